What follows belongs to an exercise in optimizing a design on an open flow for small area, a short achievable clock period and few clock cycles; a production flow would make more cautious choices. Where RTL was checked, it was by simulation tests only, not by an equivalence proof against the original. Runs are listed by start time; runs that overlapped did not see each other's results, and the first one shown may already differ from the original design. The series may have gaps, and a smaller design here may also do less where the tests do not look. No functional check of the RTL was part of runs 11, 12, 14 and 17. No activity file was given, so power comes from the tool's default toggle rates.

$ cat flow/run.sh
#!/bin/bash
# synth_recipe.tcl (not shown) runs the flow's synth.tcl, then flattens the netlist and writes it again
# the make line also repeats each setting of config.mk as NAME=value (left out here)
make -C /OpenROAD-flow-scripts/flow DESIGN_CONFIG=/design/flow/config.mk WORK_HOME=/design/flow/orfs CLKGATE_MAP_FILE= SYNTH_SCRIPT=/design/flow/synth_recipe.tcl finish
$ cat flow/config.mk
export PLATFORM = sky130hd
export DESIGN_NAME = control
export DESIGN_NICKNAME = control
export VERILOG_FILES = /design/flow/design.v
export SDC_FILE = /design/flow/constraint.sdc
export NUM_CORES = 8
export LEC_CHECK = 0
export CAP_MARGIN = 20
export CORE_MARGIN = 2
export CORE_UTILIZATION = 40
export SLEW_MARGIN = 20
$ cat flow/constraint.sdc
create_clock -name core_clock -period 32.0 [get_ports {i_clk}]
set_input_delay 6.4000 -clock core_clock [delete_from_list [all_inputs] [get_ports {i_clk}]]
set_output_delay 6.4000 -clock core_clock [all_outputs]
set_load 0.01 [all_outputs]
$ cat flow/design.v
module cla_nbit #(
  parameter n = 4
) (
  input   [n-1:0] a,
  input   [n-1:0] b,
  input           ci,
  output  [n-1:0] s,
  output          co
);
  wire [n-1:0] g;
  wire [n-1:0] p;
  /*verilator lint_off UNOPTFLAT*/
  wire [  n:0] c;
  /*verilator lint_on UNOPTFLAT*/
  assign c[0] = ci;
  assign co   = c[n];
  genvar i;   
  generate
    for (i = 0; i < n; i = i + 1) begin : addbit
      assign s[i] = a[i] ^ b[i] ^ c[i];
      assign g[i] = a[i] & b[i];
      assign p[i] = a[i] | b[i];
      assign c[i + 1] = g[i] | (p[i] & c[i]);
    end
  endgenerate
endmodule
module mul2x2(
  input  [1:0] a,
  input  [1:0] b,
  output [3:0] c
);
  wire [3:0] tmp;
  assign tmp[0] = a[0] & b[0];
  assign tmp[1] = (a[1]&b[0]) ^ (a[0]&b[1]);
  assign tmp[2] = (a[0]&b[1]) & (a[1]&b[0]) ^ (a[1]&b[1]);
  assign tmp[3] = (a[0]&b[1]) & (a[1]&b[0]) & (a[1]&b[1]);
  assign c 	= {tmp[3],tmp[2],tmp[1],tmp[0]};
endmodule
module mul4x4(
  input  [3:0] a,
  input  [3:0] b,
  output [7:0] c
);
  wire [15:0] tmp1;
  wire [ 5:0] result1;
  wire [ 5:0] result2;
  wire 	      co1,co2,co3;
  mul2x2 u1(a[3:2],b[3:2],tmp1[15:12]);
  mul2x2 u2(a[1:0],b[3:2],tmp1[11:8]);
  mul2x2 u3(a[3:2],b[1:0],tmp1[7:4]);
  mul2x2 u4(a[1:0],b[1:0],tmp1[3:0]);
  cla_nbit #(.n(6)) u5({tmp1[15:12],2'b0},{2'b0,tmp1[11:8]},1'b0	,result1	,co1);
  cla_nbit #(.n(6)) u6({2'b0,tmp1[7:4]}  ,{4'b0,tmp1[3:2]} ,co1 	,result2	,co2);
  cla_nbit #(.n(6)) u7(result1           ,result2	   ,co2 	,c[7:2] 	,co3);
  assign c[1:0] = tmp1[1:0];
endmodule
module mul8x8(
  input  [ 7:0] a,
  input  [ 7:0] b,
  output [15:0] c
);
  wire [31:0] tmp1;
  wire [11:0] result1;
  wire [11:0] result2;
  wire        co1,co2,co3;
  mul4x4 u1(a[7:4],b[7:4],tmp1[31:24]);
  mul4x4 u2(a[3:0],b[7:4],tmp1[23:16]);
  mul4x4 u3(a[7:4],b[3:0],tmp1[15:8]);
  mul4x4 u4(a[3:0],b[3:0],tmp1[7:0]);
  cla_nbit #(.n(12)) u5({tmp1[31:24],4'b0} ,{4'b0,tmp1[23:16]} ,1'b0 ,result1 ,co1);
  cla_nbit #(.n(12)) u6({4'b0,tmp1[15:8]}  ,{8'b0,tmp1[7:4]}   ,co1  ,result2 ,co2);
  cla_nbit #(.n(12)) u7(result1		   ,result2	       ,co2  ,c[15:4] ,co3);
  assign c[3:0] = tmp1[3:0];
endmodule
module mul16x16(
  input  [15:0] a,
  input  [15:0] b,
  output [31:0] c);
  wire [63:0] tmp1,tmp2;
  wire [23:0] result1;
  wire [23:0] result2;
  wire co1,co2,co3;
  assign tmp2 = tmp1;
  mul8x8 u1(a[15:8],b[15:8],tmp1[63:48]);
  mul8x8 u2(a[7:0] ,b[15:8],tmp1[47:32]);
  mul8x8 u3(a[15:8],b[ 7:0],tmp1[31:16]);
  mul8x8 u4(a[7:0] ,b[ 7:0],tmp1[15:0]);
  cla_nbit #(.n(24)) u5({tmp2[63:48],8'b0} ,{8'b0,tmp2[47:32]} ,1'b0 ,result1 ,co1);
  cla_nbit #(.n(24)) u6({8'b0,tmp2[31:16]} ,{16'b0,tmp2[15:8]} ,co1  ,result2 ,co2);
  cla_nbit #(.n(24)) u7(result1            ,result2            ,co2  ,c[31:8] ,co3);
  assign c[7:0] = tmp2[7:0];
endmodule
module mul_normalizer (
  input  [ 4:0] exponent,
  input  [21:0] mantissa_prod,
  output [14:0] result
);
  wire [4:0] result_exponent;
  wire [9:0] result_mantissa;
  assign result_exponent = (mantissa_prod[21]) ? (exponent + 1'b1): exponent;
  assign result_mantissa = (mantissa_prod[21]) ? mantissa_prod[20:11]:mantissa_prod[19:10];
  assign result          = {result_exponent,result_mantissa};
endmodule
module int_fp_mul (
  input         mode,
  input  [15:0] a,
  input  [15:0] b,
  output [15:0] c,
  output        error  
);
  wire [15:0] c_tmp;
  wire        c_sign,a_zero,b_zero;
  wire [ 4:0] sum_exponent, biased_sum_exponent;
  wire [15:0] multiplier_input1,multiplier_input2;
  wire [31:0] multiplier_output;
  wire [14:0] normalized_out;
  wire [21:0] mantissa_prod;
  wire c1,c2,underflow,overflow;
  assign overflow = (c1 && c2 && ~biased_sum_exponent[4]) ? 1'b1 :1'b0;
  assign underflow = (~c1 && ~c2 && biased_sum_exponent[4]) ? 1'b1:1'b0;
  assign a_zero = ~(|a);
  assign b_zero = ~(|b);
  assign c_sign = a[15] ^ b[15];
  assign multiplier_input1 = mode ? {5'b0,1'b1,a[9:0]} : ((a[7]==1'b0) ? {9'b0,a[6:0]} : {9'b0,~a[6:0]+1'b1});
  assign multiplier_input2 = mode ? {5'b0,1'b1,b[9:0]} : ((b[7]==1'b0) ? {9'b0,b[6:0]} : {9'b0,~b[6:0]+1'b1});
  assign c = mode ? ((a_zero | b_zero) ? 16'b0 : c_tmp) : ((a[7]^b[7] == 1'b0) ? multiplier_output[15:0] : {1'b1,~multiplier_output[14:0]+1'b1});
  assign c_tmp = (~error) ? {c_sign,normalized_out} : (underflow ? {c_sign,15'b0000_0000_0000_000} : {c_sign,5'b1111_1,10'b0000_0000_00});
  assign error = overflow | underflow; 
  assign mantissa_prod = multiplier_output[21:0];
  mul16x16 u1(multiplier_input1,multiplier_input2,multiplier_output);
  cla_nbit #(.n(5)) u2(a[14:10],b[14:10],1'b0,sum_exponent,c1);  
  cla_nbit #(.n(5)) u3(sum_exponent, 5'b10001,1'b0,biased_sum_exponent,c2);  
  mul_normalizer u4(biased_sum_exponent,mantissa_prod,normalized_out);
endmodule
module alignment (
  input  [14:0] bigger, 
  input  [14:0] smaller,
  output [10:0] aligned_small
);
  wire c1;
  wire [4:0] bigger_exponent, smaller_exponent, shift_bits;
  assign bigger_exponent  = bigger  [14:10];
  assign smaller_exponent = smaller [14:10];
  assign aligned_small    = ({1'b1,smaller[9:0]} >> shift_bits);
  cla_nbit #(.n(5)) u1(bigger_exponent,~smaller_exponent+1'b1,1'b0,shift_bits,c1);
endmodule
module add_normalizer (
  input             sign,
  input      [ 4:0] exponent,
  input      [10:0] mantissa_add,
  output reg [15:0] result,
  input             if_carray,
  input             if_sub
);
  reg [4:0] number_of_zero_lead;
  reg [10:0] norm_mantissa_add;
  reg [9:0] mantissa_tmp;
  wire [4:0] shift_left_exp;
  wire c1;
  always @ (*) begin
    if (mantissa_add[10:4] == 7'b0000_001) begin
      number_of_zero_lead = 5'd6;
      norm_mantissa_add   = (mantissa_add << 4'd6);
    end else if (mantissa_add[10:5] == 6'b0000_01) begin 
      number_of_zero_lead = 5'd5;
      norm_mantissa_add   = (mantissa_add << 4'd5);
    end else if (mantissa_add[10:6] == 5'b0000_1) begin
      number_of_zero_lead = 5'd4;
      norm_mantissa_add   = (mantissa_add << 4'd4);
    end else if (mantissa_add[10:7] == 4'b0001) begin
      number_of_zero_lead = 5'd3;
      norm_mantissa_add   = (mantissa_add << 4'd3);
    end else if (mantissa_add[10:8] == 3'b001) begin
      number_of_zero_lead = 5'd2;
      norm_mantissa_add   = (mantissa_add << 4'd2);
    end else if (mantissa_add[10:9] == 2'b01) begin
      number_of_zero_lead = 5'd1;
      norm_mantissa_add   = (mantissa_add << 4'd1);
    end else begin 
      number_of_zero_lead = 5'd0;
      norm_mantissa_add   = mantissa_add[10:0];
    end 
  end
  always @(*) begin
    result[15]      = sign;
    if (!if_sub) begin 
      result[14:10] = if_carray ? exponent + 1'b1 : exponent;
      result[9:0]   = if_carray ? mantissa_add[10:1] : mantissa_add[9:0];
    end else begin 
      result[14:10] = shift_left_exp;
      result[9:0]   = norm_mantissa_add[9:0];
    end 
  end
  cla_nbit #(.n(5)) u1(exponent,~number_of_zero_lead+1'b1,1'b0,shift_left_exp,c1);
endmodule
module int_fp_add (
  input         mode,
  input  [15:0] a,
  input  [15:0] b,
  output [15:0] c
);
  wire [10:0] adder_input_1,adder_input_2,aligned_small,adder_output;
  wire if_sub,a_sign, b_sign, c_sign,c1, c2;
  wire [15:0] normalized_out;
  wire [4:0] higher_add,higher_a,higher_b;
  wire [15:0] result;
  reg [14:0] bigger, smaller;
  reg a_larger_b;
  assign a_sign        = a[15];
  assign b_sign        = b[15];
  assign if_sub        = (a_sign == b_sign) ? 1'b0 : 1'b1;
  assign c_sign        = a_larger_b ? a_sign : b_sign;
  assign higher_a      = (mode == 1'b0) ? a[15:11] : 5'b0;
  assign higher_b      = (mode == 1'b0) ? b[15:11] : 5'b0;
  assign adder_input_1 = (mode==1'b0) ? a[10:0] :{1'b1,bigger[9:0]};
  assign adder_input_2 = (mode==1'b0) ? b[10:0] : (if_sub ? ~aligned_small + 1'b1 : aligned_small);
  assign c             = (mode == 1'b0) ? {higher_add,adder_output} :
                         (a[14:0] == 15'b0) ? b :
                         (b[14:0] == 15'b0) ? a : result;
  always @(*) begin
    if (a[14:0] > b[14:0]) begin
      bigger = a[14:0];
      smaller = b[14:0];
      a_larger_b = 1'b1;
    end else begin 
      bigger = b[14:0];
      smaller = a[14:0];
      a_larger_b = 1'b0;
    end 
  end
  alignment u1(bigger,smaller,aligned_small);
  cla_nbit #(.n(11)) u2(adder_input_1,adder_input_2,1'b0,adder_output,c1);
  cla_nbit #(.n(5)) u3(higher_a,higher_b,c1,higher_add,c2);
  add_normalizer u4(c_sign,bigger[14:10],adder_output,result,c1,if_sub);
endmodule
module mac_unit
(
  input     [15:0] in_a,  
  input     [15:0] in_b,  
  input     [15:0] in_c,  
  input 	   mode,
  output    [15:0] mac_out,
  output 	   error
);
  wire [15:0] mul_out;
  int_fp_add add(
    .mode  (mode   ),
    .a     (mul_out),
    .b     (in_c   ),
    .c     (mac_out)
  );
  int_fp_mul mul(
    .mode  (mode   ),
    .a     (in_a   ),
    .b     (in_b   ),
    .c     (mul_out),
    .error (error  )
  );
endmodule
`default_nettype none
module delay2 #(
  parameter WIDTH = 16,
  parameter DEPTH = 3
) (
  input  wire                 clk,
  input  wire                 reset,
  input  wire [WIDTH - 1 : 0] data_in,
  output wire [WIDTH - 1 : 0] data_out
);
  wire [WIDTH - 1 : 0] connect_wire [DEPTH : 0];
  assign data_out        = connect_wire[DEPTH];
  assign connect_wire[0] = data_in;
  genvar i;
  generate
    for (i = 1; i <= DEPTH; i = i + 1) begin
      dff #(.WIDTH(WIDTH)) DFF(
        .clk(clk),
        .rst(reset),
        .inp(connect_wire[i-1]),
        .outp(connect_wire[i]));
    end
  endgenerate
endmodule
module dff#(
    parameter WIDTH = 1
  ) (
    input wire clk,
    input wire rst,
    input wire [WIDTH-1:0] inp,
    output reg [WIDTH-1:0] outp
  );
  always @(posedge clk) begin
    outp <= rst ? {WIDTH{1'b0}} : inp;
  end
endmodule
`default_nettype wire
`default_nettype none
module PE #(
  parameter W = 16
) (
  input  wire                 i_clk,
  input  wire                 i_rst,
  input  wire                 i_en,
  input  wire                 i_mode,
  input  wire [    W - 1 : 0] i_A,
  input  wire [    W - 1 : 0] i_B,
  output wire [    W - 1 : 0] o_A,
  output wire [    W - 1 : 0] o_B,
  output reg  [    W - 1 : 0] o_C,
  output wire                 o_error
);
  wire sync_load;
  assign o_A = i_A_buffered;
  assign o_B = i_B_buffered;
  assign sync_load = i_rst | ~i_en;
  wire [W - 1 : 0] i_A_buffered;
  wire [W - 1 : 0] i_B_buffered;
  reg  [15 : 0] accu;
  wire [15 : 0] mac_out;
  delay2 #(.WIDTH(W), .DEPTH(1)) delayA(.clk(i_clk), .reset(i_rst), .data_in(i_A), .data_out(i_A_buffered));
  delay2 #(.WIDTH(W), .DEPTH(1)) delayB(.clk(i_clk), .reset(i_rst), .data_in(i_B), .data_out(i_B_buffered));
  always @(posedge i_clk) begin
    if (sync_load) begin
      accu <= 0;
      o_C  <= 0;
    end
    else begin
      accu <= mac_out;
      o_C  <= mac_out;
    end
  end
  mac_unit u0_mac(
    .in_a    (i_A_buffered),
    .in_b    (i_B_buffered),
    .in_c    (accu),
    .mode    (i_mode),
    .mac_out (mac_out),
    .error   (o_error)
  );
endmodule
`default_nettype wire
`default_nettype none
module systolic #(
  parameter W = 16,
  parameter N = 3
) (
  input  wire                         i_clk,
  input  wire                         i_rst,
  input  wire                         i_en,
  input  wire                         i_mode,
  input  wire [        W * N - 1 : 0] i_A,
  input  wire [        W * N - 1 : 0] i_B,
  output wire [    W * N * N - 1 : 0] o_C
);
  localparam O_VEC_WIDTH = W;
  wire [W - 1 : 0] a00, a01, a02, b00, b01, b02;
  wire [W - 1 : 0] pe_a_00_01, pe_a_01_02, pe_a_10_11, pe_a_11_12, pe_a_20_21, pe_a_21_22;
  wire [W - 1 : 0] pe_b_00_10, pe_b_01_11, pe_b_02_12, pe_b_10_20, pe_b_11_21, pe_b_12_22;
  wire pe00_err, pe01_err, pe02_err, pe10_err, pe11_err, pe12_err, pe20_err, pe21_err, pe22_err;
  wire [O_VEC_WIDTH - 1 : 0] c00, c01, c02, c10, c11, c12, c20, c21, c22;
  assign a00 = i_A[0 * W +: W];
  assign a01 = i_A[1 * W +: W];
  assign a02 = i_A[2 * W +: W];
  assign b00 = i_B[0 * W +: W];
  assign b01 = i_B[1 * W +: W];
  assign b02 = i_B[2 * W +: W];
  PE #(.W(W)) PE00(.i_clk(i_clk),.i_rst(i_rst),.i_en(i_en), .i_mode(i_mode), .i_A(a00),        .i_B(b00),      .o_A(pe_a_00_01),.o_B(pe_b_00_10),.o_C(c00), .o_error(pe00_err));
  PE #(.W(W)) PE01(.i_clk(i_clk),.i_rst(i_rst),.i_en(i_en), .i_mode(i_mode), .i_A(pe_a_00_01), .i_B(b01),      .o_A(pe_a_01_02),.o_B(pe_b_01_11),.o_C(c01), .o_error(pe01_err));
  PE #(.W(W)) PE02(.i_clk(i_clk),.i_rst(i_rst),.i_en(i_en), .i_mode(i_mode), .i_A(pe_a_01_02), .i_B(b02),      .o_A(),          .o_B(pe_b_02_12),.o_C(c02), .o_error(pe02_err));
  PE #(.W(W)) PE10(.i_clk(i_clk),.i_rst(i_rst),.i_en(i_en), .i_mode(i_mode), .i_A(a01),       .i_B(pe_b_00_10),.o_A(pe_a_10_11),.o_B(pe_b_10_20),.o_C(c10), .o_error(pe10_err));
  PE #(.W(W)) PE11(.i_clk(i_clk),.i_rst(i_rst),.i_en(i_en), .i_mode(i_mode), .i_A(pe_a_10_11),.i_B(pe_b_01_11),.o_A(pe_a_11_12),.o_B(pe_b_11_21),.o_C(c11), .o_error(pe11_err));
  PE #(.W(W)) PE12(.i_clk(i_clk),.i_rst(i_rst),.i_en(i_en), .i_mode(i_mode), .i_A(pe_a_11_12),.i_B(pe_b_02_12),.o_A(),          .o_B(pe_b_12_22),.o_C(c12), .o_error(pe12_err));
  PE #(.W(W)) PE20(.i_clk(i_clk),.i_rst(i_rst),.i_en(i_en), .i_mode(i_mode), .i_A(a02),       .i_B(pe_b_10_20),.o_A(pe_a_20_21),.o_B(),          .o_C(c20), .o_error(pe20_err));
  PE #(.W(W)) PE21(.i_clk(i_clk),.i_rst(i_rst),.i_en(i_en), .i_mode(i_mode), .i_A(pe_a_20_21),.i_B(pe_b_11_21),.o_A(pe_a_21_22),.o_B(),          .o_C(c21), .o_error(pe21_err));
  PE #(.W(W)) PE22(.i_clk(i_clk),.i_rst(i_rst),.i_en(i_en), .i_mode(i_mode), .i_A(pe_a_21_22),.i_B(pe_b_12_22),.o_A(),          .o_B(),          .o_C(c22), .o_error(pe22_err));
  assign o_C[0 * O_VEC_WIDTH +: O_VEC_WIDTH] = c00;
  assign o_C[1 * O_VEC_WIDTH +: O_VEC_WIDTH] = c01;
  assign o_C[2 * O_VEC_WIDTH +: O_VEC_WIDTH] = c02;
  assign o_C[3 * O_VEC_WIDTH +: O_VEC_WIDTH] = c10;
  assign o_C[4 * O_VEC_WIDTH +: O_VEC_WIDTH] = c11;
  assign o_C[5 * O_VEC_WIDTH +: O_VEC_WIDTH] = c12;
  assign o_C[6 * O_VEC_WIDTH +: O_VEC_WIDTH] = c20;
  assign o_C[7 * O_VEC_WIDTH +: O_VEC_WIDTH] = c21;
  assign o_C[8 * O_VEC_WIDTH +: O_VEC_WIDTH] = c22;
endmodule
`default_nettype none
module control #(
  parameter W = 16,
  parameter N = 3
) (
  input  wire                         i_clk,
  input  wire                         i_rst,
  input  wire                         i_en,
  input  wire                         i_mode,
  input  wire [    W * N * N - 1 : 0] i_A,
  input  wire [    W * N * N - 1 : 0] i_B,
  output wire [    W * N * N - 1 : 0] o_C,
  output wire                         o_done
);
  reg [3 : 0] states, next_states;
  reg  [W - 1 : 0] a00, a01, a02;
  wire [W - 1 : 0] a01_q, a02_q;
  reg  [W - 1 : 0] b00, b01, b02;
  wire [W - 1 : 0] b01_q, b02_q;
  wire [W * N - 1 : 0] A_in;
  wire [W * N - 1 : 0] B_in;
  assign A_in = {a02_q, a01_q, a00};
  assign B_in = {b02_q, b01_q, b00};  
  always @(posedge i_clk) begin
    if (i_rst | ~i_en) begin
      states <= 4'b0000;
    end
    else if (i_en) begin
      states <= next_states;
    end
  end
  always @(*) begin
    if (states == 4'b1001) begin
      next_states = 4'b1001;
    end else begin
      next_states = states + 4'b0001;
    end
  end
  assign o_done = (states == 4'b1001);	
  always @(*) begin
    case (states)
      4'b0001: begin
        a00 = i_A[    W - 1 : 0 * W];
        a01 = i_A[2 * W - 1 : 1 * W];
        a02 = i_A[3 * W - 1 : 2 * W];
        b00 = i_B[    W - 1 : 0 * W];
        b01 = i_B[2 * W - 1 : 1 * W];
        b02 = i_B[3 * W - 1 : 2 * W];
      end
      4'b0010: begin
        a00 = i_A[4 * W - 1 : 3 * W];
        a01 = i_A[5 * W - 1 : 4 * W];
        a02 = i_A[6 * W - 1 : 5 * W];
        b00 = i_B[4 * W - 1 : 3 * W];
        b01 = i_B[5 * W - 1 : 4 * W];
        b02 = i_B[6 * W - 1 : 5 * W];
      end
      4'b0011: begin
        a00 = i_A[7 * W - 1 : 6 * W];
        a01 = i_A[8 * W - 1 : 7 * W];
        a02 = i_A[9 * W - 1 : 8 * W];
        b00 = i_B[7 * W - 1 : 6 * W];
        b01 = i_B[8 * W - 1 : 7 * W];
        b02 = i_B[9 * W - 1 : 8 * W];
      end
      default: begin
	a00 = 0;
	a01 = 0;
	a02 = 0;
	b00 = 0;
	b01 = 0;
	b02 = 0;
      end
    endcase
  end
  systolic #(.W(W), .N(N)) sys(.i_clk(i_clk), .i_rst(i_rst), .i_en(i_en), .i_mode(i_mode), .i_A(A_in), .i_B(B_in), .o_C(o_C));
  delay2 #(.WIDTH(W), .DEPTH(1)) delayA1(.clk(i_clk), .reset(i_rst), .data_in(a01), .data_out(a01_q));
  delay2 #(.WIDTH(W), .DEPTH(2)) delayA2(.clk(i_clk), .reset(i_rst), .data_in(a02), .data_out(a02_q));
  delay2 #(.WIDTH(W), .DEPTH(1)) delayB1(.clk(i_clk), .reset(i_rst), .data_in(b01), .data_out(b01_q));
  delay2 #(.WIDTH(W), .DEPTH(2)) delayB2(.clk(i_clk), .reset(i_rst), .data_in(b02), .data_out(b02_q));
endmodule
`default_nettype wire
==> results.txt, run 1 <==
----------------------------------------------------
[Synthesis]
  Instance count of the mapped netlist ... between 10000 and 15000
  Count of flip-flops with a built-in enable after synthesis ... 0
  FF+latch count, synth ... ~530
  Count of yosys warnings during synthesis ... 7
  Unique masters post-synth ... 109
  Most used DFF post-synth ... dfxtp_1
  Netlist Area Pre-Place ... slightly above 0.1 mm²
  Sequential share of the synthesized area ... 0.103
  Synthesized Nets ... between 15000 and 20000
  Asr flop ratio synth ... 0
  Average cell area after synthesis ... between 8 and 9 µm²

[Finish]
  Nets ... about 16000
  Area growth from synthesis to layout ... 16.4%
  Top library cells by usage in the layout, fill and taps aside ... inv_1, nor2_1, ha_1, fa_1, nand2_1
  Fill cell count ... between 20000 and 30000
  Largest registers ... delayA2.genblk1.DFF.outp x32, delayB2.genblk1.DFF.outp x32
  Fraction of the core area covered by cells at the end of the flow ... 0.469
  Number of standard cells in the layout, taps in and fillers out ... 16893
  Most common cell after layout, fill and taps aside ... inv_1
  Ratio of cells with drive above 1 in the final layout ... 0.126
  FF/Latch Area ... 0.0107 mm²
  Total area of multi-input combinational cells ... approximately 0.085 mm²

[Min path]
  Worst Hold Launch ... delayB2.genblk1[1].DFF.outp[1]
  Number of stages on the worst hold path ... 1
  Hold Path Sink ... delayB2.genblk1[2].DFF.outp[1]
  Class of the tightest hold or removal check ... reg -> reg

[Worst setup path]
  Max incr delay on CP ... just under 0.5 ns
  Critical Path Source Type ... primary input
  Critical R2R Capture ... sys.PE01.o_C[14]
  Crit path depth ... between 100 and 150
  Crit Path Category ... in -> reg
  Critical-path maximum fanout ... 9
  Cell occurring most often along the worst timing path ... fa_2
  Cell depth of the worst flop-to-flop path ... between 100 and 150
  Crit end category ... flip-flop
  Combined buffer and inverter count along the critical path ... 23
  Source of the worst register-to-register timing path ... sys.PE01.delayB.genblk1[1].DFF.outp[0]
  Data required time at the worst endpoint ... 32.60 ns
  Setup slack, reg-to-reg ... slightly below 5 ns
  Kind of cell adding the most delay to the critical path ... adder cells
  Data arrival time of the critical path ... 31.81 ns
  Library cell contributing the largest single delay on the critical path ... fa_1

[CTS]
  Clock sink count ... 532
  H-tree depth ... 3
  Clock buffer count from CTS ... 74
  Buffer type at the clock tree root ... clkbuf_16
  Clock tree from TritonCTS ... done
  Post-CTS clock slew at the launch and capture registers of the worst setup and hold paths ... 0.06 ns
  Worst-skew pair later-pin latency ... 0.73 ns
  Deepest clock path buffer count ... 3
  CTS Hold Buffers Added ... 0

[Timing]
  Slew HR ... 0.283
  Final worst path period need ... 31.21 ns
  Max Transition Viols Final ... 0
  Count of endpoints failing setup in the final report ... 0
  Max Clk Rate ... around 0.032 GHz
  Least-Margin Pin Slew ... 1.07 ns
  Hold Fails Final Rpt ... 0
  Unrepaired setup endpoints after global routing ... true
  Post-Route Skew ... 0.0403 ns
  Post-route clock period utilization ... 0.975

[Pwr]
  Worst-case vdd ir drop ... between 0.04 and 0.05 mV
  Cell Pwr Density ... between 30 and 40 mW/mm²
  Cell leakage power ... 55.5 nW

[GRT]
  Global-route total usage across every layer ... 0.266
  First-pass GRT wire length ... 550000 µm
  Number of global-route vias before repair ... 91090
  Number of antenna violations at the first check in global routing ... 11
  Pin count of the biggest net entering global routing ... 92
  Final global-route overflow total ... 0

[Placement]
  Buffers on Ports ... 436
  Routability Congestion ... 0.972
  Number of instances in the placed design ... approximately 17000
  Dpl hpwl ... 294000 µm

[Floorplan]
  Height of the die ... approximately 500 µm
  Cell Rows ... 186
  Std-Cell Core Area ... approximately 0.26 mm²
  Number of placed I/O pins ... 437
  Initial core utilization ... 0.403
  Die boundary width ... a little over 500 µm
  Die ar. ... 0.263 mm²

[Route]
  Vias per cell ... roughly 5.6
  Number of nets still failing antenna checks after routing ... 0
  Final WL ... about 360000 µm
  Wire length per cell after detailed routing ... ~21 µm
  Number of violations reported at the end of detailed-routing iteration 0 ... between 8000 and 9000
  Vias ... approximately 94000
  Post-route DRC ... 0
  Length of the first detailed-routing pass in iterations ... 9

[Status]
  Status ... timing/DRC/antenna clean

[Run]
  # Max-Cap Violations ... 0

----------------------------------------------------
## cells in the mapped netlist, types with 78 or more instances
cell type / number / area share
xor2_1: 205 / 0.017
o211ai_1: 84 / 0.0061
nor3_1: 142 / 0.0069
a31oi_1: 123 / 0.0074
o22ai_1: 83 / 0.0050
mux2i_1: 257 / 0.025
dfxtp_1: 532 / 0.10
nand3_1: 221 / 0.011
nor4_1: 111 / 0.0067
nor2b_1: 287 / 0.017
xnor2_1: 326 / 0.028
nand2_1: 777 / 0.028
inv_1: 2083 / 0.076
clkbuf_1: 515 / 0.019
mux2_2: 98 / 0.011
fa_1: 1089 / 0.21
and3_1: 176 / 0.011
a222oi_1: 99 / 0.0096
ha_1: 1413 / 0.17
nand2b_1: 78 / 0.0047
nor2_1: 1645 / 0.060
and2_1: 120 / 0.0073
o21ai_0: 451 / 0.022
a211oi_1: 169 / 0.012
a21oi_1: 576 / 0.028
## metrics by stage
stage | setup WS (ns) | area (µm²) | total power [mW] | TNS [ns] | hold slack [ns]
floorplan | -0.247 | 106000 | 2.63 | -0.513 | 0.414
global placement | -0.0567 | 116000 | 3.41 | -0.0567 | 0.418
detailed placement | -0.243 | 116000 | 3.39 | -1.85 | 0.424
CTS | 0.516 | 119000 | 4.31 | 0 | 0.437
global route | -0.205 | 120000 | 4.75 | -0.517 | 0.456
finish | 0.792 | 120000 | 4.44 | 0 | 0.434
## worst reg2reg max path, delay by kind of cell, from the launching register on
family,cells,cell delay (ns)
XOR/XNOR,4,0.68
buffers and inverters,20,1.72
multiplexers,2,0.48
flip-flops,1,0.54
AO/OA/AOI/OAI,13,2.60
AND/OR/NAND/NOR,12,2.67
adder cells (fa/ha/maj),58,18.24
## cells by family after synthesis
logic type                 share of synthesized area
and+or+nand+nor                                0.175
buffers and inverters                         0.0992
adders and majority gates                      0.385
AOI/OAI and AO/OA                              0.145
xor gates and xnor gates                      0.0457
DFF                                            0.103
muxes                                         0.0462
## layer usage
metal | share of wire | track usage
met2 | 0.44 | 0.413
met1 | 0.46 | 0.385
met5 | 0.00020 | 0
met4 | 0.025 | 0.0636
met3 | 0.081 | 0.0416
## final cells by class
cell class	count	share of cell area
sequential	532	0.0885
multi-input combinational	9607	0.709
timing repair inverter	1	0.0000935
clock buffer	93	0.0170
tap	3384	0.0352
timing repair buffer	1123	0.0799
antenna	4	0.0000831
inverter	2104	0.0658
clock inverter	45	0.00427
## how the worst max path moves through the flow
stage / startpoint / end / slack [ns]
after floorplan: i_mode / sys.PE20.accu[14] / -0.25
after global placement: i_mode / sys.PE02.o_C[14] / -0.06
after detailed placement: i_mode / sys.PE12.accu[14] / -0.24
after CTS: i_mode / sys.PE12.accu[14] / 0.52
after global routing: i_mode / sys.PE11.accu[14] / -0.21
final: i_mode / sys.PE01.o_C[14] / 0.79
## power by group
part           internal (mW)  total (mW)  switching [mW]
clock                  0.505       0.895           0.390
combinational           1.15        2.83            1.68
sequential             0.676       0.711          0.0347
## repair_timing
action | CTS | global route
endpoints found under the setup margin | 0 | 29
gates resized for setup | 0 | 305
buffers inserted | 0 | 69
Testbench counts, summed over its fixed seeds: cycles 32,000.
==> run 2: changes to the inputs <==
==> flow/design.v (replaced) <==
`default_nettype none
module control #(
  parameter W = 16,
  parameter N = 3
) (
  input  wire                         i_clk,
  input  wire                         i_rst,
  input  wire                         i_en,
  input  wire                         i_mode,
  input  wire [    W * N * N - 1 : 0] i_A,
  input  wire [    W * N * N - 1 : 0] i_B,
  output wire [    W * N * N - 1 : 0] o_C,
  output wire                         o_done
);
  localparam [3:0] LAST = 4'd12;
  reg [3:0] cnt;
  always @(posedge i_clk) begin
    if (i_rst | ~i_en) cnt <= 4'd0;
    else if (cnt != LAST) cnt <= cnt + 4'd1;
  end
  assign o_done = (cnt == LAST);
  reg mode;
  always @(posedge i_clk) mode <= i_mode;
  reg [15:0] a_op;
  reg [15:0] b_op0, b_op1, b_op2;
  always @(posedge i_clk) begin
    case (cnt)
      4'd0: a_op <= i_A[0*16 +: 16];
      4'd1: a_op <= i_A[1*16 +: 16];
      4'd2: a_op <= i_A[2*16 +: 16];
      4'd3: a_op <= i_A[3*16 +: 16];
      4'd4: a_op <= i_A[4*16 +: 16];
      4'd5: a_op <= i_A[5*16 +: 16];
      4'd6: a_op <= i_A[6*16 +: 16];
      4'd7: a_op <= i_A[7*16 +: 16];
      default: a_op <= i_A[8*16 +: 16];
    endcase
    if (cnt < 4'd3) begin
      b_op0 <= i_B[0*16 +: 16]; b_op1 <= i_B[1*16 +: 16]; b_op2 <= i_B[2*16 +: 16];
    end else if (cnt < 4'd6) begin
      b_op0 <= i_B[3*16 +: 16]; b_op1 <= i_B[4*16 +: 16]; b_op2 <= i_B[5*16 +: 16];
    end else begin
      b_op0 <= i_B[6*16 +: 16]; b_op1 <= i_B[7*16 +: 16]; b_op2 <= i_B[8*16 +: 16];
    end
  end
  wire first = (cnt >= 4'd2) & (cnt <= 4'd4);
  wire [47:0] c0, c1, c2;
  mac_lane lane0(.clk(i_clk), .mode(mode), .first(first), .a(a_op), .b(b_op0), .r0(c0[32 +: 16]), .r1(c0[16 +: 16]), .r2(c0[0 +: 16]));
  mac_lane lane1(.clk(i_clk), .mode(mode), .first(first), .a(a_op), .b(b_op1), .r0(c1[32 +: 16]), .r1(c1[16 +: 16]), .r2(c1[0 +: 16]));
  mac_lane lane2(.clk(i_clk), .mode(mode), .first(first), .a(a_op), .b(b_op2), .r0(c2[32 +: 16]), .r1(c2[16 +: 16]), .r2(c2[0 +: 16]));
  assign o_C[0*16 +: 16] = c0[0 +: 16];
  assign o_C[1*16 +: 16] = c1[0 +: 16];
  assign o_C[2*16 +: 16] = c2[0 +: 16];
  assign o_C[3*16 +: 16] = c0[16 +: 16];
  assign o_C[4*16 +: 16] = c1[16 +: 16];
  assign o_C[5*16 +: 16] = c2[16 +: 16];
  assign o_C[6*16 +: 16] = c0[32 +: 16];
  assign o_C[7*16 +: 16] = c1[32 +: 16];
  assign o_C[8*16 +: 16] = c2[32 +: 16];
endmodule
module mac_lane (
  input  wire        clk,
  input  wire        mode,
  input  wire        first,
  input  wire [15:0] a,
  input  wire [15:0] b,
  output reg  [15:0] r0,
  output reg  [15:0] r1,
  output reg  [15:0] r2
);
  wire [15:0] p;
  fmul u_mul(.mode(mode), .a(a), .b(b), .c(p));
  reg [15:0] p_q;
  always @(posedge clk) p_q <= p;
  wire [15:0] acc = first ? 16'h0000 : r1;
  wire [27:0] s1;
  fadd_s1 u_s1(.mode(mode), .a(p_q), .b(acc), .s(s1));
  reg [27:0] s1_q;
  always @(posedge clk) s1_q <= s1;
  wire [15:0] sum;
  fadd_s2 u_s2(.mode(mode), .s(s1_q), .c(sum));
  always @(posedge clk) begin
    r0 <= sum;
    r1 <= r0;
    r2 <= r1;
  end
endmodule
module fmul (
  input  wire        mode,
  input  wire [15:0] a,
  input  wire [15:0] b,
  output wire [15:0] c
);
  wire [6:0] ma7 = a[7] ? -a[6:0] : a[6:0];
  wire [6:0] mb7 = b[7] ? -b[6:0] : b[6:0];
  wire [10:0] x = mode ? {1'b1, a[9:0]} : {4'b0, ma7};
  wire [10:0] y = mode ? {1'b1, b[9:0]} : {4'b0, mb7};
  wire [21:0] p = x * y;
  wire [5:0] s = a[14:10] + b[14:10];
  wire ovf = s >= 6'd47;
  wire unf = s < 6'd15;
  wire [4:0] e = s[4:0] - 5'd15;
  wire [4:0] ex = p[21] ? e + 5'd1 : e;
  wire [9:0] mt = p[21] ? p[20:11] : p[19:10];
  wire sg = a[15] ^ b[15];
  wire zero = ~|a | ~|b;
  wire [15:0] fp = zero ? 16'h0000 : unf ? {sg, 15'b0} : ovf ? {sg, 5'b11111, 10'b0} : {sg, ex, mt};
  wire neg = a[7] ^ b[7];
  wire [14:0] np = -p[14:0];
  wire [15:0] it = neg ? {1'b1, np} : {2'b0, p[13:0]};
  assign c = mode ? fp : it;
endmodule
module fadd_s1 (
  input  wire        mode,
  input  wire [15:0] a,
  input  wire [15:0] b,
  output wire [27:0] s
);
  wire agb = a[14:0] > b[14:0];
  wire [14:0] big = agb ? a[14:0] : b[14:0];
  wire [14:0] sml = agb ? b[14:0] : a[14:0];
  wire sg = agb ? a[15] : b[15];
  wire byp = (a[14:0] == 15'b0) | (b[14:0] == 15'b0);
  wire sub = (a[15] ^ b[15]) & ~byp;
  wire [4:0] sh = big[14:10] - sml[14:10];
  wire [10:0] al = byp ? 11'b0 : ({1'b1, sml[9:0]} >> sh);
  wire [15:0] isum = a + b;
  assign s = mode ? {sub, sg, big, al} : {1'b0, isum, 11'b0};
endmodule
module fadd_s2 (
  input  wire        mode,
  input  wire [27:0] s,
  output wire [15:0] c
);
  wire sub = s[27];
  wire sg = s[26];
  wire [14:0] big = s[25:11];
  wire [10:0] al = s[10:0];
  wire [10:0] op2 = sub ? -al : al;
  wire [11:0] sum = {1'b1, big[9:0]} + op2;
  wire [10:0] m = sum[10:0];
  wire cy = sum[11];
  reg [2:0] nz;
  always @(*) begin
    if (m[10:4] == 7'b0000001) nz = 3'd6;
    else if (m[10:5] == 6'b000001) nz = 3'd5;
    else if (m[10:6] == 5'b00001) nz = 3'd4;
    else if (m[10:7] == 4'b0001) nz = 3'd3;
    else if (m[10:8] == 3'b001) nz = 3'd2;
    else if (m[10:9] == 2'b01) nz = 3'd1;
    else nz = 3'd0;
  end
  wire [10:0] mn = m << nz;
  wire [14:0] rfp = sub ? {big[14:10] - {2'b0, nz}, mn[9:0]} :
                    cy  ? {big[14:10] + 5'd1, m[10:1]} : {big[14:10], m[9:0]};
  assign c = mode ? {sg, rfp} : {s[26:11]};
endmodule
`default_nettype wire
==> run 2 against run 1 <==
Net effect: cell count is 65% lower; setup slack better by 23 ns; highest routed layer is now met4; global-route usage decreased by 2.5 points.
==> results.txt, run 2 <==
----------------------------------------------------
[Timing]
  Count of endpoints failing setup in the final report ... 0 (unchanged)
  Hold Fails Final Rpt ... 0 (unchanged)
  Post-Route Skew ... 0.0142 ns (-0.0261 ns)
  Unrepaired setup endpoints after global routing ... false
  Post-route clock period utilization ... 0.270 (-0.705)
  Fin Setup TNS ... 0 ns (unchanged)
  Slew HR ... 0.302 (+0.0194)
  Least-Margin Pin Slew ... 1.04 ns (-0.0326 ns)
  Max Clk Rate ... 0.116 GHz (+260%)
  Final worst path period need ... 8.65 ns (-22.56 ns)
  Max Transition Viols Final ... 0 (unchanged)

[Synthesis]
  Synth top cells by count ... inv_1, nand2_1, nor2_1, ha_1, dfxtp_1
  Unique masters post-synth ... 100 (-8.3%)
  FF+latch count, synth ... 345 (-35%)
  Share of the synthesized area in the top cell type ... 0.190 (-0.0206)
  Most used DFF post-synth ... dfxtp_1
  Count of flip-flops with a built-in enable after synthesis ... 0 (unchanged)
  Sequential share of the synthesized area ... 0.190 (+0.0872)
  Asr flop ratio synth ... 0 (unchanged)
  Count of yosys warnings during synthesis ... 3 (-4)
  Leading area contributor after synthesis ... dfxtp_1
  Instance count of the mapped netlist ... 4399 (-66%)
  Synthesized Nets ... 5314 (-66%)
  Cells taking the most area after synthesis ... dfxtp_1, fa_1, ha_1
  Top-count cell post-synth ... inv_1
  Average cell area after synthesis ... 8.26 µm² (+2.6%)
  Netlist Area Pre-Place ... 0.0363 mm² (-65%)

[CTS]
  Clock buffer count from CTS ... 43 (-42%)
  Number of gates resized after cts ... 0 (unchanged)
  Clock sink count ... 345 (-35%)
  Deepest clock path buffer count ... 3 (unchanged)
  Buffer type at the clock tree root ... clkbuf_16
  Worst-skew pair later-pin latency ... 0.59 ns (-0.14 ns)
  Buffers inserted during post-CTS setup optimization ... 0 (unchanged)
  CTS Hold Buffers Added ... 0 (unchanged)
  Post-CTS clock slew at the launch and capture registers of the worst setup and hold paths ... 0.06 ns (about the same)
  H-tree depth ... 2 (-1)
  Clock tree from TritonCTS ... done

[Route]
  Met2 Wirelength ... 52800 µm (-66%)
  Post-route DRC ... 0 (unchanged)
  Final WL ... 115000 µm (-68%)
  Wire length per cell after detailed routing ... 19.4 µm (-9.0%)
  Vias ... 32656 (-65%)
  DR top layer ... met4
  Number of violations reported at the end of detailed-routing iteration 0 ... 2065 (-76%)
  Length of the first detailed-routing pass in iterations ... 5 (-4)
  Number of nets still failing antenna checks after routing ... 0 (unchanged)
  Wire length on met1 ... 53200 µm (-68%)
  Vias per cell ... 5.49 (-1.0%)
  Routed met3 length ... 6220 µm (-79%)

[GRT]
  Global-route total usage across every layer ... 0.241 (-0.0250)
  First-pass GRT wire length ... 180000 µm (-67%)
  Final global-route overflow total ... 0 (unchanged)
  Number of antenna violations at the first check in global routing ... 1 (-10)
  Pin count of the biggest net entering global routing ... 171 (+86%)
  Number of global-route vias before repair ... 31817 (-65%)

[Placement]
  Buffers on Ports ... 436 (unchanged)
  Routability Congestion ... 0.906 (-6.9%)
  Dpl hpwl ... 91500 µm (-69%)

[Status]
  Status ... timing/DRC/antenna clean

[Worst setup path]
  Crit end category ... output port
  Data arrival time of the critical path ... 2.25 ns (-29.56 ns)
  Critical-path maximum fanout ... 10 (+1)
  Critical Path Source Type ... flip-flop
  Data required time at the worst endpoint ... 25.60 ns (-7.00 ns)
  Crit Path Category ... reg -> out

[Finish]
  Ratio of cells with drive above 1 in the final layout ... 0.0501 (-0.0761)
  Area growth from synthesis to layout ... 19.2%
  Largest registers ... lane0.s1_q x28, lane1.s1_q x28, lane2.s1_q x28
  Most common cell after layout, fill and taps aside ... inv_1
  Nets ... 5649 (-65%)
  Top library cells by usage in the layout, fill and taps aside ... inv_1, clkdlybuf4s50_1, nand2_1, nor2_1, ha_1

[Floorplan]
  Height of the die ... 305 µm (-40%)
  Die ar. ... 0.0932 mm² (-65%)
  Initial core utilization ... 0.404 (+0.000969)
  Number of placed I/O pins ... 437 (unchanged)
  Std-Cell Core Area ... 0.0900 mm² (-65%)
  Cell Rows ... 110 (-41%)
  Die boundary width ... 305 µm (-40%)

[Run]
  # Max-Cap Violations ... 0 (unchanged)

[Min path]
  Class of the tightest hold or removal check ... reg -> reg

----------------------------------------------------
run 2: layout make-up:
class | instances | area, µm²
fillers | 8803 | 46700
well taps | 1176 | 1470
clock inverters | 27 | 319
multi-input cells | 3386 | 27000
clock buffers | 53 | 1160
flip-flops and latches | 345 | 6910
diodes | 1 | 2.50
inverters | 488 | 1830
repair buffers | 470 | 4630
run 2: path summary, 6_finish.rpt:
check,from,end,slack [ns],cells after the start
worst max-delay path,cnt[1],o_done,23.35,5
worst min-delay path,lane2.s1_q[26],lane2.r0[15],0.33,0
worst max register to register,a_op[0],lane0.p_q[12],24.29,27
worst min register to register,lane2.s1_q[26],lane2.r0[15],0.33,0
run 2: worst max-delay path: stages (launching register included):
cell	delay, ns
dfxtp_1	0.54
inv_1	0.14
ha_1	0.25
nand3_1	0.19
inv_1	0.07
clkdlybuf4s50_1	0.48
run 2: cells by family after synthesis:
kind of cell / count (synthesis) / share of synthesized area
simple gates: 1385 / 0.181
compound gates: 950 / 0.176
buf+inv: 668 / 0.0700
fa+ha+maj: 623 / 0.267
flops: 345 / 0.190
xor+xnor: 232 / 0.0559
mux: 196 / 0.0597
run 2: per-stage QoR:
| step | std cells | hold slack, ns | utilization | cell area, µm² | worst slack, ns |
|---|---|---|---|---|---|
| 6_report | 5946 | 0.326 | 0.481 | 43300 | 23.35 |
| 5_1_grt | 5946 | 0.332 | 0.481 | 43300 | 23.23 |
| 4_1_cts | 5945 | 0.326 | 0.481 | 43300 | 23.33 |
| 3_5_place_dp | 5865 | 0.312 | 0.465 | 41800 | 23.96 |
| 3_3_place_gp | 5865 | 0.310 | 0.465 | 41800 | 24.01 |
| 2_1_floorplan | 4399 | 0.310 | - | 36300 | 24.44 |
run 2: layer usage:
| layer | up-vias | global-route usage |
|---|---|---|
| met1 | 15611 | 0.333 |
| li1 | 15942 | - |
| met2 | 965 | 0.398 |
| met4 | 0 | 0.0640 |
| met5 | - | 0 |
| met3 | 138 | 0.0297 |
Testbench counts for the RTL of run 2, summed over its fixed seeds: cycles 41,600.
Power of run 2 is not shown: the default activity estimate is doubtful for this run.
==> run 3: changes to the inputs <==
--- a/flow/design.v
+++ b/flow/design.v
@@ -14,3 +14,3 @@
 );
-  localparam [3:0] LAST = 4'd12;
+  localparam [3:0] LAST = 4'd11;
   reg [3:0] cnt;
@@ -45,7 +45,8 @@
   end
-  wire first = (cnt >= 4'd2) & (cnt <= 4'd4);
+  reg clr;
+  always @(posedge i_clk) clr <= (cnt <= 4'd2);
   wire [47:0] c0, c1, c2;
-  mac_lane lane0(.clk(i_clk), .mode(mode), .first(first), .a(a_op), .b(b_op0), .r0(c0[32 +: 16]), .r1(c0[16 +: 16]), .r2(c0[0 +: 16]));
-  mac_lane lane1(.clk(i_clk), .mode(mode), .first(first), .a(a_op), .b(b_op1), .r0(c1[32 +: 16]), .r1(c1[16 +: 16]), .r2(c1[0 +: 16]));
-  mac_lane lane2(.clk(i_clk), .mode(mode), .first(first), .a(a_op), .b(b_op2), .r0(c2[32 +: 16]), .r1(c2[16 +: 16]), .r2(c2[0 +: 16]));
+  mac_lane lane0(.clk(i_clk), .mode(mode), .clr(clr), .a(a_op), .b(b_op0), .r0(c0[32 +: 16]), .r1(c0[16 +: 16]), .r2(c0[0 +: 16]));
+  mac_lane lane1(.clk(i_clk), .mode(mode), .clr(clr), .a(a_op), .b(b_op1), .r0(c1[32 +: 16]), .r1(c1[16 +: 16]), .r2(c1[0 +: 16]));
+  mac_lane lane2(.clk(i_clk), .mode(mode), .clr(clr), .a(a_op), .b(b_op2), .r0(c2[32 +: 16]), .r1(c2[16 +: 16]), .r2(c2[0 +: 16]));
   assign o_C[0*16 +: 16] = c0[0 +: 16];
@@ -63,3 +64,3 @@
   input  wire        mode,
-  input  wire        first,
+  input  wire        clr,
   input  wire [15:0] a,
@@ -74,9 +75,4 @@
   always @(posedge clk) p_q <= p;
-  wire [15:0] acc = first ? 16'h0000 : r1;
-  wire [27:0] s1;
-  fadd_s1 u_s1(.mode(mode), .a(p_q), .b(acc), .s(s1));
-  reg [27:0] s1_q;
-  always @(posedge clk) s1_q <= s1;
   wire [15:0] sum;
-  fadd_s2 u_s2(.mode(mode), .s(s1_q), .c(sum));
+  fadd u_add(.mode(mode), .x(p_q), .y(r2), .c(sum));
   always @(posedge clk) begin
@@ -84,3 +80,3 @@
     r1 <= r0;
-    r2 <= r1;
+    r2 <= clr ? 16'h0000 : r1;
   end
@@ -108,36 +104,35 @@
   wire neg = a[7] ^ b[7];
-  wire [14:0] np = -p[14:0];
-  wire [15:0] it = neg ? {1'b1, np} : {2'b0, p[13:0]};
-  assign c = mode ? fp : it;
+  assign c = mode ? fp : {neg, 1'b0, p[13:0]};
 endmodule
-module fadd_s1 (
+module fadd (
   input  wire        mode,
-  input  wire [15:0] a,
-  input  wire [15:0] b,
-  output wire [27:0] s
-);
-  wire agb = a[14:0] > b[14:0];
-  wire [14:0] big = agb ? a[14:0] : b[14:0];
-  wire [14:0] sml = agb ? b[14:0] : a[14:0];
-  wire sg = agb ? a[15] : b[15];
-  wire byp = (a[14:0] == 15'b0) | (b[14:0] == 15'b0);
-  wire sub = (a[15] ^ b[15]) & ~byp;
-  wire [4:0] sh = big[14:10] - sml[14:10];
-  wire [10:0] al = byp ? 11'b0 : ({1'b1, sml[9:0]} >> sh);
-  wire [15:0] isum = a + b;
-  assign s = mode ? {sub, sg, big, al} : {1'b0, isum, 11'b0};
-endmodule
-module fadd_s2 (
-  input  wire        mode,
-  input  wire [27:0] s,
+  input  wire [15:0] x,
+  input  wire [15:0] y,
   output wire [15:0] c
 );
-  wire sub = s[27];
-  wire sg = s[26];
-  wire [14:0] big = s[25:11];
-  wire [10:0] al = s[10:0];
-  wire [10:0] op2 = sub ? -al : al;
-  wire [11:0] sum = {1'b1, big[9:0]} + op2;
-  wire [10:0] m = sum[10:0];
-  wire cy = sum[11];
+  wire [14:0] negp = -{1'b0, x[13:0]};
+  wire [15:0] pint = x[15] ? {1'b1, negp} : {2'b0, x[13:0]};
+  wire [15:0] isum = pint + y;
+  wire [4:0] ex = x[14:10], ey = y[14:10];
+  wire [9:0] mx = x[9:0], my = y[9:0];
+  wire sub = x[15] ^ y[15];
+  wire [5:0] dxy = {1'b0, ex} - {1'b0, ey};
+  wire [5:0] dyx = {1'b0, ey} - {1'b0, ex};
+  wire xe_gt = dyx[5];    
+  wire [4:0] d = xe_gt ? dxy[4:0] : dyx[4:0];
+  wire [4:0] eb = xe_gt ? ex : ey;
+  wire [9:0] fmb = xe_gt ? mx : my;
+  wire [9:0] fms = xe_gt ? my : mx;
+  wire [10:0] al = {1'b1, fms} >> d;
+  wire [11:0] fsum = {1'b1, fmb} + (sub ? {1'b1, ~al} + 12'd1 : {1'b0, al});
+  wire [14:0] rfar = sub ? (fsum[10] ? {eb, fsum[9:0]} : {eb - 5'd1, fsum[8:0], 1'b0}) :
+                           (fsum[11] ? {eb + 5'd1, fsum[10:1]} : {eb, fsum[9:0]});
+  wire fsg = xe_gt ? x[15] : y[15];
+  wire eq = (d == 5'd0);
+  wire [10:0] dm_xy = {1'b0, mx} - {1'b0, my};
+  wire [10:0] dm_yx = {1'b0, my} - {1'b0, mx};
+  wire mx_gt = dm_yx[10];
+  wire [10:0] n1 = {1'b1, fmb} - {1'b0, 1'b1, fms[9:1]};
+  wire [10:0] m = eq ? (mx_gt ? dm_xy : dm_yx) : n1;
+  wire nsg = eq ? (mx_gt ? x[15] : y[15]) : fsg;
   reg [2:0] nz;
@@ -153,5 +148,8 @@
   wire [10:0] mn = m << nz;
-  wire [14:0] rfp = sub ? {big[14:10] - {2'b0, nz}, mn[9:0]} :
-                    cy  ? {big[14:10] + 5'd1, m[10:1]} : {big[14:10], m[9:0]};
-  assign c = mode ? {sg, rfp} : {s[26:11]};
+  wire [14:0] rnear = {eb - {2'b0, nz}, mn[9:0]};
+  wire near = sub & (d[4:1] == 4'd0);
+  wire [15:0] fp = (x[14:0] == 15'b0) ? y :
+                   (y[14:0] == 15'b0) ? x :
+                   near ? {nsg, rnear} : {fsg, rfar};
+  assign c = mode ? fp : isum;
 endmodule
==> run 3 against run 2 <==
Net effect: still clean on timing, DRC and antenna; setup slack got worse by 0.052 ns; first-iteration DRC count rose by 66%; largest cell class unchanged; non-clock buffer count rose by 31.
==> results.txt, run 3 <==
----------------------------------------------------
[Route]
  Post-route DRC ... 0 (unchanged)
  Final WL ... 154000 µm (+33%)
  Vias per cell ... 5.84 (+6.3%)
  Wire length per cell after detailed routing ... 22.7 µm (+17%)
  Number of violations reported at the end of detailed-routing iteration 0 ... 3437 (+66%)
  Length of the first detailed-routing pass in iterations ... 6 (+1)
  Number of nets still failing antenna checks after routing ... 0 (unchanged)
  Vias ... 39585 (+21%)

[Worst setup path]
  Crit end category ... output port
  Crit Path Category ... reg -> out
  Data arrival time of the critical path ... 2.30 ns (+0.05 ns)
  Data required time at the worst endpoint ... 25.60 ns (about the same)
  Critical Path Source Type ... flip-flop
  Critical-path maximum fanout ... 8 (-2)
  Cell depth of the worst flop-to-flop path ... 25 (-7.4%)

[Synthesis]
  Most used DFF post-synth ... dfxtp_1
  Share of the synthesized area in the top cell type ... 0.132 (-0.0579)
  Average cell area after synthesis ... 7.81 µm² (-5.5%)
  Leading area contributor after synthesis ... fa_1
  Top-count cell post-synth ... inv_1
  Adder-Cell Fraction of Synth Area ... 0.262 (-0.00481)
  Instance count of the mapped netlist ... 5179 (+18%)
  Largest family of logic cells by synthesized area ... adder cells
  Count of flip-flops with a built-in enable after synthesis ... 0 (unchanged)
  Count of yosys warnings during synthesis ... 3 (unchanged)
  Synth top cells by count ... inv_1, nand2_1, ha_1, nor2_1, a21oi_1
  Netlist Area Pre-Place ... 0.0404 mm² (+11%)
  Cells taking the most area after synthesis ... fa_1, dfxtp_1, ha_1
  Xor and xnor fraction of the mapped netlist area ... 0.0586 (+0.00264)
  Multiplexer share of the synthesized area ... 0.0691 (+0.00941)
  Asr flop ratio synth ... 0 (unchanged)
  Sequential share of the synthesized area ... 0.130 (-0.0604)
  Unique masters post-synth ... 103 (+3.0%)
  FF+latch count, synth ... 262 (-24%)
  Synthesized Nets ... 6157 (+16%)
  Area fraction in compound gates after synthesis ... 0.213 (+0.0360)
  Simple-Gate Fraction of Synth Area ... 0.192 (+0.0106)

[Floorplan]
  Cell Rows ... 116 (+5.5%)
  Initial core utilization ... 0.404 (about the same)
  Die boundary width ... 322 µm (+5.4%)
  Number of placed I/O pins ... 437 (unchanged)
  Std-Cell Core Area ... 0.100 mm² (+11%)
  Height of the die ... 322 µm (+5.4%)
  Die ar. ... 0.104 mm² (+11%)

[GRT]
  Pin count of the biggest net entering global routing ... 193 (+13%)
  First-pass GRT wire length ... 231000 µm (+28%)
  Number of global-route vias before repair ... 38206 (+20%)
  Global-route total usage across every layer ... 0.289 (+0.0481)
  Final global-route overflow total ... 0 (unchanged)
  Number of antenna violations at the first check in global routing ... 5 (+4)

[Timing]
  Unrepaired setup endpoints after global routing ... false
  Least-Margin Pin Slew ... 1.06 ns (+0.0186 ns)
  Max Transition Viols Final ... 0 (unchanged)
  Final worst path period need ... 8.70 ns (+0.0521 ns)
  Hold Fails Final Rpt ... 0 (unchanged)
  Post-route clock period utilization ... 0.272 (+0.00163)
  Max Clk Rate ... 0.115 GHz (-0.60%)
  Fin Setup TNS ... 0 ns (unchanged)
  Post-Route Skew ... 0.0354 ns (+0.0212 ns)
  Slew HR ... 0.286 (-0.0164)
  Count of endpoints failing setup in the final report ... 0 (unchanged)

[CTS]
  Clock sink count ... 262 (-24%)
  Deepest clock path buffer count ... 3 (unchanged)
  Number of gates resized after cts ... 0 (unchanged)
  H-tree depth ... 2 (unchanged)
  Worst-skew pair later-pin latency ... 0.61 ns (+0.02 ns)
  Buffer type at the clock tree root ... clkbuf_16
  Post-CTS clock slew at the launch and capture registers of the worst setup and hold paths ... 0.06 ns (about the same)
  CTS Hold Buffers Added ... 0 (unchanged)
  Clock buffer count from CTS ... 36 (-16%)
  Buffers inserted during post-CTS setup optimization ... 0 (unchanged)
  Clock tree from TritonCTS ... done

[Finish]
  Top library cells by usage in the layout, fill and taps aside ... inv_1, clkdlybuf4s50_1, nand2_1, ha_1, nor2_1
  Area growth from synthesis to layout ... 16.5%
  Nets ... 6431 (+14%)
  Ratio of cells with drive above 1 in the final layout ... 0.0464 (-0.00376)
  Most common cell after layout, fill and taps aside ... inv_1
  Fill cell count ... 10083 (+15%)
  Area of all placed cells without fillers ... 0.0471 mm² (+8.8%)

[Min path]
  Class of the tightest hold or removal check ... reg -> reg
  Number of stages on the worst hold path ... 0 (unchanged)

[Run]
  # Max-Cap Violations ... 0 (unchanged)

[Placement]
  Buffers on Ports ... 436 (unchanged)
  Dpl hpwl ... 123000 µm (+35%)
  Routability Congestion ... 0.997 (+10%)
  Placed cell areas ... 0.0460 mm² (+9.9%)

[Status]
  Status ... timing/DRC/antenna clean

----------------------------------------------------
==> run 3: final timing paths <==
| path | from | slack [ns] | end |
|---|---|---|---|
| max | cnt[1] | 23.30 | o_done |
| min | lane1.r0[12] | 0.34 | lane1.r1[12] |
| max reg2reg | lane0.r2[13] | 23.32 | lane0.r0[0] |
| min reg2reg | lane1.r0[12] | 0.34 | lane1.r1[12] |
==> run 3: kinds of logic (layout without fill, tap and decap cells) <==
family	Yosys count	count (layout)
xor+xnor	268	268
compound gates	1295	1295
other cells	0	2
fa+ha+maj	686	686
flops	262	262
buf+inv	809	1109
simple gates	1610	1610
mux	249	249
==> run 3: area by class of cell <==
class | count | area, µm² | area share
multi-input cells | 4108 | 32200 | 0.683
diodes | 2 | 5.00 | 0.000106
clock inverters | 15 | 134 | 0.00284
well taps | 1298 | 1620 | 0.0345
inverters | 544 | 2040 | 0.0433
clock buffers | 49 | 1000 | 0.0212
repair buffers | 501 | 4860 | 0.103
flip-flops and latches | 262 | 5250 | 0.111
==> run 3: layer usage <==
layer  GRT usage  vias to the layer above  wire (µm)
li1            -                    18761          -
met1       0.369                    18791      63800
met2       0.475                     1699      70400
met3      0.0439                      332      11100
met4       0.143                        2       8270
met5           0                        -         13
==> run 3: stage by stage <==
stage | hold slack (ns) | instances | utilization | worst slack, ns
after global placement | 0.333 | 6713 | 0.459 | 23.40
final | 0.345 | 6779 | 0.470 | 23.30
after global routing | 0.350 | 6779 | 0.470 | 22.75
after detailed placement | 0.338 | 6713 | 0.459 | 23.17
after floorplan | 0.382 | 5179 | - | 24.64
after CTS | 0.349 | 6777 | 0.470 | 23.15
==> run 3: worst max-delay path: stages (launching register included) <==
cell and delay (ns):
dfxtp_1 0.52, ha_1 0.27, nand2_1 0.07, nor2_1 0.24, clkdlybuf4s50_1 0.60
Testbench counts for the RTL of run 3, summed over its fixed seeds: cycles 38,400.
Power of run 3 is not shown: the default activity estimate is doubtful for this run.
==> run 4: changes to the inputs <==
--- a/flow/design.v
+++ b/flow/design.v
@@ -16,7 +16,13 @@
   reg [3:0] cnt;
+  reg       done;
   always @(posedge i_clk) begin
-    if (i_rst | ~i_en) cnt <= 4'd0;
-    else if (cnt != LAST) cnt <= cnt + 4'd1;
+    if (i_rst | ~i_en) begin
+      cnt  <= 4'd0;
+      done <= 1'b0;
+    end else begin
+      if (cnt != LAST) cnt <= cnt + 4'd1;
+      done <= (cnt >= LAST - 4'd1);
+    end
   end
-  assign o_done = (cnt == LAST);
+  assign o_done = done;
   reg mode;
@@ -104,3 +110,4 @@
   wire neg = a[7] ^ b[7];
-  assign c = mode ? fp : {neg, 1'b0, p[13:0]};
+  wire pz = (a[6:0] == 7'd0) | (b[6:0] == 7'd0);
+  assign c = mode ? fp : {neg, neg & pz, p[13:0]};
 endmodule
@@ -112,16 +119,19 @@
 );
-  wire [14:0] negp = -{1'b0, x[13:0]};
-  wire [15:0] pint = x[15] ? {1'b1, negp} : {2'b0, x[13:0]};
-  wire [15:0] isum = pint + y;
+  wire neg = x[15];
+  wire [15:0] isum0 = y + {neg, neg, x[13:0] ^ {14{neg}}} + {15'd0, neg};
+  wire [15:0] isum = {isum0[15] ^ x[14], isum0[14:0]};
   wire [4:0] ex = x[14:10], ey = y[14:10];
   wire [9:0] mx = x[9:0], my = y[9:0];
-  wire sub = x[15] ^ y[15];
+  wire xz = (x[14:0] == 15'd0);
+  wire yz = (y[14:0] == 15'd0);
+  wire byp = xz | yz;
+  wire sub = (x[15] ^ y[15]) & ~byp;
   wire [5:0] dxy = {1'b0, ex} - {1'b0, ey};
   wire [5:0] dyx = {1'b0, ey} - {1'b0, ex};
-  wire xe_gt = dyx[5];    
-  wire [4:0] d = xe_gt ? dxy[4:0] : dyx[4:0];
-  wire [4:0] eb = xe_gt ? ex : ey;
-  wire [9:0] fmb = xe_gt ? mx : my;
-  wire [9:0] fms = xe_gt ? my : mx;
-  wire [10:0] al = {1'b1, fms} >> d;
+  wire xbig = ~xz & (yz | dyx[5]);    
+  wire [4:0] d = xbig ? dxy[4:0] : dyx[4:0];
+  wire [4:0] eb = xbig ? ex : ey;
+  wire [9:0] fmb = xbig ? mx : my;
+  wire [9:0] fms = xbig ? my : mx;
+  wire [10:0] al = {~byp, fms & {10{~byp}}} >> d;
   wire [11:0] fsum = {1'b1, fmb} + (sub ? {1'b1, ~al} + 12'd1 : {1'b0, al});
@@ -129,3 +139,3 @@
                            (fsum[11] ? {eb + 5'd1, fsum[10:1]} : {eb, fsum[9:0]});
-  wire fsg = xe_gt ? x[15] : y[15];
+  wire fsg = xbig ? x[15] : y[15];
   wire eq = (d == 5'd0);
@@ -150,5 +160,3 @@
   wire near = sub & (d[4:1] == 4'd0);
-  wire [15:0] fp = (x[14:0] == 15'b0) ? y :
-                   (y[14:0] == 15'b0) ? x :
-                   near ? {nsg, rnear} : {fsg, rfar};
+  wire [15:0] fp = near ? {nsg, rnear} : {fsg, rfar};
   assign c = mode ? fp : isum;
==> flow/flow/run.sh (new file) <==
#!/bin/bash
# The standard flow, with plain buffers (buf_2) on the ports
bash standard.sh BUFFER_PORTS_ARGS="-buffer_cell sky130_fd_sc_hd__buf_2" finish > standard.log 2>&1
==> flow/standard.sh (new file) <==
#!/bin/bash
# synth_recipe.tcl (not shown) runs the flow's synth.tcl, then flattens the netlist and writes it again
# the make line also repeats each setting of config.mk as NAME=value (left out here)
make -C /OpenROAD-flow-scripts/flow DESIGN_CONFIG=/design/flow/config.mk WORK_HOME=/design/flow/orfs CLKGATE_MAP_FILE= SYNTH_SCRIPT=/design/flow/synth_recipe.tcl "${@:-finish}"
removed: flow/run.sh
==> run 4 against run 3 <==
Net effect: setup slack better by 0.26 ns; register-to-register slack gained 0.24 ns; sequential share of layout area rose by 0.96 points; synthesized cell count shrank 4.0%; flip-flop and latch count up 1; still clean; critical path type is now reg -> reg.
==> results.txt, run 4 <==
----------------------------------------------------
[Status]
  Status ... timing/DRC/antenna clean

[Finish]
  Ratio of cells with drive above 1 in the final layout ... 0.123 (+0.0764)
  FF/Latch Area ... 0.00527 mm² (+0.38%)
  Fill cell count ... 9736 (-3.4%)
  Nets ... 6271 (-2.5%)
  Total area of multi-input combinational cells ... 0.0308 mm² (-4.2%)
  Area growth from synthesis to layout ... 11.9%
  Top library cells by usage in the layout, fill and taps aside ... inv_1, nor2_1, buf_2, nand2_1, ha_1
  Most common cell after layout, fill and taps aside ... inv_1

[CTS]
  Post-CTS clock slew at the launch and capture registers of the worst setup and hold paths ... 0.06 ns (about the same)
  H-tree depth ... 2 (unchanged)
  Clock sink count ... 263 (+0.38%)
  Worst-skew pair later-pin latency ... 0.60 ns (about the same)
  Number of gates resized after cts ... 0 (unchanged)
  Buffers inserted during post-CTS setup optimization ... 0 (unchanged)
  Clock buffer count from CTS ... 36 (unchanged)
  CTS Hold Buffers Added ... 0 (unchanged)
  Clock tree from TritonCTS ... done
  Deepest clock path buffer count ... 3 (unchanged)
  Buffer type at the clock tree root ... clkbuf_16

[Placement]
  Buffers on Ports ... 436 (unchanged)
  Routability Congestion ... 0.989 (-0.87%)
  Dpl hpwl ... 112000 µm (-9.0%)

[Worst setup path]
  Data required time at the worst endpoint ... 32.49 ns (+6.89 ns)
  Critical-path maximum fanout ... 48 (+40)
  Data arrival time of the critical path ... 8.92 ns (+6.62 ns)
  Critical Path Source Type ... flip-flop
  Library cell contributing the largest single delay on the critical path ... xnor2_2
  Max incr delay on CP ... 0.83 ns (+0.23 ns)
  Crit Path Category ... reg -> reg
  Cell occurring most often along the worst timing path ... inv_1
  Crit end category ... flip-flop

[GRT]
  Pin count of the biggest net entering global routing ... 73 (-62%)
  Global-route total usage across every layer ... 0.274 (-0.0153)
  First-pass GRT wire length ... 212000 µm (-8.1%)
  Final global-route overflow total ... 0 (unchanged)
  Number of global-route vias before repair ... 36224 (-5.2%)
  Number of antenna violations at the first check in global routing ... 10 (+5)

[Timing]
  Max Transition Viols Final ... 0 (unchanged)
  Least-Margin Pin Slew ... 1.17 ns (+0.116 ns)
  Max Clk Rate ... 0.119 GHz (+3.1%)
  Hold Fails Final Rpt ... 0 (unchanged)
  Final worst path period need ... 8.44 ns (-0.263 ns)
  Slew HR ... 0.212 (-0.0743)
  Fin Setup TNS ... 0 ns (unchanged)
  Count of endpoints failing setup in the final report ... 0 (unchanged)
  Unrepaired setup endpoints after global routing ... false
  Post-Route Skew ... 0.0362 ns (+0.000819 ns)
  Post-route clock period utilization ... 0.264 (-0.00822)

[Synthesis]
  Most used DFF post-synth ... dfxtp_1
  Synth top cells by count ... inv_1, nor2_1, nand2_1, ha_1, a21oi_1
  Share of the synthesized area in the top cell type ... 0.137 (+0.00519)
  Unique masters post-synth ... 93 (-9.7%)
  Top-count cell post-synth ... inv_1
  Leading area contributor after synthesis ... fa_1
  Synthesized Nets ... 5949 (-3.4%)
  Netlist Area Pre-Place ... 0.0389 mm² (-3.8%)
  Average cell area after synthesis ... 7.82 µm² (+0.19%)
  Sequential share of the synthesized area ... 0.135 (+0.00561)
  FF+latch count, synth ... 263 (+0.38%)
  Cells taking the most area after synthesis ... fa_1, dfxtp_1, ha_1
  Instance count of the mapped netlist ... 4974 (-4.0%)
  Count of flip-flops with a built-in enable after synthesis ... 0 (unchanged)
  Count of yosys warnings during synthesis ... 3 (unchanged)
  Asr flop ratio synth ... 0 (unchanged)

[Run]
  # Max-Cap Violations ... 0 (unchanged)

[Route]
  Wire length per cell after detailed routing ... 21.2 µm (-6.2%)
  Final WL ... 140000 µm (-8.7%)
  Length of the first detailed-routing pass in iterations ... 6 (unchanged)
  Vias ... 38036 (-3.9%)
  Post-route DRC ... 0 (unchanged)
  Vias per cell ... 5.76 (-1.3%)
  Number of nets still failing antenna checks after routing ... 0 (unchanged)
  Number of violations reported at the end of detailed-routing iteration 0 ... 3260 (-5.1%)

[Floorplan]
  Die boundary width ... 316 µm (-1.9%)
  Std-Cell Core Area ... 0.0966 mm² (-3.6%)
  Cell Rows ... 114 (-1.7%)
  Height of the die ... 316 µm (-1.9%)
  Initial core utilization ... 0.403 (-0.000848)
  Die ar. ... 0.0998 mm² (-3.7%)
  Number of placed I/O pins ... 437 (unchanged)

[Min path]
  Class of the tightest hold or removal check ... reg -> reg

----------------------------------------------------
run 4: changes by cell type after synthesis, sizes merged, moves of 22 or more:
cell and change:
a22oi +34, a31oi -49, clkbuf -44, mux2i -30
nor3 +29, o21ai -50, xor2 +22
run 4: final cells by class:
class | instances | share of cell area
Antenna cell | 6 | 0.000345
Tap cell | 1276 | 0.0367
Clock buffer | 48 | 0.0234
Sequential cell | 263 | 0.121
Inverter | 546 | 0.0471
Multi-Input combinational cell | 3954 | 0.708
Clock inverter | 13 | 0.00287
Timing Repair Buffer | 495 | 0.0603
run 4: path summary, 6_finish.rpt:
kind	start	endpoint	slack, ns	depth (start not counted)
min	lane0.r0[13]	lane0.r1[13]	0.32	0
max reg2reg	mode	lane1.p_q[14]	23.56	30
max	mode	lane1.p_q[14]	23.56	30
min reg2reg	lane0.r0[13]	lane0.r1[13]	0.32	0
run 4: cells by family (layout without fill, tap and decap cells):
kind of cell / Yosys count / in the layout / synth area share
other: 0 / 6 / 0
muxes: 204 / 204 / 0.0583
and+or+nand+nor: 1619 / 1619 / 0.200
buffers and inverters: 757 / 1102 / 0.0739
xor gates and xnor gates: 279 / 279 / 0.0628
adders and majority gates: 683 / 683 / 0.271
DFF: 263 / 263 / 0.135
AOI/OAI and AO/OA: 1169 / 1169 / 0.199
run 4: per-layer routing:
layer / routed length (µm) / share of wire / GRT usage
met3: 11000 / 0.078 / 0.0436
met2: 61000 / 0.44 / 0.425
met1: 60600 / 0.43 / 0.369
met4: 7620 / 0.054 / 0.137
met5: 0 / 0 / 0
run 4: worst max-delay path: cells and delay by family (launching register included):
family | cells | cell delay (ns)
AND/OR/NAND/NOR | 6 | 1.10
flip-flops | 1 | 0.47
buffers and inverters | 7 | 1.35
adder cells (fa/ha/maj) | 6 | 2.15
AO/OA/AOI/OAI | 8 | 1.66
XOR/XNOR | 3 | 1.55
run 4: per-stage QoR:
step | std cells | instance area [µm²] | utilization | hold WS [ns] | worst slack, ns
floorplan | 4974 | 38900 | - | 0.382 | 24.78
detailed placement | 6534 | 42400 | 0.439 | 0.337 | 23.67
finish | 6601 | 43500 | 0.451 | 0.316 | 23.56
CTS | 6595 | 43500 | 0.451 | 0.325 | 23.67
global route | 6601 | 43500 | 0.451 | 0.325 | 22.87
global placement | 6534 | 42400 | 0.439 | 0.332 | 23.83
Testbench counts for the RTL of run 4, summed over its fixed seeds: cycles 38,400.
Power of run 4 is not shown: the default activity estimate is doubtful for this run.
==> run 5: changes to the inputs <==
==> flow/flow/run.sh (replaced) <==
#!/bin/bash
# The standard flow, with plain buffers (buf_2) on the ports, and timing
# repair asked to leave 24.5 ns of setup slack
bash standard.sh BUFFER_PORTS_ARGS="-buffer_cell sky130_fd_sc_hd__buf_2" SETUP_SLACK_MARGIN=24.5 finish > standard.log 2>&1
==> run 5 against run 4 <==
Net effect: still clean; non-clock buffer count rose by 109; routed wire length rose by 3.0%; final area rose by 5.0%; die area did not move; core utilization rose by 2.2 points; first-iteration DRC count rose by 2.4%; via count rose by 1.7%; synthesized area did not move; count of clock-buffer cells in the layout did not move; cell count rose by 1.7%; largest cell class unchanged; highest routed layer unchanged.
==> results.txt, run 5 <==
----------------------------------------------------
[CTS]
  Clock tree from TritonCTS ... done
  Deepest clock path buffer count ... 3 (unchanged)
  H-tree depth ... 2 (unchanged)
  Buffer type at the clock tree root ... clkbuf_16
  Worst-skew pair later-pin latency ... 0.60 ns (about the same)
  Clock sink count ... 263 (unchanged)
  Post-CTS clock slew at the launch and capture registers of the worst setup and hold paths ... 0.06 ns (about the same)
  CTS Hold Buffers Added ... 0 (unchanged)
  Clock buffer count from CTS ... 36 (unchanged)

[Timing]
  Post-route clock period utilization ... 0.236 (-0.0277)
  Least-Margin Pin Slew ... 1.21 ns (+0.0375 ns)
  Hold Fails Final Rpt ... 0 (unchanged)
  Max Transition Viols Final ... 0 (unchanged)
  Slew HR ... 0.186 (-0.0252)
  Count of endpoints failing setup in the final report ... 0 (unchanged)
  Max Clk Rate ... 0.132 GHz (+12%)
  Unrepaired setup endpoints after global routing ... true
  Post-Route Skew ... 0.0340 ns (-0.00222 ns)
  Fin worst setup slack ... 24.45 ns (+0.888 ns)
  Final worst path period need ... 7.55 ns (-0.888 ns)
  Fin Setup TNS ... 0 ns (unchanged)

[Route]
  Final WL ... 144000 µm (+3.0%)
  Post-route DRC ... 0 (unchanged)
  Number of violations reported at the end of detailed-routing iteration 0 ... 3338 (+2.4%)
  Number of nets still failing antenna checks after routing ... 0 (unchanged)
  Wire length per cell after detailed routing ... 21.5 µm (+1.3%)
  Length of the first detailed-routing pass in iterations ... 6 (unchanged)
  Vias ... 38664 (+1.7%)
  Vias per cell ... 5.76 (about the same)

[Finish]
  Area growth from synthesis to layout ... 17.5%
  FF/Latch Area ... 0.00552 mm² (+4.8%)
  Most common cell after layout, fill and taps aside ... inv_1
  Top library cells by usage in the layout, fill and taps aside ... inv_1, nor2_1, nand2_1, ha_1, buf_2
  Nets ... 6381 (+1.8%)
  Total area of multi-input combinational cells ... 0.0314 mm² (+1.8%)
  Fill cell count ... 9530 (-2.1%)
  Ratio of cells with drive above 1 in the final layout ... 0.171 (+0.0485)

[Worst setup path]
  Kind of cell adding the most delay to the critical path ... flip-flops
  Critical Path Source Type ... flip-flop
  Max incr delay on CP ... 0.31 ns (-0.52 ns)
  Library cell contributing the largest single delay on the critical path ... dfxtp_2
  Cell occurring most often along the worst timing path ... buf_6
  Data required time at the worst endpoint ... 25.60 ns (-6.89 ns)
  List of cells traversed by the critical path ... buf_6 > buf_6
  Crit Path Category ... reg -> out
  Critical-path maximum fanout ... 2 (-96%)
  Crit end category ... output port
  Combined buffer and inverter count along the critical path ... 2 (-5)
  Data arrival time of the critical path ... 1.15 ns (-7.77 ns)

[Synthesis]
  Instance count of the mapped netlist ... 4974 (unchanged)
  Sequential share of the synthesized area ... 0.135 (unchanged)
  Unique masters post-synth ... 93 (unchanged)
  Share of the synthesized area in the top cell type ... 0.137 (unchanged)
  Synthesized Nets ... 5949 (unchanged)
  Most used DFF post-synth ... dfxtp_1
  Cells taking the most area after synthesis ... fa_1, dfxtp_1, ha_1
  Synth top cells by count ... inv_1, nor2_1, nand2_1, ha_1, a21oi_1
  Asr flop ratio synth ... 0 (unchanged)
  Leading area contributor after synthesis ... fa_1
  Netlist Area Pre-Place ... 0.0389 mm² (unchanged)
  Count of flip-flops with a built-in enable after synthesis ... 0 (unchanged)
  FF+latch count, synth ... 263 (unchanged)
  Average cell area after synthesis ... 7.82 µm² (unchanged)
  Top-count cell post-synth ... inv_1
  Count of yosys warnings during synthesis ... 3 (unchanged)

[Floorplan]
  Std-Cell Core Area ... 0.0966 mm² (unchanged)
  Die boundary width ... 316 µm (unchanged)
  Die ar. ... 0.0998 mm² (unchanged)
  Number of placed I/O pins ... 437 (unchanged)
  Height of the die ... 316 µm (unchanged)
  Cell Rows ... 114 (unchanged)
  Initial core utilization ... 0.403 (unchanged)

[GRT]
  First-pass GRT wire length ... 215000 µm (+1.4%)
  Final global-route overflow total ... 0 (unchanged)
  Global-route total usage across every layer ... 0.279 (+0.00437)
  Pin count of the biggest net entering global routing ... 73 (unchanged)
  Number of global-route vias before repair ... 36637 (+1.1%)
  Number of antenna violations at the first check in global routing ... 10 (unchanged)

[Placement]
  Routability Congestion ... 0.989 (unchanged)
  Placement-stage worst setup slack ... 23.67 ns (unchanged)
  Dpl hpwl ... 112000 µm (unchanged)
  Buffers on Ports ... 436 (unchanged)

[Min path]
  Class of the tightest hold or removal check ... reg -> reg

[Run]
  # Max-Cap Violations ... 0 (unchanged)

[Status]
  Status ... timing/DRC/antenna clean

----------------------------------------------------
-- run 5: changes by cell type in the layout (fill, tap and decap cells not counted), sizes merged --
cell,delta
buf,+106
clkbuf,+3
xnor2,+1
-- run 5: worst paths after layout --
kind | startpoint | to | slack [ns] | cells after the start
min | lane0.r0[13] | lane0.r1[13] | 0.32 | 0
min reg2reg | lane0.r0[13] | lane0.r1[13] | 0.32 | 0
max | lane2.r2[5] | o_C[37] | 24.45 | 2
max reg2reg | a_op[0] | lane0.p_q[13] | 24.73 | 27
-- run 5: what timing repair did --
action,in CTS,in global routing
endpoints found under the setup margin,162,123
pin swaps,1,13
cloned,0,4
resized for setup,235,111
buffers inserted,68,38
-- run 5: final cells by class --
type | count | area share
clock buffers | 48 | 0.0223
inverters | 546 | 0.0452
diodes | 6 | 0.000328
clock inverters | 13 | 0.00274
multi-input cells | 3955 | 0.687
flip-flops and latches | 263 | 0.121
well taps | 1276 | 0.0349
repair buffers | 604 | 0.0870
-- run 5: routing by layer --
layer  vias up  share of wire  track usage  wire length, µm
li1      18233              -            -                -
met1     18322           0.42        0.373            61200
met2      1807           0.44        0.433            62900
met3       302          0.084       0.0462            12200
met4         0          0.056        0.141             8090
met5         -              0            0                0
-- run 5: metrics by stage --
stage / instances / area, µm² / hold slack (ns) / utilization
2_1_floorplan: 4974 / 38900 / 0.382 / -
3_3_place_gp: 6534 / 42400 / 0.332 / 0.439
3_5_place_dp: 6534 / 42400 / 0.337 / 0.439
4_1_cts: 6663 / 44800 / 0.325 / 0.464
5_1_grt: 6711 / 45700 / 0.320 / 0.473
6_report: 6711 / 45700 / 0.317 / 0.473
-- run 5: kinds of logic after synthesis --
group,count (synthesis),share of synthesized area
AND/OR/NAND/NOR,1619,0.200
AO/OA/AOI/OAI,1169,0.199
buffers and inverters,757,0.0739
adder cells (fa/ha/maj),683,0.271
XOR/XNOR,279,0.0628
flip-flops,263,0.135
multiplexers,204,0.0583
Power of run 5 is not shown: the default activity estimate is doubtful for this run.
==> run 6: changes to the inputs <==
--- a/flow/design.v
+++ b/flow/design.v
@@ -123,3 +123,2 @@
   wire [4:0] ex = x[14:10], ey = y[14:10];
-  wire [9:0] mx = x[9:0], my = y[9:0];
   wire xz = (x[14:0] == 15'd0);
@@ -128,21 +127,16 @@
   wire sub = (x[15] ^ y[15]) & ~byp;
-  wire [5:0] dxy = {1'b0, ex} - {1'b0, ey};
-  wire [5:0] dyx = {1'b0, ey} - {1'b0, ex};
-  wire xbig = ~xz & (yz | dyx[5]);    
-  wire [4:0] d = xbig ? dxy[4:0] : dyx[4:0];
+  wire xgt = x[14:0] > y[14:0];
+  wire xbig = ~xz & (yz | xgt);
+  wire [4:0] dxy = ex - ey;
+  wire [4:0] dyx = ey - ex;
+  wire [4:0] d = xbig ? dxy : dyx;
   wire [4:0] eb = xbig ? ex : ey;
-  wire [9:0] fmb = xbig ? mx : my;
-  wire [9:0] fms = xbig ? my : mx;
-  wire [10:0] al = {~byp, fms & {10{~byp}}} >> d;
-  wire [11:0] fsum = {1'b1, fmb} + (sub ? {1'b1, ~al} + 12'd1 : {1'b0, al});
-  wire [14:0] rfar = sub ? (fsum[10] ? {eb, fsum[9:0]} : {eb - 5'd1, fsum[8:0], 1'b0}) :
-                           (fsum[11] ? {eb + 5'd1, fsum[10:1]} : {eb, fsum[9:0]});
-  wire fsg = xbig ? x[15] : y[15];
-  wire eq = (d == 5'd0);
-  wire [10:0] dm_xy = {1'b0, mx} - {1'b0, my};
-  wire [10:0] dm_yx = {1'b0, my} - {1'b0, mx};
-  wire mx_gt = dm_yx[10];
-  wire [10:0] n1 = {1'b1, fmb} - {1'b0, 1'b1, fms[9:1]};
-  wire [10:0] m = eq ? (mx_gt ? dm_xy : dm_yx) : n1;
-  wire nsg = eq ? (mx_gt ? x[15] : y[15]) : fsg;
+  wire [9:0] mb = xbig ? x[9:0] : y[9:0];
+  wire [9:0] ms = xbig ? y[9:0] : x[9:0];
+  wire sg = xbig ? x[15] : y[15];
+  wire [10:0] alx = {~byp, x[9:0] & {10{~byp}}} >> dyx;
+  wire [10:0] aly = {~byp, y[9:0] & {10{~byp}}} >> dxy;
+  wire [10:0] al = xbig ? aly : alx;
+  wire [11:0] sum = {1'b0, 1'b1, mb} + {1'b0, al ^ {11{sub}}} + {11'd0, sub};
+  wire [10:0] m = sum[10:0];
   reg [2:0] nz;
@@ -158,6 +152,5 @@
   wire [10:0] mn = m << nz;
-  wire [14:0] rnear = {eb - {2'b0, nz}, mn[9:0]};
-  wire near = sub & (d[4:1] == 4'd0);
-  wire [15:0] fp = near ? {nsg, rnear} : {fsg, rfar};
-  assign c = mode ? fp : isum;
+  wire [14:0] r = sub ? {eb - {2'b0, nz}, mn[9:0]} :
+                  sum[11] ? {eb + 5'd1, m[10:1]} : {eb, m[9:0]};
+  assign c = mode ? {sg, r} : isum;
 endmodule
==> run 6 against run 5 <==
Net effect: highest routed layer unchanged; sequential share of layout area increased by 1.5 points; register-to-register slack improved by 0.14 ns; non-clock buffer count decreased by 13; critical endpoint is now o_C[3]; flip-flop and latch count unchanged; final area decreased by 12%; die area decreased by 12%; synthesized area decreased by 12%; global-route usage decreased by 1.6 points.
==> results.txt, run 6 <==
----------------------------------------------------
[Finish]
  Fill cell count ... 8493 (-11%)
  Fraction of the core area covered by cells at the end of the flow ... 0.475 (+0.00192)
  Most common cell after layout, fill and taps aside ... inv_1
  Top library cells by usage in the layout, fill and taps aside ... inv_1, buf_2, nand2_1, nor2_1, ha_1
  Area growth from synthesis to layout ... 17.9%
  Ratio of cells with drive above 1 in the final layout ... 0.189 (+0.0179)
  Nets ... 5600 (-12%)

[Route]
  Post-route DRC ... 0 (unchanged)
  Length of the first detailed-routing pass in iterations ... 5 (-1)
  Vias ... 32844 (-15%)
  Number of violations reported at the end of detailed-routing iteration 0 ... 2350 (-30%)
  Final WL ... 121000 µm (-16%)
  Vias per cell ... 5.59 (-2.9%)
  Wire length per cell after detailed routing ... 20.6 µm (-4.2%)
  Number of nets still failing antenna checks after routing ... 0 (unchanged)

[CTS]
  CTS Hold Buffers Added ... 0 (unchanged)
  H-tree depth ... 2 (unchanged)
  Clock sink count ... 263 (unchanged)
  Worst-skew pair later-pin latency ... 0.59 ns (about the same)
  Clock buffer count from CTS ... 34 (-5.6%)
  Deepest clock path buffer count ... 3 (unchanged)
  Buffer type at the clock tree root ... clkbuf_16
  Clock tree from TritonCTS ... done
  Post-CTS clock slew at the launch and capture registers of the worst setup and hold paths ... 0.06 ns (about the same)

[Floorplan]
  Cell Rows ... 107 (-6.1%)
  Die boundary width ... 297 µm (-6.1%)
  Number of placed I/O pins ... 437 (unchanged)
  Initial core utilization ... 0.403 (about the same)
  Height of the die ... 297 µm (-6.1%)
  Std-Cell Core Area ... 0.0850 mm² (-12%)
  Die ar. ... 0.0880 mm² (-12%)

[Placement]
  Placement-stage worst setup slack ... 23.48 ns (-0.190 ns)
  Routability Congestion ... 0.956 (-3.3%)
  Buffers on Ports ... 436 (unchanged)
  Dpl hpwl ... 94800 µm (-16%)

[Worst setup path]
  Combined buffer and inverter count along the critical path ... 2 (unchanged)
  Critical-path maximum fanout ... 2 (unchanged)
  Data arrival time of the critical path ... 1.14 ns (about the same)
  Max incr delay on CP ... 0.34 ns (+0.03 ns)
  Library cell contributing the largest single delay on the critical path ... dfxtp_4
  Crit end category ... output port
  Data required time at the worst endpoint ... 25.60 ns (about the same)
  List of cells traversed by the critical path ... buf_8 > buf_6
  Kind of cell adding the most delay to the critical path ... flip-flops
  Crit Path Category ... reg -> out
  Critical Path Source Type ... flip-flop

[Synthesis]
  Leading area contributor after synthesis ... dfxtp_1
  Synthesized Nets ... 5158 (-13%)
  Unique masters post-synth ... 102 (+9.7%)
  Simple-Gate Fraction of Synth Area ... 0.191 (-0.00857)
  Area fraction in compound gates after synthesis ... 0.168 (-0.0303)
  Instance count of the mapped netlist ... 4255 (-14%)
  Top-count cell post-synth ... inv_1
  Share of the synthesized area in the top cell type ... 0.154 (+0.0162)
  Count of yosys warnings during synthesis ... 3 (unchanged)
  Asr flop ratio synth ... 0 (unchanged)
  FF+latch count, synth ... 263 (unchanged)
  Largest family of logic cells by synthesized area ... adder cells
  Average cell area after synthesis ... 8.06 µm² (+3.0%)
  Adder-Cell Fraction of Synth Area ... 0.280 (+0.00839)
  Sequential share of the synthesized area ... 0.154 (+0.0183)
  Most used DFF post-synth ... dfxtp_1
  Netlist Area Pre-Place ... 0.0343 mm² (-12%)
  Multiplexer share of the synthesized area ... 0.0637 (+0.00543)
  Xor and xnor fraction of the mapped netlist area ... 0.0700 (+0.00717)
  Cells taking the most area after synthesis ... dfxtp_1, fa_1, ha_1
  Count of flip-flops with a built-in enable after synthesis ... 0 (unchanged)
  Synth top cells by count ... inv_1, nand2_1, nor2_1, ha_1, dfxtp_1

[GRT]
  Global route hottest layer ... met2
  Global-route total usage across every layer ... 0.262 (-0.0165)
  First-pass GRT wire length ... 182000 µm (-16%)
  Met1 track demand over resource in global routing ... 0.341 (-0.0317)
  Number of global-route vias before repair ... 31380 (-14%)
  Number of antenna violations at the first check in global routing ... 11 (+1)
  M2 GR Usage ... 0.426 (-0.00705)
  Final global-route overflow total ... 0 (unchanged)
  Pin count of the biggest net entering global routing ... 62 (-15%)
  Met3 routing resource usage after global routing ... 0.0369 (-0.00924)

[Timing]
  Count of endpoints failing setup in the final report ... 0 (unchanged)
  Post-route clock period utilization ... 0.236 (about the same)
  Max Clk Rate ... 0.133 GHz (about the same)
  Fin Setup TNS ... 0 ns (unchanged)
  Post-Route Skew ... 0.0337 ns (-0.000311 ns)
  Hold Fails Final Rpt ... 0 (unchanged)
  Max Transition Viols Final ... 0 (unchanged)
  Least-Margin Pin Slew ... 1.10 ns (-0.112 ns)
  Fin worst setup slack ... 24.46 ns (+0.00720 ns)
  Final worst path period need ... 7.54 ns (-0.00720 ns)
  Slew HR ... 0.266 (+0.0800)
  Unrepaired setup endpoints after global routing ... true

[Run]
  # Max-Cap Violations ... 0 (unchanged)

[Pwr]
  Worst-case vdd ir drop ... 0.0871 mV
  Cell leakage power ... between 15 and 20 nW
  Cell Pwr Density ... approximately 100 mW/mm²
  Power, Total ... approximately 4.2 mW

[Status]
  Status ... timing/DRC/antenna clean

[Min path]
  Class of the tightest hold or removal check ... reg -> reg

----------------------------------------------------
-- run 6: worst reg2reg max path: stages (launching register included) --
cell and delay (ns):
dfxtp_1 0.39, inv_1 0.15, ha_1 0.24, nand2_1 0.11, nor3_1 0.22, nor2_2 0.12, xnor2_1 0.42, buf_4 0.31
nor2_1 0.09, fa_1 0.52, inv_1 0.05, fa_1 0.47, fa_1 0.55, inv_1 0.06, fa_1 0.53, inv_1 0.06
fa_1 0.54, inv_1 0.04, ha_1 0.38, nand3_1 0.11, a21o_1 0.18, a31oi_1 0.23, a21oi_1 0.15, a21oi_4 0.36
mux2_2 0.38, a2111o_1 0.33, o21ai_0 0.08
-- run 6: cell families (layout without fill, tap and decap cells) --
logic type | count (synthesis) | in the layout
simple gates | 1391 | 1391
compound gates | 876 | 876
buf+inv | 654 | 1118
fa+ha+maj | 611 | 611
xor+xnor | 273 | 273
flops | 263 | 263
mux | 187 | 187
other cells | 0 | 8
-- run 6: repair_timing --
item,CTS,global route
setup endpoints to repair,106,77
pin swaps,0,9
endpoints found under the hold margin,0,0
buffers inserted,49,56
gates cloned,0,2
gates resized for setup,178,75
-- run 6: report_power, final --
group / internal, mW / switching [mW] / total, mW
Combinational: 1.33 / 1.88 / 3.21
Sequential: 0.437 / 0.136 / 0.574
Clock: 0.211 / 0.168 / 0.379
Total: 1.98 / 2.18 / 4.16
-- run 6: layout make-up --
type,count,area (µm²),share of cell area
multi-input cells,3338,27100,0.670
diodes,8,20.0,0.000495
inverters,468,1780,0.0440
repair buffers,591,3550,0.0880
repair inverters,1,8.76,0.000217
well taps,1144,1430,0.0354
clock inverters,19,171,0.00424
clock buffers,39,890,0.0220
flip-flops and latches,263,5490,0.136
-- run 6: path summary, 6_finish.rpt --
kind,from,endpoint,slack (ns),cells past startpoint
worst min register to register,lane2.r0[7],lane2.r1[7],0.33,0
worst max register to register,a_op[1],lane0.p_q[12],24.87,26
worst min-delay path,lane2.r0[7],lane2.r1[7],0.33,0
worst max-delay path,lane0.r2[3],o_C[3],24.46,2
-- run 6: through the flow --
| stage | area (µm²) | cells | hold slack [ns] |
|---|---|---|---|
| 2_1_floorplan | 34300 | 4255 | 0.382 |
| 3_3_place_gp | 37600 | 5698 | 0.333 |
| 3_5_place_dp | 37600 | 5698 | 0.331 |
| 4_1_cts | 39600 | 5805 | 0.319 |
| 5_1_grt | 40400 | 5871 | 0.351 |
| 6_report | 40400 | 5871 | 0.328 |
-- run 6: routing by layer --
metal | vias to the layer above | wire length, µm
li1 | 15568 | -
met4 | 0 | 6300
met2 | 1392 | 55100
met5 | - | 0
met1 | 15636 | 50500
met3 | 248 | 9010
Testbench counts for the RTL of run 6, summed over its fixed seeds: cycles 38,400.
==> run 7: changes to the inputs <==
==> flow/flow/run.sh (replaced) <==
#!/bin/bash
# The standard flow, with plain buffers (buf_1) on the ports, and timing
# repair asked to leave 24.5 ns of setup slack
bash standard.sh BUFFER_PORTS_ARGS="-buffer_cell sky130_fd_sc_hd__buf_1" SETUP_SLACK_MARGIN=24.5 finish > standard.log 2>&1
==> run 7 against run 6 <==
Net effect: still clean on timing, DRC and antenna; first-iteration DRC count grew 3.4%; synthesized cell count is the same; flip-flop and latch count stayed put; final area is 0.31% lower; clock skew is 0.011 ns lower; global-route usage up 0.26 points; synthesized area unchanged; count of clock-buffer cells in the layout stayed put; sequential power increased by 2%; critical endpoint is now o_C[4]; highest routed layer unchanged.
==> results.txt, run 7 <==
----------------------------------------------------
[Synthesis]
  Simple-Gate Fraction of Synth Area ... 0.191 (unchanged)
  Xor and xnor fraction of the mapped netlist area ... 0.0700 (unchanged)
  Largest family of logic cells by synthesized area ... adder cells
  Synthesized Nets ... 5158 (unchanged)
  Adder-Cell Fraction of Synth Area ... 0.280 (unchanged)
  Sequential share of the synthesized area ... 0.154 (unchanged)
  Instance count of the mapped netlist ... 4255 (unchanged)
  Asr flop ratio synth ... 0 (unchanged)
  Cells taking the most area after synthesis ... dfxtp_1, fa_1, ha_1
  Netlist Area Pre-Place ... 0.0343 mm² (unchanged)
  Most used DFF post-synth ... dfxtp_1
  Count of flip-flops with a built-in enable after synthesis ... 0 (unchanged)
  Share of the synthesized area in the top cell type ... 0.154 (unchanged)
  Count of yosys warnings during synthesis ... 3 (unchanged)
  Average cell area after synthesis ... 8.06 µm² (unchanged)
  Top-count cell post-synth ... inv_1
  Unique masters post-synth ... 102 (unchanged)
  FF+latch count, synth ... 263 (unchanged)
  Leading area contributor after synthesis ... dfxtp_1
  Area fraction in compound gates after synthesis ... 0.168 (unchanged)
  Multiplexer share of the synthesized area ... 0.0637 (unchanged)
  Synth top cells by count ... inv_1, nand2_1, nor2_1, ha_1, dfxtp_1

[Worst setup path]
  Max incr delay on CP ... 0.32 ns (-0.02 ns)
  Cell depth of the worst flop-to-flop path ... 24 (-7.7%)
  Source of the worst register-to-register timing path ... mode
  Crit path depth ... 2 (unchanged)
  Kind of cell adding the most delay to the critical path ... flip-flops
  Crit end category ... output port
  Cell occurring most often along the worst timing path ... buf_6
  Setup slack, reg-to-reg ... 24.79 ns (-0.08 ns)
  Library cell contributing the largest single delay on the critical path ... dfxtp_2
  Data arrival time of the critical path ... 1.14 ns (about the same)
  Critical-path maximum fanout ... 2 (unchanged)
  Data required time at the worst endpoint ... 25.60 ns (about the same)
  Crit Path Category ... reg -> out
  Launch point of the critical path ... lane0.r2[4]
  Critical path capture point ... o_C[4]
  Critical R2R Capture ... lane0.p_q[12]
  List of cells traversed by the critical path ... buf_6 > buf_6
  Combined buffer and inverter count along the critical path ... 2 (unchanged)
  Critical Path Source Type ... flip-flop

[CTS]
  Clock buffer count from CTS ... 31 (-8.8%)
  Buffer type at the clock tree root ... clkbuf_16
  Deepest clock path buffer count ... 3 (unchanged)
  Clock tree from TritonCTS ... done
  H-tree depth ... 1 (-1)
  Worst-skew pair later-pin latency ... 0.62 ns (+0.03 ns)
  Post-CTS clock slew at the launch and capture registers of the worst setup and hold paths ... 0.06 ns (about the same)
  Clock sink count ... 263 (unchanged)

[Placement]
  Routability Congestion ... 0.977 (+2.2%)
  Buffers on Ports ... 436 (unchanged)
  Dpl hpwl ... 94900 µm (about the same)

[Floorplan]
  Initial core utilization ... 0.403 (unchanged)
  Die ar. ... 0.0880 mm² (unchanged)
  Height of the die ... 297 µm (unchanged)
  Std-Cell Core Area ... 0.0850 mm² (unchanged)
  Die boundary width ... 297 µm (unchanged)
  Number of placed I/O pins ... 437 (unchanged)
  Cell Rows ... 107 (unchanged)

[Timing]
  Max Transition Viols Final ... 0 (unchanged)
  Post-Route Skew ... 0.0225 ns (-0.0112 ns)
  WHS ... 0.343 ns (+0.0145 ns)
  Slew HR ... 0.292 (+0.0253)
  Count of endpoints failing setup in the final report ... 0 (unchanged)
  Hold Fails Final Rpt ... 0 (unchanged)
  Fin Setup TNS ... 0 ns (unchanged)
  Least-Margin Pin Slew ... 1.06 ns (-0.0389 ns)
  Max Clk Rate ... 0.133 GHz (about the same)
  Final worst path period need ... 7.54 ns (-0.00180 ns)
  Unrepaired setup endpoints after global routing ... true
  Post-route clock period utilization ... 0.236 (about the same)

[GRT]
  Pin count of the biggest net entering global routing ... 70 (+13%)
  Final global-route overflow total ... 0 (unchanged)
  Number of antenna violations at the first check in global routing ... 8 (-3)
  Global-route total usage across every layer ... 0.265 (+0.00258)
  Number of global-route vias before repair ... 31877 (+1.6%)
  First-pass GRT wire length ... 184000 µm (+1.1%)

[Pwr]
  Switching component of the power ... 2.18 mW (-0.19%)
  Combinational power share ... 0.768 (-0.003)
  Cell leakage power ... 18.5 nW (-4.5%)
  Cell Pwr Density ... 104 mW/mm² (+0.96%)
  Portion of total power attributed to the clock network ... 0.091 (about the same)
  Power, Total ... 4.19 mW (+0.64%)
  Worst-case vdd ir drop ... 0.0812 mV (-6.8%)
  Net Sw Frac ... 0.519 (-0.00434)
  Internal ... 2.01 mW (+1.6%)
  Reg power frac ... 0.140 (+0.002)

[Status]
  Status ... timing/DRC/antenna clean

[Finish]
  Top library cells by usage in the layout, fill and taps aside ... inv_1, nand2_1, nor2_1, ha_1, buf_1
  Ratio of cells with drive above 1 in the final layout ... 0.138 (-0.0511)
  Most common cell after layout, fill and taps aside ... inv_1
  Nets ... 5578 (-0.39%)
  Area growth from synthesis to layout ... 17.5%
  Fraction of the core area covered by cells at the end of the flow ... 0.474 (-0.00147)

[Route]
  Vias per cell ... 5.59 (about the same)
  Final WL ... 120000 µm (-0.42%)
  Number of violations reported at the end of detailed-routing iteration 0 ... 2430 (+3.4%)
  Length of the first detailed-routing pass in iterations ... 6 (+1)
  Number of nets still failing antenna checks after routing ... 0 (unchanged)
  Post-route DRC ... 0 (unchanged)
  Wire length per cell after detailed routing ... 20.6 µm (about the same)
  Vias ... 32691 (-0.47%)

[Run]
  # Max-Cap Violations ... 0 (unchanged)

[Min path]
  Class of the tightest hold or removal check ... reg -> reg

----------------------------------------------------
-- run 7: cell counts after synthesis --
Identical to the previous run, type by type.
-- run 7: logic make-up after synthesis --
family | after synthesis
xor gates and xnor gates | 273
buffers and inverters | 654
AOI/OAI and AO/OA | 876
adders and majority gates | 611
DFF | 263
muxes | 187
and+or+nand+nor | 1391
-- run 7: how the worst min path moves through the flow --
| stage | from | end | cells after the start |
|---|---|---|---|
| 2_1_floorplan | lane0.r0[0] | lane0.r1[0] | 0 |
| 3_3_place_gp | lane2.r0[7] | lane2.r1[7] | 0 |
| 3_5_place_dp | lane1.r0[14] | lane1.r1[14] | 0 |
| 4_1_cts | lane0.r0[4] | lane0.r1[4] | 0 |
| 5_1_grt | lane0.r0[4] | lane0.r1[4] | 0 |
| 6_report | lane0.r0[4] | lane0.r1[4] | 0 |
-- run 7: what timing repair did --
item,CTS,global route
pin swaps,1,8
setup buffers,55,30
endpoints found under the hold margin,0,0
hold buffers,0,0
endpoints found under the setup margin,194,125
resized for setup,422,101
-- run 7: per-layer routing --
| metal | global-route usage | vias up | part of all wire |
|---|---|---|---|
| li1 | - | 15494 | - |
| met1 | 0.340 | 15537 | 0.41 |
| met2 | 0.431 | 1415 | 0.46 |
| met3 | 0.0419 | 245 | 0.079 |
| met4 | 0.133 | 0 | 0.054 |
| met5 | 0 | - | 0 |
-- run 7: power groups by stage --
| stage | registers, mW | clock network [mW] | logic, mW |
|---|---|---|---|
| finish | 0.588 | 0.382 | 3.22 |
| global route | 0.599 | 0.405 | 3.61 |
| CTS | 0.579 | 0.393 | 3.14 |
| detailed placement | 0.577 | 0 | 3.07 |
| global placement | 0.578 | 0 | 3.05 |
| floorplan | 0.536 | 0 | 2.35 |
-- run 7: metrics by stage --
step	cell area (µm²)	std cells	setup WS (ns)
6_report	40300	5847	24.46
4_1_cts	39600	5812	24.42
3_3_place_gp	37000	5701	23.54
2_1_floorplan	34300	4255	24.99
5_1_grt	40300	5847	24.42
3_5_place_dp	37000	5701	23.55
-- run 7: final cells by class --
| class | count | area [µm²] |
|---|---|---|
| repair buffers | 573 | 3390 |
| clock buffers | 39 | 836 |
| flip-flops and latches | 263 | 5580 |
| diodes | 5 | 12.5 |
| clock inverters | 17 | 246 |
| multi-input cells | 3338 | 27000 |
| inverters | 468 | 1770 |
| well taps | 1144 | 1430 |
| fillers | 8430 | 44700 |
==> run 8: changes to the inputs <==
==> flow/flow/run.sh (replaced) <==
#!/bin/bash
# The standard flow, with plain buffers (buf_2) on the ports, ABC's area
# script, and timing repair asked to leave 24.5 ns of setup slack
bash standard.sh BUFFER_PORTS_ARGS="-buffer_cell sky130_fd_sc_hd__buf_2" SETUP_SLACK_MARGIN=24.5 ABC_AREA=1 finish > standard.log 2>&1
==> run 8 against run 7 <==
Net effect: critical path type unchanged; worst hold slack got worse by 0.0034 ns; synthesized area up 0.35%; die area grew 0.34%; maximum frequency rose by 0.48%; clock skew grew 0.0035 ns; largest cell class unchanged; still clean on timing, DRC and antenna; register-to-register slack better by 0.08 ns; via count rose by 5.8%; core utilization shrank 0.25 points; setup slack improved by 0.036 ns; global-route usage rose by 1.3 points; final area is 0.36% lower.
==> results.txt, run 8 <==
----------------------------------------------------
[Route]
  Met2 Wirelength ... 58200 µm (+5.8%)
  Length of the first detailed-routing pass in iterations ... 6 (unchanged)
  Number of violations reported at the end of detailed-routing iteration 0 ... 2670 (+9.9%)
  Vias ... 34580 (+5.8%)
  Wire length on met1 ... 52700 µm (+6.6%)
  Vias per cell ... 5.26 (-5.9%)
  Routed met3 length ... 8540 µm (-10%)
  Final WL ... 127000 µm (+5.0%)
  Number of nets still failing antenna checks after routing ... 0 (unchanged)
  DR top layer ... met5
  Wire length per cell after detailed routing ... 19.3 µm (-6.5%)
  Post-route DRC ... 0 (unchanged)

[Synthesis]
  Instance count of the mapped netlist ... 4974 (+17%)
  Count of flip-flops with a built-in enable after synthesis ... 0 (unchanged)
  Sequential share of the synthesized area ... 0.153 (-0.000531)
  Top-count cell post-synth ... nand2_1
  Average cell area after synthesis ... 6.91 µm² (-14%)
  Leading area contributor after synthesis ... dfxtp_1
  Count of yosys warnings during synthesis ... 3 (unchanged)
  Unique masters post-synth ... 70 (-31%)
  Synth top cells by count ... nand2_1, inv_1, nor2_1, ha_1, o21ai_0
  Synthesized Nets ... 5877 (+14%)
  Share of the synthesized area in the top cell type ... 0.153 (-0.000531)
  Most used DFF post-synth ... dfxtp_1
  Netlist Area Pre-Place ... 0.0344 mm² (+0.35%)
  Cells taking the most area after synthesis ... dfxtp_1, fa_1, ha_1
  Asr flop ratio synth ... 0 (unchanged)
  FF+latch count, synth ... 263 (unchanged)

[Placement]
  Buffers on Ports ... 436 (unchanged)
  Number of instances in the placed design ... 6424 (+13%)
  Placed cell areas ... 0.0376 mm² (+1.4%)
  Placement-stage worst setup slack ... 23.20 ns (-0.354 ns)
  Routability Congestion ... 0.987 (+1.0%)
  Dpl hpwl ... 102000 µm (+7.1%)

[Timing]
  Count of endpoints failing setup in the final report ... 0 (unchanged)
  Final worst path period need ... 7.50 ns (-0.0361 ns)
  Post-route clock period utilization ... 0.235 (-0.00113)
  Fin worst setup slack ... 24.50 ns (+0.0361 ns)
  Least-Margin Pin Slew ... 1.14 ns (+0.0785 ns)
  Unrepaired setup endpoints after global routing ... true
  Slew HR ... 0.240 (-0.0514)
  Fin Setup TNS ... 0 ns (unchanged)
  Hold Fails Final Rpt ... 0 (unchanged)
  Post-Route Skew ... 0.0260 ns (+0.00347 ns)
  Max Clk Rate ... 0.133 GHz (+0.48%)
  Max Transition Viols Final ... 0 (unchanged)

[GRT]
  Final global-route overflow total ... 0 (unchanged)
  Global-route total usage across every layer ... 0.278 (+0.0130)
  Pin count of the biggest net entering global routing ... 51 (-27%)
  Number of antenna violations at the first check in global routing ... 8 (unchanged)
  Number of global-route vias before repair ... 33521 (+5.2%)
  First-pass GRT wire length ... 192000 µm (+4.7%)

[CTS]
  Deepest clock path buffer count ... 3 (unchanged)
  H-tree depth ... 2 (+1)
  Post-CTS clock slew at the launch and capture registers of the worst setup and hold paths ... 0.06 ns (about the same)
  Buffer type at the clock tree root ... clkbuf_16
  Worst-skew pair later-pin latency ... 0.58 ns (-0.04 ns)
  Clock buffer count from CTS ... 35 (+13%)
  Clock tree from TritonCTS ... done
  Clock sink count ... 263 (unchanged)

[Worst setup path]
  Crit Path Category ... reg -> out
  Critical path capture point ... o_C[19]
  Data arrival time of the critical path ... 1.10 ns (-0.04 ns)
  Critical-path maximum fanout ... 2 (unchanged)
  Data required time at the worst endpoint ... 25.60 ns (about the same)
  Source of the worst register-to-register timing path ... mode
  Critical Path Source Type ... flip-flop
  Launch point of the critical path ... lane1.r2[3]
  Max incr delay on CP ... 0.41 ns (+0.09 ns)
  Combined buffer and inverter count along the critical path ... 1 (-1)
  Crit path depth ... 1 (-1)
  Kind of cell adding the most delay to the critical path ... flip-flops
  Library cell contributing the largest single delay on the critical path ... dfxtp_4
  Cell depth of the worst flop-to-flop path ... 28 (+17%)
  List of cells traversed by the critical path ... buf_6
  Crit end category ... output port
  Critical R2R Capture ... lane2.p_q[14]
  Setup slack, reg-to-reg ... 24.87 ns (+0.08 ns)

[Status]
  Status ... timing/DRC/antenna clean

[Finish]
  Nets ... 6299 (+13%)
  Most common cell after layout, fill and taps aside ... nand2_1
  FF/Latch Area ... 0.00550 mm² (-1.3%)
  Total area of multi-input combinational cells ... 0.0254 mm² (-6.1%)
  Area of all placed cells without fillers ... 0.0401 mm² (-0.36%)
  Fill cell count ... 8892 (+5.5%)
  Area growth from synthesis to layout ... 16.7%
  Number of standard cells in the layout, taps in and fillers out ... 6571 (+12%)
  Ratio of cells with drive above 1 in the final layout ... 0.162 (+0.0243)
  Top library cells by usage in the layout, fill and taps aside ... nand2_1, inv_1, nor2_1, buf_2, ha_1

[Floorplan]
  Height of the die ... 297 µm (+0.17%)
  Initial core utilization ... 0.404 (+0.000762)
  Cell Rows ... 107 (unchanged)
  Std-Cell Core Area ... 0.0851 mm² (+0.16%)
  Die boundary width ... 297 µm (+0.17%)
  Die ar. ... 0.0883 mm² (+0.34%)
  Number of placed I/O pins ... 437 (unchanged)

[Run]
  # Max-Cap Violations ... 0 (unchanged)

[Min path]
  Class of the tightest hold or removal check ... reg -> reg

----------------------------------------------------
## run 8: cell count changes after synthesis, moves of 36 or more
cell,change
o21ai_0,+156
inv_1,+348
mux2i_1,-130
nor3_1,-44
and3_1,-58
a21o_1,-36
xnor2_1,-81
and2_1,-45
nand2_1,+655
a31oi_1,+49
nor2b_1,-73
nand3_1,+150
## run 8: metrics by stage
| stage | hold WS, ns | utilization |
|---|---|---|
| detailed placement | 0.334 | 0.441 |
| floorplan | 0.382 | - |
| CTS | 0.337 | 0.466 |
| global placement | 0.329 | 0.441 |
| finish | 0.339 | 0.471 |
| global route | 0.341 | 0.471 |
## run 8: kinds of logic after synthesis
kind of cell | synth area share
buffers and inverters | 0.115
XOR/XNOR | 0.0601
AO/OA/AOI/OAI | 0.152
adder cells (fa/ha/maj) | 0.279
AND/OR/NAND/NOR | 0.241
flip-flops | 0.153
multiplexers | 0.000291
## run 8: routing by layer
metal,vias up,global-route usage
li1,16889,-
met2,1321,0.465
met3,221,0.0429
met5,-,0
met4,4,0.138
met1,16145,0.347
## run 8: worst min-delay path by stage
stage                       from           end  slack [ns]  cells past startpoint
finish               lane1.r0[1]   lane1.r1[1]        0.34                      0
floorplan            lane0.r0[0]   lane0.r1[0]        0.38                      0
global route        lane0.r0[11]  lane0.r1[11]        0.34                      0
detailed placement   lane1.r0[1]   lane1.r1[1]        0.33                      0
CTS                 lane0.r0[11]  lane0.r1[11]        0.34                      0
global placement    lane0.r0[12]  lane0.r1[12]        0.33                      0
## run 8: final cells by class
class                           instances  share of cell area
Multi-Input combinational cell       3685               0.632
Timing Repair inverter                  6            0.000998
Sequential cell                       263               0.137
Clock buffer                           43              0.0241
Inverter                              870              0.0826
Antenna cell                            5            0.000312
Timing Repair Buffer                  535              0.0801
Tap cell                             1144              0.0357
Clock inverter                         20             0.00689
## run 8: repair_timing
item / in CTS / in global routing
endpoints found under the setup margin: 120 / 100
setup buffers: 52 / 20
hold buffers: 0 / 0
endpoints found under the hold margin: 0 / 0
pin swaps: 0 / 1
cloned: 4 / 3
gates resized for setup: 162 / 77
Power of run 8 is not shown: the default activity estimate is doubtful for this run.
==> run 9: changes to the inputs <==
==> flow/flow/run.sh (replaced) <==
#!/bin/bash
# The standard flow, with plain buffers (buf_1) on the ports, timing
# repair asked to leave 24.5 ns of setup slack, larger clock-sink clusters
bash standard.sh BUFFER_PORTS_ARGS="-buffer_cell sky130_fd_sc_hd__buf_1" SETUP_SLACK_MARGIN=24.5 finish > standard.log 2>&1
--- a/flow/config.mk
+++ b/flow/config.mk
@@ -10,2 +10,4 @@
 export CORE_UTILIZATION = 40
+export CTS_CLUSTER_DIAMETER = 80
+export CTS_CLUSTER_SIZE = 24
 export SLEW_MARGIN = 20
==> run 9 against run 8 <==
Net effect: still clean; worst hold slack gained 0.010 ns; routed wire length shrank 4.7%; critical path depth grew 1; count of clock-buffer cells in the layout shrank 19; register-to-register slack lost 0.13 ns; global-route usage shrank 1.4 points; synthesized area shrank 0.35%.
==> results.txt, run 9 <==
----------------------------------------------------
[Route]
  Length of the first detailed-routing pass in iterations ... 5 (-1)
  Vias ... 32697 (-5.4%)
  Wire length per cell after detailed routing ... 20.7 µm (+7.3%)
  Final WL ... 121000 µm (-4.7%)
  Number of nets still failing antenna checks after routing ... 0 (unchanged)
  Vias per cell ... 5.60 (+6.4%)
  Post-route DRC ... 0 (unchanged)
  Number of violations reported at the end of detailed-routing iteration 0 ... 2537 (-5.0%)

[Synthesis]
  Leading area contributor after synthesis ... dfxtp_1
  FF+latch count, synth ... 263 (unchanged)
  Top-count cell post-synth ... inv_1
  Share of the synthesized area in the top cell type ... 0.154 (+0.000531)
  Sequential share of the synthesized area ... 0.154 (+0.000531)
  Most used DFF post-synth ... dfxtp_1
  Instance count of the mapped netlist ... 4255 (-14%)
  Count of yosys warnings during synthesis ... 3 (unchanged)
  Average cell area after synthesis ... 8.06 µm² (+16%)
  Unique masters post-synth ... 102 (+46%)
  Asr flop ratio synth ... 0 (unchanged)
  Count of flip-flops with a built-in enable after synthesis ... 0 (unchanged)
  Cells taking the most area after synthesis ... dfxtp_1, fa_1, ha_1
  Synthesized Nets ... 5158 (-12%)
  Netlist Area Pre-Place ... 0.0343 mm² (-0.35%)
  Synth top cells by count ... inv_1, nand2_1, nor2_1, ha_1, dfxtp_1

[Finish]
  Nets ... 5572 (-12%)
  Fill cell count ... 8445 (-5.0%)
  Ratio of cells with drive above 1 in the final layout ... 0.133 (-0.0299)
  Area growth from synthesis to layout ... 16.8% (about the same)
  Fraction of the core area covered by cells at the end of the flow ... 0.471 (-0.000509)
  Number of standard cells in the layout, taps in and fillers out ... 5837 (-11%)
  Top library cells by usage in the layout, fill and taps aside ... inv_1, nand2_1, nor2_1, ha_1, buf_1
  Area of all placed cells without fillers ... 0.0400 mm² (-0.26%)
  Most common cell after layout, fill and taps aside ... inv_1

[Floorplan]
  Die ar. ... 0.0880 mm² (-0.34%)
  Initial core utilization ... 0.403 (-0.000762)
  Cell Rows ... 107 (unchanged)
  Std-Cell Core Area ... 0.0850 mm² (-0.16%)
  Die boundary width ... 297 µm (-0.17%)
  Number of placed I/O pins ... 437 (unchanged)
  Height of the die ... 297 µm (-0.17%)

[Worst setup path]
  Critical Path Source Type ... flip-flop
  Cell occurring most often along the worst timing path ... buf_6
  List of cells traversed by the critical path ... buf_6 > buf_6
  Critical-path maximum fanout ... 2 (unchanged)
  Crit Path Category ... reg -> out
  Crit end category ... output port
  Combined buffer and inverter count along the critical path ... 2 (+1)
  Data arrival time of the critical path ... 1.13 ns (+0.03 ns)
  Data required time at the worst endpoint ... 25.60 ns (about the same)
  Library cell contributing the largest single delay on the critical path ... dfxtp_2
  Kind of cell adding the most delay to the critical path ... flip-flops
  Max incr delay on CP ... 0.32 ns (-0.09 ns)

[GRT]
  Global-route total usage across every layer ... 0.263 (-0.0143)
  Number of antenna violations at the first check in global routing ... 11 (+3)
  Final global-route overflow total ... 0 (unchanged)
  Pin count of the biggest net entering global routing ... 70 (+37%)
  First-pass GRT wire length ... 183000 µm (-4.9%)
  Number of global-route vias before repair ... 31741 (-5.3%)

[Timing]
  Hold Fails Final Rpt ... 0 (unchanged)
  Fin worst setup slack ... 24.47 ns (-0.0247 ns)
  Post-Route Skew ... 0.0591 ns (+0.0331 ns)
  Count of endpoints failing setup in the final report ... 0 (unchanged)
  Final worst path period need ... 7.53 ns (+0.0247 ns)
  Post-route clock period utilization ... 0.235 (+0.000772)
  Max Clk Rate ... 0.133 GHz (-0.33%)
  Max Transition Viols Final ... 0 (unchanged)
  Unrepaired setup endpoints after global routing ... true
  Slew HR ... 0.286 (+0.0461)
  WHS ... 0.350 ns (+0.0105 ns)
  Least-Margin Pin Slew ... 1.06 ns (-0.0791 ns)
  Fin Setup TNS ... 0 ns (unchanged)

[CTS]
  H-tree depth ... 1 (-1)
  Clock tree from TritonCTS ... done
  CTS Hold Buffers Added ... 0 (unchanged)
  Clock buffer count from CTS ... 23 (-34%)
  Buffer type at the clock tree root ... clkbuf_16
  Post-CTS clock slew at the launch and capture registers of the worst setup and hold paths ... 0.09 ns (+0.03 ns)
  Clock sink count ... 263 (unchanged)
  Deepest clock path buffer count ... 3 (unchanged)
  Worst-skew pair later-pin latency ... 0.61 ns (+0.03 ns)

[Pwr]
  Net Sw Frac ... 0.529
  Switching component of the power ... roughly 2.2 mW
  Combinational power share ... 0.780
  Reg power frac ... 0.142
  Cell leakage power ... 18.4 nW
  Cell Pwr Density ... between 100 and 150 mW/mm²
  Portion of total power attributed to the clock network ... 0.078
  Internal ... 1.94 mW
  Worst-case vdd ir drop ... around 0.08 mV
  Power, Total ... roughly 4.1 mW

[Placement]
  Placement-stage worst setup slack ... 23.55 ns (+0.354 ns)
  Buffers on Ports ... 436 (unchanged)
  Number of instances in the placed design ... 5701 (-11%)
  Routability Congestion ... 0.977 (-1.0%)
  Placed cell areas ... 0.0370 mm² (-1.4%)
  Dpl hpwl ... 94900 µm (-6.7%)

[Status]
  Status ... timing/DRC/antenna clean

[Run]
  # Max-Cap Violations ... 0 (unchanged)

[Min path]
  Class of the tightest hold or removal check ... reg -> reg

----------------------------------------------------
[run 9: cell types whose count changed in the layout (fill, tap and decap cells not counted), sizes merged, moves of 44 or more]
| cell | before | now |
|---|---|---|
| nor2b | 0 | 73 |
| xnor2 | 63 | 139 |
| inv | 846 | 477 |
| mux2i | 1 | 132 |
| nor3 | 61 | 105 |
| and3 | 0 | 58 |
| nand2 | 1087 | 400 |
| o21ai | 360 | 180 |
| nand3 | 277 | 116 |
| and2 | 3 | 49 |
| a31oi | 84 | 35 |
[run 9: area by class of cell]
type                            count  area [µm²]  share of cell area
Timing Repair Buffer              575        3360              0.0840
Clock buffer                       24         579              0.0145
Antenna cell                        8        20.0            0.000500
Sequential cell                   263        5560               0.139
Multi-Input combinational cell   3338       27000               0.675
Tap cell                         1144        1430              0.0358
Clock inverter                     17         290             0.00725
Inverter                          468        1770              0.0443
[run 9: cell families (layout without fill, tap and decap cells)]
logic type | count (synthesis) | after routing | share of synthesized area
and+or+nand+nor | 1391 | 1391 | 0.191
DFF | 263 | 263 | 0.154
buffers and inverters | 654 | 1084 | 0.0735
adders and majority gates | 611 | 611 | 0.280
AOI/OAI and AO/OA | 876 | 876 | 0.168
xor gates and xnor gates | 273 | 273 | 0.0700
other | 0 | 8 | 0
muxes | 187 | 187 | 0.0637
[run 9: worst paths after layout]
kind / startpoint / endpoint / slack, ns / cells after the start
min: lane1.r0[11] / lane1.r1[11] / 0.35 / 0
min reg2reg: lane1.r0[11] / lane1.r1[11] / 0.35 / 0
max: lane0.r2[4] / o_C[4] / 24.47 / 2
max reg2reg: b_op0[0] / lane0.p_q[12] / 24.74 / 24
[run 9: what timing repair did]
| item | CTS | global route |
|---|---|---|
| endpoints found under the setup margin | 176 | 121 |
| gates cloned | 0 | 1 |
| pin swaps | 0 | 9 |
| setup buffers | 56 | 30 |
| gates resized for setup | 388 | 108 |
[run 9: power by group through the flow]
stage | combinational (mW) | sequential [mW] | clock (mW)
after floorplan | 2.35 | 0.536 | 0
after global placement | 3.05 | 0.578 | 0
after detailed placement | 3.07 | 0.577 | 0
after CTS | 3.15 | 0.578 | 0.332
after global routing | 3.61 | 0.596 | 0.342
final | 3.22 | 0.586 | 0.321
[run 9: routing by layer]
metal | track usage | vias up | wire length, µm
li1 | - | 15487 | -
met1 | 0.340 | 15556 | 49600
met2 | 0.433 | 1409 | 55300
met3 | 0.0372 | 245 | 9480
met4 | 0.126 | 0 | 6300
met5 | 0 | - | 0
==> run 10: changes to the inputs <==
==> flow/flow/run.sh (replaced) <==
#!/bin/bash
# The standard flow, with plain buffers (buf_1) on the ports, and timing
# repair asked to leave 24.5 ns of setup slack
bash standard.sh BUFFER_PORTS_ARGS="-buffer_cell sky130_fd_sc_hd__buf_1" SETUP_SLACK_MARGIN=24.5 finish > standard.log 2>&1
--- a/flow/config.mk
+++ b/flow/config.mk
@@ -9,5 +9,4 @@
 export CORE_MARGIN = 2
-export CORE_UTILIZATION = 40
-export CTS_CLUSTER_DIAMETER = 80
-export CTS_CLUSTER_SIZE = 24
+export CORE_UTILIZATION = 65
+export PLACE_DENSITY = 0.75
 export SLEW_MARGIN = 20
==> run 10 against run 9 <==
Net effect: critical path depth decreased by 1; maximum frequency increased by 0.18%; non-clock buffer count decreased by 12; sequential power decreased by 1%; register-to-register slack got worse by 0.04 ns; final area decreased by 1.4%; routed wire length decreased by 2.3%; cell count decreased by 7.9%; clock power increased by 18%; core utilization increased by 28 points.
==> results.txt, run 10 <==
----------------------------------------------------
[Finish]
  Total area of multi-input combinational cells ... 0.0270 mm² (about the same)
  Nets ... 5567 (-0.090%)
  Top library cells by usage in the layout, fill and taps aside ... inv_1, nand2_1, nor2_1, ha_1, buf_1
  Fill cell count ... 4031 (-52%)
  Ratio of cells with drive above 1 in the final layout ... 0.127 (-0.00515)
  FF/Latch Area ... 0.00554 mm² (-0.27%)
  Area growth from synthesis to layout ... 15.1%
  Most common cell after layout, fill and taps aside ... inv_1

[Status]
  Status ... timing/DRC/antenna clean

[Placement]
  Buffers on Ports ... 436 (unchanged)
  Routability Congestion ... 1.01 (+3.5%)
  Dpl hpwl ... 88500 µm (-6.7%)

[Route]
  Wire length per cell after detailed routing ... 21.9 µm (+6.1%)
  Vias per cell ... 6.29 (+12%)
  Length of the first detailed-routing pass in iterations ... 6 (+1)
  Number of violations reported at the end of detailed-routing iteration 0 ... 3649 (+44%)
  Number of nets still failing antenna checks after routing ... 0 (unchanged)
  Final WL ... 118000 µm (-2.3%)
  Post-route DRC ... 0 (unchanged)
  Vias ... 33820 (+3.4%)

[Timing]
  Count of endpoints failing setup in the final report ... 0 (unchanged)
  Least-Margin Pin Slew ... 1.01 ns (-0.0474 ns)
  Fin Setup TNS ... 0 ns (unchanged)
  Unrepaired setup endpoints after global routing ... true
  Max Transition Viols Final ... 0 (unchanged)
  Final worst path period need ... 7.52 ns (-0.0136 ns)
  WHS ... 0.337 ns (-0.0127 ns)
  Post-route clock period utilization ... 0.235 (-0.000425)
  Post-Route Skew ... 0.0387 ns (-0.0203 ns)
  Slew HR ... 0.320 (+0.0342)
  Hold Fails Final Rpt ... 0 (unchanged)
  Max Clk Rate ... 0.133 GHz (+0.18%)

[GRT]
  First-pass GRT wire length ... 176000 µm (-3.8%)
  Global-route total usage across every layer ... 0.416 (+0.152)
  Final global-route overflow total ... 0 (unchanged)
  Number of global-route vias before repair ... 31950 (+0.66%)
  Number of antenna violations at the first check in global routing ... 3 (-8)
  Pin count of the biggest net entering global routing ... 97 (+39%)

[Pwr]
  Combinational power share ... 0.773 (-0.007)
  Power, Total ... 4.22 mW (+2.1%)
  Cell leakage power ... 18.4 nW (about the same)
  Switching component of the power ... 2.21 mW (+1.1%)
  Portion of total power attributed to the clock network ... 0.090 (+0.012)
  Reg power frac ... 0.137 (-0.005)
  Internal ... 2.01 mW (+3.3%)
  Worst-case vdd ir drop ... 0.0967 mV (+21%)
  Net Sw Frac ... 0.524 (-0.00549)
  Cell Pwr Density ... 107 mW/mm² (+3.6%)

[Synthesis]
  Average cell area after synthesis ... 8.06 µm² (unchanged)
  Share of the synthesized area in the top cell type ... 0.154 (unchanged)
  Leading area contributor after synthesis ... dfxtp_1
  Most used DFF post-synth ... dfxtp_1
  Synth top cells by count ... inv_1, nand2_1, nor2_1, ha_1, dfxtp_1
  Netlist Area Pre-Place ... 0.0343 mm² (unchanged)
  Cells taking the most area after synthesis ... dfxtp_1, fa_1, ha_1
  FF+latch count, synth ... 263 (unchanged)
  Asr flop ratio synth ... 0 (unchanged)
  Instance count of the mapped netlist ... 4255 (unchanged)
  Count of flip-flops with a built-in enable after synthesis ... 0 (unchanged)
  Synthesized Nets ... 5158 (unchanged)
  Unique masters post-synth ... 102 (unchanged)
  Sequential share of the synthesized area ... 0.154 (unchanged)
  Top-count cell post-synth ... inv_1
  Count of yosys warnings during synthesis ... 3 (unchanged)

[Worst setup path]
  Critical R2R Capture ... lane0.p_q[12]
  Data required time at the worst endpoint ... 25.60 ns (about the same)
  Library cell contributing the largest single delay on the critical path ... dfxtp_4
  Source of the worst register-to-register timing path ... mode
  Max incr delay on CP ... 0.37 ns (+0.05 ns)
  List of cells traversed by the critical path ... buf_6
  Critical Path Source Type ... flip-flop
  Crit end category ... output port
  Data arrival time of the critical path ... 1.12 ns (about the same)
  Kind of cell adding the most delay to the critical path ... flip-flops
  Launch point of the critical path ... lane0.r2[6]
  Crit Path Category ... reg -> out
  Cell depth of the worst flop-to-flop path ... 20 (-17%)
  Combined buffer and inverter count along the critical path ... 1 (-1)
  Setup slack, reg-to-reg ... 24.70 ns (-0.04 ns)
  Crit path depth ... 1 (-1)
  Critical-path maximum fanout ... 2 (unchanged)

[Floorplan]
  Cell Rows ... 84 (-21%)
  Die ar. ... 0.0546 mm² (-38%)
  Die boundary width ... 234 µm (-21%)
  Initial core utilization ... 0.655 (+0.252)
  Std-Cell Core Area ... 0.0523 mm² (-38%)
  Height of the die ... 234 µm (-21%)
  Number of placed I/O pins ... 437 (unchanged)

[Min path]
  Number of stages on the worst hold path ... 0 (unchanged)
  Class of the tightest hold or removal check ... reg -> reg
  Worst Hold Launch ... lane1.r0[7]
  Hold Path Sink ... lane1.r1[7]

[CTS]
  H-tree depth ... 1 (unchanged)
  Buffer type at the clock tree root ... clkbuf_16
  Clock sink count ... 263 (unchanged)
  Deepest clock path buffer count ... 3 (unchanged)
  Clock buffer count from CTS ... 30 (+30%)
  Worst-skew pair later-pin latency ... 0.62 ns (about the same)
  Post-CTS clock slew at the launch and capture registers of the worst setup and hold paths ... 0.07 ns (-0.02 ns)
  CTS Hold Buffers Added ... 0 (unchanged)
  Clock tree from TritonCTS ... done

[Run]
  # Max-Cap Violations ... 0 (unchanged)

----------------------------------------------------
-- run 10: power groups by stage --
| stage | combinational (mW) | clock [mW] | sequential, mW |
|---|---|---|---|
| 6_report | 3.26 | 0.378 | 0.578 |
| 4_1_cts | 3.12 | 0.379 | 0.556 |
| 3_3_place_gp | 3.03 | 0 | 0.562 |
| 5_1_grt | 3.61 | 0.393 | 0.584 |
| 3_5_place_dp | 3.06 | 0 | 0.564 |
| 2_1_floorplan | 2.35 | 0 | 0.536 |
-- run 10: logic make-up (layout without fill, tap and decap cells) --
kind of cell               count (synthesis)  in the layout  synth area share
AOI/OAI and AO/OA                        876            876             0.168
adders and majority gates                611            611             0.280
buffers and inverters                    654           1085            0.0735
xor gates and xnor gates                 273            273            0.0700
DFF                                      263            263             0.154
muxes                                    187            187            0.0637
other                                      0              2                 0
and+or+nand+nor                         1391           1391             0.191
-- run 10: worst max-delay path by stage --
stage,end
floorplan,a_op[11]
global placement,lane2.p_q[9]
detailed placement,lane1.p_q[10]
CTS,o_C[6]
global route,lane1.r0[14]
finish,o_C[6]
-- run 10: metal layers --
layer,track usage,wire (µm),vias to the layer above
li1,-,-,15490
met5,0,0,-
met1,0.524,44700,15831
met3,0.0930,13000,428
met2,0.642,51600,2071
met4,0.267,8610,0
-- run 10: through the flow --
step / setup slack [ns] / util / instances / instance area, µm²
2_1_floorplan: 24.99 / - / 4255 / 34300
3_3_place_gp: 23.89 / 0.696 / 5237 / 36400
3_5_place_dp: 23.90 / 0.696 / 5237 / 36400
4_1_cts: 24.47 / 0.738 / 5343 / 38600
6_report: 24.48 / 0.754 / 5376 / 39500
5_1_grt: 24.44 / 0.754 / 5376 / 39500
-- run 10: cell type report --
type,count,share of cell area
Sequential cell,263,0.140
Timing Repair Buffer,563,0.0816
Inverter,468,0.0448
Clock inverter,13,0.00488
Antenna cell,2,0.000127
Clock buffer,41,0.0221
Tap cell,688,0.0218
Multi-Input combinational cell,3338,0.684
-- run 10: repair_timing --
item,CTS,global route
cloned,0,0
pin swaps,0,7
hold endpoints to repair,0,0
gates resized for setup,304,169
setup buffers,52,31
endpoints found under the setup margin,169,165
==> run 11: changes to the inputs <==
--- a/flow/design.v
+++ b/flow/design.v
@@ -120,4 +120,2 @@
   wire neg = x[15];
-  wire [15:0] isum0 = y + {neg, neg, x[13:0] ^ {14{neg}}} + {15'd0, neg};
-  wire [15:0] isum = {isum0[15] ^ x[14], isum0[14:0]};
   wire [4:0] ex = x[14:10], ey = y[14:10];
@@ -128,9 +126,7 @@
   wire xgt = x[14:0] > y[14:0];
-  wire xbig = ~xz & (yz | xgt);
+  wire xbig = mode & ~xz & (yz | xgt);
   wire [4:0] dxy = ex - ey;
   wire [4:0] dyx = ey - ex;
-  wire [4:0] d = xbig ? dxy : dyx;
   wire [4:0] eb = xbig ? ex : ey;
   wire [9:0] mb = xbig ? x[9:0] : y[9:0];
-  wire [9:0] ms = xbig ? y[9:0] : x[9:0];
   wire sg = xbig ? x[15] : y[15];
@@ -139,3 +135,5 @@
   wire [10:0] al = xbig ? aly : alx;
-  wire [11:0] sum = {1'b0, 1'b1, mb} + {1'b0, al ^ {11{sub}}} + {11'd0, sub};
+  wire [15:0] opa = mode ? {5'd0, 1'b1, mb} : {y[15:10], mb};
+  wire [15:0] opb = mode ? {5'd0, al ^ {11{sub}}} : {neg, neg, x[13:0] ^ {14{neg}}};
+  wire [15:0] sum = opa + opb + {15'd0, mode ? sub : neg};
   wire [10:0] m = sum[10:0];
@@ -154,3 +152,3 @@
                   sum[11] ? {eb + 5'd1, m[10:1]} : {eb, m[9:0]};
-  assign c = mode ? {sg, r} : isum;
+  assign c = mode ? {sg, r} : {sum[15] ^ x[14], sum[14:0]};
 endmodule
--- a/flow/config.mk
+++ b/flow/config.mk
@@ -9,4 +9,3 @@
 export CORE_MARGIN = 2
-export CORE_UTILIZATION = 65
-export PLACE_DENSITY = 0.75
+export CORE_UTILIZATION = 40
 export SLEW_MARGIN = 20
==> run 11 against run 10 <==
Net effect: routed wire length down 2.3%; critical endpoint is now o_done; critical path type unchanged; synthesized cell count down 3.5%; clock skew down 0.014 ns; largest power group unchanged; maximum frequency up 0.52%; global-route usage down 15 points; non-clock buffer count down 15.
==> results.txt, run 11 <==
----------------------------------------------------
[Timing]
  Max Transition Viols Final ... 0 (unchanged)
  Slew HR ... 0.274 (-0.0462)
  WHS ... 0.338 ns (+0.00138 ns)
  Final worst path period need ... 7.48 ns (-0.0388 ns)
  Max Clk Rate ... 0.134 GHz (+0.52%)
  Least-Margin Pin Slew ... 1.08 ns (+0.0689 ns)
  Post-route clock period utilization ... 0.234 (-0.00121)
  Fin Setup TNS ... 0 ns (unchanged)
  Unrepaired setup endpoints after global routing ... true
  Count of endpoints failing setup in the final report ... 0 (unchanged)
  Hold Fails Final Rpt ... 0 (unchanged)
  Post-Route Skew ... 0.0252 ns (-0.0136 ns)

[Route]
  Met2 Wirelength ... 51600 µm (about the same)
  Wire length on met1 ... 50000 µm (+12%)
  DR top layer ... met4
  Routed met3 length ... 8100 µm (-38%)
  Final WL ... 115000 µm (-2.3%)
  Length of the first detailed-routing pass in iterations ... 6 (unchanged)
  Number of violations reported at the end of detailed-routing iteration 0 ... 2637 (-28%)
  Wire length per cell after detailed routing ... 20.6 µm (-6.0%)
  Number of nets still failing antenna checks after routing ... 0 (unchanged)
  Vias per cell ... 5.62 (-11%)
  Vias ... 31388 (-7.2%)
  Post-route DRC ... 0 (unchanged)

[Worst setup path]
  List of cells traversed by the critical path ... buf_1
  Data arrival time of the critical path ... 1.08 ns (-0.04 ns)
  Data required time at the worst endpoint ... 25.60 ns (about the same)
  Critical-path maximum fanout ... 1 (-1)
  Crit end category ... output port
  Critical Path Source Type ... flip-flop
  Max incr delay on CP ... 0.35 ns (-0.02 ns)
  Kind of cell adding the most delay to the critical path ... flip-flops
  Crit Path Category ... reg -> out
  Library cell contributing the largest single delay on the critical path ... dfxtp_1
  Combined buffer and inverter count along the critical path ... 1 (unchanged)

[Synthesis]
  Instance count of the mapped netlist ... 4104 (-3.5%)
  Multiplexer share of the synthesized area ... 0.0775 (+0.0138)
  Synthesized Nets ... 4980 (-3.5%)
  Cells taking the most area after synthesis ... dfxtp_1, fa_1, ha_1
  Count of flip-flops with a built-in enable after synthesis ... 0 (unchanged)
  Simple-Gate Fraction of Synth Area ... 0.182 (-0.00924)
  Average cell area after synthesis ... 8.15 µm² (+1.1%)
  Share of the synthesized area in the top cell type ... 0.157 (+0.00388)
  Unique masters post-synth ... 95 (-6.9%)
  Leading area contributor after synthesis ... dfxtp_1
  Netlist Area Pre-Place ... 0.0334 mm² (-2.5%)
  Area fraction in compound gates after synthesis ... 0.172 (+0.00403)
  Sequential share of the synthesized area ... 0.157 (+0.00388)
  Adder-Cell Fraction of Synth Area ... 0.277 (-0.00304)
  FF+latch count, synth ... 263 (unchanged)
  Count of yosys warnings during synthesis ... 3 (unchanged)
  Largest family of logic cells by synthesized area ... adder cells
  Asr flop ratio synth ... 0 (unchanged)
  Synth top cells by count ... inv_1, nor2_1, nand2_1, ha_1, dfxtp_1
  Most used DFF post-synth ... dfxtp_1
  Top-count cell post-synth ... inv_1
  Xor and xnor fraction of the mapped netlist area ... 0.0605 (-0.00946)

[Floorplan]
  Std-Cell Core Area ... 0.0832 mm² (+59%)
  Initial core utilization ... 0.402 (-0.253)
  Die boundary width ... 293 µm (+25%)
  Number of placed I/O pins ... 437 (unchanged)
  Cell Rows ... 106 (+26%)
  Height of the die ... 293 µm (+25%)
  Die ar. ... 0.0859 mm² (+57%)

[GRT]
  Pin count of the biggest net entering global routing ... 87 (-10%)
  Number of global-route vias before repair ... 30165 (-5.6%)
  Number of antenna violations at the first check in global routing ... 2 (-1)
  Final global-route overflow total ... 0 (unchanged)
  First-pass GRT wire length ... 175000 µm (-0.30%)
  Global-route total usage across every layer ... 0.262 (-0.154)

[Pwr]
  Cell leakage power ... 17.5 nW (-5.1%)
  Cell Pwr Density ... 104 mW/mm² (-2.4%)
  Worst-case vdd ir drop ... 0.0852 mV (-12%)
  Portion of total power attributed to the clock network ... 0.100 (+0.010)
  Net Sw Frac ... 0.520 (-0.00361)
  Internal ... 1.92 mW (-4.4%)
  Reg power frac ... 0.138 (about the same)
  Power, Total ... 4.00 mW (-5.1%)
  Combinational power share ... 0.763 (-0.010)
  Switching component of the power ... 2.08 mW (-5.7%)

[Placement]
  Placed cell areas ... 0.0360 mm² (-1.1%)
  Dpl hpwl ... 90900 µm (+2.7%)
  Number of instances in the placed design ... 5456 (+4.2%)
  Buffers on Ports ... 436 (unchanged)
  Routability Congestion ... 0.954 (-5.7%)

[CTS]
  Deepest clock path buffer count ... 3 (unchanged)
  Clock buffer count from CTS ... 34 (+13%)
  H-tree depth ... 2 (+1)
  Worst-skew pair later-pin latency ... 0.58 ns (-0.04 ns)
  Buffer type at the clock tree root ... clkbuf_16
  CTS Hold Buffers Added ... 0 (unchanged)
  Post-CTS clock slew at the launch and capture registers of the worst setup and hold paths ... 0.06 ns (about the same)
  Clock tree from TritonCTS ... done
  Clock sink count ... 263 (unchanged)

[Finish]
  Most common cell after layout, fill and taps aside ... inv_1
  Ratio of cells with drive above 1 in the final layout ... 0.110 (-0.0175)
  Nets ... 5360 (-3.7%)
  Fill cell count ... 8262 (+100%)
  Top library cells by usage in the layout, fill and taps aside ... inv_1, nor2_1, buf_1, nand2_1, ha_1
  Number of standard cells in the layout, taps in and fillers out ... 5586 (+3.9%)
  Area of all placed cells without fillers ... 0.0384 mm² (-2.8%)
  Area growth from synthesis to layout ... 14.8%

[Run]
  # Max-Cap Violations ... 0 (unchanged)

[Min path]
  Class of the tightest hold or removal check ... reg -> reg

[Status]
  Status ... timing/DRC/antenna clean

----------------------------------------------------
==> run 11: changes by cell type after synthesis, moves of 23 or more <==
cell     delta
ha_1       -27
a21oi_1    -43
inv_1      -29
mux2_2     +23
mux2i_1    +33
nor3_1     -23
xor2_1     -33
a22oi_1    +45
o21a_1     +23
nand2_1    -72
nor2_1     -26
==> run 11: per-layer routing <==
layer	vias to the layer above	global-route usage
met5	-	0
met3	201	0.0455
li1	14971	-
met4	0	0.120
met1	14993	0.345
met2	1223	0.417
==> run 11: repair_timing <==
| item | 4_1_cts | 5_1_grt |
|---|---|---|
| buffers inserted | 53 | 17 |
| resized for setup | 207 | 63 |
| pin swaps | 4 | 5 |
| endpoints found under the setup margin | 125 | 85 |
| cloned | 2 | 0 |
==> run 11: power by group through the flow <==
| stage | logic (mW) | registers, mW | clock network [mW] |
|---|---|---|---|
| floorplan | 2.24 | 0.527 | 0 |
| global placement | 2.93 | 0.556 | 0 |
| detailed placement | 2.95 | 0.556 | 0 |
| CTS | 2.99 | 0.546 | 0.412 |
| global route | 3.42 | 0.560 | 0.422 |
| finish | 3.05 | 0.550 | 0.399 |
==> run 11: area by class of cell <==
class                           instances  area [µm²]  area share
Antenna cell                            2        5.00    0.000130
Clock buffer                           39         911      0.0237
Clock inverter                         17         216     0.00564
Inverter                              440        1660      0.0433
Multi-Input combinational cell       3197       26100       0.679
Sequential cell                       263        5480       0.143
Tap cell                             1080        1350      0.0352
Timing Repair Buffer                  548        2690      0.0700
==> run 11: through the flow <==
step	utilization	setup slack, ns
floorplan	-	24.99
global placement	0.433	23.42
detailed placement	0.433	23.13
CTS	0.457	24.50
global route	0.461	24.43
finish	0.461	24.52
==> run 11: kinds of logic after synthesis <==
family	Yosys count
fa+ha+maj	584
compound gates	870
buf+inv	646
simple gates	1276
flops	263
mux	234
xor+xnor	231
==> run 11: path summary, 6_finish.rpt <==
| path | from | end | slack [ns] | cells past startpoint |
|---|---|---|---|---|
| worst max-delay path | done | o_done | 24.52 | 1 |
| worst max register to register | a_op[7] | lane0.p_q[8] | 24.73 | 21 |
| worst min register to register | lane0.r0[13] | lane0.r1[13] | 0.34 | 0 |
| worst min-delay path | lane0.r0[13] | lane0.r1[13] | 0.34 | 0 |
==> run 12: changes to the inputs <==
--- a/flow/config.mk
+++ b/flow/config.mk
@@ -7,5 +7,7 @@
 export LEC_CHECK = 0
+export ABC_AREA = 1
 export CAP_MARGIN = 20
 export CORE_MARGIN = 2
-export CORE_UTILIZATION = 40
+export CORE_UTILIZATION = 65
+export PLACE_DENSITY = 0.75
 export SLEW_MARGIN = 20
==> run 12 against run 11 <==
Net effect: still clean; count of clock-buffer cells in the layout decreased by 3; maximum frequency shrank 0.62%; sequential power shrank 3%; non-clock buffer count down 36; combinational power increased by 6%; core utilization increased by 28 points; final area grew 2.0%; global-route usage increased by 14 points; critical path depth is the same; cell count is 15% higher; largest cell class unchanged; largest power group unchanged; highest routed layer unchanged.
==> results.txt, run 12 <==
----------------------------------------------------
[Synthesis]
  Xor and xnor fraction of the mapped netlist area ... 0.0278 (-0.0328)
  Count of yosys warnings during synthesis ... 3 (unchanged)
  Netlist Area Pre-Place ... 0.0349 mm² (+4.4%)
  Sequential share of the synthesized area ... 0.151 (-0.00660)
  FF+latch count, synth ... 263 (unchanged)
  Top-count cell post-synth ... nand2_1
  Simple-Gate Fraction of Synth Area ... 0.315 (+0.133)
  Share of the synthesized area in the top cell type ... 0.152 (-0.00516)
  Count of flip-flops with a built-in enable after synthesis ... 0 (unchanged)
  Unique masters post-synth ... 62 (-35%)
  Asr flop ratio synth ... 0 (unchanged)
  Largest family of logic cells by synthesized area ... simple AND/OR/NAND/NOR gates
  Adder-Cell Fraction of Synth Area ... 0.265 (-0.0116)
  Most used DFF post-synth ... dfxtp_1
  Multiplexer share of the synthesized area ... 0 (-0.0775)
  Area fraction in compound gates after synthesis ... 0.122 (-0.0504)
  Average cell area after synthesis ... 6.55 µm² (-20%)
  Synthesized Nets ... 6205 (+25%)
  Synth top cells by count ... nand2_1, inv_1, nand3_1, nor2_1, ha_1
  Leading area contributor after synthesis ... nand2_1
  Instance count of the mapped netlist ... 5329 (+30%)
  Cells taking the most area after synthesis ... nand2_1, dfxtp_1, fa_1

[Worst setup path]
  Data required time at the worst endpoint ... 25.60 ns (about the same)
  Critical Path Source Type ... flip-flop
  Combined buffer and inverter count along the critical path ... 1 (unchanged)
  Crit Path Category ... reg -> out
  Critical-path maximum fanout ... 4 (+3)
  Kind of cell adding the most delay to the critical path ... flip-flops
  Data arrival time of the critical path ... 1.12 ns (+0.04 ns)
  Crit end category ... output port
  Library cell contributing the largest single delay on the critical path ... dfxtp_4
  Max incr delay on CP ... 0.40 ns (+0.05 ns)
  List of cells traversed by the critical path ... buf_6

[Finish]
  Fill cell count ... 4377 (-47%)
  Area growth from synthesis to layout ... 12.1%
  Most common cell after layout, fill and taps aside ... nand2_1
  Antenna diode count ... 0 (-2)
  Nets ... 6583 (+23%)
  Total area of multi-input combinational cells ... 0.0256 mm² (-1.8%)
  FF/Latch Area ... 0.00550 mm² (+0.39%)
  Top library cells by usage in the layout, fill and taps aside ... nand2_1, inv_1, nand3_1, nor2_1, ha_1
  Ratio of cells with drive above 1 in the final layout ... 0.0925 (-0.0174)
  Number of standard cells in the layout, taps in and fillers out ... 6420 (+15%)

[Route]
  Number of violations reported at the end of detailed-routing iteration 0 ... 3794 (+44%)
  Vias per cell ... 5.83 (+3.8%)
  Vias ... 37459 (+19%)
  Length of the first detailed-routing pass in iterations ... 10 (+4)
  Final WL ... 116000 µm (+0.90%)
  Wire length per cell after detailed routing ... 18.1 µm (-12%)
  Post-route DRC ... 0 (unchanged)
  Number of nets still failing antenna checks after routing ... 0 (unchanged)

[Timing]
  Max Transition Viols Final ... 0 (unchanged)
  Post-Route Skew ... 0.0175 ns (-0.00764 ns)
  Slew HR ... 0.313 (+0.0391)
  WHS ... 0.338 ns (-0.000142 ns)
  Post-route clock period utilization ... 0.235 (+0.00145)
  Unrepaired setup endpoints after global routing ... true
  Final worst path period need ... 7.52 ns (+0.0465 ns)
  Hold Fails Final Rpt ... 0 (unchanged)
  Max Clk Rate ... 0.133 GHz (-0.62%)
  Count of endpoints failing setup in the final report ... 0 (unchanged)
  Least-Margin Pin Slew ... 1.03 ns (-0.0533 ns)
  Fin Setup TNS ... 0 ns (unchanged)

[Pwr]
  Cell leakage power ... 20.2 nW (+15%)
  Worst-case vdd ir drop ... 0.107 mV (+26%)
  Cell Pwr Density ... 105 mW/mm² (+1.1%)
  Power, Total ... 4.13 mW (+3.1%)

[GRT]
  Met1 track demand over resource in global routing ... 0.524 (+0.179)
  Pin count of the biggest net entering global routing ... 151 (+74%)
  Final global-route overflow total ... 0 (unchanged)
  Number of global-route vias before repair ... 34904 (+16%)
  Number of antenna violations at the first check in global routing ... 0 (-2)
  Global-route total usage across every layer ... 0.403 (+0.142)
  First-pass GRT wire length ... 181000 µm (+3.1%)
  Met3 routing resource usage after global routing ... 0.0796 (+0.0342)
  Global route hottest layer ... met2
  M2 GR Usage ... 0.635 (+0.218)

[Placement]
  Routability Congestion ... 1.03 (+7.7%)
  Buffers on Ports ... 436 (unchanged)
  Dpl hpwl ... 88900 µm (-2.2%)
  Number of instances in the placed design ... 6300 (+15%)

[CTS]
  Buffer type at the clock tree root ... clkbuf_16
  Clock tree from TritonCTS ... done
  Clock sink count ... 263 (unchanged)
  Deepest clock path buffer count ... 3 (unchanged)
  Clock buffer count from CTS ... 31 (-8.8%)
  Post-CTS clock slew at the launch and capture registers of the worst setup and hold paths ... 0.06 ns (about the same)
  H-tree depth ... 1 (-1)
  Worst-skew pair later-pin latency ... 0.62 ns (+0.04 ns)

[Floorplan]
  Number of placed I/O pins ... 437 (unchanged)
  Die ar. ... 0.0555 mm² (-35%)
  Cell Rows ... 84 (-21%)
  Die boundary width ... 236 µm (-20%)
  Height of the die ... 236 µm (-20%)
  Initial core utilization ... 0.660 (+0.258)
  Std-Cell Core Area ... 0.0529 mm² (-36%)

[Status]
  Status ... timing/DRC/antenna clean

[Min path]
  Class of the tightest hold or removal check ... reg -> reg

[Run]
  # Max-Cap Violations ... 0 (unchanged)

----------------------------------------------------
run 12: changes by cell type in the layout (fill, tap and decap cells not counted), sizes merged, moves of 95 or more:
cell / delta
inv: +442
mux2i: -164
nand2: +1137
nand3: +362
nor2: +95
o21ai: +136
run 12: path summary, 6_finish.rpt:
check | cells past startpoint | to | start | slack, ns
max | 1 | o_C[9] | lane0.r2[9] | 24.48
min | 0 | lane1.r1[8] | lane1.r0[8] | 0.34
max reg2reg | 28 | lane0.p_q[14] | mode | 24.66
min reg2reg | 0 | lane1.r1[8] | lane1.r0[8] | 0.34
run 12: cells by family (layout without fill, tap and decap cells):
kind of cell	count (synthesis)	count (layout)
XOR/XNOR	108	108
adder cells (fa/ha/maj)	584	584
AND/OR/NAND/NOR	2575	2575
AO/OA/AOI/OAI	723	723
flip-flops	263	263
buffers and inverters	1076	1479
run 12: repair_timing:
item	CTS	global route
setup endpoints to repair	177	117
cloned	2	2
resized for setup	281	80
hold endpoints to repair	0	0
setup buffers	47	11
hold buffers	0	0
run 12: through the flow:
step	utilization	cell area (µm²)	worst slack (ns)
2_1_floorplan	-	34900	24.97
3_3_place_gp	0.696	36800	24.14
3_5_place_dp	0.696	36800	23.78
4_1_cts	0.734	38800	24.45
5_1_grt	0.740	39100	24.33
6_report	0.740	39100	24.48
run 12: layout make-up:
type,count,area share
Multi-Input combinational cell,3990,0.654
Tap cell,688,0.0220
Clock buffer,36,0.0208
Timing Repair inverter,4,0.000704
Inverter,905,0.0878
Clock inverter,22,0.00662
Timing Repair Buffer,512,0.0676
Sequential cell,263,0.141
run 12: power breakdown:
part	internal (mW)	leakage [nW]	total [mW]	switching, mW
Clock	0.217	0.527	0.376	0.159
Sequential	0.437	2.24	0.534	0.0974
Combinational	1.09	17.4	3.22	2.12
Total	1.75	20.2	4.13	2.38
run 12: per-layer routing:
layer | vias to the layer above | part of all wire
met2 | 2291 | 0.44
li1 | 17815 | -
met4 | 0 | 0.064
met1 | 16945 | 0.39
met3 | 408 | 0.11
met5 | - | 0
==> run 13: changes to the inputs <==
--- a/flow/design.v
+++ b/flow/design.v
@@ -1 +1,311 @@
+module mul11 (
+  input  wire [10:0] x,
+  input  wire [10:0] y,
+  output wire [21:0] p
+);
+  wire pp0_0 = x[0] & y[0];
+  wire pp0_1 = x[0] & y[1];
+  wire pp0_2 = x[0] & y[2];
+  wire pp0_3 = x[0] & y[3];
+  wire pp0_4 = x[0] & y[4];
+  wire pp0_5 = x[0] & y[5];
+  wire pp0_6 = x[0] & y[6];
+  wire pp0_7 = x[0] & y[7];
+  wire pp0_8 = x[0] & y[8];
+  wire pp0_9 = x[0] & y[9];
+  wire pp0_10 = x[0] & y[10];
+  wire pp1_0 = x[1] & y[0];
+  wire pp1_1 = x[1] & y[1];
+  wire pp1_2 = x[1] & y[2];
+  wire pp1_3 = x[1] & y[3];
+  wire pp1_4 = x[1] & y[4];
+  wire pp1_5 = x[1] & y[5];
+  wire pp1_6 = x[1] & y[6];
+  wire pp1_7 = x[1] & y[7];
+  wire pp1_8 = x[1] & y[8];
+  wire pp1_9 = x[1] & y[9];
+  wire pp1_10 = x[1] & y[10];
+  wire pp2_0 = x[2] & y[0];
+  wire pp2_1 = x[2] & y[1];
+  wire pp2_2 = x[2] & y[2];
+  wire pp2_3 = x[2] & y[3];
+  wire pp2_4 = x[2] & y[4];
+  wire pp2_5 = x[2] & y[5];
+  wire pp2_6 = x[2] & y[6];
+  wire pp2_7 = x[2] & y[7];
+  wire pp2_8 = x[2] & y[8];
+  wire pp2_9 = x[2] & y[9];
+  wire pp2_10 = x[2] & y[10];
+  wire pp3_0 = x[3] & y[0];
+  wire pp3_1 = x[3] & y[1];
+  wire pp3_2 = x[3] & y[2];
+  wire pp3_3 = x[3] & y[3];
+  wire pp3_4 = x[3] & y[4];
+  wire pp3_5 = x[3] & y[5];
+  wire pp3_6 = x[3] & y[6];
+  wire pp3_7 = x[3] & y[7];
+  wire pp3_8 = x[3] & y[8];
+  wire pp3_9 = x[3] & y[9];
+  wire pp3_10 = x[3] & y[10];
+  wire pp4_0 = x[4] & y[0];
+  wire pp4_1 = x[4] & y[1];
+  wire pp4_2 = x[4] & y[2];
+  wire pp4_3 = x[4] & y[3];
+  wire pp4_4 = x[4] & y[4];
+  wire pp4_5 = x[4] & y[5];
+  wire pp4_6 = x[4] & y[6];
+  wire pp4_7 = x[4] & y[7];
+  wire pp4_8 = x[4] & y[8];
+  wire pp4_9 = x[4] & y[9];
+  wire pp4_10 = x[4] & y[10];
+  wire pp5_0 = x[5] & y[0];
+  wire pp5_1 = x[5] & y[1];
+  wire pp5_2 = x[5] & y[2];
+  wire pp5_3 = x[5] & y[3];
+  wire pp5_4 = x[5] & y[4];
+  wire pp5_5 = x[5] & y[5];
+  wire pp5_6 = x[5] & y[6];
+  wire pp5_7 = x[5] & y[7];
+  wire pp5_8 = x[5] & y[8];
+  wire pp5_9 = x[5] & y[9];
+  wire pp5_10 = x[5] & y[10];
+  wire pp6_0 = x[6] & y[0];
+  wire pp6_1 = x[6] & y[1];
+  wire pp6_2 = x[6] & y[2];
+  wire pp6_3 = x[6] & y[3];
+  wire pp6_4 = x[6] & y[4];
+  wire pp6_5 = x[6] & y[5];
+  wire pp6_6 = x[6] & y[6];
+  wire pp6_7 = x[6] & y[7];
+  wire pp6_8 = x[6] & y[8];
+  wire pp6_9 = x[6] & y[9];
+  wire pp6_10 = x[6] & y[10];
+  wire pp7_0 = x[7] & y[0];
+  wire pp7_1 = x[7] & y[1];
+  wire pp7_2 = x[7] & y[2];
+  wire pp7_3 = x[7] & y[3];
+  wire pp7_4 = x[7] & y[4];
+  wire pp7_5 = x[7] & y[5];
+  wire pp7_6 = x[7] & y[6];
+  wire pp7_7 = x[7] & y[7];
+  wire pp7_8 = x[7] & y[8];
+  wire pp7_9 = x[7] & y[9];
+  wire pp7_10 = x[7] & y[10];
+  wire pp8_0 = x[8] & y[0];
+  wire pp8_1 = x[8] & y[1];
+  wire pp8_2 = x[8] & y[2];
+  wire pp8_3 = x[8] & y[3];
+  wire pp8_4 = x[8] & y[4];
+  wire pp8_5 = x[8] & y[5];
+  wire pp8_6 = x[8] & y[6];
+  wire pp8_7 = x[8] & y[7];
+  wire pp8_8 = x[8] & y[8];
+  wire pp8_9 = x[8] & y[9];
+  wire pp8_10 = x[8] & y[10];
+  wire pp9_0 = x[9] & y[0];
+  wire pp9_1 = x[9] & y[1];
+  wire pp9_2 = x[9] & y[2];
+  wire pp9_3 = x[9] & y[3];
+  wire pp9_4 = x[9] & y[4];
+  wire pp9_5 = x[9] & y[5];
+  wire pp9_6 = x[9] & y[6];
+  wire pp9_7 = x[9] & y[7];
+  wire pp9_8 = x[9] & y[8];
+  wire pp9_9 = x[9] & y[9];
+  wire pp9_10 = x[9] & y[10];
+  wire pp10_0 = x[10] & y[0];
+  wire pp10_1 = x[10] & y[1];
+  wire pp10_2 = x[10] & y[2];
+  wire pp10_3 = x[10] & y[3];
+  wire pp10_4 = x[10] & y[4];
+  wire pp10_5 = x[10] & y[5];
+  wire pp10_6 = x[10] & y[6];
+  wire pp10_7 = x[10] & y[7];
+  wire pp10_8 = x[10] & y[8];
+  wire pp10_9 = x[10] & y[9];
+  wire pp10_10 = x[10] & y[10];
+  wire t1 = pp0_9 ^ pp1_8;
+  wire t2 = pp0_9 & pp1_8;
+  wire t3 = pp0_10 ^ pp1_9 ^ pp2_8;
+  wire t4 = (pp0_10 & pp1_9) | (pp0_10 & pp2_8) | (pp1_9 & pp2_8);
+  wire t5 = pp3_7 ^ pp4_6;
+  wire t6 = pp3_7 & pp4_6;
+  wire t7 = pp1_10 ^ pp2_9 ^ pp3_8;
+  wire t8 = (pp1_10 & pp2_9) | (pp1_10 & pp3_8) | (pp2_9 & pp3_8);
+  wire t9 = pp4_7 ^ pp5_6;
+  wire t10 = pp4_7 & pp5_6;
+  wire t11 = pp2_10 ^ pp3_9 ^ pp4_8;
+  wire t12 = (pp2_10 & pp3_9) | (pp2_10 & pp4_8) | (pp3_9 & pp4_8);
+  wire t13 = pp0_6 ^ pp1_5;
+  wire t14 = pp0_6 & pp1_5;
+  wire t15 = pp0_7 ^ pp1_6 ^ pp2_5;
+  wire t16 = (pp0_7 & pp1_6) | (pp0_7 & pp2_5) | (pp1_6 & pp2_5);
+  wire t17 = pp3_4 ^ pp4_3;
+  wire t18 = pp3_4 & pp4_3;
+  wire t19 = pp0_8 ^ pp1_7 ^ pp2_6;
+  wire t20 = (pp0_8 & pp1_7) | (pp0_8 & pp2_6) | (pp1_7 & pp2_6);
+  wire t21 = pp3_5 ^ pp4_4 ^ pp5_3;
+  wire t22 = (pp3_5 & pp4_4) | (pp3_5 & pp5_3) | (pp4_4 & pp5_3);
+  wire t23 = pp6_2 ^ pp7_1;
+  wire t24 = pp6_2 & pp7_1;
+  wire t25 = t1 ^ pp2_7 ^ pp3_6;
+  wire t26 = (t1 & pp2_7) | (t1 & pp3_6) | (pp2_7 & pp3_6);
+  wire t27 = pp4_5 ^ pp5_4 ^ pp6_3;
+  wire t28 = (pp4_5 & pp5_4) | (pp4_5 & pp6_3) | (pp5_4 & pp6_3);
+  wire t29 = pp7_2 ^ pp8_1 ^ pp9_0;
+  wire t30 = (pp7_2 & pp8_1) | (pp7_2 & pp9_0) | (pp8_1 & pp9_0);
+  wire t31 = t3 ^ t5 ^ pp5_5;
+  wire t32 = (t3 & t5) | (t3 & pp5_5) | (t5 & pp5_5);
+  wire t33 = pp6_4 ^ pp7_3 ^ pp8_2;
+  wire t34 = (pp6_4 & pp7_3) | (pp6_4 & pp8_2) | (pp7_3 & pp8_2);
+  wire t35 = pp9_1 ^ pp10_0 ^ t2;
+  wire t36 = (pp9_1 & pp10_0) | (pp9_1 & t2) | (pp10_0 & t2);
+  wire t37 = t7 ^ t9 ^ pp6_5;
+  wire t38 = (t7 & t9) | (t7 & pp6_5) | (t9 & pp6_5);
+  wire t39 = pp7_4 ^ pp8_3 ^ pp9_2;
+  wire t40 = (pp7_4 & pp8_3) | (pp7_4 & pp9_2) | (pp8_3 & pp9_2);
+  wire t41 = pp10_1 ^ t4 ^ t6;
+  wire t42 = (pp10_1 & t4) | (pp10_1 & t6) | (t4 & t6);
+  wire t43 = t11 ^ pp5_7 ^ pp6_6;
+  wire t44 = (t11 & pp5_7) | (t11 & pp6_6) | (pp5_7 & pp6_6);
+  wire t45 = pp7_5 ^ pp8_4 ^ pp9_3;
+  wire t46 = (pp7_5 & pp8_4) | (pp7_5 & pp9_3) | (pp8_4 & pp9_3);
+  wire t47 = pp10_2 ^ t8 ^ t10;
+  wire t48 = (pp10_2 & t8) | (pp10_2 & t10) | (t8 & t10);
+  wire t49 = pp3_10 ^ pp4_9 ^ pp5_8;
+  wire t50 = (pp3_10 & pp4_9) | (pp3_10 & pp5_8) | (pp4_9 & pp5_8);
+  wire t51 = pp6_7 ^ pp7_6 ^ pp8_5;
+  wire t52 = (pp6_7 & pp7_6) | (pp6_7 & pp8_5) | (pp7_6 & pp8_5);
+  wire t53 = pp9_4 ^ pp10_3 ^ t12;
+  wire t54 = (pp9_4 & pp10_3) | (pp9_4 & t12) | (pp10_3 & t12);
+  wire t55 = pp4_10 ^ pp5_9 ^ pp6_8;
+  wire t56 = (pp4_10 & pp5_9) | (pp4_10 & pp6_8) | (pp5_9 & pp6_8);
+  wire t57 = pp7_7 ^ pp8_6 ^ pp9_5;
+  wire t58 = (pp7_7 & pp8_6) | (pp7_7 & pp9_5) | (pp8_6 & pp9_5);
+  wire t59 = pp5_10 ^ pp6_9 ^ pp7_8;
+  wire t60 = (pp5_10 & pp6_9) | (pp5_10 & pp7_8) | (pp6_9 & pp7_8);
+  wire t61 = pp0_4 ^ pp1_3;
+  wire t62 = pp0_4 & pp1_3;
+  wire t63 = pp0_5 ^ pp1_4 ^ pp2_3;
+  wire t64 = (pp0_5 & pp1_4) | (pp0_5 & pp2_3) | (pp1_4 & pp2_3);
+  wire t65 = pp3_2 ^ pp4_1;
+  wire t66 = pp3_2 & pp4_1;
+  wire t67 = t13 ^ pp2_4 ^ pp3_3;
+  wire t68 = (t13 & pp2_4) | (t13 & pp3_3) | (pp2_4 & pp3_3);
+  wire t69 = pp4_2 ^ pp5_1 ^ pp6_0;
+  wire t70 = (pp4_2 & pp5_1) | (pp4_2 & pp6_0) | (pp5_1 & pp6_0);
+  wire t71 = t15 ^ t17 ^ pp5_2;
+  wire t72 = (t15 & t17) | (t15 & pp5_2) | (t17 & pp5_2);
+  wire t73 = pp6_1 ^ pp7_0 ^ t14;
+  wire t74 = (pp6_1 & pp7_0) | (pp6_1 & t14) | (pp7_0 & t14);
+  wire t75 = t19 ^ t21 ^ t23;
+  wire t76 = (t19 & t21) | (t19 & t23) | (t21 & t23);
+  wire t77 = pp8_0 ^ t16 ^ t18;
+  wire t78 = (pp8_0 & t16) | (pp8_0 & t18) | (t16 & t18);
+  wire t79 = t25 ^ t27 ^ t29;
+  wire t80 = (t25 & t27) | (t25 & t29) | (t27 & t29);
+  wire t81 = t20 ^ t22 ^ t24;
+  wire t82 = (t20 & t22) | (t20 & t24) | (t22 & t24);
+  wire t83 = t31 ^ t33 ^ t35;
+  wire t84 = (t31 & t33) | (t31 & t35) | (t33 & t35);
+  wire t85 = t26 ^ t28 ^ t30;
+  wire t86 = (t26 & t28) | (t26 & t30) | (t28 & t30);
+  wire t87 = t37 ^ t39 ^ t41;
+  wire t88 = (t37 & t39) | (t37 & t41) | (t39 & t41);
+  wire t89 = t32 ^ t34 ^ t36;
+  wire t90 = (t32 & t34) | (t32 & t36) | (t34 & t36);
+  wire t91 = t43 ^ t45 ^ t47;
+  wire t92 = (t43 & t45) | (t43 & t47) | (t45 & t47);
+  wire t93 = t38 ^ t40 ^ t42;
+  wire t94 = (t38 & t40) | (t38 & t42) | (t40 & t42);
+  wire t95 = t49 ^ t51 ^ t53;
+  wire t96 = (t49 & t51) | (t49 & t53) | (t51 & t53);
+  wire t97 = t44 ^ t46 ^ t48;
+  wire t98 = (t44 & t46) | (t44 & t48) | (t46 & t48);
+  wire t99 = t55 ^ t57 ^ pp10_4;
+  wire t100 = (t55 & t57) | (t55 & pp10_4) | (t57 & pp10_4);
+  wire t101 = t50 ^ t52 ^ t54;
+  wire t102 = (t50 & t52) | (t50 & t54) | (t52 & t54);
+  wire t103 = t59 ^ pp8_7 ^ pp9_6;
+  wire t104 = (t59 & pp8_7) | (t59 & pp9_6) | (pp8_7 & pp9_6);
+  wire t105 = pp10_5 ^ t56 ^ t58;
+  wire t106 = (pp10_5 & t56) | (pp10_5 & t58) | (t56 & t58);
+  wire t107 = pp6_10 ^ pp7_9 ^ pp8_8;
+  wire t108 = (pp6_10 & pp7_9) | (pp6_10 & pp8_8) | (pp7_9 & pp8_8);
+  wire t109 = pp9_7 ^ pp10_6 ^ t60;
+  wire t110 = (pp9_7 & pp10_6) | (pp9_7 & t60) | (pp10_6 & t60);
+  wire t111 = pp7_10 ^ pp8_9 ^ pp9_8;
+  wire t112 = (pp7_10 & pp8_9) | (pp7_10 & pp9_8) | (pp8_9 & pp9_8);
+  wire t113 = pp0_3 ^ pp1_2;
+  wire t114 = pp0_3 & pp1_2;
+  wire t115 = t61 ^ pp2_2 ^ pp3_1;
+  wire t116 = (t61 & pp2_2) | (t61 & pp3_1) | (pp2_2 & pp3_1);
+  wire t117 = t63 ^ t65 ^ pp5_0;
+  wire t118 = (t63 & t65) | (t63 & pp5_0) | (t65 & pp5_0);
+  wire t119 = t67 ^ t69 ^ t64;
+  wire t120 = (t67 & t69) | (t67 & t64) | (t69 & t64);
+  wire t121 = t71 ^ t73 ^ t68;
+  wire t122 = (t71 & t73) | (t71 & t68) | (t73 & t68);
+  wire t123 = t75 ^ t77 ^ t72;
+  wire t124 = (t75 & t77) | (t75 & t72) | (t77 & t72);
+  wire t125 = t79 ^ t81 ^ t76;
+  wire t126 = (t79 & t81) | (t79 & t76) | (t81 & t76);
+  wire t127 = t83 ^ t85 ^ t80;
+  wire t128 = (t83 & t85) | (t83 & t80) | (t85 & t80);
+  wire t129 = t87 ^ t89 ^ t84;
+  wire t130 = (t87 & t89) | (t87 & t84) | (t89 & t84);
+  wire t131 = t91 ^ t93 ^ t88;
+  wire t132 = (t91 & t93) | (t91 & t88) | (t93 & t88);
+  wire t133 = t95 ^ t97 ^ t92;
+  wire t134 = (t95 & t97) | (t95 & t92) | (t97 & t92);
+  wire t135 = t99 ^ t101 ^ t96;
+  wire t136 = (t99 & t101) | (t99 & t96) | (t101 & t96);
+  wire t137 = t103 ^ t105 ^ t100;
+  wire t138 = (t103 & t105) | (t103 & t100) | (t105 & t100);
+  wire t139 = t107 ^ t109 ^ t104;
+  wire t140 = (t107 & t109) | (t107 & t104) | (t109 & t104);
+  wire t141 = t111 ^ pp10_7 ^ t108;
+  wire t142 = (t111 & pp10_7) | (t111 & t108) | (pp10_7 & t108);
+  wire t143 = pp8_10 ^ pp9_9 ^ pp10_8;
+  wire t144 = (pp8_10 & pp9_9) | (pp8_10 & pp10_8) | (pp9_9 & pp10_8);
+  wire t145 = pp0_2 ^ pp1_1;
+  wire t146 = pp0_2 & pp1_1;
+  wire t147 = t113 ^ pp2_1 ^ pp3_0;
+  wire t148 = (t113 & pp2_1) | (t113 & pp3_0) | (pp2_1 & pp3_0);
+  wire t149 = t115 ^ pp4_0 ^ t114;
+  wire t150 = (t115 & pp4_0) | (t115 & t114) | (pp4_0 & t114);
+  wire t151 = t117 ^ t62 ^ t116;
+  wire t152 = (t117 & t62) | (t117 & t116) | (t62 & t116);
+  wire t153 = t119 ^ t66 ^ t118;
+  wire t154 = (t119 & t66) | (t119 & t118) | (t66 & t118);
+  wire t155 = t121 ^ t70 ^ t120;
+  wire t156 = (t121 & t70) | (t121 & t120) | (t70 & t120);
+  wire t157 = t123 ^ t74 ^ t122;
+  wire t158 = (t123 & t74) | (t123 & t122) | (t74 & t122);
+  wire t159 = t125 ^ t78 ^ t124;
+  wire t160 = (t125 & t78) | (t125 & t124) | (t78 & t124);
+  wire t161 = t127 ^ t82 ^ t126;
+  wire t162 = (t127 & t82) | (t127 & t126) | (t82 & t126);
+  wire t163 = t129 ^ t86 ^ t128;
+  wire t164 = (t129 & t86) | (t129 & t128) | (t86 & t128);
+  wire t165 = t131 ^ t90 ^ t130;
+  wire t166 = (t131 & t90) | (t131 & t130) | (t90 & t130);
+  wire t167 = t133 ^ t94 ^ t132;
+  wire t168 = (t133 & t94) | (t133 & t132) | (t94 & t132);
+  wire t169 = t135 ^ t98 ^ t134;
+  wire t170 = (t135 & t98) | (t135 & t134) | (t98 & t134);
+  wire t171 = t137 ^ t102 ^ t136;
+  wire t172 = (t137 & t102) | (t137 & t136) | (t102 & t136);
+  wire t173 = t139 ^ t106 ^ t138;
+  wire t174 = (t139 & t106) | (t139 & t138) | (t106 & t138);
+  wire t175 = t141 ^ t110 ^ t140;
+  wire t176 = (t141 & t110) | (t141 & t140) | (t110 & t140);
+  wire t177 = t143 ^ t112 ^ t142;
+  wire t178 = (t143 & t112) | (t143 & t142) | (t112 & t142);
+  wire t179 = pp9_10 ^ pp10_9 ^ t144;
+  wire t180 = (pp9_10 & pp10_9) | (pp9_10 & t144) | (pp10_9 & t144);
+  wire [21:0] ra = {1'b0, pp10_10, t179, t177, t175, t173, t171, t169, t167, t165, t163, t161, t159, t157, t155, t153, t151, t149, t147, t145, pp0_1, pp0_0};
+  wire [21:0] rb = {1'b0, t180, t178, t176, t174, t172, t170, t168, t166, t164, t162, t160, t158, t156, t154, t152, t150, t148, t146, pp2_0, pp1_0, 1'b0};
+  assign p = ra + rb;
+endmodule
 `default_nettype none
@@ -99,3 +409,4 @@
   wire [10:0] y = mode ? {1'b1, b[9:0]} : {4'b0, mb7};
-  wire [21:0] p = x * y;
+  wire [21:0] p;
+  mul11 u_mul(.x(x), .y(y), .p(p));
   wire [5:0] s = a[14:10] + b[14:10];
--- a/flow/config.mk
+++ b/flow/config.mk
@@ -7,7 +7,5 @@
 export LEC_CHECK = 0
-export ABC_AREA = 1
 export CAP_MARGIN = 20
 export CORE_MARGIN = 2
-export CORE_UTILIZATION = 65
-export PLACE_DENSITY = 0.75
+export CORE_UTILIZATION = 40
 export SLEW_MARGIN = 20
==> run 13 against run 12 <==
Net effect: sequential power grew 6.6%; register-to-register slack improved by 0.25 ns; global-route usage shrank 14 points; total power fell by 11%; synthesized cell count shrank 28%; core utilization shrank 26 points; highest routed layer unchanged; via count down 20%; final area decreased by 5.7%.
==> results.txt, run 13 <==
----------------------------------------------------
[CTS]
  Buffer type at the clock tree root ... clkbuf_16
  Deepest clock path buffer count ... 3 (unchanged)
  Clock tree from TritonCTS ... done
  Worst-skew pair later-pin latency ... 0.62 ns (about the same)
  H-tree depth ... 1 (unchanged)
  Post-CTS clock slew at the launch and capture registers of the worst setup and hold paths ... 0.07 ns (about the same)
  Clock sink count ... 263 (unchanged)
  CTS Hold Buffers Added ... 0 (unchanged)
  Clock buffer count from CTS ... 31 (unchanged)

[Worst setup path]
  Library cell contributing the largest single delay on the critical path ... dfxtp_4
  Critical-path maximum fanout ... 2 (-2)
  Data required time at the worst endpoint ... 25.60 ns (about the same)
  Data arrival time of the critical path ... 1.20 ns (+0.08 ns)
  Critical Path Source Type ... flip-flop
  Max incr delay on CP ... 0.34 ns (-0.06 ns)
  Kind of cell adding the most delay to the critical path ... flip-flops
  List of cells traversed by the critical path ... buf_4 > buf_6
  Combined buffer and inverter count along the critical path ... 2 (+1)
  Crit Path Category ... reg -> out
  Crit end category ... output port

[Finish]
  Number of standard cells in the layout, taps in and fillers out ... 5297 (-17%)
  Ratio of cells with drive above 1 in the final layout ... 0.145 (+0.0524)
  Nets ... 5017 (-24%)
  Most common cell after layout, fill and taps aside ... nor2_1
  Area of all placed cells without fillers ... 0.0369 mm² (-5.7%)
  Total area of multi-input combinational cells ... 0.0243 mm² (-4.9%)
  Fill cell count ... 7664 (+75%)
  FF/Latch Area ... 0.00556 mm² (+1.0%)
  Top library cells by usage in the layout, fill and taps aside ... nor2_1, inv_1, buf_1, fa_1, nand2_1
  Area growth from synthesis to layout ... 17.6%

[Route]
  Vias ... 29931 (-20%)
  Final WL ... 111000 µm (-4.5%)
  Number of nets still failing antenna checks after routing ... 0 (unchanged)
  Number of violations reported at the end of detailed-routing iteration 0 ... 2304 (-39%)
  Wire length per cell after detailed routing ... 20.9 µm (+16%)
  Post-route DRC ... 0 (unchanged)
  Length of the first detailed-routing pass in iterations ... 6 (-4)
  Vias per cell ... 5.65 (-3.2%)

[Pwr]
  Combinational power share ... 0.747 (-0.032)
  Net Sw Frac ... 0.509 (-0.0670)
  Cell Pwr Density ... 99.7 mW/mm² (-5.4%)
  Switching component of the power ... 1.87 mW (-21%)
  Cell leakage power ... 16.7 nW (-17%)
  Portion of total power attributed to the clock network ... 0.098 (+0.007)
  Reg power frac ... 0.155 (+0.026)
  Internal ... 1.81 mW (+3.3%)
  Worst-case vdd ir drop ... 0.0667 mV (-38%)

[Timing]
  Unrepaired setup endpoints after global routing ... true
  Count of endpoints failing setup in the final report ... 0 (unchanged)
  Max Transition Viols Final ... 0 (unchanged)
  Post-Route Skew ... 0.0237 ns (+0.00614 ns)
  Post-route clock period utilization ... 0.237 (+0.00229)
  Hold Fails Final Rpt ... 0 (unchanged)
  Slew HR ... 0.233 (-0.0808)
  Least-Margin Pin Slew ... 1.14 ns (+0.115 ns)
  Fin Setup TNS ... 0 ns (unchanged)
  Max Clk Rate ... 0.132 GHz (-0.97%)
  Final worst path period need ... 7.60 ns (+0.0734 ns)
  Fin worst setup slack ... 24.40 ns (-0.0734 ns)

[Floorplan]
  Initial core utilization ... 0.404 (-0.256)
  Std-Cell Core Area ... 0.0776 mm² (+47%)
  Die ar. ... 0.0807 mm² (+45%)
  Cell Rows ... 102 (+21%)
  Number of placed I/O pins ... 437 (unchanged)
  Height of the die ... 284 µm (+21%)
  Die boundary width ... 284 µm (+21%)

[Run]
  # Max-Cap Violations ... 0 (unchanged)

[GRT]
  Number of antenna violations at the first check in global routing ... 6 (+6)
  Number of global-route vias before repair ... 28487 (-18%)
  Final global-route overflow total ... 0 (unchanged)
  First-pass GRT wire length ... 166000 µm (-8.2%)
  Global-route total usage across every layer ... 0.262 (-0.141)
  Pin count of the biggest net entering global routing ... 117 (-23%)

[Synthesis]
  Average cell area after synthesis ... 8.19 µm² (+25%)
  Count of yosys warnings during synthesis ... 3 (unchanged)
  Share of the synthesized area in the top cell type ... 0.168 (+0.0155)
  FF+latch count, synth ... 263 (unchanged)
  Leading area contributor after synthesis ... dfxtp_1
  Unique masters post-synth ... 102 (+65%)
  Most used DFF post-synth ... dfxtp_1
  Netlist Area Pre-Place ... 0.0314 mm² (-10%)
  Instance count of the mapped netlist ... 3830 (-28%)
  Cells taking the most area after synthesis ... dfxtp_1, fa_1, ha_1
  Count of flip-flops with a built-in enable after synthesis ... 0 (unchanged)
  Synth top cells by count ... nor2_1, inv_1, dfxtp_1, fa_1, nand2_1
  Synthesized Nets ... 4619 (-26%)
  Sequential share of the synthesized area ... 0.168 (+0.0170)
  Asr flop ratio synth ... 0 (unchanged)
  Top-count cell post-synth ... nor2_1

[Placement]
  Placement-stage worst setup slack ... 23.62 ns (-0.163 ns)
  Dpl hpwl ... 84800 µm (-4.6%)
  Buffers on Ports ... 436 (unchanged)
  Routability Congestion ... 0.941 (-8.4%)
  Number of instances in the placed design ... 5162 (-18%)
  Placed cell areas ... 0.0340 mm² (-7.6%)

[Min path]
  Class of the tightest hold or removal check ... reg -> reg

[Status]
  Status ... timing/DRC/antenna clean

----------------------------------------------------
-- run 13: cell count changes after synthesis, sizes merged, moves of 66 or more --
cell	delta
mux2i	+146
a22oi	+66
ha	-90
nor2b	+77
xnor2	+116
o21ai	-146
inv	-520
nand3	-404
nand2	-1216
-- run 13: worst register-to-register path, delay by kind of cell, from the launching register on --
kind,cells,cell delay (ns)
simple gates,5,1.79
flops,1,0.36
compound gates,15,3.27
xor+xnor,2,0.26
fa+ha+maj,3,0.92
buf+inv,3,0.41
-- run 13: through the flow --
stage	utilization	total power, mW	hold slack [ns]
floorplan	-	2.53	0.382
global route	0.476	4.01	0.352
CTS	0.468	3.59	0.334
global placement	0.438	3.15	0.335
detailed placement	0.438	3.16	0.340
finish	0.476	3.68	0.343
-- run 13: layout make-up --
| class | instances | share of cell area |
|---|---|---|
| Sequential cell | 263 | 0.151 |
| Inverter | 363 | 0.0372 |
| Antenna cell | 5 | 0.000339 |
| Clock buffer | 42 | 0.0238 |
| Tap cell | 1040 | 0.0353 |
| Clock inverter | 15 | 0.00387 |
| Timing Repair Buffer | 549 | 0.0898 |
| Multi-Input combinational cell | 3020 | 0.659 |
-- run 13: timing repair --
action                     4_1_cts  5_1_grt
setup endpoints to repair      176      198
cloned                           1        2
setup buffers                   58       12
pin swaps                        2        5
gates resized for setup        339      133
-- run 13: path summary, 6_finish.rpt --
| path | slack [ns] | to | startpoint | cells past startpoint |
|---|---|---|---|---|
| max | 24.40 | o_C[10] | lane0.r2[10] | 2 |
| min | 0.34 | lane2.r1[8] | lane2.r0[8] | 0 |
| max reg2reg | 24.91 | lane2.r0[13] | lane2.r2[2] | 28 |
| min reg2reg | 0.34 | lane2.r1[8] | lane2.r0[8] | 0 |
-- run 13: power groups by stage --
| stage | Combinational, mW | Clock [mW] | Sequential, mW |
|---|---|---|---|
| 6_report | 2.75 | 0.362 | 0.569 |
| 5_1_grt | 3.05 | 0.384 | 0.578 |
| 4_1_cts | 2.66 | 0.369 | 0.557 |
| 3_5_place_dp | 2.60 | 0 | 0.559 |
| 3_3_place_gp | 2.59 | 0 | 0.560 |
| 2_1_floorplan | 2.01 | 0 | 0.527 |
-- run 13: logic make-up after synthesis --
family / Yosys count / synth area share
simple gates: 1210 / 0.180
compound gates: 864 / 0.181
buf+inv: 550 / 0.0673
fa+ha+maj: 497 / 0.261
flops: 263 / 0.168
xor+xnor: 241 / 0.0680
mux: 205 / 0.0753
-- run 13: layer usage --
layer	part of all wire	global-route usage
met5	0	0
met4	0.049	0.117
met3	0.075	0.0334
met2	0.46	0.425
met1	0.42	0.348
Testbench counts for the RTL of run 13, summed over its fixed seeds: cycles 38,400.
==> run 14: changes to the inputs <==
--- a/flow/design.v
+++ b/flow/design.v
@@ -364,5 +364,5 @@
   wire [47:0] c0, c1, c2;
-  mac_lane lane0(.clk(i_clk), .mode(mode), .clr(clr), .a(a_op), .b(b_op0), .r0(c0[32 +: 16]), .r1(c0[16 +: 16]), .r2(c0[0 +: 16]));
-  mac_lane lane1(.clk(i_clk), .mode(mode), .clr(clr), .a(a_op), .b(b_op1), .r0(c1[32 +: 16]), .r1(c1[16 +: 16]), .r2(c1[0 +: 16]));
-  mac_lane lane2(.clk(i_clk), .mode(mode), .clr(clr), .a(a_op), .b(b_op2), .r0(c2[32 +: 16]), .r1(c2[16 +: 16]), .r2(c2[0 +: 16]));
+  mac_lane lane0(.clk(i_clk), .mode(mode), .clr(clr), .a(a_op), .b(b_op0), .r0(c0[32 +: 16]), .r1(c0[16 +: 16]), .ro(c0[0 +: 16]));
+  mac_lane lane1(.clk(i_clk), .mode(mode), .clr(clr), .a(a_op), .b(b_op1), .r0(c1[32 +: 16]), .r1(c1[16 +: 16]), .ro(c1[0 +: 16]));
+  mac_lane lane2(.clk(i_clk), .mode(mode), .clr(clr), .a(a_op), .b(b_op2), .r0(c2[32 +: 16]), .r1(c2[16 +: 16]), .ro(c2[0 +: 16]));
   assign o_C[0*16 +: 16] = c0[0 +: 16];
@@ -385,3 +385,3 @@
   output reg  [15:0] r1,
-  output reg  [15:0] r2
+  output reg  [15:0] ro
 );
@@ -393,2 +393,3 @@
   fadd u_add(.mode(mode), .x(p_q), .y(r2), .c(sum));
+  reg [15:0] r2;
   always @(posedge clk) begin
@@ -397,2 +398,3 @@
     r2 <= clr ? 16'h0000 : r1;
+    ro <= r1;
   end
==> run 14 against run 13 <==
Net effect: maximum frequency increased by 1.5%; highest routed layer is now met5; flip-flop and latch count increased by 48; count of clock-buffer cells in the layout increased by 2; largest power group unchanged.
==> results.txt, run 14 <==
----------------------------------------------------
[Route]
  Number of violations reported at the end of detailed-routing iteration 0 ... 2316 (+0.52%)
  Number of nets still failing antenna checks after routing ... 0 (unchanged)
  Post-route DRC ... 0 (unchanged)
  Vias per cell ... 5.73 (+1.3%)
  Final WL ... 116000 µm (+5.0%)
  Wire length per cell after detailed routing ... 21.3 µm (+1.9%)
  Length of the first detailed-routing pass in iterations ... 6 (unchanged)
  Vias ... 31271 (+4.5%)

[Min path]
  Worst Hold Launch ... lane1.r0[13]
  Number of stages on the worst hold path ... 0 (unchanged)
  Hold Path Sink ... lane1.r1[13]
  Class of the tightest hold or removal check ... reg -> reg

[Timing]
  Post-Route Skew ... 0.0285 ns (+0.00488 ns)
  Max Transition Viols Final ... 0 (unchanged)
  Slew HR ... 0.263 (+0.0303)
  Post-route clock period utilization ... 0.234 (-0.00351)
  Hold Fails Final Rpt ... 0 (unchanged)
  Final worst path period need ... 7.48 ns (-0.112 ns)
  Max Clk Rate ... 0.134 GHz (+1.5%)
  Unrepaired setup endpoints after global routing ... true
  Count of endpoints failing setup in the final report ... 0 (unchanged)
  Least-Margin Pin Slew ... 1.10 ns (-0.0452 ns)
  Fin Setup TNS ... 0 ns (unchanged)

[GRT]
  Final global-route overflow total ... 0 (unchanged)
  Pin count of the biggest net entering global routing ... 97 (-17%)
  First-pass GRT wire length ... 177000 µm (+6.4%)
  Global-route total usage across every layer ... 0.264 (+0.00233)
  Number of global-route vias before repair ... 30229 (+6.1%)
  Number of antenna violations at the first check in global routing ... 4 (-2)

[Synthesis]
  Netlist Area Pre-Place ... 0.0333 mm² (+6.1%)
  Average cell area after synthesis ... 8.32 µm² (+1.6%)
  Sequential share of the synthesized area ... 0.187 (+0.0193)
  FF+latch count, synth ... 311 (+18%)
  Most used DFF post-synth ... dfxtp_1
  Top-count cell post-synth ... nor2_1
  Synth top cells by count ... nor2_1, inv_1, dfxtp_1, nand2_1, fa_1
  Count of yosys warnings during synthesis ... 3 (unchanged)
  Unique masters post-synth ... 98 (-3.9%)
  Synthesized Nets ... 4786 (+3.6%)
  Leading area contributor after synthesis ... dfxtp_1
  Count of flip-flops with a built-in enable after synthesis ... 0 (unchanged)
  Instance count of the mapped netlist ... 3997 (+4.4%)
  Asr flop ratio synth ... 0 (unchanged)
  Share of the synthesized area in the top cell type ... 0.187 (+0.0193)
  Cells taking the most area after synthesis ... dfxtp_1, fa_1, ha_1

[Finish]
  Ratio of cells with drive above 1 in the final layout ... 0.111 (-0.0339)
  Most common cell after layout, fill and taps aside ... nor2_1
  Area growth from synthesis to layout ... 14.7%
  Nets ... 5149 (+2.6%)
  Fraction of the core area covered by cells at the end of the flow ... 0.464 (-0.0116)
  Top library cells by usage in the layout, fill and taps aside ... nor2_1, inv_1, buf_1, nand2_1, fa_1
  Area of all placed cells without fillers ... 0.0382 mm² (+3.4%)

[Worst setup path]
  Critical-path maximum fanout ... 3 (+1)
  Crit Path Category ... reg -> out
  Data arrival time of the critical path ... 1.08 ns (-0.12 ns)
  Crit end category ... output port
  Kind of cell adding the most delay to the critical path ... flip-flops
  Cell depth of the worst flop-to-flop path ... 22 (-21%)
  Max incr delay on CP ... 0.39 ns (+0.05 ns)
  Critical Path Source Type ... flip-flop
  Combined buffer and inverter count along the critical path ... 1 (-1)
  Data required time at the worst endpoint ... 25.60 ns (about the same)
  Setup slack, reg-to-reg ... 24.78 ns (-0.13 ns)
  Critical R2R Capture ... lane0.p_q[6]
  Library cell contributing the largest single delay on the critical path ... dfxtp_4
  Source of the worst register-to-register timing path ... mode
  List of cells traversed by the critical path ... buf_6

[Floorplan]
  Std-Cell Core Area ... 0.0822 mm² (+6.0%)
  Initial core utilization ... 0.405 (about the same)
  Number of placed I/O pins ... 437 (unchanged)
  Cell Rows ... 105 (+2.9%)
  Die boundary width ... 292 µm (+2.9%)
  Die ar. ... 0.0855 mm² (+6.0%)
  Height of the die ... 292 µm (+2.9%)

[Placement]
  Routability Congestion ... 0.957 (+1.8%)
  Dpl hpwl ... 91300 µm (+7.7%)
  Buffers on Ports ... 436 (unchanged)
  Placed cell areas ... 0.0359 mm² (+5.6%)

[CTS]
  Clock sink count ... 311 (+18%)
  Post-CTS clock slew at the launch and capture registers of the worst setup and hold paths ... 0.07 ns (about the same)
  Buffer type at the clock tree root ... clkbuf_16
  Deepest clock path buffer count ... 3 (unchanged)
  Clock buffer count from CTS ... 38 (+23%)
  H-tree depth ... 2 (+1)
  Worst-skew pair later-pin latency ... 0.58 ns (-0.04 ns)
  Clock tree from TritonCTS ... done
  CTS Hold Buffers Added ... 0 (unchanged)

[Pwr]
  Cell leakage power ... 16.9 nW (+0.98%)
  Cell Pwr Density ... 108 mW/mm² (+8.1%)
  Worst-case vdd ir drop ... 0.0669 mV (+0.34%)

[Run]
  # Max-Cap Violations ... 0 (unchanged)

[Status]
  Status ... timing/DRC/antenna clean

----------------------------------------------------
==> run 14: cell types whose count changed after synthesis, sizes merged, moves of 17 or more <==
cell,delta
a211oi,+20
dfxtp,+48
nand2,+22
nor2,-50
nor3,+23
o211ai,+17
==> run 14: how the worst max path moves through the flow <==
stage | startpoint | to | slack [ns] | depth (start not counted)
detailed placement | mode | lane0.p_q[6] | 24.21 | 21
global route | mode | lane0.p_q[7] | 24.48 | 23
finish | lane0.r1[15] | o_C[63] | 24.52 | 1
floorplan | i_A[112] | a_op[0] | 24.99 | 3
global placement | mode | lane2.p_q[6] | 24.30 | 22
CTS | lane2.r0[13] | o_C[141] | 24.48 | 1
==> run 14: what timing repair did <==
item / in CTS / in global routing
endpoints found under the setup margin: 122 / 85
cloned: 2 / 2
pin swaps: 2 / 10
buffers inserted: 12 / 16
gates resized for setup: 154 / 75
==> run 14: cell families after synthesis <==
| family | Yosys count | share of synthesized area |
|---|---|---|
| adder cells (fa/ha/maj) | 497 | 0.246 |
| AO/OA/AOI/OAI | 957 | 0.194 |
| buffers and inverters | 554 | 0.0632 |
| XOR/XNOR | 242 | 0.0645 |
| flip-flops | 311 | 0.187 |
| multiplexers | 205 | 0.0705 |
| AND/OR/NAND/NOR | 1231 | 0.175 |
==> run 14: final cells by class <==
| type | count | area [µm²] |
|---|---|---|
| antenna | 1 | 2.50 |
| multi-input combinational | 3135 | 25300 |
| inverter | 371 | 1410 |
| timing repair inverter | 1 | 5.00 |
| sequential | 311 | 6330 |
| clock inverter | 26 | 353 |
| clock buffer | 44 | 1020 |
| timing repair buffer | 502 | 2350 |
| tap | 1070 | 1340 |
| fill | 8282 | 44100 |
==> run 14: metrics by stage <==
step	hold WS [ns]	total power [mW]	cells	worst slack [ns]
floorplan	0.382	2.77	3997	24.99
global placement	0.334	3.49	5356	24.30
detailed placement	0.336	3.50	5356	24.21
CTS	0.341	4.04	5440	24.48
global route	0.344	4.46	5461	24.48
finish	0.339	4.11	5461	24.52
==> run 14: worst register-to-register path, cell delays in order (launching register included) <==
cell,delay [ns]
dfxtp_4,0.48
inv_8,0.28
nand2_1,0.24
nor2_1,0.66
xnor2_4,0.19
buf_12,0.16
nor2_1,0.07
fa_1,0.54
inv_1,0.05
fa_1,0.51
fa_1,0.54
inv_1,0.05
fa_1,0.50
fa_1,0.48
ha_1,0.35
o21a_1,0.22
o2111ai_1,0.27
nor2_1,0.09
a211oi_1,0.28
o211ai_1,0.25
nand2_1,0.36
nor2_1,0.18
a221o_1,0.37
==> run 14: report_power, final <==
group | switching, mW | internal [mW] | leakage [nW]
sequential | 0.138 | 0.528 | 2.61
combinational | 1.76 | 1.22 | 13.6
clock | 0.195 | 0.278 | 0.670
==> run 14: per-layer routing <==
metal	global-route usage	vias up	routed length, µm
met1	0.337	14989	48200
met4	0.114	2	5490
li1	-	14704	-
met2	0.442	1349	54400
met3	0.0420	227	8410
met5	0	-	13
==> run 15: changes to the inputs <==
--- a/flow/design.v
+++ b/flow/design.v
@@ -364,5 +364,5 @@
   wire [47:0] c0, c1, c2;
-  mac_lane lane0(.clk(i_clk), .mode(mode), .clr(clr), .a(a_op), .b(b_op0), .r0(c0[32 +: 16]), .r1(c0[16 +: 16]), .ro(c0[0 +: 16]));
-  mac_lane lane1(.clk(i_clk), .mode(mode), .clr(clr), .a(a_op), .b(b_op1), .r0(c1[32 +: 16]), .r1(c1[16 +: 16]), .ro(c1[0 +: 16]));
-  mac_lane lane2(.clk(i_clk), .mode(mode), .clr(clr), .a(a_op), .b(b_op2), .r0(c2[32 +: 16]), .r1(c2[16 +: 16]), .ro(c2[0 +: 16]));
+  mac_lane lane0(.clk(i_clk), .mode(mode), .clr(clr), .a(a_op), .b(b_op0), .r0(c0[32 +: 16]), .r1(c0[16 +: 16]), .r2(c0[0 +: 16]));
+  mac_lane lane1(.clk(i_clk), .mode(mode), .clr(clr), .a(a_op), .b(b_op1), .r0(c1[32 +: 16]), .r1(c1[16 +: 16]), .r2(c1[0 +: 16]));
+  mac_lane lane2(.clk(i_clk), .mode(mode), .clr(clr), .a(a_op), .b(b_op2), .r0(c2[32 +: 16]), .r1(c2[16 +: 16]), .r2(c2[0 +: 16]));
   assign o_C[0*16 +: 16] = c0[0 +: 16];
@@ -385,3 +385,3 @@
   output reg  [15:0] r1,
-  output reg  [15:0] ro
+  output reg  [15:0] r2
 );
@@ -393,3 +393,2 @@
   fadd u_add(.mode(mode), .x(p_q), .y(r2), .c(sum));
-  reg [15:0] r2;
   always @(posedge clk) begin
@@ -398,3 +397,2 @@
     r2 <= clr ? 16'h0000 : r1;
-    ro <= r1;
   end
--- a/flow/config.mk
+++ b/flow/config.mk
@@ -7,2 +7,3 @@
 export LEC_CHECK = 0
+export ABC_AREA = 1
 export CAP_MARGIN = 20
==> run 15 against run 14 <==
Net effect: count of clock-buffer cells in the layout shrank 6; flip-flop and latch count shrank 48; synthesized cell count grew 34%; first-iteration DRC count grew 36%; largest cell class unchanged; highest routed layer is now met4.
==> results.txt, run 15 <==
----------------------------------------------------
[Route]
  Vias ... 36501 (+17%)
  Vias per cell ... 5.28 (-7.9%)
  Length of the first detailed-routing pass in iterations ... 8 (+2)
  Post-route DRC ... 0 (unchanged)
  Wire length per cell after detailed routing ... 18.7 µm (-13%)
  Number of violations reported at the end of detailed-routing iteration 0 ... 3139 (+36%)
  Number of nets still failing antenna checks after routing ... 0 (unchanged)
  Final WL ... 129000 µm (+11%)

[Synthesis]
  Netlist Area Pre-Place ... 0.0340 mm² (+2.1%)
  Synth top cells by count ... nand2_1, inv_1, nand3_1, nor2_1, o21ai_0
  Cells taking the most area after synthesis ... nand2_1, dfxtp_1, fa_1
  Unique masters post-synth ... 56 (-43%)
  Count of yosys warnings during synthesis ... 3 (unchanged)
  Asr flop ratio synth ... 0 (unchanged)
  Top-count cell post-synth ... nand2_1
  Instance count of the mapped netlist ... 5367 (+34%)
  Synthesized Nets ... 6156 (+29%)
  Most used DFF post-synth ... dfxtp_1
  FF+latch count, synth ... 263 (-15%)
  Share of the synthesized area in the top cell type ... 0.157 (-0.0303)
  Count of flip-flops with a built-in enable after synthesis ... 0 (unchanged)
  Leading area contributor after synthesis ... nand2_1
  Sequential share of the synthesized area ... 0.155 (-0.0322)
  Average cell area after synthesis ... 6.33 µm² (-24%)

[Worst setup path]
  List of cells traversed by the critical path ... buf_6
  Combined buffer and inverter count along the critical path ... 1 (unchanged)
  Crit Path Category ... reg -> out
  Library cell contributing the largest single delay on the critical path ... dfxtp_4
  Kind of cell adding the most delay to the critical path ... flip-flops
  Max incr delay on CP ... 0.39 ns (about the same)
  Data arrival time of the critical path ... 1.12 ns (+0.04 ns)
  Critical Path Source Type ... flip-flop
  Critical-path maximum fanout ... 2 (-1)
  Crit end category ... output port
  Data required time at the worst endpoint ... 25.60 ns (about the same)

[Finish]
  Ratio of cells with drive above 1 in the final layout ... 0.0922 (-0.0187)
  Top library cells by usage in the layout, fill and taps aside ... nand2_1, inv_1, nand3_1, nor2_1, o21ai_0
  Fill cell count ... 8888 (+7.3%)
  Area growth from synthesis to layout ... 15.7%
  Most common cell after layout, fill and taps aside ... nand2_1
  Nets ... 6545 (+27%)

[CTS]
  H-tree depth ... 1 (-1)
  Worst-skew pair later-pin latency ... 0.63 ns (+0.05 ns)
  Clock tree from TritonCTS ... done
  Clock buffer count from CTS ... 31 (-18%)
  Buffer type at the clock tree root ... clkbuf_16
  CTS Hold Buffers Added ... 0 (unchanged)
  Post-CTS clock slew at the launch and capture registers of the worst setup and hold paths ... 0.08 ns (about the same)
  Clock sink count ... 263 (-15%)
  Deepest clock path buffer count ... 3 (unchanged)

[Timing]
  Post-Route Skew ... 0.0265 ns (-0.00207 ns)
  Least-Margin Pin Slew ... 1.02 ns (-0.0805 ns)
  Max Clk Rate ... 0.133 GHz (-0.52%)
  Unrepaired setup endpoints after global routing ... true
  Final worst path period need ... 7.52 ns (+0.0388 ns)
  Slew HR ... 0.315 (+0.0518)
  Fin Setup TNS ... 0 ns (unchanged)
  Hold Fails Final Rpt ... 0 (unchanged)
  Count of endpoints failing setup in the final report ... 0 (unchanged)
  Post-route clock period utilization ... 0.235 (+0.00121)
  Max Transition Viols Final ... 0 (unchanged)

[GRT]
  First-pass GRT wire length ... 197000 µm (+11%)
  Pin count of the biggest net entering global routing ... 143 (+47%)
  Number of global-route vias before repair ... 34516 (+14%)
  Global-route total usage across every layer ... 0.289 (+0.0248)
  Number of antenna violations at the first check in global routing ... 6 (+2)
  Final global-route overflow total ... 0 (unchanged)

[Pwr]
  Cell leakage power ... 20.3 nW (+20%)
  Internal ... 1.73 mW (-15%)
  Net Sw Frac ... 0.570 (+0.0614)
  Cell Pwr Density ... 102 mW/mm² (-5.4%)
  Combinational power share ... 0.767 (+0.044)
  Reg power frac ... 0.139 (-0.023)
  Portion of total power attributed to the clock network ... 0.094 (-0.021)
  Power, Total ... 4.01 mW (-2.5%)
  Worst-case vdd ir drop ... 0.0750 mV (+12%)
  Switching component of the power ... 2.28 mW (+9.3%)

[Floorplan]
  Number of placed I/O pins ... 437 (unchanged)
  Cell Rows ... 106 (+0.95%)
  Die ar. ... 0.0873 mm² (+2.1%)
  Initial core utilization ... 0.405 (+0.000903)
  Die boundary width ... 295 µm (+1.1%)
  Height of the die ... 295 µm (+1.1%)
  Std-Cell Core Area ... 0.0838 mm² (+1.9%)

[Min path]
  Class of the tightest hold or removal check ... reg -> reg

[Run]
  # Max-Cap Violations ... 0 (unchanged)

[Status]
  Status ... timing/DRC/antenna clean

[Placement]
  Dpl hpwl ... 104000 µm (+14%)
  Routability Congestion ... 1.02 (+6.8%)
  Buffers on Ports ... 436 (unchanged)

----------------------------------------------------
run 15: cell count changes in the layout (fill, tap and decap cells not counted), sizes merged, moves of 71 or more:
cell	change
a22oi	-71
nand2	+1184
mux2i	-142
inv	+511
nor2b	-80
o21ai	+170
xnor2	-122
nor2	+100
nand3	+453
run 15: worst paths after layout:
path                     start           end  slack [ns]  cells past startpoint
setup / recovery  lane1.r2[15]       o_C[31]       24.48                      1
hold / removal    lane1.r0[15]  lane1.r1[15]        0.34                      0
setup reg to reg       a_op[0]  lane1.p_q[7]       24.95                     28
hold reg to reg   lane1.r0[15]  lane1.r1[15]        0.34                      0
run 15: logic make-up after synthesis:
| family | Yosys count | synth area share |
|---|---|---|
| and+or+nand+nor | 2681 | 0.332 |
| xor gates and xnor gates | 92 | 0.0239 |
| DFF | 263 | 0.155 |
| buffers and inverters | 1080 | 0.122 |
| adders and majority gates | 497 | 0.241 |
| muxes | 2 | 0.000589 |
| AOI/OAI and AO/OA | 752 | 0.126 |
run 15: routing by layer:
| metal | track usage | part of all wire |
|---|---|---|
| met1 | 0.376 | 0.42 |
| met2 | 0.473 | 0.45 |
| met3 | 0.0438 | 0.078 |
| met4 | 0.130 | 0.050 |
| met5 | 0 | 0 |
run 15: repair_timing:
action | CTS | global route
setup buffers | 50 | 14
resized for setup | 364 | 93
pin swaps | 0 | 0
gates cloned | 1 | 1
setup endpoints to repair | 157 | 170
run 15: final cells by class:
| type | instances | area (µm²) | share of cell area |
|---|---|---|---|
| sequential | 263 | 5540 | 0.141 |
| clock buffer | 38 | 842 | 0.0214 |
| clock inverter | 19 | 234 | 0.00595 |
| timing repair buffer | 525 | 3190 | 0.0811 |
| timing repair inverter | 2 | 12.5 | 0.000318 |
| inverter | 909 | 3430 | 0.0873 |
| tap | 1134 | 1420 | 0.0361 |
| antenna | 5 | 12.5 | 0.000318 |
| multi-input combinational | 4024 | 24600 | 0.627 |
run 15: power by group through the flow:
stage / registers (mW) / logic [mW] / clock network [mW]
global placement: 0.543 / 2.94 / 0
global route: 0.562 / 3.47 / 0.401
detailed placement: 0.543 / 2.95 / 0
floorplan: 0.517 / 2.20 / 0
CTS: 0.541 / 3.00 / 0.387
finish: 0.555 / 3.08 / 0.379
run 15: metrics by stage:
stage | cells | utilization | instance area, µm² | setup slack, ns | hold WS (ns)
global route | 6919 | 0.469 | 39300 | 24.43 | 0.345
finish | 6919 | 0.469 | 39300 | 24.48 | 0.338
detailed placement | 6791 | 0.436 | 36500 | 24.34 | 0.335
CTS | 6899 | 0.463 | 38800 | 24.44 | 0.340
floorplan | 5367 | - | 34000 | 25.08 | 0.382
global placement | 6791 | 0.436 | 36500 | 24.52 | 0.333
Testbench counts for the RTL of run 15, summed over its fixed seeds: cycles 38,400.
==> run 16: changes to the inputs <==
==> flow/flow/run.sh (replaced) <==
#!/bin/bash
# The standard flow, with plain buffers (buf_1) on the ports, and timing
# repair asked to leave 24.65 ns of setup slack
bash standard.sh BUFFER_PORTS_ARGS="-buffer_cell sky130_fd_sc_hd__buf_1" SETUP_SLACK_MARGIN=24.65 finish > standard.log 2>&1
--- a/flow/config.mk
+++ b/flow/config.mk
@@ -7,3 +7,2 @@
 export LEC_CHECK = 0
-export ABC_AREA = 1
 export CAP_MARGIN = 20
==> run 16 against run 15 <==
Net effect: count of clock-buffer cells in the layout up 4; maximum frequency rose by 0.30%; routed wire length decreased by 13%; sequential power grew 4.1%; clock power shrank 4%; critical endpoint is now o_C[20]; global-route usage shrank 2.4 points; die area is 7.6% lower; still clean; first-iteration DRC count shrank 26%; cell count shrank 23%; final area shrank 4.9%; synthesized cell count fell by 29%; flip-flop and latch count unchanged.
==> results.txt, run 16 <==
----------------------------------------------------
[Timing]
  Least-Margin Pin Slew ... 1.14 ns (+0.123 ns)
  Slew HR ... 0.234 (-0.0804)
  Final worst path period need ... 7.50 ns (-0.0225 ns)
  Hold Fails Final Rpt ... 0 (unchanged)
  Max Clk Rate ... 0.133 GHz (+0.30%)
  Post-route clock period utilization ... 0.234 (-0.000703)
  Unrepaired setup endpoints after global routing ... true
  Fin Setup TNS ... 0 ns (unchanged)
  Max Transition Viols Final ... 0 (unchanged)
  Count of endpoints failing setup in the final report ... 0 (unchanged)
  Post-Route Skew ... 0.0211 ns (-0.00532 ns)

[Finish]
  Number of standard cells in the layout, taps in and fillers out ... 5320 (-23%)
  Nets ... 5040 (-23%)
  Most common cell after layout, fill and taps aside ... nor2_1
  Area of all placed cells without fillers ... 0.0374 mm² (-4.9%)
  Ratio of cells with drive above 1 in the final layout ... 0.153 (+0.0605)
  Area growth from synthesis to layout ... 19.3%
  Top library cells by usage in the layout, fill and taps aside ... nor2_1, inv_1, buf_1, fa_1, nand2_1
  Fraction of the core area covered by cells at the end of the flow ... 0.482 (+0.0130)

[Synthesis]
  Leading area contributor after synthesis ... dfxtp_1
  Count of flip-flops with a built-in enable after synthesis ... 0 (unchanged)
  Synthesized Nets ... 4619 (-25%)
  Average cell area after synthesis ... 8.19 µm² (+29%)
  Unique masters post-synth ... 102 (+82%)
  Share of the synthesized area in the top cell type ... 0.168 (+0.0110)
  Cells taking the most area after synthesis ... dfxtp_1, fa_1, ha_1
  Synth top cells by count ... nor2_1, inv_1, dfxtp_1, fa_1, nand2_1
  Top-count cell post-synth ... nor2_1
  Netlist Area Pre-Place ... 0.0314 mm² (-7.7%)
  Sequential share of the synthesized area ... 0.168 (+0.0129)
  Instance count of the mapped netlist ... 3830 (-29%)
  Most used DFF post-synth ... dfxtp_1
  Count of yosys warnings during synthesis ... 3 (unchanged)
  FF+latch count, synth ... 263 (unchanged)
  Asr flop ratio synth ... 0 (unchanged)

[Run]
  # Max-Cap Violations ... 0 (unchanged)

[Placement]
  Dpl hpwl ... 84800 µm (-18%)
  Buffers on Ports ... 436 (unchanged)
  Placed cell areas ... 0.0340 mm² (-6.8%)
  Number of instances in the placed design ... 5162 (-24%)
  Routability Congestion ... 0.941 (-8.0%)

[Worst setup path]
  Crit end category ... output port
  Combined buffer and inverter count along the critical path ... 1 (unchanged)
  Kind of cell adding the most delay to the critical path ... flip-flops
  Critical Path Source Type ... flip-flop
  Crit Path Category ... reg -> out
  Critical R2R Capture ... lane2.r0[13]
  Data arrival time of the critical path ... 1.10 ns (-0.02 ns)
  Cell depth of the worst flop-to-flop path ... 28 (unchanged)
  Setup slack, reg-to-reg ... 25.03 ns (+0.08 ns)
  Source of the worst register-to-register timing path ... lane2.r2[2]
  Critical-path maximum fanout ... 2 (unchanged)
  Max incr delay on CP ... 0.36 ns (-0.03 ns)
  Library cell contributing the largest single delay on the critical path ... dfxtp_4
  List of cells traversed by the critical path ... buf_6
  Data required time at the worst endpoint ... 25.60 ns (about the same)

[Min path]
  Class of the tightest hold or removal check ... reg -> reg
  Hold Path Sink ... lane0.r1[9]
  Number of stages on the worst hold path ... 0 (unchanged)
  Worst Hold Launch ... lane0.r0[9]

[Route]
  Vias per cell ... 5.66 (+7.2%)
  Post-route DRC ... 0 (unchanged)
  Number of nets still failing antenna checks after routing ... 0 (unchanged)
  Length of the first detailed-routing pass in iterations ... 6 (-2)
  Vias ... 30096 (-18%)
  Final WL ... 112000 µm (-13%)
  Wire length per cell after detailed routing ... 21.0 µm (+13%)
  Number of violations reported at the end of detailed-routing iteration 0 ... 2338 (-26%)

[Status]
  Status ... timing/DRC/antenna clean

[Floorplan]
  Cell Rows ... 102 (-3.8%)
  Die boundary width ... 284 µm (-3.9%)
  Std-Cell Core Area ... 0.0776 mm² (-7.4%)
  Number of placed I/O pins ... 437 (unchanged)
  Die ar. ... 0.0807 mm² (-7.6%)
  Initial core utilization ... 0.404 (-0.00116)
  Height of the die ... 284 µm (-3.9%)

[GRT]
  Number of global-route vias before repair ... 28673 (-17%)
  Final global-route overflow total ... 0 (unchanged)
  First-pass GRT wire length ... 168000 µm (-15%)
  Pin count of the biggest net entering global routing ... 117 (-18%)
  Global-route total usage across every layer ... 0.265 (-0.0236)
  Number of antenna violations at the first check in global routing ... 6 (unchanged)

[CTS]
  Clock sink count ... 263 (unchanged)
  H-tree depth ... 1 (unchanged)
  CTS Hold Buffers Added ... 0 (unchanged)
  Clock buffer count from CTS ... 31 (unchanged)
  Deepest clock path buffer count ... 3 (unchanged)
  Clock tree from TritonCTS ... done
  Worst-skew pair later-pin latency ... 0.62 ns (about the same)
  Post-CTS clock slew at the launch and capture registers of the worst setup and hold paths ... 0.07 ns (about the same)
  Buffer type at the clock tree root ... clkbuf_16

[Pwr]
  Worst-case vdd ir drop ... 0.0671 mV (-11%)
  Cell Pwr Density ... 100 mW/mm² (-1.6%)
  Cell leakage power ... 17.0 nW (-16%)

----------------------------------------------------
==> run 16: changes by cell type in the layout (fill, tap and decap cells not counted), moves of 38 or more <==
cell / previous run / this run
nor2_1: 522 / 484
buf_4: 87 / 129
xnor2_1: 39 / 146
and3_1: 0 / 39
a22oi_1: 3 / 66
o21ai_0: 314 / 159
mux2i_1: 2 / 144
nand3_1: 530 / 76
inv_1: 873 / 361
nor2b_1: 0 / 77
a21o_1: 9 / 67
nand2_1: 1417 / 248
a21oi_1: 201 / 241
==> run 16: area by class of cell <==
class	count	area, µm²
multi-input cells	3020	24300
clock inverters	15	143
well taps	1040	1300
flip-flops and latches	263	5580
inverters	363	1370
clock buffers	42	877
repair buffers	572	3790
diodes	5	12.5
fillers	7580	40200
==> run 16: worst max-delay path by stage <==
stage,from,to,slack (ns),cells after the start
6_report,lane1.r2[4],o_C[20],24.50,1
5_1_grt,lane1.r2[4],o_C[20],24.47,1
3_5_place_dp,mode,lane0.p_q[13],23.62,24
4_1_cts,lane0.r0[13],o_C[109],24.46,1
2_1_floorplan,a_op[0],lane0.p_q[13],24.84,26
3_3_place_gp,mode,lane0.p_q[13],23.71,24
==> run 16: cells by family (layout without fill, tap and decap cells) <==
family          count (synthesis)  after routing  share of synthesized area
other cells                     0              5                          0
xor+xnor                      241            244                     0.0680
buf+inv                       550            992                     0.0673
flops                         263            263                      0.168
simple gates                 1210           1210                      0.180
compound gates                864            864                      0.181
mux                           205            205                     0.0753
fa+ha+maj                     497            497                      0.261
==> run 16: metrics by stage <==
step           total power, mW  setup slack [ns]  hold WS (ns)
2_1_floorplan             2.53             24.84         0.382
3_3_place_gp              3.15             23.71         0.335
3_5_place_dp              3.16             23.62         0.340
4_1_cts                   3.65             24.46         0.345
5_1_grt                   4.09             24.47         0.352
6_report                  3.75             24.50         0.344
==> run 16: per-layer routing <==
metal | vias to the layer above | part of all wire | track usage | routed length (µm)
met5 | - | 0 | 0 | 0
met4 | 0 | 0.049 | 0.117 | 5440
met3 | 215 | 0.071 | 0.0336 | 7970
met2 | 1344 | 0.46 | 0.435 | 51300
met1 | 14477 | 0.42 | 0.350 | 47100
li1 | 14060 | - | - | -
==> run 16: repair_timing <==
| item | CTS | global route |
|---|---|---|
| setup buffers | 64 | 29 |
| cloned | 2 | 1 |
| pin swaps | 4 | 8 |
| gates resized for setup | 475 | 54 |
| setup endpoints to repair | 199 | 212 |
==> run 16: power by group <==
part | total [mW] | internal, mW | switching, mW | leakage [nW]
registers | 0.578 | 0.441 | 0.137 | 2.24
clock network | 0.362 | 0.202 | 0.160 | 0.500
logic | 2.81 | 1.22 | 1.60 | 14.2
total | 3.75 | 1.86 | 1.89 | 17.0
==> run 17: changes to the inputs <==
--- a/flow/design.v
+++ b/flow/design.v
@@ -361,8 +361,8 @@
   end
-  reg clr;
-  always @(posedge i_clk) clr <= (cnt <= 4'd2);
+  reg [2:0] first;
+  always @(posedge i_clk) first <= {3{(cnt >= 4'd1) & (cnt <= 4'd3)}};
   wire [47:0] c0, c1, c2;
-  mac_lane lane0(.clk(i_clk), .mode(mode), .clr(clr), .a(a_op), .b(b_op0), .r0(c0[32 +: 16]), .r1(c0[16 +: 16]), .r2(c0[0 +: 16]));
-  mac_lane lane1(.clk(i_clk), .mode(mode), .clr(clr), .a(a_op), .b(b_op1), .r0(c1[32 +: 16]), .r1(c1[16 +: 16]), .r2(c1[0 +: 16]));
-  mac_lane lane2(.clk(i_clk), .mode(mode), .clr(clr), .a(a_op), .b(b_op2), .r0(c2[32 +: 16]), .r1(c2[16 +: 16]), .r2(c2[0 +: 16]));
+  mac_lane lane0(.clk(i_clk), .mode(mode), .first(first[0]), .a(a_op), .b(b_op0), .r0(c0[32 +: 16]), .r1(c0[16 +: 16]), .r2(c0[0 +: 16]));
+  mac_lane lane1(.clk(i_clk), .mode(mode), .first(first[1]), .a(a_op), .b(b_op1), .r0(c1[32 +: 16]), .r1(c1[16 +: 16]), .r2(c1[0 +: 16]));
+  mac_lane lane2(.clk(i_clk), .mode(mode), .first(first[2]), .a(a_op), .b(b_op2), .r0(c2[32 +: 16]), .r1(c2[16 +: 16]), .r2(c2[0 +: 16]));
   assign o_C[0*16 +: 16] = c0[0 +: 16];
@@ -380,3 +380,3 @@
   input  wire        mode,
-  input  wire        clr,
+  input  wire        first,
   input  wire [15:0] a,
@@ -392,3 +392,3 @@
   wire [15:0] sum;
-  fadd u_add(.mode(mode), .x(p_q), .y(r2), .c(sum));
+  fadd u_add(.mode(mode), .x(p_q), .y(r2 & {16{~first}}), .c(sum));
   always @(posedge clk) begin
@@ -396,3 +396,3 @@
     r1 <= r0;
-    r2 <= clr ? 16'h0000 : r1;
+    r2 <= r1;
   end
==> flow/flow/run.sh (replaced) <==
#!/bin/bash
# The standard flow, with plain buffers (buf_1) on the ports, and timing
# repair asked to leave 24.5 ns of setup slack
bash standard.sh BUFFER_PORTS_ARGS="-buffer_cell sky130_fd_sc_hd__buf_1" SETUP_SLACK_MARGIN=24.5 finish > standard.log 2>&1
==> run 17 against run 16 <==
Net effect: worst hold slack worse by 0.013 ns; still clean on timing, DRC and antenna; global-route usage increased by 0.79 points; register-to-register slack worse by 0.25 ns; clock skew is 0.0020 ns higher; final area up 0.67%; routed wire length grew 3.6%; sequential share of layout area is 0.21 points lower; synthesized cell count increased by 2.1%; critical path depth unchanged.
==> results.txt, run 17 <==
----------------------------------------------------
[Status]
  Status ... timing/DRC/antenna clean

[Timing]
  Least-Margin Pin Slew ... 1.18 ns (+0.0441 ns)
  Hold Fails Final Rpt ... 0 (unchanged)
  Post-route clock period utilization ... 0.234 (about the same)
  Post-Route Skew ... 0.0232 ns (+0.00202 ns)
  Max Transition Viols Final ... 0 (unchanged)
  Count of endpoints failing setup in the final report ... 0 (unchanged)
  Unrepaired setup endpoints after global routing ... true
  Fin Setup TNS ... 0 ns (unchanged)
  Slew HR ... 0.205 (-0.0296)
  Final worst path period need ... 7.50 ns (-0.000400 ns)
  Max Clk Rate ... 0.133 GHz (about the same)

[Floorplan]
  Die ar. ... 0.0821 mm² (+1.8%)
  Std-Cell Core Area ... 0.0790 mm² (+1.8%)
  Number of placed I/O pins ... 437 (unchanged)
  Initial core utilization ... 0.404 (about the same)
  Die boundary width ... 287 µm (+0.88%)
  Cell Rows ... 103 (+0.98%)
  Height of the die ... 287 µm (+0.88%)

[Synthesis]
  Unique masters post-synth ... 91 (-11%)
  Instance count of the mapped netlist ... 3910 (+2.1%)
  Average cell area after synthesis ... 8.17 µm² (-0.29%)
  Sequential share of the synthesized area ... 0.165 (-0.00295)
  Share of the synthesized area in the top cell type ... 0.165 (-0.00295)
  Asr flop ratio synth ... 0 (unchanged)
  Leading area contributor after synthesis ... dfxtp_1
  Synthesized Nets ... 4700 (+1.8%)
  Count of flip-flops with a built-in enable after synthesis ... 0 (unchanged)
  FF+latch count, synth ... 263 (unchanged)
  Netlist Area Pre-Place ... 0.0319 mm² (+1.8%)
  Top-count cell post-synth ... nor2_1
  Most used DFF post-synth ... dfxtp_1
  Cells taking the most area after synthesis ... dfxtp_1, fa_1, ha_1
  Count of yosys warnings during synthesis ... 3 (unchanged)
  Synth top cells by count ... nor2_1, inv_1, nand2_1, dfxtp_1, fa_1

[CTS]
  H-tree depth ... 1 (unchanged)
  CTS Hold Buffers Added ... 0 (unchanged)
  Clock buffer count from CTS ... 31 (unchanged)
  Post-CTS clock slew at the launch and capture registers of the worst setup and hold paths ... 0.06 ns (about the same)
  Clock tree from TritonCTS ... done
  Buffer type at the clock tree root ... clkbuf_16
  Deepest clock path buffer count ... 3 (unchanged)
  Clock sink count ... 263 (unchanged)
  Worst-skew pair later-pin latency ... 0.60 ns (-0.02 ns)

[Worst setup path]
  Max incr delay on CP ... 0.38 ns (+0.02 ns)
  Crit end category ... output port
  List of cells traversed by the critical path ... buf_6
  Crit Path Category ... reg -> out
  Cell depth of the worst flop-to-flop path ... 22 (-21%)
  Critical R2R Capture ... lane2.p_q[14]
  Setup slack, reg-to-reg ... 24.78 ns (-0.25 ns)
  Combined buffer and inverter count along the critical path ... 1 (unchanged)
  Crit path depth ... 1 (unchanged)
  Kind of cell adding the most delay to the critical path ... flip-flops
  Critical-path maximum fanout ... 2 (unchanged)
  Library cell contributing the largest single delay on the critical path ... dfxtp_4
  Data arrival time of the critical path ... 1.10 ns (about the same)
  Data required time at the worst endpoint ... 25.60 ns (about the same)
  Source of the worst register-to-register timing path ... a_op[0]
  Critical Path Source Type ... flip-flop

[Run]
  # Max-Cap Violations ... 0 (unchanged)

[Min path]
  Worst Hold Launch ... lane2.r1[8]
  Number of stages on the worst hold path ... 0 (unchanged)
  Class of the tightest hold or removal check ... reg -> reg
  Hold Path Sink ... lane2.r2[8]

[GRT]
  Final global-route overflow total ... 0 (unchanged)
  Number of antenna violations at the first check in global routing ... 2 (-4)
  Met1 track demand over resource in global routing ... 0.367 (+0.0165)
  Met3 routing resource usage after global routing ... 0.0267 (-0.00689)
  Global route hottest layer ... met2
  First-pass GRT wire length ... 177000 µm (+5.0%)
  M2 GR Usage ... 0.453 (+0.0177)
  Global-route total usage across every layer ... 0.273 (+0.00790)
  Pin count of the biggest net entering global routing ... 66 (-44%)
  Number of global-route vias before repair ... 30094 (+5.0%)

[Route]
  Vias ... 30824 (+2.4%)
  Number of nets still failing antenna checks after routing ... 0 (unchanged)
  Vias per cell ... 5.71 (+0.92%)
  Final WL ... 116000 µm (+3.6%)
  Number of violations reported at the end of detailed-routing iteration 0 ... 2787 (+19%)
  Wire length per cell after detailed routing ... 21.5 µm (+2.1%)
  Length of the first detailed-routing pass in iterations ... 7 (+1)
  Post-route DRC ... 0 (unchanged)

[Placement]
  Routability Congestion ... 0.960 (+2.1%)
  Dpl hpwl ... 89400 µm (+5.4%)
  Buffers on Ports ... 436 (unchanged)

[Finish]
  Nets ... 5114 (+1.5%)
  Area growth from synthesis to layout ... 18.0%
  Ratio of cells with drive above 1 in the final layout ... 0.146 (-0.00670)
  Most common cell after layout, fill and taps aside ... nor2_1
  Top library cells by usage in the layout, fill and taps aside ... nor2_1, inv_1, buf_1, nand2_1, fa_1

----------------------------------------------------
==> run 17: changes by cell type in the layout (fill, tap and decap cells not counted), sizes merged, moves of 22 or more <==
| cell | change |
|---|---|
| a31oi | +22 |
| a21oi | -28 |
| a221oi | +32 |
| nor2b | -28 |
| a22o | +35 |
| nor3 | +28 |
| nand2 | +26 |
| nand3 | +26 |
| a22oi | -64 |
==> run 17: kinds of logic after synthesis <==
group	after synthesis	share of synthesized area
AOI/OAI and AO/OA	916	0.195
adders and majority gates	498	0.257
xor gates and xnor gates	241	0.0661
buffers and inverters	544	0.0653
and+or+nand+nor	1245	0.181
muxes	203	0.0714
DFF	263	0.165
==> run 17: area by class of cell <==
class                           instances  area, µm²
Multi-Input combinational cell       3104      25000
Sequential cell                       263       5530
Antenna cell                            1       2.50
Fill cell                            7817      41300
Clock buffer                           36        825
Tap cell                             1050       1310
Timing Repair inverter                  1       5.00
Inverter                              358       1370
Timing Repair Buffer                  565       3370
Clock inverter                         21        267
==> run 17: worst max path at each step <==
stage	start	to
final	lane0.r2[15]	o_C[15]
after global routing	lane0.r2[15]	o_C[15]
after CTS	lane0.r2[14]	o_C[14]
after detailed placement	first[0]	lane0.r0[14]
after global placement	first[0]	lane0.r0[14]
after floorplan	first[0]	lane1.r0[14]
==> run 17: per-layer routing <==
layer / share of wire / vias to the layer above / wire length [µm]
met5: 0 / - / 0
met4: 0.044 / 0 / 5140
met3: 0.061 / 218 / 7050
met2: 0.46 / 1230 / 53300
met1: 0.43 / 14859 / 50300
li1: - / 14517 / -
==> run 17: through the flow <==
stage	hold slack [ns]	cells	instance area [µm²]	setup slack, ns	utilization
after floorplan	0.382	3910	31900	24.60	-
after global placement	0.331	5257	34600	23.03	0.438
after detailed placement	0.334	5257	34600	22.84	0.438
after CTS	0.337	5376	37200	24.44	0.471
after global routing	0.340	5399	37700	24.46	0.477
final	0.331	5399	37700	24.50	0.477
==> run 17: timing repair <==
| action | 4_1_cts | 5_1_grt |
|---|---|---|
| setup endpoints to repair | 235 | 77 |
| gates resized for setup | 407 | 66 |
| endpoints found under the hold margin | 0 | 0 |
| pin swaps | 3 | 10 |
| setup buffers | 60 | 21 |
| gates cloned | 2 | 1 |
Power of run 17 is not shown: the default activity estimate is doubtful for this run.
==> run 18: changes to the inputs <==
--- a/flow/design.v
+++ b/flow/design.v
@@ -361,8 +361,8 @@
   end
-  reg [2:0] first;
-  always @(posedge i_clk) first <= {3{(cnt >= 4'd1) & (cnt <= 4'd3)}};
+  reg clr;
+  always @(posedge i_clk) clr <= (cnt <= 4'd2);
   wire [47:0] c0, c1, c2;
-  mac_lane lane0(.clk(i_clk), .mode(mode), .first(first[0]), .a(a_op), .b(b_op0), .r0(c0[32 +: 16]), .r1(c0[16 +: 16]), .r2(c0[0 +: 16]));
-  mac_lane lane1(.clk(i_clk), .mode(mode), .first(first[1]), .a(a_op), .b(b_op1), .r0(c1[32 +: 16]), .r1(c1[16 +: 16]), .r2(c1[0 +: 16]));
-  mac_lane lane2(.clk(i_clk), .mode(mode), .first(first[2]), .a(a_op), .b(b_op2), .r0(c2[32 +: 16]), .r1(c2[16 +: 16]), .r2(c2[0 +: 16]));
+  mac_lane lane0(.clk(i_clk), .mode(mode), .clr(clr), .a(a_op), .b(b_op0), .r0(c0[32 +: 16]), .r1(c0[16 +: 16]), .r2(c0[0 +: 16]));
+  mac_lane lane1(.clk(i_clk), .mode(mode), .clr(clr), .a(a_op), .b(b_op1), .r0(c1[32 +: 16]), .r1(c1[16 +: 16]), .r2(c1[0 +: 16]));
+  mac_lane lane2(.clk(i_clk), .mode(mode), .clr(clr), .a(a_op), .b(b_op2), .r0(c2[32 +: 16]), .r1(c2[16 +: 16]), .r2(c2[0 +: 16]));
   assign o_C[0*16 +: 16] = c0[0 +: 16];
@@ -380,3 +380,3 @@
   input  wire        mode,
-  input  wire        first,
+  input  wire        clr,
   input  wire [15:0] a,
@@ -392,3 +392,3 @@
   wire [15:0] sum;
-  fadd u_add(.mode(mode), .x(p_q), .y(r2 & {16{~first}}), .c(sum));
+  fadd u_add(.mode(mode), .x(p_q), .y(r2), .c(sum));
   always @(posedge clk) begin
@@ -396,3 +396,3 @@
     r1 <= r0;
-    r2 <= r1;
+    r2 <= clr ? 16'h0000 : r1;
   end
==> flow/run.sh (new file) <==
#!/bin/bash
# synth_recipe.tcl (not shown) runs the flow's synth.tcl, then flattens the netlist and writes it again
# the make line also repeats each setting of config.mk as NAME=value (left out here)
make -C /OpenROAD-flow-scripts/flow DESIGN_CONFIG=/design/flow/config.mk WORK_HOME=/design/flow/orfs CLKGATE_MAP_FILE= SYNTH_SCRIPT=/design/flow/synth_recipe.tcl finish
removed: flow/flow/run.sh
removed: flow/standard.sh
==> run 18 against run 17 <==
Net effect: flip-flop and latch count did not move; synthesized area shrank 1.8%; maximum frequency down 8.7%; global-route usage down 1.2 points; cell count decreased by 3.1%; final area grew 0.81%; die area decreased by 1.7%; still clean on timing, DRC and antenna; count of clock-buffer cells in the layout down 1; non-clock buffer count down 79; core utilization up 1.3 points; sequential share of layout area decreased by 0.81 points; register-to-register slack got worse by 0.80 ns.
==> results.txt, run 18 <==
----------------------------------------------------
[GRT]
  First-pass GRT wire length ... 167000 µm (-5.6%)
  Global-route total usage across every layer ... 0.261 (-0.0125)
  Final global-route overflow total ... 0 (unchanged)
  Pin count of the biggest net entering global routing ... 87 (+32%)
  Met1 track demand over resource in global routing ... 0.353 (-0.0141)
  Number of antenna violations at the first check in global routing ... 9 (+7)
  Met3 routing resource usage after global routing ... 0.0307 (+0.00400)
  M2 GR Usage ... 0.425 (-0.0276)
  Number of global-route vias before repair ... 28592 (-5.0%)
  Global route hottest layer ... met2

[Timing]
  Hold Fails Final Rpt ... 0 (unchanged)
  Max Clk Rate ... 0.122 GHz (-8.7%)
  Fin Setup TNS ... 0 ns (unchanged)
  Post-route clock period utilization ... 0.257 (+0.0222)
  Count of endpoints failing setup in the final report ... 0 (unchanged)
  Post-Route Skew ... 0.0279 ns (+0.00469 ns)
  Least-Margin Pin Slew ... 1.13 ns (-0.0527 ns)
  Unrepaired setup endpoints after global routing ... false
  Max Transition Viols Final ... 0 (unchanged)
  Final worst path period need ... 8.21 ns (+0.710 ns)
  Slew HR ... 0.240 (+0.0354)

[Synthesis]
  Sequential share of the synthesized area ... 0.168 (+0.00295)
  Asr flop ratio synth ... 0 (unchanged)
  Share of the synthesized area in the top cell type ... 0.168 (+0.00295)
  Average cell area after synthesis ... 8.19 µm² (+0.29%)
  Count of flip-flops with a built-in enable after synthesis ... 0 (unchanged)
  Adder-Cell Fraction of Synth Area ... 0.261 (+0.00420)
  Largest family of logic cells by synthesized area ... adder cells
  Simple-Gate Fraction of Synth Area ... 0.180 (-0.000555)
  Cells taking the most area after synthesis ... dfxtp_1, fa_1, ha_1
  Synthesized Nets ... 4619 (-1.7%)
  Most used DFF post-synth ... dfxtp_1
  Leading area contributor after synthesis ... dfxtp_1
  Count of yosys warnings during synthesis ... 3 (unchanged)
  Xor and xnor fraction of the mapped netlist area ... 0.0680 (+0.00190)
  Unique masters post-synth ... 102 (+12%)
  Synth top cells by count ... nor2_1, inv_1, dfxtp_1, fa_1, nand2_1
  Multiplexer share of the synthesized area ... 0.0753 (+0.00391)
  Area fraction in compound gates after synthesis ... 0.181 (-0.0144)
  Netlist Area Pre-Place ... 0.0314 mm² (-1.8%)
  Instance count of the mapped netlist ... 3830 (-2.0%)
  Top-count cell post-synth ... nor2_1
  FF+latch count, synth ... 263 (unchanged)

[Finish]
  Fill cell count ... 7698 (-1.5%)
  Area of all placed cells without fillers ... 0.0380 mm² (+0.81%)
  Nets ... 4950 (-3.2%)
  Most common cell after layout, fill and taps aside ... nor2_1
  Ratio of cells with drive above 1 in the final layout ... 0.0593 (-0.0868)
  Area growth from synthesis to layout ... 21.0%
  Number of standard cells in the layout, taps in and fillers out ... 5231 (-3.1%)
  Top library cells by usage in the layout, fill and taps aside ... nor2_1, clkdlybuf4s50_1, inv_1, fa_1, dfxtp_1
  Total area of multi-input combinational cells ... 0.0241 mm² (-3.5%)
  FF/Latch Area ... 0.00527 mm² (-4.7%)

[Worst setup path]
  Critical Path Source Type ... flip-flop
  Data arrival time of the critical path ... 1.81 ns (+0.71 ns)
  Critical-path maximum fanout ... 8 (+6)
  Kind of cell adding the most delay to the critical path ... buffers and inverters
  List of cells traversed by the critical path ... clkdlybuf4s50_1
  Crit Path Category ... reg -> out
  Combined buffer and inverter count along the critical path ... 1 (unchanged)
  Library cell contributing the largest single delay on the critical path ... clkdlybuf4s50_1
  Data required time at the worst endpoint ... 25.60 ns (about the same)
  Max incr delay on CP ... 0.62 ns (+0.24 ns)
  Crit end category ... output port

[Pwr]
  Portion of total power attributed to the clock network ... 0.109
  Switching component of the power ... approximately 1.8 mW
  Cell leakage power ... between 15 and 20 nW
  Reg power frac ... 0.149
  Combinational power share ... 0.742
  Worst-case vdd ir drop ... 0.0705 mV
  Net Sw Frac ... 0.497
  Cell Pwr Density ... between 90 and 100 mW/mm²
  Internal ... roughly 1.9 mW

[Floorplan]
  Die boundary width ... 284 µm (-0.87%)
  Die ar. ... 0.0807 mm² (-1.7%)
  Std-Cell Core Area ... 0.0776 mm² (-1.8%)
  Cell Rows ... 102 (-0.97%)
  Initial core utilization ... 0.404 (about the same)
  Number of placed I/O pins ... 437 (unchanged)
  Height of the die ... 284 µm (-0.87%)

[Run]
  # Max-Cap Violations ... 0 (unchanged)

[Route]
  Final WL ... 108000 µm (-6.6%)
  Wire length per cell after detailed routing ... 20.7 µm (-3.6%)
  Number of nets still failing antenna checks after routing ... 0 (unchanged)
  Post-route DRC ... 0 (unchanged)
  Vias ... 29140 (-5.5%)
  Length of the first detailed-routing pass in iterations ... 6 (-1)
  Vias per cell ... 5.57 (-2.4%)
  Number of violations reported at the end of detailed-routing iteration 0 ... 2210 (-21%)

[CTS]
  Buffer type at the clock tree root ... clkbuf_16
  Buffers inserted during post-CTS setup optimization ... 0 (-100%)
  Clock tree from TritonCTS ... done
  Clock sink count ... 263 (unchanged)
  Worst-skew pair later-pin latency ... 0.61 ns (about the same)
  H-tree depth ... 1 (unchanged)
  Deepest clock path buffer count ... 3 (unchanged)
  CTS Hold Buffers Added ... 0 (unchanged)
  Post-CTS clock slew at the launch and capture registers of the worst setup and hold paths ... 0.06 ns (about the same)
  Number of gates resized after cts ... 0 (-100%)
  Clock buffer count from CTS ... 30 (-3.2%)

[Status]
  Status ... timing/DRC/antenna clean

[Min path]
  Class of the tightest hold or removal check ... reg -> reg

[Placement]
  Placed cell areas ... 0.0368 mm² (+6.2%)
  Buffers on Ports ... 436 (unchanged)
  Number of instances in the placed design ... 5168 (-1.7%)
  Dpl hpwl ... 86100 µm (-3.6%)
  Routability Congestion ... 0.941 (-2.0%)

----------------------------------------------------
-- run 18: cell count changes after synthesis, sizes merged, moves of 20 or more --
cell	previous run	this run
a21oi	217	245
a221oi	42	10
a22o	36	1
a22oi	2	66
a31oi	67	45
nand2	275	249
nand3	102	76
nand4	26	46
nor2	469	490
nor2b	50	78
nor3	88	60
-- run 18: cell families (layout without fill, tap and decap cells) --
kind of cell	Yosys count	in the layout
AOI/OAI and AO/OA	864	864
other	0	7
muxes	205	205
DFF	263	263
and+or+nand+nor	1210	1210
buffers and inverters	550	904
adders and majority gates	497	497
xor gates and xnor gates	241	241
-- run 18: final timing paths --
kind / depth (start not counted) / slack, ns / from / to
worst max register to register: 25 / 23.98 / a_op[0] / lane0.p_q[13]
worst min-delay path: 0 / 0.35 / lane0.r0[1] / lane0.r1[1]
worst min register to register: 0 / 0.35 / lane0.r0[1] / lane0.r1[1]
worst max-delay path: 1 / 23.79 / lane1.r2[15] / o_C[31]
-- run 18: power by group through the flow --
stage                     sequential (mW)  combinational [mW]  clock, mW
after floorplan                     0.527                2.01          0
after global placement              0.558                2.69          0
after detailed placement            0.558                2.71          0
after CTS                           0.552                2.73      0.413
after global routing                0.565                3.06      0.425
final                               0.553                2.75      0.405
-- run 18: layout make-up --
| class | count | area share |
|---|---|---|
| multi-input cells | 3017 | 0.635 |
| flip-flops and latches | 263 | 0.139 |
| inverters | 363 | 0.0359 |
| clock buffers | 35 | 0.0214 |
| repair buffers | 486 | 0.125 |
| clock inverters | 20 | 0.00919 |
| well taps | 1040 | 0.0343 |
| diodes | 7 | 0.000461 |
-- run 18: metal layers --
| layer | vias to the layer above | share of wire | wire length [µm] |
|---|---|---|---|
| met5 | - | 0.000083 | 9 |
| li1 | 13885 | - | - |
| met2 | 1076 | 0.46 | 49600 |
| met4 | 2 | 0.041 | 4440 |
| met1 | 13995 | 0.44 | 47600 |
| met3 | 182 | 0.061 | 6610 |
-- run 18: metrics by stage --
stage / setup WS [ns] / util / total power [mW] / hold WS [ns]
after global routing: 23.59 / 0.489 / 4.05 / 0.353
after CTS: 23.76 / 0.489 / 3.69 / 0.350
after floorplan: 24.84 / - / 2.53 / 0.382
final: 23.79 / 0.489 / 3.71 / 0.347
after detailed placement: 24.04 / 0.474 / 3.27 / 0.336
after global placement: 24.08 / 0.474 / 3.25 / 0.334
Testbench counts for the RTL of run 18, summed over its fixed seeds: cycles 38,400.

[what the ideal ports hide]
Ports are ideal in the flow. The routed layouts listed here were re-timed in OpenROAD. Step 1 assumes that a clkbuf_16 drives the clock port and a buf_2 every other input. Step 2 moves the port delays by t, midway between the first and last clock arrival at a register: inputs arrive t later, outputs are due t later. That takes back most of the time a late clock gives input paths. Three values: ideal, step 1, step 2; two values: the first two.
| run | t (ns) | slack for setup (ns) | worst hold slack (ns) | worst setup path after step 2 | latest minus earliest clock arrival (ns) |
|---|---|---|---|---|---|
| run 1 | 0.797 | 0.792 / 0.716 / -0.082 | 0.434 / 0.434 / 0.434 | input to register | 0.043 / 0.043 |
| run 2 | 0.649 | 23.352 / 23.285 / 23.933 | 0.326 / 0.326 / 0.326 | register to output | 0.015 / 0.015 |
| run 3 | 0.664 | 23.300 / 23.232 / 23.322 | 0.345 / 0.345 / 0.345 | register to register | 0.046 / 0.047 |
| run 4 | 0.649 | 23.563 / 23.563 / 23.563 | 0.316 / 0.316 / 0.316 | register to register | 0.046 / 0.047 |
| run 5 | 0.646 | 24.451 / 24.386 / 24.054 | 0.317 / 0.317 / 0.317 | input to register | 0.043 / 0.044 |
| run 6 | 0.630 | 24.458 / 24.396 / 24.196 | 0.328 / 0.328 / 0.328 | input to register | 0.034 / 0.034 |
| run 7 | 0.665 | 24.460 / 24.399 / 24.178 | 0.343 / 0.343 / 0.343 | input to register | 0.026 / 0.025 |
| run 8 | 0.640 | 24.496 / 24.427 / 24.199 | 0.339 / 0.339 / 0.339 | input to register | 0.027 / 0.026 |
| run 9 | 0.643 | 24.471 / 24.409 / 24.207 | 0.350 / 0.350 / 0.350 | input to register | 0.059 / 0.059 |
| run 10 | 0.669 | 24.485 / 24.420 / 24.271 | 0.337 / 0.337 / 0.337 | input to register | 0.039 / 0.039 |
| run 11 | 0.626 | 24.523 / 24.463 / 24.296 | 0.338 / 0.338 / 0.338 | input to register | 0.025 / 0.026 |
| run 12 | 0.673 | 24.477 / 24.414 / 24.586 | 0.338 / 0.338 / 0.338 | input to register | 0.018 / 0.017 |
| run 13 | 0.670 | 24.403 / 24.343 / 24.565 | 0.343 / 0.343 / 0.343 | input to register | 0.024 / 0.024 |
| run 14 | 0.629 | 24.516 / 24.453 / 24.649 | 0.339 / 0.339 / 0.339 | input to register | 0.033 / 0.033 |
| run 15 | 0.682 | 24.477 / 24.407 / 24.653 | 0.338 / 0.338 / 0.338 | input to register | 0.027 / 0.027 |
| run 16 | 0.669 | 24.500 / 24.440 / 24.547 | 0.344 / 0.344 / 0.344 | input to register | 0.022 / 0.022 |
| run 17 | 0.661 | 24.500 / 24.432 / 24.203 | 0.331 / 0.331 / 0.331 | input to register | 0.024 / 0.023 |
| run 18 | 0.660 | 23.790 / 23.729 / 23.978 | 0.347 / 0.347 / 0.347 | register to register | 0.027 / 0.028 |
With both steps, setup timing fails in run 1, where it was met with ideal ports. For run 1, which loses most, drivers alone change the setup slack by -0.076 ns; drivers and shift together by -0.874 ns.
